Context: an optimization exercise on an open-source flow, tuned for small area. The choices shown serve that exercise and are no tape-out recipe.
At most, simulation tests tie the RTL to the original design; equivalence was not proved.
The runs stand in the order in which they began. Some may have run side by side, so a run need not build on the results above it, and the first need not be the original design.
Some runs may be left out. An edit can pass the tests and still lose a function that they never use.
No functional check of the RTL was part of runs 4 to 7.
No driver is modelled on the clock port, so clocking that relies on it looks cheaper here than on a real chip.
Power figures rest on the tool's default switching activity, not on a simulated workload.

==> design.v <==
module uart_rx # (
	parameter CLK_FREQ = 50_000_000,
	parameter BAUD_RATE = 9_600
) (
	input wire clk,
	input wire nrst,
	input wire rxd,
	output reg [7:0] data,
	output reg data_v
);
localparam DATA_W = 8;
localparam N = CLK_FREQ / BAUD_RATE;
localparam N3_2 = (3 * CLK_FREQ) / 2 / BAUD_RATE;
reg state_input;	
reg [2:0] state;  
reg [$clog2(N3_2)-1:0] cnt;
reg cnt_low;
always @(posedge clk) begin
	data_v <= 0;
	cnt_low <= (cnt <= 1);
	if (!nrst) begin
		state_input <= 0;
		state <= 0;
		cnt <= 0;
		data <= 0;
	end else if (!state_input) begin
		if (cnt_low) begin  
			if (rxd == 0) begin
				state_input <= 1;
				state <= 0;  
				cnt <= N3_2;
				cnt_low <= 0;
			end
		end else begin
			cnt <= cnt - 1;
		end
	end else begin
		if (cnt_low) begin
			data <= {rxd, data[7:1]};
			state_input <= (state != DATA_W - 1);
			state <= state + 1;
			cnt <= N;
			cnt_low <= 0;
			data_v <= (state == DATA_W - 1);
		end else begin
			cnt <= cnt - 1;
		end
	end
end
endmodule  
module uart_rx_dbg # (
	parameter CLK_FREQ = 50_000_000,
	parameter BAUD_RATE = 9_600
) (
	input wire clk,
	input wire nrst,
	input wire rxd,
	output reg [15:0] data,
	output reg data_v
);
localparam N = CLK_FREQ / BAUD_RATE;
reg [15:0] cnt;
wire good_cnt;
reg rxd_r;
assign good_cnt = (N * 3 / 4 <= cnt) && (cnt <= N * 5 / 4);
always @(posedge clk) begin
	rxd_r <= rxd;
	data_v <= 0;
	if (!nrst) begin
		cnt <= 0;
	end else if (rxd_r != rxd) begin
		if (good_cnt) begin
			data <= cnt;
			data_v <= 1;
		end
		cnt <= 0;
	end else begin
		cnt <= (cnt != '1) ? (cnt + 1) : '1;
	end
end
endmodule  
module uart_tx # (
	parameter CLK_FREQ = 50_000_000,
	parameter BAUD_RATE = 9600,
	parameter DATA_W = 8
) (
	input wire clk,
	input wire nrst,
	input wire [DATA_W-1:0] data,
	input wire data_valid,
	output reg data_ready,
	output reg txd
);
localparam N = CLK_FREQ / BAUD_RATE;
reg cnt0;
reg last_state;
reg [$clog2(N)-1:0] cnt;
reg [$clog2(DATA_W)-1:0] state;
reg [3:0] ostate;
always @(posedge clk) begin
	cnt0 <= (cnt <= 1);
	if (!nrst) begin
		cnt <= 0;
		state <= 0;
		ostate <= 0;
		last_state <= 0;
		data_ready <= 0;
		txd <= 1;
	end else if ((ostate == 0) && data_valid) begin
		cnt0 <= 0;
		cnt <= N;
		ostate <= 1;
		txd <= 0;  
	end else if (ostate == 1) begin
		if (cnt0) begin
			cnt0 <= 0;
			cnt <= N;
			state <= 0;
			ostate <= 2;
			txd <= data[0];
		end else begin
			cnt <= cnt - 1;
		end
	end else if (ostate == 2) begin
		if (cnt0) begin
			cnt0 <= 0;
			cnt <= N;
			if (last_state) begin
				last_state <= 0;
				state <= 0;
				ostate <= 3;
				txd <= 1;  
			end else begin
				last_state <= (state == DATA_W - 2 ? 1 : 0);
				state <= state + 1;
				ostate <= 2;
				txd <= data[state + 1];
			end
		end else begin
			cnt <= cnt - 1;
		end
	end else if (ostate == 3) begin
		if (cnt0) begin
			cnt0 <= 0;
			ostate <= 0;
			data_ready <= 1;
		end else begin
			cnt <= cnt - 1;
		end
	end
end
endmodule  
module led (
	input wire clk,
	input wire nrst,
	input wire [31:0] data,  
	output wire [7:0] led_segments,
	output wire [7:0] led_enable
);
reg [15:0] cnt;
reg [3:0] digit;
reg [7:0] segments;
reg [7:0] enable;
assign led_segments = segments;
assign led_enable = enable;
always @(posedge clk) begin
	if (!nrst) begin
		cnt <= 0;
		digit <= '1;
		enable <= '1;
	end else begin
		cnt <= cnt + 1;
		digit <= data[cnt[15:13]*4 +: 4];
		for (integer i = 0; i < 8; i++) begin
			enable[i] <= (cnt[15:13] != i);
		end
	end
end
always @(posedge clk) begin
	if (!nrst) begin
		segments <= '1;
	end else	case (digit)
		0: segments <= 8'b1100_0000;
		1: segments <= 8'b1111_1001;
		2: segments <= 8'b1010_0100;
		3: segments <= 8'b1011_0000;
		4: segments <= 8'b1001_1001;
		5: segments <= 8'b1001_0010;
		6: segments <= 8'b1000_0010;
		7: segments <= 8'b1111_1000;
		8: segments <= 8'b1000_0000;
		9: segments <= 8'b1001_0000;
		10:segments <= 8'b1000_1000;
		11:segments <= 8'b1000_0011;
		12:segments <= 8'b1100_0110;
		13:segments <= 8'b1010_0001;
		14:segments <= 8'b1000_0110;
		15:segments <= 8'b1000_1110;
	endcase  
end
endmodule  
module ac4e6_board (
	input wire clk50,
	input wire [3:0] key,
	input wire [7:0] switch,
	input wire ps2_data,
	input wire ps2_sdck,
	input wire ch340_rx,
	output wire ch340_tx,
	output wire buzzer,
	output wire [7:0] led_segments,
	output wire [7:0] led_enable,
	output wire [2:0] vga_rgb,
	output wire vga_hsync,
	output wire vga_vsync,
	output wire [11:0] led
);
assign buzzer = '1;
assign vga_rgb = '1;
assign vga_hsync = '1;
assign vga_vsync = '1;
assign led = '1;
wire nrst, rst;
assign nrst = key[2];
assign rst = !nrst;
wire [7:0] uart_q;
wire uart_qv;
uart_rx i_uart_rx(clk50, nrst, ch340_rx, uart_q, uart_qv);
wire [15:0] uart_dbg;
wire uart_dbg_v;
uart_rx_dbg i_uart_dbg(clk50, nrst, ch340_rx, uart_dbg, uart_dbg_v);
localparam DATA_BUF_LG2 = 2;
reg [8*(1<<DATA_BUF_LG2)-1:0] ch340_data_buf;  
reg [7:0] ch340_data;
reg [DATA_BUF_LG2-1:0] ch340_data_h;
reg [DATA_BUF_LG2-1:0] ch340_data_t;
reg ch340_data_valid;
wire ch340_data_ready;
uart_tx i_uart_tx(clk50, nrst, ch340_data, ch340_data_valid, ch340_data_ready, ch340_tx);
always @(posedge clk50) begin
	if (!nrst) begin
		ch340_data_buf <= 0;
		ch340_data <= 0;
		ch340_data_h <= 0;
		ch340_data_t <= 0;
		ch340_data_valid <= 0;
	end else begin
		if (uart_qv) begin
			ch340_data_buf[ch340_data_t*8 +: 8] <= uart_q;
			ch340_data_t <= ch340_data_t + 1;
			ch340_data_valid <= 1;
		end
		if (ch340_data_h != ch340_data_t) begin
			ch340_data <= ch340_data_buf[ch340_data_h*8 +: 8];
			ch340_data_valid <= 1;
		end
		if (ch340_data_valid && ch340_data_ready) begin
			ch340_data_h <= ch340_data_h + 1;
			ch340_data_valid <= 0;
		end
	end
end
reg [31:0] led_data;  
led i_led(clk50, nrst, led_data, led_segments, led_enable);
always @(posedge clk50) begin
	if (!nrst) begin
		led_data <= 0;
	end else if (uart_dbg_v) begin
		led_data[15:0] <= uart_dbg;
		led_data[31:16] <= led_data[15:0];
	end
end
endmodule  
==> run.sh <==
#!/bin/bash
# synth_recipe.tcl (not shown) runs the flow's synth.tcl, then flattens the netlist and writes it again
# the make line also repeats each setting of config.mk as NAME=value (left out here)
make -C /OpenROAD-flow-scripts/flow DESIGN_CONFIG=/design/flow/config.mk WORK_HOME=/design/flow/orfs CLKGATE_MAP_FILE= SYNTH_SCRIPT=/design/flow/synth_recipe.tcl finish
==> config.mk <==
export PLATFORM = sky130hd
export DESIGN_NAME = ac4e6_board
export DESIGN_NICKNAME = ac4e6_board
export VERILOG_FILES = /design/flow/design.v
export SDC_FILE = /design/flow/constraint.sdc
export NUM_CORES = 4
export LEC_CHECK = 0
export CAP_MARGIN = 20
export CORE_MARGIN = 2
export CORE_UTILIZATION = 40
export SLEW_MARGIN = 20
==> constraint.sdc <==
create_clock -name core_clock -period 20.0 [get_ports {clk50}]
set_input_delay 4.0000 -clock core_clock [delete_from_list [all_inputs] [get_ports {clk50}]]
set_output_delay 4.0000 -clock core_clock [all_outputs]
set_load 0.01 [all_outputs]
==> results.rst, run 1 <==
.. list-table::
   :header-rows: 1

   * - Metric
     - Value
   * - Worst hold path cell count
     - 2
   * - Highest metal used
     - met4
   * - Post-synth top area share
     - between 40% and 50%
   * - Total power per unit cell area
     - 90.9 nW/um2
   * - Non-filler instance count after layout
     - ~1100
   * - Antenna Violating Nets Remaining
     - 0
   * - Worst clock skew on the final layout
     - 9.31 ps
   * - Switching pwr
     - 0.213 mW
   * - Endpoint of the worst register-to-register path
     - i_uart_tx.cnt[4]
   * - Combinational share of power
     - 9.7%
   * - Worst EP arrival
     - around 6000 ps
   * - Dpl cells
     - between 1000 and 1500
   * - Prevailing post-synth register cell
     - dfxtp_1
   * - CTS resizes
     - 0
   * - Largest net degree at the start of global routing
     - 87
   * - Worst hold slack after final layout
     - around 460 ps
   * - HPWL after detailed placement
     - between 10 and 15 mm
   * - Hold/Removal Path Class
     - reg2reg
   * - Via density
     - 5.17
   * - Area of the die
     - roughly 22000 um2
   * - Portion of the post-synthesis area used by sequential elements
     - between 40% and 50%
   * - Leading post-synthesis cells by cell area
     - dfxtp_1, mux2i_1, edfxtp_1, nor2_1, mux4_2
   * - Number of synthesized register bits
     - a little under 200
   * - Most frequent cell after synthesis
     - dfxtp_1
   * - Worst R2R Path Depth
     - 6
   * - Final number of hold-violating endpoints
     - 0
   * - Die H
     - around 150 um
   * - H-Tree Depth
     - 4
   * - Total count of max-transition violations in the final report
     - 0
   * - Gr usage total
     - 14.8%
   * - Top Ports
     - a little over 50
   * - Iteration-0 DRC Markers
     - about 300
   * - Relative max-transition margin
     - between 30% and 40%
   * - Cell area after synthesis
     - roughly 8500 um2
   * - DIE WIDTH
     - around 150 um
   * - Longest Clk Path Bufs
     - 2
   * - Count of clock tree sinks
     - a little under 200
   * - Internal power of the cells
     - around 0.64 mW
   * - Minimum period implied by the final worst setup slack
     - 5880 ps
   * - CTS tree
     - done
   * - Total overflow reported by the global router
     - 0
   * - Length of routed met3 wiring
     - roughly 440 um
   * - Wire length of the first global-routing pass
     - 27.0 mm
   * - Clock Power Share
     - about two fifths
   * - Max-cap check violation count
     - 0
   * - Finished Core Util
     - roughly 45%
   * - Critical Path Sink Type
     - register
   * - Final estimated routing congestion in global placement
     - slightly below 0.8
   * - Starting utilization of the core area
     - about two fifths
   * - Rows
     - 53
   * - Period utilization
     - a little under 30%
   * - Met1 wire length
     - 7.83 mm
   * - Type of the setup path with the least slack
     - in2reg
   * - Maximum operating frequency
     - 170 MHz
   * - Sum of routed wire length over all layers
     - ~15 mm
   * - Area added between synthesis and finish
     - 10.7%
   * - Met2 WL post-DR
     - 7.06 mm
   * - Async SR Flop Fraction
     - 0%
   * - Required time of the worst setup path
     - between 20000 and 25000 ps
   * - Max rail drop VDD
     - 0.0000513 V
   * - Top post-synthesis cells by count
     - dfxtp_1, nor2_1, nand2_1, a21oi_1, mux2i_1
   * - Transition time at the pin with the least slew margin
     - 1000 ps
   * - Synth warnings
     - 5
   * - Average footprint of a synthesized cell
     - around 9.7 um2
   * - Core Box Area
     - about 21000 um2
   * - Crit start category
     - primary input
   * - Critical path peak fanout
     - 44
   * - Via count of the first global-routing pass
     - between 5000 and 6000
   * - Layout cells sized above 1
     - between 7 and 8%
   * - Standby leakage power
     - between 3 and 4 nW
   * - Number of buffers inserted during clock tree synthesis
     - 17
   * - Clock-pin slew reported for the worst setup and hold paths after clock tree synthesis
     - ~70 ps
   * - Clock latency (worst-skew pair)
     - roughly 430 ps
   * - Pwr Total
     - approximately 0.85 mW
   * - Post-synthesis cell type count
     - 64
   * - Number of nets in the final layout
     - roughly 900
   * - DR vias
     - between 5000 and 6000
   * - Final count of negative-setup-slack endpoints
     - 0
   * - Count of flip-flops with a built-in enable after synthesis
     - 16
   * - Min-delay src
     - i_uart_tx.cnt[9]
   * - Min-Delay Endpoint
     - i_uart_tx.cnt[9]
   * - Worst setup slack for register-to-register paths
     - about 18000 ps
   * - Diode insertion count for antenna repair
     - 0
   * - CTS Hold Bufs
     - 0
   * - Synthesized instance count
     - between 800 and 900
   * - Switching power share of the total
     - 25.0%
   * - Count of buffers from port buffering
     - 18
   * - Most area-hungry cell type in the Yosys netlist
     - dfxtp_1
   * - Postcts setup bufs
     - 0
   * - Total Neg Setup Slack
     - 0 ps
   * - Unrepaired setup endpoints after global routing
     - no
   * - Status
     - finished clean
   * - Source of the worst register-to-register timing path
     - i_uart_tx.ostate[1]
   * - First-pass iteration count of the detailed router
     - 5
   * - Average routed wire per standard cell
     - around 13 um
   * - Origin of the worst setup path
     - key[2]
   * - Clock tree root buffer cell
     - clkbuf_16
   * - Register share of total power
     - 50.1%
   * - Number of antenna violations at the first check in global routing
     - 0
   * - Fill cell count
     - 1993
   * - Number of remaining DRC errors
     - 0
[state kept, by name, summed over array words and instances (netlist names), 4 cells and up]
register and count:
i_uart_dbg.data 16, i_led.cnt 16, i_uart_rx.cnt 13, ch340_data_buf 32
i_led.segments 7, i_uart_dbg.cnt 16, i_led.enable 8, i_uart_tx.cnt 13
ch340_data 8, led_data 32, i_uart_rx.data 8, i_led.digit 4
[metrics by stage]
stage	worst slack (ps)	instance area, um2
2_1_floorplan	12480	8520
3_3_place_gp	13640	8760
3_5_place_dp	13650	8760
4_1_cts	14100	9360
5_1_grt	13930	9360
6_report	14120	9360
[cell families (layout without fill, tap and decap cells)]
family	count (synthesis)	after routing	synth area share (%)
simple gates	299	299	16.8
xor+xnor	30	30	3.11
compound gates	158	158	12.3
fa+ha+maj	27	27	4.00
buf+inv	89	78	4.96
flops	195	195	48.1
mux	68	68	10.6
other cells	1	19	0.0444
[worst max-delay path by stage]
stage | endpoint | slack, ps | depth (start not counted)
2_1_floorplan | i_uart_dbg.data[0] | 12480 | 3
3_3_place_gp | i_uart_dbg.data[3] | 13640 | 6
3_5_place_dp | i_uart_dbg.data[3] | 13650 | 6
4_1_cts | i_uart_dbg.data[2] | 14100 | 6
5_1_grt | i_uart_dbg.data[9] | 13930 | 6
6_report | i_uart_dbg.data[13] | 14120 | 6
[area by class of cell]
cell class | instances | area [um2] | share of cell area [%]
Clock buffer | 19 | 454 | 4.85
Clock inverter | 13 | 145 | 1.55
Multi-Input combinational cell | 601 | 4050 | 43.3
Sequential cell | 195 | 4070 | 43.4
Timing Repair Buffer | 21 | 203 | 2.17
Tap cell | 275 | 344 | 3.68
Inverter | 25 | 96.3 | 1.03
[metal layers]
metal | vias to the layer above | global-route usage (%)
li1 | 3052 | -
met3 | 11 | 3.03
met5 | - | 0
met4 | 0 | 4.38
met2 | 87 | 23.3
met1 | 2795 | 20.6
[critical path, cell delays in order]
cell	delay, ps
clkdlybuf4s50_1	450
buf_4	290
inv_4	240
or4_1	490
a2111oi_2	220
buf_4	280
[power groups by stage]
| stage | Combinational (mW) | Sequential (mW) | Clock [mW] |
|---|---|---|---|
| 5_1_grt | 0.0933 | 0.430 | 0.371 |
| 2_1_floorplan | 0.0719 | 0.429 | 0 |
| 4_1_cts | 0.0819 | 0.426 | 0.353 |
| 3_3_place_gp | 0.0804 | 0.434 | 0 |
| 3_5_place_dp | 0.0818 | 0.435 | 0 |
| 6_report | 0.0823 | 0.426 | 0.343 |
[cell usage in the layout (no fill, tap or decap), drive strengths merged, types with 7 or more instances in the layout]
cell type / n
mux2i: 49
a22oi: 34
ha: 27
conb: 19
nor3: 12
or4: 11
nor2: 127
inv: 31
or3: 17
edfxtp: 16
nand2: 64
nand4: 7
xor2: 9
mux4: 17
a21oi: 49
nor4: 10
clkdlybuf4s50: 18
dfxtp: 179
o21ai: 22
nand3: 18
clkbuf: 19
xnor2: 21
a31oi: 7
==> run 2, diff against run 1 <==
==> design.v (replaced) <==
module uart_rx # (
	parameter CLK_FREQ = 50_000_000,
	parameter BAUD_RATE = 9_600
) (
	input wire clk,
	input wire nrst,
	input wire rxd,
	output reg [7:0] data,
	output reg data_v
);
localparam N = CLK_FREQ / BAUD_RATE;
localparam N3_2 = (3 * CLK_FREQ) / 2 / BAUD_RATE;
reg state_input;
reg [2:0] state;
reg [12:0] cnt;
wire cnt_low = (cnt == 0);
always @(posedge clk) begin
	data_v <= 0;
	if (!nrst) begin
		state_input <= 0;
		state <= 0;
		cnt <= 0;
	end else if (!state_input) begin
		if (cnt_low) begin
			if (rxd == 0) begin
				state_input <= 1;
				cnt <= N3_2;
			end
		end else begin
			cnt <= cnt - 1;
		end
	end else begin
		if (cnt_low) begin
			data <= {rxd, data[7:1]};
			state_input <= (state != 7);
			state <= state + 1;
			cnt <= N;
			data_v <= (state == 7);
		end else begin
			cnt <= cnt - 1;
		end
	end
end
endmodule  
module uart_rx_dbg (
	input wire clk,
	input wire nrst,
	input wire rxd,
	output wire [12:0] data,
	output wire data_v
);
reg [12:0] cnt;
reg rxd_r;
reg edge_r;
wire chg = rxd_r != rxd;
wire [12:0] cur = edge_r ? 13'd0 : cnt;
assign data = cnt;
assign data_v = edge_r && (cnt >= 13'd3906) && (cnt <= 13'd6510);
always @(posedge clk) begin
	rxd_r <= rxd;
	edge_r <= nrst && chg;
	if (!nrst) begin
		cnt <= 0;
	end else if (chg) begin
		cnt <= cur;
	end else begin
		cnt <= (cur != 13'h1fff) ? (cur + 1) : cur;
	end
end
endmodule  
module uart_tx (
	input wire clk,
	input wire nrst,
	input wire [7:0] data,
	input wire data_valid,
	output reg data_ready,
	output reg txd
);
localparam N = 50_000_000 / 9600;
reg [12:0] cnt;
reg [3:0] ph;
wire cnt0 = (cnt == 0);
wire [3:0] bi = ph - 4'd1;  
always @(posedge clk) begin
	if (!nrst) begin
		ph <= 0;
		data_ready <= 0;
		txd <= 1;
	end else if (ph == 0) begin
		if (data_valid) begin
			cnt <= N;
			ph <= 1;
			txd <= 0;
		end
	end else if (cnt0) begin
		cnt <= N;
		if (ph == 10) begin
			ph <= 0;
			data_ready <= 1;
		end else begin
			ph <= ph + 1;
			txd <= (ph == 9) ? 1'b1 : data[bi[2:0]];
		end
	end else begin
		cnt <= cnt - 1;
	end
end
endmodule  
module led (
	input wire clk,
	input wire nrst,
	input wire [31:0] data,  
	output reg [7:0] led_segments,
	output reg [7:0] led_enable
);
reg [15:0] c;
reg r1;
reg [3:0] digit;
reg [3:0] digit_d;
wire [15:0] cnt = r1 ? 16'd0 : c + 16'd1;
always @(posedge clk) begin
	r1 <= !nrst;
	c <= cnt;
	digit_d <= digit;
	if (!nrst)
		digit <= 4'hf;
	else
		digit <= data[cnt[15:13]*4 +: 4];
end
always @(*) begin
	led_enable = 8'hff;
	if (!r1) led_enable[c[15:13]] = 1'b0;
	if (r1) led_segments = 8'hff;
	else case (digit_d)
		0: led_segments = 8'b1100_0000;
		1: led_segments = 8'b1111_1001;
		2: led_segments = 8'b1010_0100;
		3: led_segments = 8'b1011_0000;
		4: led_segments = 8'b1001_1001;
		5: led_segments = 8'b1001_0010;
		6: led_segments = 8'b1000_0010;
		7: led_segments = 8'b1111_1000;
		8: led_segments = 8'b1000_0000;
		9: led_segments = 8'b1001_0000;
		10:led_segments = 8'b1000_1000;
		11:led_segments = 8'b1000_0011;
		12:led_segments = 8'b1100_0110;
		13:led_segments = 8'b1010_0001;
		14:led_segments = 8'b1000_0110;
		default: led_segments = 8'b1000_1110;
	endcase
end
endmodule  
module ac4e6_board (
	input wire clk50,
	input wire [3:0] key,
	input wire [7:0] switch,
	input wire ps2_data,
	input wire ps2_sdck,
	input wire ch340_rx,
	output wire ch340_tx,
	output wire buzzer,
	output wire [7:0] led_segments,
	output wire [7:0] led_enable,
	output wire [2:0] vga_rgb,
	output wire vga_hsync,
	output wire vga_vsync,
	output wire [11:0] led
);
assign buzzer = '1;
assign vga_rgb = '1;
assign vga_hsync = '1;
assign vga_vsync = '1;
assign led = '1;
wire nrst;
assign nrst = key[2];
wire [7:0] uart_q;
wire uart_qv;
uart_rx i_uart_rx(clk50, nrst, ch340_rx, uart_q, uart_qv);
wire [12:0] uart_dbg;
wire uart_dbg_v;
uart_rx_dbg i_uart_dbg(clk50, nrst, ch340_rx, uart_dbg, uart_dbg_v);
reg [7:0] ch340_data;
reg [1:0] pend;
reg loaded;
reg ch340_data_valid;
wire ch340_data_ready;
uart_tx i_uart_tx(clk50, nrst, ch340_data, ch340_data_valid, ch340_data_ready, ch340_tx);
wire rd = pend != 0;
wire adv = ch340_data_valid && ch340_data_ready;
always @(posedge clk50) begin
	if (rd && !loaded)
		ch340_data <= uart_q;
	if (!nrst) begin
		pend <= 0;
		loaded <= 0;
		ch340_data_valid <= 0;
	end else begin
		loaded <= rd && !adv;
		pend <= pend + uart_qv - adv;
		if (adv)
			ch340_data_valid <= 0;
		else if (uart_qv || rd)
			ch340_data_valid <= 1;
	end
end
reg [12:0] led_lo, led_hi;
led i_led(clk50, nrst, {3'b0, led_hi, 3'b0, led_lo}, led_segments, led_enable);
always @(posedge clk50) begin
	if (!nrst) begin
		led_lo <= 0;
		led_hi <= 0;
	end else if (uart_dbg_v) begin
		led_lo <= uart_dbg;
		led_hi <= led_lo;
	end
end
endmodule  
--- a/config.mk
+++ b/config.mk
@@ -6,4 +6,5 @@
 export NUM_CORES = 4
 export LEC_CHECK = 0
+export ABC_AREA = 1
 export CAP_MARGIN = 20
 export CORE_MARGIN = 2
==> run 2 against run 1 <==
Effect of this change:
- area after synthesis down 24%
- routed wire length down 21%
- register-to-register slack worse by 50 ps
- clock skew down 2.2 ps
- critical endpoint is now led_enable[0]
- clock power fell by about 10%
==> results.rst, run 2 <==
.. list-table::
   :header-rows: 1

   * - Metric
     - Value
   * - Final number of hold-violating endpoints
     - 0 (unchanged)
   * - Critical Path Sink Type
     - output port
   * - Total Neg Setup Slack
     - 0 ps (unchanged)
   * - Gr usage total
     - 15.4% (+0.61 points)
   * - Average routed wire per standard cell
     - 11.2 um (-17%)
   * - Rows
     - 46 (-13%)
   * - Highest metal used
     - met4
   * - Area of the die
     - 17200 um2 (-23%)
   * - Average footprint of a synthesized cell
     - 7.69 um2 (-21%)
   * - Maximum operating frequency
     - 160 MHz (-5.8%)
   * - Finished Core Util
     - 46.4% (+1.6 points)
   * - Relative max-transition margin
     - 54.9% (+22 points)
   * - Sum of buffers and inverters on the critical path
     - 3 (-1)
   * - Transition time at the pin with the least slew margin
     - 675 ps (-326 ps)
   * - Cell area after synthesis
     - 6450 um2 (-24%)
   * - Top Ports
     - 51 (unchanged)
   * - Length of routed met3 wiring
     - 409 um (-7.5%)
   * - Crit start category
     - register
   * - Min-delay src
     - i_uart_rx.data[0]
   * - Worst hold path cell count
     - 0 (-2)
   * - Unrepaired setup endpoints after global routing
     - no
   * - Synthesized instance count
     - 839 (-3.2%)
   * - Clock-pin slew reported for the worst setup and hold paths after clock tree synthesis
     - 50 ps (-20 ps)
   * - DR vias
     - 5143 (-13%)
   * - Leading post-synthesis cells by cell area
     - dfxtp_1, edfxtp_1, nand2_1, nor2_1, inv_1
   * - First-pass iteration count of the detailed router
     - 5 (unchanged)
   * - Clock latency (worst-skew pair)
     - 420 ps (about the same)
   * - DIE WIDTH
     - 131 um (-12%)
   * - Standby leakage power
     - 2.96 nW (-7.4%)
   * - Largest net degree at the start of global routing
     - 42 (-52%)
   * - Async SR Flop Fraction
     - 0% (unchanged)
   * - Worst R2R Path Depth
     - 10 (+4)
   * - Diode insertion count for antenna repair
     - 0 (unchanged)
   * - Worst setup slack for register-to-register paths
     - 17590 ps (-50 ps)
   * - Via density
     - 4.73 (-8.6%)
   * - Antenna Violating Nets Remaining
     - 0 (unchanged)
   * - CTS resizes
     - 0 (unchanged)
   * - Count of buffers from port buffering
     - 18 (unchanged)
   * - HPWL after detailed placement
     - 8.21 mm (-18%)
   * - Core Box Area
     - 15800 um2 (-24%)
   * - Total overflow reported by the global router
     - 0 (unchanged)
   * - Number of flip-flops in the largest register
     - 16
   * - Starting utilization of the core area
     - 40.8% (+0.30 points)
   * - Most flops, register
     - i_led.c
   * - Count of flip-flops with a built-in enable after synthesis
     - 29 (+13)
   * - Final estimated routing congestion in global placement
     - 0.786 (+2.0%)
   * - H-Tree Depth
     - 4 (unchanged)
   * - Min-Delay Endpoint
     - ch340_data[0]
   * - Worst path cell trace
     - inv_1, ha_1, xor2_1, inv_1, nor2_1, nand4_1, clkdlybuf4s50_1
   * - Met2 WL post-DR
     - 5.50 mm (-22%)
   * - Die H
     - 131 um (-12%)
   * - Number of nets in the final layout
     - 899 (-0.55%)
   * - Max rail drop VDD
     - 0.0000706 V (+38%)
   * - Layout cells sized above 1
     - 9.29% (+1.5 points)
   * - Hold/Removal Path Class
     - reg2reg
   * - Longest Clk Path Bufs
     - 2 (unchanged)
   * - Clock tree root buffer cell
     - clkbuf_16
   * - Area added between synthesis and finish
     - 13.8%
   * - Total power per unit cell area
     - 102 nW/um2 (+12%)
   * - Period utilization
     - 31.2% (+1.8 points)
   * - Cell family with the largest share of critical-path delay
     - buffers and inverters
   * - CTS Hold Bufs
     - 0 (unchanged)
   * - Synth warnings
     - 5 (unchanged)
   * - Fill cell count
     - 1623 (-19%)
   * - Iteration-0 DRC Markers
     - 317 (+6.0%)
   * - Most area-hungry cell type in the Yosys netlist
     - dfxtp_1
   * - Met1 wire length
     - 6.08 mm (-22%)
   * - Via count of the first global-routing pass
     - 4666 (-14%)
   * - Wire length of the first global-routing pass
     - 21.0 mm (-22%)
   * - Postcts setup bufs
     - 0 (unchanged)
   * - Prevailing post-synth register cell
     - dfxtp_1
   * - Type of the setup path with the least slack
     - reg2out
   * - Critical path peak fanout
     - 7 (-84%)
   * - Status
     - finished clean
   * - Cell repeated most along the worst path
     - inv_1
   * - CTS tree
     - done
   * - Worst EP arrival
     - 2240 ps (-3760 ps)
   * - Number of buffers inserted during clock tree synthesis
     - 17 (unchanged)
   * - Minimum period implied by the final worst setup slack
     - 6240 ps (+363 ps)
   * - Max-cap check violation count
     - 0 (unchanged)
   * - Number of synthesized register bits
     - 126 (-35%)
   * - Leading cell types in the layout, fill and taps excluded
     - nand2_1, nor2_1, dfxtp_1, inv_1, o21ai_0
   * - Top post-synthesis cells by count
     - nand2_1, nor2_1, dfxtp_1, inv_1, o21ai_0
   * - Total count of max-transition violations in the final report
     - 0 (unchanged)
   * - Worst clock skew on the final layout
     - 7.16 ps (-2.15 ps)
   * - Sum of routed wire length over all layers
     - 12.2 mm (-21%)
   * - Delay of the slowest cell on the worst path
     - 500 ps (about the same)
   * - Most frequent cell after synthesis
     - nand2_1
   * - Most frequent standard cell in the layout excluding fill and tap cells
     - nand2_1
   * - Post-synthesis cell type count
     - 44 (-31%)
   * - Required time of the worst setup path
     - 16000 ps (-4120 ps)
   * - Slowest cell on crit path
     - clkdlybuf4s50_1
   * - Endpoint of the worst register-to-register path
     - i_uart_dbg.cnt[7]
   * - Source of the worst register-to-register timing path
     - i_uart_dbg.edge_r
   * - Final count of negative-setup-slack endpoints
     - 0 (unchanged)
   * - Portion of the post-synthesis area used by sequential elements
     - 43.6% (-4.5 points)
   * - Count of clock tree sinks
     - 126 (-35%)
   * - Number of antenna violations at the first check in global routing
     - 0 (unchanged)
   * - Post-synth top area share
     - 30.1% (-12 points)
   * - Number of remaining DRC errors
     - 0 (unchanged)
[run 2: cell count changes in the layout (fill, tap and decap cells not counted), moves of 28 or more]
cell	delta
o21ai_0	+32
a22oi_1	-34
nand2_1	+93
mux2i_1	-48
inv_1	+63
nand3_1	+28
dfxtp_1	-81
[run 2: stage by stage]
stage | instances | total power [mW] | cell area [um2] | worst slack (ps) | hold slack [ps]
floorplan | 857 | 0.417 | 6520 | 14760 | 400
global placement | 1056 | 0.443 | 6750 | 14010 | 406
detailed placement | 1056 | 0.446 | 6750 | 14030 | 411
CTS | 1088 | 0.756 | 7340 | 13730 | 424
global route | 1088 | 0.792 | 7340 | 13550 | 442
finish | 1088 | 0.746 | 7340 | 13760 | 423
[run 2: routing by layer]
metal  up-vias  global-route usage (%)
li1       2737                       -
met4         0                    5.44
met3        14                    4.52
met2        70                    24.6
met5         -                       0
met1      2322                    20.0
[run 2: logic make-up (layout without fill, tap and decap cells)]
group | count (synthesis) | in the layout | synth area share, %
xor gates and xnor gates | 24 | 24 | 3.26
adders and majority gates | 24 | 24 | 4.65
buffers and inverters | 134 | 149 | 9.35
AOI/OAI and AO/OA | 125 | 125 | 10.5
DFF | 126 | 126 | 43.6
muxes | 1 | 1 | 0.155
other | 1 | 19 | 0.0581
and+or+nand+nor | 404 | 404 | 28.4
[run 2: worst max path at each step]
stage / from / to / slack [ps] / cells after the start
after floorplan: i_led.c[13] / led_enable[0] / 14760 / 6
after global placement: ch340_rx / i_uart_dbg.cnt[5] / 14010 / 6
after detailed placement: ch340_rx / i_uart_dbg.cnt[5] / 14030 / 6
after CTS: i_led.c[13] / led_enable[0] / 13730 / 7
after global routing: i_led.c[13] / led_enable[0] / 13550 / 7
final: i_led.c[13] / led_enable[0] / 13760 / 7
[run 2: cell type report]
class                   count  area, um2  area share, %
clock inverters            11        113           1.53
inverters                  97        367           4.99
multi-input cells         597       3100           42.3
well taps                 216        270           3.68
flip-flops and latches    126       2810           38.3
repair buffers             20        195           2.66
clock buffers              21        482           6.56
[run 2: report_power, final]
part | switching (mW) | internal (mW)
Clock | 0.111 | 0.196
Sequential | 0.0163 | 0.285
Combinational | 0.0875 | 0.0499
Total | 0.215 | 0.531
==> run 3, diff against run 2 <==
--- a/config.mk
+++ b/config.mk
@@ -6,5 +6,4 @@
 export NUM_CORES = 4
 export LEC_CHECK = 0
-export ABC_AREA = 1
 export CAP_MARGIN = 20
 export CORE_MARGIN = 2
==> run 3 against run 2 <==
Effect of this change:
- sequential cell count unchanged
- clock skew about the same
- register-to-register slack worse by 380 ps
- via count down 16%
- non-clock buffer count up 2
- first-iteration DRC count down 34%
- sequential share of layout area up 2.7 points
==> results.rst, run 3 <==
.. list-table::
   :header-rows: 1

   * - Metric
     - Value
   * - Critical path peak fanout
     - 29 (+22)
   * - Origin of the worst setup path
     - i_led.r1
   * - Async SR Flop Fraction
     - 0% (unchanged)
   * - Pre-CTS setup slack
     - 13880 ps (-151 ps)
   * - Portion of the post-synthesis area used by sequential elements
     - 46.8% (+3.2 points)
   * - Die H
     - 127 um (-3.4%)
   * - Number of remaining DRC errors
     - 0 (unchanged)
   * - Count of buffers from port buffering
     - 18 (unchanged)
   * - Gr usage total
     - 14.0% (-1.4 points)
   * - Wire length of the first global-routing pass
     - 18.6 mm (-12%)
   * - Number of antenna violations at the first check in global routing
     - 0 (unchanged)
   * - Total power per unit cell area
     - 102 nW/um2 (+0.67%)
   * - Fill cell count
     - 1373 (-15%)
   * - Delay of the slowest cell on the worst path
     - 870 ps (+370 ps)
   * - Max rail drop VDD
     - 0.0000720 V (+2.1%)
   * - Count of clock tree sinks
     - 126 (unchanged)
   * - Period utilization
     - 30.7% (-0.50 points)
   * - H-Tree Depth
     - 4 (unchanged)
   * - Number of buffers inserted during clock tree synthesis
     - 17 (unchanged)
   * - Area of the die
     - 16000 um2 (-6.6%)
   * - Clock latency (worst-skew pair)
     - 410 ps (about the same)
   * - Most flops, register
     - i_led.c
   * - Relative max-transition margin
     - 42.9% (-12 points)
   * - Synthesized instance count
     - 647 (-23%)
   * - Number of nets in the final layout
     - 700 (-22%)
   * - Average footprint of a synthesized cell
     - 9.29 um2 (+21%)
   * - Final count of negative-setup-slack endpoints
     - 0 (unchanged)
   * - Worst hold path cell count
     - 0 (unchanged)
   * - CTS resizes
     - 0 (unchanged)
   * - Status
     - finished clean
   * - Synth warnings
     - 5 (unchanged)
   * - Internal power of the cells
     - 0.528 mW (-0.62%)
   * - DR vias
     - 4329 (-16%)
   * - Critical Path Sink Type
     - output port
   * - DIE WIDTH
     - 127 um (-3.4%)
   * - HPWL after detailed placement
     - 7.26 mm (-12%)
   * - Leading post-synthesis cells by cell area
     - dfxtp_1, edfxtp_1, ha_1, nor2_1, nand3_1
   * - Transition time at the pin with the least slew margin
     - 856 ps (+181 ps)
   * - Leading cell types in the layout, fill and taps excluded
     - dfxtp_1, nor2_1, nand2_1, nand3_1, edfxtp_1
   * - Longest Clk Path Bufs
     - 2 (unchanged)
   * - Diode insertion count for antenna repair
     - 0 (unchanged)
   * - Post-synthesis cell type count
     - 62 (+41%)
   * - Number of synthesized register bits
     - 126 (unchanged)
   * - Top Ports
     - 51 (unchanged)
   * - Total count of max-transition violations in the final report
     - 0 (unchanged)
   * - Count of flip-flops with a built-in enable after synthesis
     - 29 (unchanged)
   * - Clock tree root buffer cell
     - clkbuf_16
   * - Max-cap check violation count
     - 0 (unchanged)
   * - Most frequent standard cell in the layout excluding fill and tap cells
     - dfxtp_1
   * - Rows
     - 44 (-4.3%)
   * - Most area-hungry cell type in the Yosys netlist
     - dfxtp_1
   * - Type of the setup path with the least slack
     - reg2out
   * - Via density
     - 5.05 (+6.9%)
   * - Starting utilization of the core area
     - 41.2% (+0.44 points)
   * - Required time of the worst setup path
     - 16000 ps (about the same)
   * - Worst clock skew on the final layout
     - 7.43 ps (+0.268 ps)
   * - CTS tree
     - done
   * - Postcts setup bufs
     - 0 (unchanged)
   * - Total Neg Setup Slack
     - 0 ps (unchanged)
   * - Worst path cell trace
     - nor2_1, nand3_1, clkdlybuf4s50_1
   * - Register share of total power
     - 41.8% (+1.4 points)
   * - Cell count along the critical path
     - 3 (-4)
   * - Area added between synthesis and finish
     - 14.2%
   * - Number of flip-flops in the largest register
     - 16 (unchanged)
   * - Most frequent cell after synthesis
     - dfxtp_1
   * - Switching pwr
     - 0.175 mW (-19%)
   * - Slowest cell on crit path
     - dfxtp_1
   * - Switching power share of the total
     - 24.9% (-3.9 points)
   * - Minimum period implied by the final worst setup slack
     - 6140 ps (-99.9 ps)
   * - Standby leakage power
     - 2.53 nW (-15%)
   * - Unrepaired setup endpoints after global routing
     - no
   * - Core Box Area
     - 14600 um2 (-7.8%)
   * - Clock-pin slew reported for the worst setup and hold paths after clock tree synthesis
     - 50 ps (about the same)
   * - Largest net degree at the start of global routing
     - 59 (+40%)
   * - Source of the worst register-to-register timing path
     - i_uart_rx.cnt[4]
   * - Cell area after layout
     - 6870 um2 (-6.5%)
   * - Layout cells sized above 1
     - 7.88% (-1.4 points)
   * - Sum of buffers and inverters on the critical path
     - 1 (-2)
   * - Top post-synthesis cells by count
     - dfxtp_1, nor2_1, nand2_1, nand3_1, edfxtp_1
   * - Maximum operating frequency
     - 163 MHz (+1.6%)
   * - Antenna Violating Nets Remaining
     - 0 (unchanged)
   * - Clock Power Share
     - 44.0% (+2.8 points)
   * - First-pass iteration count of the detailed router
     - 4 (-1)
   * - Worst R2R Path Depth
     - 6 (-4)
   * - Crit start category
     - register
   * - CTS Hold Bufs
     - 0 (unchanged)
   * - Via count of the first global-routing pass
     - 4168 (-11%)
   * - Sum of routed wire length over all layers
     - 10.5 mm (-13%)
   * - Worst EP arrival
     - 2140 ps (-100 ps)
   * - Area after DPL
     - 6270 um2 (-7.0%)
   * - Min-delay src
     - i_uart_rx.data[0]
   * - Combinational share of power
     - 14.3% (-4.1 points)
   * - Average routed wire per standard cell
     - 12.3 um (+10%)
   * - Hold/Removal Path Class
     - reg2reg
   * - Iteration-0 DRC Markers
     - 210 (-34%)
   * - Total overflow reported by the global router
     - 0 (unchanged)
   * - Final estimated routing congestion in global placement
     - 0.800 (+1.8%)
   * - Cell area after synthesis
     - 6010 um2 (-6.8%)
   * - Post-synth top area share
     - 32.3% (+2.2 points)
   * - Worst Setup Slack, final
     - 13860 ps (+99.9 ps)
   * - Prevailing post-synth register cell
     - dfxtp_1
   * - Cell family with the largest share of critical-path delay
     - flip-flops
   * - Final number of hold-violating endpoints
     - 0 (unchanged)
[run 3: cell count changes after synthesis, moves of 10 or more]
cell | before | now
o21ai_0 | 54 | 12
nand2_1 | 157 | 59
a21oi_1 | 46 | 27
o21ai_1 | 11 | 21
clkbuf_1 | 12 | 25
nand2b_1 | 0 | 11
xnor2_1 | 9 | 23
nor2_2 | 10 | 0
inv_1 | 87 | 20
mux2i_1 | 1 | 19
nor2_1 | 130 | 76
[run 3: area by class of cell]
type,instances,area [um2],area share [%]
Sequential cell,126,2810,41.0
Clock inverter,9,144,2.10
Tap cell,184,230,3.35
Multi-Input combinational cell,471,2940,42.9
Inverter,22,82.6,1.20
Clock buffer,23,448,6.52
Timing Repair Buffer,22,205,2.99
[run 3: metal layers]
layer	global-route usage (%)	wire length, um
met1	17.4	5010
met4	6.08	151
met3	3.71	366
met5	0	0
met2	23.2	5010
[run 3: kinds of logic after synthesis]
family / synth area share [%]
and+or+nand+nor: 22.9
adders and majority gates: 5.00
AOI/OAI and AO/OA: 8.93
buffers and inverters: 5.45
DFF: 46.8
other: 0.0624
muxes: 4.85
xor gates and xnor gates: 5.97
[run 3: final timing paths]
path | to | slack (ps)
worst max-delay path | led_enable[6] | 13860
worst min-delay path | ch340_data[0] | 420
worst max register to register | i_uart_rx.state[0] | 17210
worst min register to register | ch340_data[0] | 420
[run 3: power by group through the flow]
| stage | registers, mW | logic [mW] | clock network [mW] |
|---|---|---|---|
| final | 0.293 | 0.100 | 0.309 |
| after global routing | 0.296 | 0.113 | 0.329 |
| after CTS | 0.293 | 0.101 | 0.317 |
| after detailed placement | 0.298 | 0.101 | 0 |
| after global placement | 0.297 | 0.0958 | 0 |
| after floorplan | 0.293 | 0.0865 | 0 |
[run 3: per-stage QoR]
step	cells	total power, mW	utilization (%)	hold slack [ps]
floorplan	665	0.380	-	400
global placement	825	0.393	43.0	402
detailed placement	825	0.399	43.0	406
CTS	857	0.710	47.0	418
global route	857	0.738	47.1	428
finish	857	0.702	47.1	420
==> run 4, diff against run 3 <==
--- a/design.v
+++ b/design.v
@@ -1,6 +1,3 @@
-module uart_rx # (
-	parameter CLK_FREQ = 50_000_000,
-	parameter BAUD_RATE = 9_600
-) (
+module uart_rx (
 	input wire clk,
 	input wire nrst,
@@ -9,10 +6,11 @@
 	output reg data_v
 );
-localparam N = CLK_FREQ / BAUD_RATE;
-localparam N3_2 = (3 * CLK_FREQ) / 2 / BAUD_RATE;
+localparam [12:0] L_N = 13'd339;
+localparam [12:0] L_N3_2 = 13'd4953;
 reg state_input;
-reg [2:0] state;
+reg [2:0] state;  
 reg [12:0] cnt;
 wire cnt_low = (cnt == 0);
+wire [12:0] cnt_step = {cnt[11:0], cnt[12] ^ cnt[2] ^ (cnt[12] && cnt[11:0] == 0)};
 always @(posedge clk) begin
 	data_v <= 0;
@@ -25,8 +23,8 @@
 			if (rxd == 0) begin
 				state_input <= 1;
-				cnt <= N3_2;
+				cnt <= L_N3_2;
 			end
 		end else begin
-			cnt <= cnt - 1;
+			cnt <= cnt_step;
 		end
 	end else begin
@@ -35,8 +33,8 @@
 			state_input <= (state != 7);
 			state <= state + 1;
-			cnt <= N;
+			cnt <= L_N;
 			data_v <= (state == 7);
 		end else begin
-			cnt <= cnt - 1;
+			cnt <= cnt_step;
 		end
 	end
@@ -77,8 +75,9 @@
 	output reg txd
 );
-localparam N = 50_000_000 / 9600;
+localparam [12:0] L_N = 13'd339;
 reg [12:0] cnt;
 reg [3:0] ph;
 wire cnt0 = (cnt == 0);
+wire [12:0] cnt_step = {cnt[11:0], cnt[12] ^ cnt[2] ^ (cnt[12] && cnt[11:0] == 0)};
 wire [3:0] bi = ph - 4'd1;  
 always @(posedge clk) begin
@@ -89,10 +88,10 @@
 	end else if (ph == 0) begin
 		if (data_valid) begin
-			cnt <= N;
+			cnt <= L_N;
 			ph <= 1;
 			txd <= 0;
 		end
 	end else if (cnt0) begin
-		cnt <= N;
+		cnt <= L_N;
 		if (ph == 10) begin
 			ph <= 0;
@@ -103,5 +102,5 @@
 		end
 	end else begin
-		cnt <= cnt - 1;
+		cnt <= cnt_step;
 	end
 end
@@ -114,21 +113,26 @@
 	output reg [7:0] led_enable
 );
-reg [15:0] c;
+reg [12:0] c_lo;
+reg [2:0] c_hi;
 reg r1;
 reg [3:0] digit;
 reg [3:0] digit_d;
-wire [15:0] cnt = r1 ? 16'd0 : c + 16'd1;
+wire lo_z = (c_lo[11:0] == 0);
+wire [12:0] lo_step = {c_lo[11:0], c_lo[12] ^ c_lo[3] ^ c_lo[2] ^ c_lo[0] ^ lo_z};
+wire [12:0] cnt_lo = r1 ? 13'd0 : lo_step;
+wire [2:0] cnt_hi = r1 ? 3'd0 : c_hi + (c_lo[12] && lo_z);
 always @(posedge clk) begin
 	r1 <= !nrst;
-	c <= cnt;
+	c_lo <= cnt_lo;
+	c_hi <= cnt_hi;
 	digit_d <= digit;
 	if (!nrst)
 		digit <= 4'hf;
 	else
-		digit <= data[cnt[15:13]*4 +: 4];
+		digit <= data[cnt_hi*4 +: 4];
 end
 always @(*) begin
 	led_enable = 8'hff;
-	if (!r1) led_enable[c[15:13]] = 1'b0;
+	if (!r1) led_enable[c_hi] = 1'b0;
 	if (r1) led_segments = 8'hff;
 	else case (digit_d)
--- a/config.mk
+++ b/config.mk
@@ -6,6 +6,10 @@
 export NUM_CORES = 4
 export LEC_CHECK = 0
+export ABC_AREA = 1
 export CAP_MARGIN = 20
 export CORE_MARGIN = 2
 export CORE_UTILIZATION = 40
+export CTS_BUF_LIST = sky130_fd_sc_hd__clkbuf_4
+export CTS_CLUSTER_DIAMETER = 100
+export CTS_CLUSTER_SIZE = 30
 export SLEW_MARGIN = 20
==> run 4 against run 3 <==
Effect of this change:
- largest power group is now sequential cells
- final cell count increased by 17%
- largest cell class is now registers
- non-clock buffer count is 2 lower
- clock-buffer cell count shrank 3
- power shrank 22%
- sequential cell count unchanged
- design area decreased by 4.9%
- routed wire length grew 0.28%
- critical path type unchanged
- fmax down 2.2%
- utilization shrank 2.3 points
==> results.rst, run 4 <==
.. list-table::
   :header-rows: 1

   * - Metric
     - Value
   * - Area added between synthesis and finish
     - 9.23%
   * - First-pass iteration count of the detailed router
     - 4 (unchanged)
   * - Top post-synthesis cells by count
     - nand2_1, nor2_1, inv_1, dfxtp_1, nand3_1
   * - Average footprint of a synthesized cell
     - 7.60 um2 (-18%)
   * - Clock-pin slew reported for the worst setup and hold paths after clock tree synthesis
     - 100 ps (+50 ps)
   * - Clock latency (worst-skew pair)
     - 530 ps (+120 ps)
   * - CTS Hold Bufs
     - 0 (unchanged)
   * - Post-synthesis cell type count
     - 36 (-42%)
   * - Max-cap check violation count
     - 0 (unchanged)
   * - Die H
     - 126 um (-0.25%)
   * - Cell area after synthesis
     - 5980 um2 (-0.52%)
   * - Period utilization
     - 31.4% (+0.70 points)
   * - Final estimated routing congestion in global placement
     - 0.791 (-1.2%)
   * - Iteration-0 DRC Markers
     - 294 (+40%)
   * - Total overflow reported by the global router
     - 0 (unchanged)
   * - Most frequent standard cell in the layout excluding fill and tap cells
     - nand2_1
   * - Starting utilization of the core area
     - 41.0% (-0.21 points)
   * - HPWL after detailed placement
     - 7.06 mm (-2.9%)
   * - DIE WIDTH
     - 126 um (-0.25%)
   * - Critical path peak fanout
     - 6 (-79%)
   * - Count of clock tree sinks
     - 126 (unchanged)
   * - Antenna Violating Nets Remaining
     - 0 (unchanged)
   * - Total power per unit cell area
     - 83.6 nW/um2 (-18%)
   * - Count of flip-flops with a built-in enable after synthesis
     - 29 (unchanged)
   * - Number of synthesized register bits
     - 126 (unchanged)
   * - Clock tree root buffer cell
     - clkbuf_4
   * - Via count of the first global-routing pass
     - 4181 (+0.31%)
   * - Required time of the worst setup path
     - 16000 ps (about the same)
   * - Synthesized instance count
     - 787 (+22%)
   * - Minimum period implied by the final worst setup slack
     - 6290 ps (+141 ps)
   * - Count of buffers from port buffering
     - 18 (unchanged)
   * - CTS tree
     - done
   * - Critical Path Sink Type
     - output port
   * - Final count of negative-setup-slack endpoints
     - 0 (unchanged)
   * - Postcts setup bufs
     - 0 (unchanged)
   * - Rows
     - 44 (unchanged)
   * - H-Tree Depth
     - 4 (unchanged)
   * - Top Ports
     - 51 (unchanged)
   * - Worst path cell trace
     - inv_1, ha_1, xor2_1, inv_1, nor2_1, nand4_1, clkdlybuf4s50_1
   * - Most frequent cell after synthesis
     - nand2_1
   * - Standby leakage power
     - 2.80 nW (+11%)
   * - Finished Core Util
     - 44.8% (-2.3 points)
   * - Number of remaining DRC errors
     - 0 (unchanged)
   * - Number of nets in the final layout
     - 839 (+20%)
   * - Synth warnings
     - 5 (unchanged)
   * - Status
     - finished clean
   * - Longest Clk Path Bufs
     - 2 (unchanged)
   * - Core Box Area
     - 14600 um2 (unchanged)
   * - Via density
     - 4.56 (-9.7%)
   * - Crit start category
     - register
   * - Average routed wire per standard cell
     - 10.6 um (-14%)
   * - Prevailing post-synth register cell
     - dfxtp_1
   * - Total count of max-transition violations in the final report
     - 0 (unchanged)
   * - Leading cell types in the layout, fill and taps excluded
     - nand2_1, nor2_1, inv_1, dfxtp_1, nand3_1
   * - Unrepaired setup endpoints after global routing
     - no
   * - Final number of hold-violating endpoints
     - 0 (unchanged)
   * - Most area-hungry cell type in the Yosys netlist
     - dfxtp_1
   * - Sum of routed wire length over all layers
     - 10.6 mm (+0.28%)
   * - Type of the setup path with the least slack
     - reg2out
   * - Delay of the slowest cell on the worst path
     - 500 ps (-370 ps)
   * - Slowest cell on crit path
     - clkdlybuf4s50_1
   * - Fill cell count
     - 1504 (+9.5%)
   * - Area of the die
     - 15900 um2 (-0.50%)
   * - DR vias
     - 4567 (+5.5%)
   * - Worst EP arrival
     - 2290 ps (+150 ps)
   * - Max rail drop VDD
     - 0.0000406 V (-44%)
   * - Post-synth top area share
     - 32.5% (+0.17 points)
   * - Gr usage total
     - 14.2% (+0.21 points)
   * - Maximum operating frequency
     - 159 MHz (-2.2%)
   * - Worst clock skew on the final layout
     - 15.0 ps (+7.61 ps)
   * - Relative max-transition margin
     - 46.2% (+3.3 points)
   * - Largest net degree at the start of global routing
     - 52 (-12%)
   * - Layout cells sized above 1
     - 6.75% (-1.1 points)
   * - Number of antenna violations at the first check in global routing
     - 1 (+1)
   * - Number of buffers inserted during clock tree synthesis
     - 17 (unchanged)
   * - Total Neg Setup Slack
     - 0 ps (unchanged)
   * - Portion of the post-synthesis area used by sequential elements
     - 47.0% (+0.24 points)
   * - Async SR Flop Fraction
     - 0% (unchanged)
   * - CTS resizes
     - 0 (unchanged)
   * - Wire length of the first global-routing pass
     - 18.8 mm (+1.2%)
   * - Cell repeated most along the worst path
     - inv_1
   * - Hold/Removal Path Class
     - reg2reg
   * - Transition time at the pin with the least slew margin
     - 806 ps (-49.4 ps)
   * - Leading post-synthesis cells by cell area
     - dfxtp_1, edfxtp_1, nand2_1, nor2_1, inv_1
==> run 4: through the flow <==
step | power, mW | area [um2] | hold WS (ps) | cells | setup WS [ps]
floorplan | 0.346 | 6050 | 400 | 805 | 14760
global placement | 0.357 | 6210 | 412 | 967 | 13860
detailed placement | 0.358 | 6210 | 417 | 967 | 13810
CTS | 0.553 | 6530 | 430 | 999 | 13630
global route | 0.577 | 6530 | 456 | 1001 | 13410
finish | 0.546 | 6530 | 432 | 1001 | 13710
==> run 4: metal layers <==
| metal | global-route usage [%] | up-vias | part of all wire (%) |
|---|---|---|---|
| li1 | - | 2496 | - |
| met1 | 18.3 | 1998 | 52 |
| met2 | 22.9 | 62 | 44 |
| met3 | 3.87 | 11 | 3.1 |
| met4 | 5.43 | 0 | 1.4 |
| met5 | 0 | - | 0 |
==> run 4: worst max-delay path, delay by kind of cell (launching register included) <==
kind | cells | cell delay [ps]
xor+xnor | 1 | 160
buf+inv | 3 | 640
simple gates | 2 | 320
flops | 1 | 450
fa+ha+maj | 1 | 210
==> run 4: cell families after synthesis <==
kind of cell	synth area share, %
AOI/OAI and AO/OA	6.03
xor gates and xnor gates	1.32
adders and majority gates	4.39
buffers and inverters	11.6
DFF	47.0
other	0.0627
and+or+nand+nor	29.5
==> run 4: where the power goes <==
| part | switching (mW) | internal (mW) | total [mW] |
|---|---|---|---|
| logic | 0.0420 | 0.0245 | 0.0665 |
| registers | 0.00935 | 0.276 | 0.285 |
| clock network | 0.0918 | 0.102 | 0.194 |
==> run 4: worst paths after layout <==
| check | startpoint | to | slack [ps] | depth (start not counted) |
|---|---|---|---|---|
| max | i_led.c_hi[0] | led_enable[0] | 13710 | 7 |
| min | i_uart_rx.cnt[1] | i_uart_rx.cnt[2] | 430 | 2 |
| max reg2reg | i_led.c_lo[4] | i_led.digit[1] | 17690 | 14 |
| min reg2reg | i_uart_rx.cnt[1] | i_uart_rx.cnt[2] | 430 | 2 |
==> run 4: layout make-up <==
class                      count  area (um2)  share of cell area [%]
multi-input combinational    523        2540                    38.9
sequential                   126        2810                    43.1
clock buffer                  20         150                    2.30
timing repair buffer          20         190                    2.91
clock inverter                12         170                    2.61
antenna                        2        5.00                  0.0766
tap                          184         230                    3.52
inverter                     114         433                    6.63
==> run 5, diff against run 4 <==
--- a/design.v
+++ b/design.v
@@ -13,28 +13,22 @@
 wire cnt_low = (cnt == 0);
 wire [12:0] cnt_step = {cnt[11:0], cnt[12] ^ cnt[2] ^ (cnt[12] && cnt[11:0] == 0)};
+wire load = cnt_low && (state_input || !rxd);
 always @(posedge clk) begin
 	data_v <= 0;
+	if (!nrst)
+		cnt <= 0;
+	else
+		cnt <= load ? (state_input ? L_N : L_N3_2) : cnt_step;
 	if (!nrst) begin
 		state_input <= 0;
 		state <= 0;
-		cnt <= 0;
-	end else if (!state_input) begin
-		if (cnt_low) begin
-			if (rxd == 0) begin
-				state_input <= 1;
-				cnt <= L_N3_2;
-			end
+	end else if (load) begin
+		if (!state_input) begin
+			state_input <= 1;
 		end else begin
-			cnt <= cnt_step;
-		end
-	end else begin
-		if (cnt_low) begin
 			data <= {rxd, data[7:1]};
 			state_input <= (state != 7);
 			state <= state + 1;
-			cnt <= L_N;
 			data_v <= (state == 7);
-		end else begin
-			cnt <= cnt_step;
 		end
 	end
@@ -78,29 +72,25 @@
 reg [12:0] cnt;
 reg [3:0] ph;
+wire idle = (ph == 1);
 wire cnt0 = (cnt == 0);
 wire [12:0] cnt_step = {cnt[11:0], cnt[12] ^ cnt[2] ^ (cnt[12] && cnt[11:0] == 0)};
-wire [3:0] bi = ph - 4'd1;  
-always @(posedge clk) begin
-	if (!nrst) begin
-		ph <= 0;
+wire [3:0] ph_inc = ph + 4'd1;
+always @(posedge clk) begin
+	cnt <= (idle || cnt0) ? L_N : cnt_step;
+	if (!nrst) begin
+		ph <= 1;
 		data_ready <= 0;
 		txd <= 1;
-	end else if (ph == 0) begin
+	end else if (idle) begin
 		if (data_valid) begin
-			cnt <= L_N;
-			ph <= 1;
+			ph <= 7;
 			txd <= 0;
 		end
 	end else if (cnt0) begin
-		cnt <= L_N;
-		if (ph == 10) begin
-			ph <= 0;
+		ph <= ph_inc;
+		if (ph == 0)
 			data_ready <= 1;
-		end else begin
-			ph <= ph + 1;
-			txd <= (ph == 9) ? 1'b1 : data[bi[2:0]];
-		end
-	end else begin
-		cnt <= cnt_step;
+		else
+			txd <= ph_inc[3] ? data[ph_inc[2:0]] : 1'b1;
 	end
 end
==> flow/run.sh (new file) <==
#!/bin/bash
# Standard ORFS layout (standard.sh) with three changes:
#  - clock tree: small clock buffers and no dummy loads,
#  - port buffers: buf_1 instead of the default choice,
#  - one tie cell per constant value instead of one per load.
set -euo pipefail
export CTS_ARGS="-sink_clustering_enable -repair_clock_nets -dont_use_dummy_load -buf_list {sky130_fd_sc_hd__clkbuf_4 sky130_fd_sc_hd__clkbuf_8}"
export BUFFER_PORTS_ARGS="-buffer_cell sky130_fd_sc_hd__buf_1"
bash standard.sh finish > standard_flow.log 2>&1
==> standard.sh (new file) <==
#!/bin/bash
# synth_recipe.tcl (not shown) runs the flow's synth.tcl, then flattens the netlist and writes it again
# the make line also repeats each setting of config.mk as NAME=value (left out here)
make -C /OpenROAD-flow-scripts/flow DESIGN_CONFIG=/design/flow/config.mk WORK_HOME=/design/flow/orfs CLKGATE_MAP_FILE= SYNTH_SCRIPT=/design/flow/synth_recipe.tcl "${@:-finish}"
==> config.mk (replaced) <==
export PLATFORM = sky130hd
export DESIGN_NAME = ac4e6_board
export DESIGN_NICKNAME = ac4e6_board
export VERILOG_FILES = /design/flow/design.v
export SDC_FILE = /design/flow/constraint.sdc
export NUM_CORES = 4
export LEC_CHECK = 0
export CAP_MARGIN = 20
export CORE_MARGIN = 2
export CORE_UTILIZATION = 40
export SLEW_MARGIN = 20
removed: run.sh
==> run 5 against run 4 <==
Effect of this change:
- combinational power fell by about 20%
- final cell count decreased by 27%
- clock power shrank about 20%
- setup slack improved by 400 ps
- non-clock buffer count is 1 higher
- synthesized cell count is 30% lower
- sequential power about the same
- fmax is 6.9% higher
- utilization is 1.7 points lower
- clock-buffer cell count decreased by 3
- routed wire length shrank 8.2%
- critical path type is now in2reg
==> results.rst, run 5 <==
.. list-table::
   :header-rows: 1

   * - Metric
     - Value
   * - Largest net degree at the start of global routing
     - 77 (+48%)
   * - Gr usage total
     - 14.2% (-0.029 points)
   * - Core Box Area
     - 13800 um2 (-5.6%)
   * - Number of nets in the final layout
     - 593 (-29%)
   * - Standby leakage power
     - 2.18 nW (-22%)
   * - H-Tree Depth
     - 4 (unchanged)
   * - Final estimated routing congestion in global placement
     - 0.821 (+3.7%)
   * - Count of flip-flops with a built-in enable after synthesis
     - 16 (-45%)
   * - Total Neg Setup Slack
     - 0 ps (unchanged)
   * - HPWL after detailed placement
     - 6.48 mm (-8.2%)
   * - Top post-synthesis cells by count
     - dfxtp_1, nand2_1, mux2i_1, nor2b_1
   * - DR vias
     - 3690 (-19%)
   * - Leading cell types in the layout, fill and taps excluded
     - dfxtp_1, nand2_1, mux2i_1, nor2b_1, nor2_1
   * - Synth warnings
     - 5 (unchanged)
   * - Clock latency (worst-skew pair)
     - 420 ps (-110 ps)
   * - CTS Hold Bufs
     - 0 (unchanged)
   * - Sum of routed wire length over all layers
     - 9.70 mm (-8.2%)
   * - Global routing met3 resource utilization
     - 3.98% (+0.11 points)
   * - Starting utilization of the core area
     - 40.5% (-0.44 points)
   * - Portion of the post-synthesis area used by sequential elements
     - 48.0% (+1.0 points)
   * - Unrepaired setup endpoints after global routing
     - no
   * - Clock tree root buffer cell
     - clkbuf_8
   * - Prevailing post-synth register cell
     - dfxtp_1
   * - Layout cells sized above 1
     - 9.19% (+2.4 points)
   * - Critical path peak fanout
     - 76 (+70)
   * - Leading post-synthesis cells by cell area
     - dfxtp_1, mux2i_1, edfxtp_1, nand2_1, ha_1
   * - Area of the die
     - 14900 um2 (-6.4%)
   * - Cell area after synthesis
     - 5580 um2 (-6.6%)
   * - Crit start category
     - primary input
   * - Switching power share of the total
     - 24.7% (-1.5 points)
   * - Number of synthesized register bits
     - 126 (unchanged)
   * - Number of buffers inserted during clock tree synthesis
     - 17 (unchanged)
   * - Via count of the first global-routing pass
     - 3655 (-13%)
   * - Count of clock tree sinks
     - 126 (unchanged)
   * - Hold/Removal Path Class
     - reg2reg
   * - Postcts setup bufs
     - 0 (unchanged)
   * - Finished Core Util
     - 43.0% (-1.7 points)
   * - Max-cap check violation count
     - 0 (unchanged)
   * - Minimum period implied by the final worst setup slack
     - 5880 ps (-404 ps)
   * - Diode insertion count for antenna repair
     - 0 (-2)
   * - Via density
     - 5.02 (+10%)
   * - Die H
     - 122 um (-3.3%)
   * - Status
     - finished clean
   * - Combinational share of power
     - 10.8% (-1.4 points)
   * - Rows
     - 43 (-2.3%)
   * - Final count of negative-setup-slack endpoints
     - 0 (unchanged)
   * - CTS tree
     - done
   * - Required time of the worst setup path
     - 20300 ps (+4300 ps)
   * - Total power per unit cell area
     - 83.2 nW/um2 (-0.42%)
   * - Total count of max-transition violations in the final report
     - 0 (unchanged)
   * - Period utilization
     - 29.4% (-2.0 points)
   * - Final number of hold-violating endpoints
     - 0 (unchanged)
   * - Worst clock skew on the final layout
     - 26.8 ps (+11.7 ps)
   * - DIE WIDTH
     - 122 um (-3.3%)
   * - Iteration-0 DRC Markers
     - 278 (-5.4%)
   * - Transition time at the pin with the least slew margin
     - 982 ps (+176 ps)
   * - Dpl cells
     - 718 (-26%)
   * - Switching pwr
     - 0.122 mW (-15%)
   * - Total overflow reported by the global router
     - 0 (unchanged)
   * - Worst EP arrival
     - 6180 ps (+3890 ps)
   * - Most frequent standard cell in the layout excluding fill and tap cells
     - dfxtp_1
   * - Number of antenna violations at the first check in global routing
     - 0 (-1)
   * - Post-synthesis cell type count
     - 70 (+94%)
   * - Max rail drop VDD
     - 0.0000612 V (+51%)
   * - Average routed wire per standard cell
     - 13.2 um (+25%)
   * - Internal power of the cells
     - 0.371 mW (-7.8%)
   * - Longest Clk Path Bufs
     - 2 (unchanged)
   * - Maximum operating frequency
     - 170 MHz (+6.9%)
   * - Async SR Flop Fraction
     - 0% (unchanged)
   * - Most used routing layer
     - met2
   * - Worst Setup Slack, final
     - 14120 ps (+404 ps)
   * - Synthesized instance count
     - 548 (-30%)
   * - First-pass iteration count of the detailed router
     - 4 (unchanged)
   * - Clock Power Share
     - 31.5% (-4.1 points)
   * - Wire length of the first global-routing pass
     - 16.9 mm (-9.9%)
   * - Register share of total power
     - 57.7% (+5.5 points)
   * - Number of remaining DRC errors
     - 0 (unchanged)
   * - Type of the setup path with the least slack
     - in2reg
   * - Relative max-transition margin
     - 34.4% (-12 points)
   * - Global Route met1 Usage
     - 18.0% (-0.33 points)
   * - Average footprint of a synthesized cell
     - 10.2 um2 (+34%)
   * - Antenna Violating Nets Remaining
     - 0 (unchanged)
   * - Top Ports
     - 51 (unchanged)
   * - Critical Path Sink Type
     - register
   * - Grt met2 use
     - 23.4% (+0.43 points)
   * - Non-filler instance count after layout
     - 735 (-27%)
   * - Most frequent cell after synthesis
     - dfxtp_1
   * - Most area-hungry cell type in the Yosys netlist
     - dfxtp_1
   * - Area added between synthesis and finish
     - 6.12%
   * - Pre-CTS setup slack
     - 13690 ps (-115 ps)
   * - Clock-pin slew reported for the worst setup and hold paths after clock tree synthesis
     - 60 ps (-40 ps)
   * - Count of buffers from port buffering
     - 18 (unchanged)
   * - Post-synth top area share
     - 39.4% (+7.0 points)
   * - CTS resizes
     - 0 (unchanged)
## run 5: cell count changes in the layout (fill, tap and decap cells not counted), moves of 18 or more
cell,change
nand2_1,-84
o21ai_0,-18
mux2i_1,+53
nand4_1,-24
nor2_1,-130
inv_1,-96
nand3_1,-29
nor2b_1,+23
a21oi_1,-20
clkbuf_4,-20
## run 5: power groups by stage
stage | combinational [mW] | sequential, mW | clock, mW
after floorplan | 0.0482 | 0.285 | 0
after global placement | 0.0519 | 0.289 | 0
after detailed placement | 0.0538 | 0.290 | 0
after CTS | 0.0540 | 0.284 | 0.161
after global routing | 0.0604 | 0.287 | 0.173
final | 0.0534 | 0.284 | 0.155
## run 5: logic make-up after synthesis
| logic type | Yosys count | synth area share (%) |
|---|---|---|
| flip-flops | 126 | 48.0 |
| other | 1 | 0.0672 |
| adder cells (fa/ha/maj) | 20 | 4.48 |
| AND/OR/NAND/NOR | 200 | 19.0 |
| multiplexers | 62 | 12.1 |
| buffers and inverters | 66 | 6.18 |
| AO/OA/AOI/OAI | 60 | 8.02 |
| XOR/XNOR | 13 | 2.04 |
## run 5: per-stage QoR
step | hold slack [ps] | instance area, um2 | power (mW)
2_1_floorplan | 400 | 5650 | 0.333
3_3_place_gp | 400 | 5690 | 0.341
3_5_place_dp | 423 | 5690 | 0.344
4_1_cts | 437 | 5930 | 0.500
5_1_grt | 453 | 5930 | 0.520
6_report | 433 | 5930 | 0.493
## run 5: area by class of cell
| type | count | area (um2) |
|---|---|---|
| Sequential cell | 126 | 2680 |
| Clock buffer | 17 | 234 |
| Tap cell | 180 | 225 |
| Timing Repair Buffer | 21 | 91.3 |
| Multi-Input combinational cell | 374 | 2630 |
| Fill cell | 1350 | 7850 |
| Inverter | 17 | 63.8 |
## run 5: critical path, cell delays in order
cell and delay, ps:
clkbuf_2 70, buf_4 570, clkinv_1 720, nor2_1 470, o311ai_0 210, o41ai_1 100
## run 5: per-layer routing
| layer | part of all wire [%] | vias to the layer above |
|---|---|---|
| met4 | 0.75 | 0 |
| met2 | 48 | 69 |
| li1 | - | 1879 |
| met5 | 0 | - |
| met1 | 48 | 1736 |
| met3 | 3.7 | 6 |
## run 5: worst paths after layout
check / start / to / slack [ps] / cells after the start
max: key[2] / i_uart_dbg.cnt[11] / 14120 / 6
max reg2reg: i_led.c_lo[0] / i_led.digit[3] / 17190 / 9
min: i_uart_tx.cnt[0] / i_uart_tx.cnt[1] / 430 / 1
min reg2reg: i_uart_tx.cnt[0] / i_uart_tx.cnt[1] / 430 / 1
==> run 6, diff against run 5 <==
==> run.sh (new file) <==
#!/bin/bash
# synth_recipe.tcl (not shown) runs the flow's synth.tcl, then flattens the netlist and writes it again
# the make line also repeats each setting of config.mk as NAME=value (left out here)
make -C /OpenROAD-flow-scripts/flow DESIGN_CONFIG=/design/flow/config.mk WORK_HOME=/design/flow/orfs CLKGATE_MAP_FILE= SYNTH_SCRIPT=/design/flow/synth_recipe.tcl finish
--- a/config.mk
+++ b/config.mk
@@ -9,3 +9,4 @@
 export CORE_MARGIN = 2
 export CORE_UTILIZATION = 40
+export CTS_BUF_LIST = sky130_fd_sc_hd__clkbuf_4 sky130_fd_sc_hd__clkbuf_8
 export SLEW_MARGIN = 20
removed: flow/run.sh
removed: standard.sh
==> run 6 against run 5 <==
Effect of this change:
- clock skew decreased by 20 ps
- combinational power increased by 2%
- power increased by 12%
- routed wire length decreased by 2.6%
- critical path type is now reg2out
- sequential cell count unchanged
- first-iteration DRC count increased by 12%
==> results.rst, run 6 <==
.. list-table::
   :header-rows: 1

   * - Metric
     - Value
   * - Largest net degree at the start of global routing
     - 77 (unchanged)
   * - CP Capture Point
     - led_enable[4]
   * - Synthesized instance count
     - 548 (unchanged)
   * - Total count of max-transition violations in the final report
     - 0 (unchanged)
   * - Clock-pin slew reported for the worst setup and hold paths after clock tree synthesis
     - 80 ps (+20 ps)
   * - HPWL after detailed placement
     - 6.40 mm (-1.2%)
   * - Multi-input gate area in the final layout
     - 2630 um2 (+0.19%)
   * - Async SR Flop Fraction
     - 0% (unchanged)
   * - Area of the die
     - 14900 um2 (unchanged)
   * - Worst EP arrival
     - 2170 ps (-4010 ps)
   * - Total power per unit cell area
     - 89.3 nW/um2 (+7.3%)
   * - Minimum period implied by the final worst setup slack
     - 6170 ps (+287 ps)
   * - First-pass iteration count of the detailed router
     - 4 (unchanged)
   * - Worst hold path cell count
     - 0 (-1)
   * - Source of the worst register-to-register timing path
     - i_led.c_lo[9]
   * - Max rail drop VDD
     - 0.0000689 V (+13%)
   * - Unrepaired setup endpoints after global routing
     - no
   * - Antenna Violating Nets Remaining
     - 0 (unchanged)
   * - CTS Hold Bufs
     - 0 (unchanged)
   * - Gr usage total
     - 13.9% (-0.30 points)
   * - Area added between synthesis and finish
     - 10.7%
   * - Leading cell types in the layout, fill and taps excluded
     - dfxtp_1, nand2_1, mux2i_1, nor2b_1, nor2_1
   * - Total overflow reported by the global router
     - 0 (unchanged)
   * - Area fraction in compound gates after synthesis
     - 8.02% (unchanged)
   * - Final estimated routing congestion in global placement
     - 0.856 (+4.3%)
   * - Origin of the worst setup path
     - i_led.r1
   * - Worst setup slack for register-to-register paths
     - 17170 ps (-20 ps)
   * - Fill cell count
     - 1334 (-1.2%)
   * - Post-synth top area share
     - 39.4% (unchanged)
   * - CTS tree
     - done
   * - Diode insertion count for antenna repair
     - 0 (unchanged)
   * - Number of nets in the final layout
     - 592 (-0.17%)
   * - Final count of negative-setup-slack endpoints
     - 0 (unchanged)
   * - Critical path peak fanout
     - 27 (-64%)
   * - Wire length of the first global-routing pass
     - 16.6 mm (-1.8%)
   * - Most frequent cell after synthesis
     - dfxtp_1
   * - Number of synthesized register bits
     - 126 (unchanged)
   * - Prevailing post-synth register cell
     - dfxtp_1
   * - Die H
     - 122 um (unchanged)
   * - Count of clock tree sinks
     - 126 (unchanged)
   * - Type of the setup path with the least slack
     - reg2out
   * - Via density
     - 4.94 (-1.7%)
   * - Count of flip-flops with a built-in enable after synthesis
     - 16 (unchanged)
   * - Synthesized-area fraction occupied by adder cells
     - 4.48% (unchanged)
   * - Via count of the first global-routing pass
     - 3608 (-1.3%)
   * - Synth warnings
     - 5 (unchanged)
   * - Clock tree root buffer cell
     - clkbuf_8
   * - Number of buffers inserted during clock tree synthesis
     - 17 (unchanged)
   * - Most used routing layer
     - met2
   * - Most area-hungry cell type in the Yosys netlist
     - dfxtp_1
   * - Total Neg Setup Slack
     - 0 ps (unchanged)
   * - Maximum operating frequency
     - 162 MHz (-4.6%)
   * - Endpoint of the worst register-to-register path
     - i_led.digit[2]
   * - Rows
     - 43 (unchanged)
   * - Max-cap check violation count
     - 0 (unchanged)
   * - Starting utilization of the core area
     - 40.5% (unchanged)
   * - Pwr Total
     - 0.552 mW (+12%)
   * - Status
     - finished clean
   * - DIE WIDTH
     - 122 um (unchanged)
   * - Transition time at the pin with the least slew margin
     - 932 ps (-50.3 ps)
   * - H-Tree Depth
     - 4 (unchanged)
   * - CTS resizes
     - 0 (unchanged)
   * - Mux contribution to synthesized area
     - 12.1% (unchanged)
   * - Simple-gate area share of the yosys netlist
     - 19.0% (unchanged)
   * - Most frequent standard cell in the layout excluding fill and tap cells
     - dfxtp_1
   * - Critical Path Sink Type
     - output port
   * - Iteration-0 DRC Markers
     - 312 (+12%)
   * - Sequential Area
     - 2680 um2 (unchanged)
   * - DR vias
     - 3698 (+0.22%)
   * - Layout cells sized above 1
     - 11.4% (+2.2 points)
   * - Final number of hold-violating endpoints
     - 0 (unchanged)
   * - Grt met2 use
     - 22.8% (-0.56 points)
   * - Post-synthesis cell type count
     - 70 (unchanged)
   * - XOR/XNOR share of the synthesized area
     - 2.04% (unchanged)
   * - Top post-synthesis cells by count
     - dfxtp_1, nand2_1, mux2i_1, nor2b_1
   * - Leading post-synthesis cells by cell area
     - dfxtp_1, mux2i_1, edfxtp_1, nand2_1, ha_1
   * - Sum of routed wire length over all layers
     - 9.45 mm (-2.6%)
   * - Global routing met3 resource utilization
     - 3.70% (-0.28 points)
   * - Crit start category
     - register
   * - Number of remaining DRC errors
     - 0 (unchanged)
   * - Number of antenna violations at the first check in global routing
     - 0 (unchanged)
   * - Portion of the post-synthesis area used by sequential elements
     - 48.0% (unchanged)
   * - Standby leakage power
     - 2.29 nW (+5.2%)
   * - Clock latency (worst-skew pair)
     - 420 ps (about the same)
   * - Cell area after synthesis
     - 5580 um2 (unchanged)
   * - Longest Clk Path Bufs
     - 2 (unchanged)
   * - Worst clock skew on the final layout
     - 6.62 ps (-20.2 ps)
   * - Worst R2R Path Depth
     - 9 (unchanged)
   * - Top Ports
     - 51 (unchanged)
   * - Relative max-transition margin
     - 37.8% (+3.4 points)
   * - Hold/Removal Path Class
     - reg2reg
   * - Required time of the worst setup path
     - 16000 ps (-4300 ps)
   * - Average routed wire per standard cell
     - 12.6 um (-4.4%)
   * - Average footprint of a synthesized cell
     - 10.2 um2 (unchanged)
   * - Global Route met1 Usage
     - 17.6% (-0.43 points)
   * - Core Box Area
     - 13800 um2 (unchanged)
   * - Count of buffers from port buffering
     - 18 (unchanged)
   * - Main combinational cell family by area after synthesis
     - simple AND/OR/NAND/NOR gates
   * - Postcts setup bufs
     - 0 (unchanged)
   * - Period utilization
     - 30.8% (+1.4 points)
==> run 6: cell counts after synthesis <==
No cell type changed its count.
==> run 6: area by class of cell <==
cell class,instances,share of cell area [%]
repair buffers,20,3.08
clock buffers,17,3.78
inverters,17,1.03
flip-flops and latches,126,43.4
multi-input cells,374,42.6
well taps,180,3.64
clock inverters,15,2.49
==> run 6: worst max-delay path, cell delays in order, from the launching register on <==
cell and delay (ps):
dfxtp_1 840, nor3_1 180, o21ai_0 150, clkdlybuf4s50_1 580
==> run 6: cell families (layout without fill, tap and decap cells) <==
logic type / count (synthesis) / in the layout
AO/OA/AOI/OAI: 60 / 60
adder cells (fa/ha/maj): 20 / 20
flip-flops: 126 / 126
buffers and inverters: 66 / 69
other: 1 / 19
XOR/XNOR: 13 / 13
multiplexers: 62 / 62
AND/OR/NAND/NOR: 200 / 200
==> run 6: worst min path at each step <==
stage | startpoint | to | slack, ps
2_1_floorplan | i_uart_rx.data[0] | ch340_data[0] | 400
3_3_place_gp | i_uart_rx.data[0] | ch340_data[0] | 400
3_5_place_dp | i_uart_rx.data[0] | ch340_data[0] | 420
4_1_cts | i_uart_rx.data[0] | ch340_data[0] | 440
5_1_grt | i_uart_rx.data[0] | ch340_data[0] | 450
6_report | i_uart_rx.data[0] | ch340_data[0] | 430
==> run 6: through the flow <==
step / setup slack [ps] / hold slack [ps] / util, % / cells / instance area [um2]
2_1_floorplan: 14700 / 400 / - / 566 / 5650
3_5_place_dp: 13640 / 415 / 42.0 / 717 / 5790
3_3_place_gp: 13690 / 401 / 42.0 / 717 / 5790
5_1_grt: 13610 / 449 / 44.9 / 749 / 6180
4_1_cts: 13760 / 435 / 44.9 / 749 / 6180
6_report: 13830 / 431 / 44.9 / 749 / 6180
==> run 6: report_power, final <==
group | switching (mW) | total (mW) | leakage [nW] | internal [mW]
registers | 0.0115 | 0.284 | 1.04 | 0.272
clock network | 0.111 | 0.214 | 0.189 | 0.103
logic | 0.0289 | 0.0544 | 1.07 | 0.0255
total | 0.152 | 0.552 | 2.29 | 0.401
==> run 6: per-layer routing <==
layer | wire length [um] | share of wire (%)
met5 | 0 | 0
met3 | 274 | 2.9
met2 | 4490 | 47
met1 | 4590 | 49
met4 | 93 | 0.98
==> run 7, diff against run 6 <==
==> flow/run.sh (new file) <==
#!/bin/bash
set -euo pipefail
export CTS_ARGS="-sink_clustering_enable -repair_clock_nets -dont_use_dummy_load -buf_list sky130_fd_sc_hd__clkbuf_4"
export BUFFER_PORTS_ARGS="-buffer_cell sky130_fd_sc_hd__buf_1"
export SKIP_REPAIR_TIE_FANOUT=1
bash standard.sh finish > standard_flow.log 2>&1
==> standard.sh (new file) <==
#!/bin/bash
# synth_recipe.tcl (not shown) runs the flow's synth.tcl, then flattens the netlist and writes it again
# the make line also repeats each setting of config.mk as NAME=value (left out here)
make -C /OpenROAD-flow-scripts/flow DESIGN_CONFIG=/design/flow/config.mk WORK_HOME=/design/flow/orfs CLKGATE_MAP_FILE= SYNTH_SCRIPT=/design/flow/synth_recipe.tcl "${@:-finish}"
--- a/config.mk
+++ b/config.mk
@@ -9,4 +9,3 @@
 export CORE_MARGIN = 2
 export CORE_UTILIZATION = 40
-export CTS_BUF_LIST = sky130_fd_sc_hd__clkbuf_4 sky130_fd_sc_hd__clkbuf_8
 export SLEW_MARGIN = 20
removed: run.sh
==> run 7 against run 6 <==
Effect of this change:
- sequential share of layout area up 3.2 points
- sequential power about the same
- via count about the same
- critical path type unchanged
- fmax rose by 6.7%
- highest routed layer unchanged
- still clean
==> results.rst, run 7 <==
.. list-table::
   :header-rows: 1

   * - Metric
     - Value
   * - Pre-CTS setup slack
     - 13680 ps (+41.0 ps)
   * - Critical Path Sink Type
     - output port
   * - Top post-synthesis cells by count
     - dfxtp_1, nand2_1, mux2i_1, nor2b_1
   * - CTS tree
     - done
   * - Maximum operating frequency
     - 173 MHz (+6.7%)
   * - Cell area after synthesis
     - 5580 um2 (unchanged)
   * - Count of flip-flops with a built-in enable after synthesis
     - 16 (unchanged)
   * - Async SR Flop Fraction
     - 0% (unchanged)
   * - Clock-pin slew reported for the worst setup and hold paths after clock tree synthesis
     - 100 ps (+20 ps)
   * - Prevailing post-synth register cell
     - dfxtp_1
   * - Hold/Removal Path Class
     - reg2reg
   * - Largest net degree at the start of global routing
     - 77 (unchanged)
   * - Total overflow reported by the global router
     - 0 (unchanged)
   * - HPWL after detailed placement
     - 6.44 mm (+0.68%)
   * - Standby leakage power
     - 2.08 nW (-9.4%)
   * - Worst hold path cell count
     - 0 (unchanged)
   * - Total count of max-transition violations in the final report
     - 0 (unchanged)
   * - Status
     - finished clean
   * - Period utilization
     - 28.9% (-1.9 points)
   * - Finished Core Util
     - 41.8% (-3.1 points)
   * - DR vias
     - 3697 (-0.027%)
   * - Longest Clk Path Bufs
     - 2 (unchanged)
   * - Sum of routed wire length over all layers
     - 9.49 mm (+0.46%)
   * - Most area-hungry cell type in the Yosys netlist
     - dfxtp_1
   * - Worst clock skew on the final layout
     - 34.9 ps (+28.3 ps)
   * - Total power per unit cell area
     - 78.3 nW/um2 (-12%)
   * - Total Neg Setup Slack
     - 0 ps (unchanged)
   * - Worst hold slack after final layout
     - 441 ps (+9.38 ps)
   * - Most frequent standard cell in the layout excluding fill and tap cells
     - dfxtp_1
   * - Transition time at the pin with the least slew margin
     - 972 ps (+40.5 ps)
   * - Worst R2R Path Depth
     - 9 (unchanged)
   * - Type of the setup path with the least slack
     - reg2out
   * - Unrepaired setup endpoints after global routing
     - no
   * - Core Box Area
     - 13800 um2 (unchanged)
   * - Postcts setup bufs
     - 0 (unchanged)
   * - Minimum period implied by the final worst setup slack
     - 5780 ps (-387 ps)
   * - Relative max-transition margin
     - 35.1% (-2.7 points)
   * - First-pass iteration count of the detailed router
     - 4 (unchanged)
   * - H-Tree Depth
     - 4 (unchanged)
   * - Rows
     - 43 (unchanged)
   * - Count of clock tree sinks
     - 126 (unchanged)
   * - CTS resizes
     - 0 (unchanged)
   * - Worst EP arrival
     - 1780 ps (-390 ps)
   * - Critical path peak fanout
     - 5 (-81%)
   * - Clock latency (worst-skew pair)
     - 530 ps (+110 ps)
   * - Post-synth top area share
     - 39.4% (unchanged)
   * - Number of remaining DRC errors
     - 0 (unchanged)
   * - Number of buffers inserted during clock tree synthesis
     - 17 (unchanged)
   * - Final estimated routing congestion in global placement
     - 0.779 (-9.0%)
   * - Average routed wire per standard cell
     - 13.2 um (+4.6%)
   * - Leading cell types in the layout, fill and taps excluded
     - dfxtp_1, nand2_1, mux2i_1, nor2b_1, nor2_1
   * - Iteration-0 DRC Markers
     - 178 (-43%)
   * - Number of synthesized register bits
     - 126 (unchanged)
   * - Wire length of the first global-routing pass
     - 16.4 mm (-1.2%)
   * - Post-synthesis cell type count
     - 70 (unchanged)
   * - Die H
     - 122 um (unchanged)
   * - Worst setup slack for register-to-register paths
     - 17130 ps (-40 ps)
   * - Average footprint of a synthesized cell
     - 10.2 um2 (unchanged)
   * - Layout cells sized above 1
     - 9.68% (-1.7 points)
   * - CTS Hold Bufs
     - 0 (unchanged)
   * - Gr usage total
     - 14.0% (+0.061 points)
   * - Via count of the first global-routing pass
     - 3665 (+1.6%)
   * - Most frequent cell after synthesis
     - dfxtp_1
   * - Final number of hold-violating endpoints
     - 0 (unchanged)
   * - Worst Setup Slack, final
     - 14220 ps (+387 ps)
   * - Area of the die
     - 14900 um2 (unchanged)
   * - Starting utilization of the core area
     - 40.5% (unchanged)
   * - Crit start category
     - register
   * - Endpoint of the worst register-to-register path
     - i_led.digit[2]
   * - Min-delay src
     - i_uart_rx.data[0]
   * - Via density
     - 5.14 (+4.1%)
   * - Max rail drop VDD
     - 0.0000522 V (-24%)
   * - Leading post-synthesis cells by cell area
     - dfxtp_1, mux2i_1, edfxtp_1, nand2_1, ha_1
   * - Antenna Violating Nets Remaining
     - 0 (unchanged)
   * - Final count of negative-setup-slack endpoints
     - 0 (unchanged)
   * - Synthesized instance count
     - 548 (unchanged)
   * - DIE WIDTH
     - 122 um (unchanged)
   * - Synth warnings
     - 5 (unchanged)
   * - Source of the worst register-to-register timing path
     - i_led.c_lo[9]
   * - Top Ports
     - 51 (unchanged)
   * - Fill cell count
     - 1363 (+2.2%)
   * - Max-cap check violation count
     - 0 (unchanged)
   * - Min-Delay Endpoint
     - ch340_data[0]
   * - Number of nets in the final layout
     - 575 (-2.9%)
   * - Count of buffers from port buffering
     - 18 (unchanged)
   * - Required time of the worst setup path
     - 16000 ps (about the same)
   * - Clock tree root buffer cell
     - clkbuf_4
   * - Portion of the post-synthesis area used by sequential elements
     - 48.0% (unchanged)
   * - Number of antenna violations at the first check in global routing
     - 1 (+1)
   * - Area added between synthesis and finish
     - 3.18%
-- run 7: cell counts after synthesis --
No cell type changed its count.
-- run 7: cells by family after synthesis --
family                   after synthesis  share of synthesized area (%)
XOR/XNOR                              13                           2.04
adder cells (fa/ha/maj)               20                           4.48
flip-flops                           126                           48.0
buffers and inverters                 66                           6.18
AND/OR/NAND/NOR                      200                           19.0
AO/OA/AOI/OAI                         60                           8.02
multiplexers                          62                           12.1
other                                  1                         0.0672
-- run 7: how the worst max path moves through the flow --
stage,start,to,slack [ps],cells past startpoint
4_1_cts,i_led.c_hi[0],led_enable[2],14150,5
3_5_place_dp,key[2],i_uart_dbg.cnt[11],13680,6
6_report,i_led.c_hi[0],led_enable[4],14220,5
2_1_floorplan,ch340_rx,i_uart_dbg.cnt[9],14700,4
5_1_grt,i_led.c_hi[0],led_enable[4],13930,5
3_3_place_gp,key[2],i_uart_dbg.cnt[11],13670,6
-- run 7: stage by stage --
| step | power (mW) | cells | area [um2] |
|---|---|---|---|
| floorplan | 0.333 | 548 | 5580 |
| global placement | 0.341 | 700 | 5620 |
| detailed placement | 0.343 | 700 | 5620 |
| CTS | 0.457 | 717 | 5750 |
| global route | 0.476 | 719 | 5760 |
| finish | 0.451 | 719 | 5760 |
-- run 7: worst max-delay path, cell delays in order (launching register included) --
cell and delay (ps):
dfxtp_1 420, inv_1 90, ha_1 290, nor3_1 200, o21ai_0 120, buf_1 140
-- run 7: layout make-up --
class                           instances  area (um2)  share of cell area (%)
Sequential cell                       126        2680                    46.6
Multi-Input combinational cell        356        2570                    44.5
Tap cell                              180         225                    3.91
Clock buffer                           17         128                    2.21
Timing Repair Buffer                   21        91.3                    1.59
Inverter                               17        63.8                    1.11
Antenna cell                            2        5.00                  0.0869
-- run 7: report_power, final --
| part | total (mW) | switching (mW) | internal [mW] |
|---|---|---|---|
| Combinational | 0.0536 | 0.0297 | 0.0239 |
| Clock | 0.114 | 0.0754 | 0.0388 |
| Sequential | 0.283 | 0.0110 | 0.272 |
-- run 7: metal layers --
layer  track usage (%)  share of wire (%)  vias up
met3              4.78                4.3       13
met1              16.7                 48     1759
met2              23.1                 46       58
li1                  -                  -     1867
met4              5.60                1.5        0
met5                 0                  0        -
==> run 8, diff against run 7 <==
--- a/design.v
+++ b/design.v
@@ -46,5 +46,5 @@
 reg edge_r;
 wire chg = rxd_r != rxd;
-wire [12:0] cur = edge_r ? 13'd0 : cnt;
+wire stop = cnt[12] & cnt[11] & cnt[9];
 assign data = cnt;
 assign data_v = edge_r && (cnt >= 13'd3906) && (cnt <= 13'd6510);
@@ -52,11 +52,10 @@
 	rxd_r <= rxd;
 	edge_r <= nrst && chg;
-	if (!nrst) begin
+	if (!nrst)
 		cnt <= 0;
-	end else if (chg) begin
-		cnt <= cur;
-	end else begin
-		cnt <= (cur != 13'h1fff) ? (cur + 1) : cur;
-	end
+	else if (edge_r)
+		cnt <= {12'b0, !chg};
+	else
+		cnt <= cnt + {12'b0, !chg && !stop};
 end
 endmodule  
@@ -100,4 +99,5 @@
 	input wire nrst,
 	input wire [31:0] data,  
+	input wire [1:0] zero,  
 	output reg [7:0] led_segments,
 	output reg [7:0] led_enable
@@ -120,5 +120,5 @@
 		digit <= 4'hf;
 	else
-		digit <= data[cnt_hi*4 +: 4];
+		digit <= zero[cnt_hi[2]] ? 4'd0 : data[cnt_hi*4 +: 4];
 end
 always @(*) begin
@@ -200,13 +200,18 @@
 end
 reg [12:0] led_lo, led_hi;
-led i_led(clk50, nrst, {3'b0, led_hi, 3'b0, led_lo}, led_segments, led_enable);
+reg z_lo, z_hi;
+led i_led(clk50, nrst, {3'b0, led_hi, 3'b0, led_lo}, {z_hi, z_lo}, led_segments, led_enable);
 always @(posedge clk50) begin
-	if (!nrst) begin
-		led_lo <= 0;
-		led_hi <= 0;
-	end else if (uart_dbg_v) begin
+	if (uart_dbg_v) begin
 		led_lo <= uart_dbg;
 		led_hi <= led_lo;
 	end
-end
-endmodule  
+	if (!nrst) begin
+		z_lo <= 1;
+		z_hi <= 1;
+	end else if (uart_dbg_v) begin
+		z_lo <= 0;
+		z_hi <= z_lo;
+	end
+end
+endmodule  
--- a/flow/run.sh
+++ b/flow/run.sh
@@ -1,3 +1,9 @@
 #!/bin/bash
+# The standard ORFS layout (standard.sh, unchanged synthesis, floorplan, power
+# grid and placement), with three settings changed:
+#  - clock tree: clkbuf_4 buffers only and no dummy loads,
+#  - port buffers: buf_1 cells,
+#  - constant outputs: one tie cell per value instead of one per port.
+# The make output goes to standard_flow.log; ORFS's per-step logs are under orfs/logs.
 set -euo pipefail
 export CTS_ARGS="-sink_clustering_enable -repair_clock_nets -dont_use_dummy_load -buf_list sky130_fd_sc_hd__clkbuf_4"
--- a/config.mk
+++ b/config.mk
@@ -8,4 +8,4 @@
 export CAP_MARGIN = 20
 export CORE_MARGIN = 2
-export CORE_UTILIZATION = 40
+export CORE_UTILIZATION = 70
 export SLEW_MARGIN = 20
==> run 8 against run 7 <==
Effect of this change:
- still clean
- critical path depth rose by 1
- power rose by 1.7%
- hold slack improved by 11 ps
- clock skew rose by 7.8 ps
- die area fell by 45%
- utilization rose by 32 points
- critical path type unchanged
==> results.rst, run 8 <==
.. list-table::
   :header-rows: 1

   * - Metric
     - Value
   * - Critical path peak fanout
     - 7 (+2)
   * - Count of buffers from port buffering
     - 18 (unchanged)
   * - Pwr Total
     - 0.459 mW (+1.7%)
   * - First-pass iteration count of the detailed router
     - 4 (unchanged)
   * - Final count of negative-setup-slack endpoints
     - 0 (unchanged)
   * - Core Box Area
     - 7290 um2 (-47%)
   * - Average footprint of a synthesized cell
     - 11.4 um2 (+12%)
   * - Cell family with the largest share of critical-path delay
     - flip-flops
   * - Minimum period implied by the final worst setup slack
     - 5820 ps (+36.6 ps)
   * - Via count of the first global-routing pass
     - 3168 (-14%)
   * - Cell area after layout
     - 5410 um2 (-6.1%)
   * - Post-synth top area share
     - 32.6% (-6.8 points)
   * - Leading post-synthesis cells by cell area
     - dfxtp_1, edfxtp_1, ha_1, mux2i_1, nor2_1
   * - Number of antenna violations at the first check in global routing
     - 0 (-1)
   * - Mux contribution to synthesized area
     - 5.17% (-7.0 points)
   * - Most frequent standard cell in the layout excluding fill and tap cells
     - dfxtp_1
   * - Critical Path Sink Type
     - output port
   * - Clock latency (worst-skew pair)
     - 490 ps (-40 ps)
   * - Delay of the slowest cell on the worst path
     - 440 ps (+20 ps)
   * - Most area-hungry cell type in the Yosys netlist
     - dfxtp_1
   * - Largest net degree at the start of global routing
     - 30 (-61%)
   * - Required time of the worst setup path
     - 16000 ps (about the same)
   * - Synthesized-area fraction occupied by adder cells
     - 4.74% (+0.26 points)
   * - CTS resizes
     - 0 (unchanged)
   * - Number of synthesized register bits
     - 128 (+1.6%)
   * - Total power per unit cell area
     - 84.8 nW/um2 (+8.3%)
   * - Gr usage total
     - 21.5% (+7.5 points)
   * - Total Neg Setup Slack
     - 0 ps (unchanged)
   * - Sequential Area
     - 2980 um2 (+11%)
   * - Main combinational cell family by area after synthesis
     - simple AND/OR/NAND/NOR gates
   * - Area after DPL
     - 5290 um2 (-6.0%)
   * - Multi-input gate area in the final layout
     - 2020 um2 (-21%)
   * - Total count of max-transition violations in the final report
     - 0 (unchanged)
   * - Hold/Removal Path Class
     - reg2reg
   * - Status
     - finished clean
   * - Final number of hold-violating endpoints
     - 0 (unchanged)
   * - Standby leakage power
     - 1.94 nW (-6.5%)
   * - Transition time at the pin with the least slew margin
     - 980 ps (+8.05 ps)
   * - Post-synthesis cell type count
     - 61 (-13%)
   * - Slowest cell on crit path
     - dfxtp_1
   * - Non-filler instance count after layout
     - 564 (-22%)
   * - Worst setup slack for register-to-register paths
     - 17140 ps (about the same)
   * - Synth warnings
     - 5 (unchanged)
   * - DIE WIDTH
     - 90.9 um (-26%)
   * - CTS tree
     - done
   * - CTS Hold Bufs
     - 0 (unchanged)
   * - Worst path cell trace
     - inv_1, ha_1, nor3_1, a21oi_1, nand3b_1, buf_1
   * - Synthesized instance count
     - 463 (-16%)
   * - Total overflow reported by the global router
     - 0 (unchanged)
   * - Prevailing post-synth register cell
     - dfxtp_1
   * - Period utilization
     - 29.1% (+0.18 points)
   * - Rows
     - 31 (-28%)
   * - Antenna Violating Nets Remaining
     - 0 (unchanged)
   * - Layout cells sized above 1
     - 9.68% (about the same)
   * - Via density
     - 5.67 (+10%)
   * - Cell area after synthesis
     - 5280 um2 (-5.4%)
   * - Count of flip-flops with a built-in enable after synthesis
     - 42 (+26)
   * - Sum of routed wire length over all layers
     - 8.21 mm (-13%)
   * - DR vias
     - 3199 (-13%)
   * - Number of remaining DRC errors
     - 0 (unchanged)
   * - Die H
     - 90.9 um (-26%)
   * - Area fraction in compound gates after synthesis
     - 7.16% (-0.87 points)
   * - Leading cell types in the layout, fill and taps excluded
     - dfxtp_1, nor2_1, edfxtp_1, nor2b_1, ha_1
   * - Fill cell count
     - 538 (-61%)
   * - Clock tree root buffer cell
     - clkbuf_4
   * - Starting utilization of the core area
     - 72.4% (+32 points)
   * - Crit start category
     - register
   * - Diode insertion count for antenna repair
     - 0 (-2)
   * - Top Ports
     - 51 (unchanged)
   * - Number of buffers inserted during clock tree synthesis
     - 17 (unchanged)
   * - Number of nets in the final layout
     - 503 (-13%)
   * - Iteration-0 DRC Markers
     - 164 (-7.9%)
   * - XOR/XNOR share of the synthesized area
     - 3.82% (+1.8 points)
   * - H-Tree Depth
     - 4 (unchanged)
   * - Most frequent cell after synthesis
     - dfxtp_1
   * - Wire length of the first global-routing pass
     - 14.1 mm (-14%)
   * - Sum of buffers and inverters on the critical path
     - 2 (unchanged)
   * - Max-cap check violation count
     - 0 (unchanged)
   * - HPWL after detailed placement
     - 5.83 mm (-9.6%)
   * - Worst EP arrival
     - 1820 ps (+40 ps)
   * - Maximum operating frequency
     - 172 MHz (-0.63%)
   * - Average routed wire per standard cell
     - 14.6 um (+10%)
   * - Async SR Flop Fraction
     - 0% (unchanged)
   * - Clock-pin slew reported for the worst setup and hold paths after clock tree synthesis
     - 80 ps (-20 ps)
   * - Area of the die
     - 8250 um2 (-45%)
   * - Top post-synthesis cells by count
     - dfxtp_1, edfxtp_1, nor2_1, nor2b_1, ha_1
   * - Final estimated routing congestion in global placement
     - 0.821 (+5.4%)
   * - Worst clock skew on the final layout
     - 42.7 ps (+7.82 ps)
   * - Relative max-transition margin
     - 34.2% (-0.91 points)
   * - Count of clock tree sinks
     - 128 (+1.6%)
   * - Simple-gate area share of the yosys netlist
     - 17.0% (-2.0 points)
   * - Type of the setup path with the least slack
     - reg2out
   * - Dpl cells
     - 547 (-22%)
   * - Area added between synthesis and finish
     - 2.51%
   * - Portion of the post-synthesis area used by sequential elements
     - 56.5% (+8.5 points)
   * - Unrepaired setup endpoints after global routing
     - no
   * - Max rail drop VDD
     - 0.0000775 V (+48%)
   * - Postcts setup bufs
     - 0 (unchanged)
   * - Longest Clk Path Bufs
     - 2 (unchanged)
run 8: changes by cell type in the layout (fill, tap and decap cells not counted), moves of 6 or more:
| cell | change |
|---|---|
| edfxtp_1 | +26 |
| nor2_1 | +21 |
| and2_1 | -6 |
| dfxtp_1 | -24 |
| nand2_1 | -56 |
| mux2i_1 | -37 |
run 8: per-layer routing:
layer / up-vias / GRT usage, % / routed length, um
met5: - / 0 / 0
met2: 69 / 37.9 / 4180
li1: 1593 / - / -
met1: 1521 / 24.8 / 3580
met4: 0 / 7.45 / 115
met3: 16 / 6.76 / 343
run 8: report_power, final:
group	internal [mW]	switching (mW)
logic	0.0232	0.0317
registers	0.282	0.0109
clock network	0.0389	0.0718
run 8: cell type report:
type | count | area share, %
repair buffers | 21 | 1.66
flip-flops and latches | 128 | 55.1
multi-input cells | 280 | 37.3
inverters | 19 | 1.32
clock buffers | 17 | 2.36
well taps | 99 | 2.29
run 8: worst reg2reg max path, cell delays in order (launching register included):
cell and delay (ps):
dfxtp_1 320, nor4_1 320, nand3_1 170, nor2_1 130, ha_1 160, ha_1 170
nor2b_1 720, mux2i_1 270, mux2i_1 110, a22oi_1 250, o21ai_0 90
run 8: final timing paths:
| check | depth (start not counted) | startpoint | end |
|---|---|---|---|
| setup / recovery | 6 | i_led.c_hi[0] | led_enable[2] |
| hold / removal | 0 | led_lo[11] | led_hi[11] |
| setup reg to reg | 10 | i_led.c_lo[9] | i_led.digit[3] |
| hold reg to reg | 0 | led_lo[11] | led_hi[11] |
run 8: logic make-up after synthesis:
| logic type | after synthesis |
|---|---|
| multiplexers | 23 |
| AND/OR/NAND/NOR | 160 |
| flip-flops | 128 |
| other | 1 |
| XOR/XNOR | 23 |
| adder cells (fa/ha/maj) | 20 |
| buffers and inverters | 55 |
| AO/OA/AOI/OAI | 53 |
run 8: stage by stage:
step	hold WS [ps]	util, %	worst slack, ps
2_1_floorplan	400	-	14500
3_3_place_gp	406	72.5	14130
3_5_place_dp	434	72.5	14090
4_1_cts	456	74.2	14160
5_1_grt	470	74.2	14050
6_report	452	74.2	14180
==> run 9, diff against run 8 <==
==> flow/run.sh (replaced) <==
#!/bin/bash
# The standard ORFS layout (standard.sh: unchanged synthesis, floorplan, power
# grid, placement and routing), with these settings changed:
#  - clock tree: clkbuf_4 buffers and no dummy loads; afterwards each leaf
#    clock buffer gets the smallest clkbuf size that keeps its flip-flop clock
#    pins' slew under 105 ps (flow/post_cts.tcl, run as ORFS's POST_CTS_TCL),
#  - port buffers: buf_1 cells,
#  - constant outputs: one tie cell per value instead of one per port.
# The make output goes to standard_flow.log; ORFS's per-step logs are under orfs/logs.
set -euo pipefail
export CTS_ARGS="-sink_clustering_enable -repair_clock_nets -dont_use_dummy_load -buf_list sky130_fd_sc_hd__clkbuf_4"
export POST_CTS_TCL="$(pwd)/flow/post_cts.tcl"
export BUFFER_PORTS_ARGS="-buffer_cell sky130_fd_sc_hd__buf_1"
export SKIP_REPAIR_TIE_FANOUT=1
bash standard.sh finish > standard_flow.log 2>&1
==> flow/post_cts.tcl (new file) <==
# After CTS: give each leaf clock buffer (one that drives flip-flops) the
# smallest clkbuf whose worst flip-flop clock-pin slew, with placement
# parasitics, stays under CLKBUF_SLEW_NS; then re-legalize the placement.
proc clkbuf_sink_slew {name} {
  set worst 0
  foreach p [get_pins -of_objects [get_nets -of_objects [get_pins $name/X]] -filter "direction==input"] {
    set s [get_property $p slew_max]
    if {$s > $worst} { set worst $s }
  }
  return $worst
}
proc clkbuf_fit {} {
  set thr 0.105
  if {[info exists ::env(CLKBUF_SLEW_NS)]} { set thr $::env(CLKBUF_SLEW_NS) }
  set sizes {sky130_fd_sc_hd__clkbuf_2 sky130_fd_sc_hd__clkbuf_4 sky130_fd_sc_hd__clkbuf_8 sky130_fd_sc_hd__clkbuf_16}
  set changed 0
  foreach inst [[ord::get_db_block] getInsts] {
    set m [[$inst getMaster] getName]
    if {[lsearch $sizes $m] < 0} continue
    set out [$inst findITerm X]
    set net [$out getNet]
    if {$net == "NULL" || [$net getSigType] != "CLOCK"} continue
    set leaf 1
    foreach it [$net getITerms] {
      if {[$it isInputSignal] && [lsearch $sizes [[[$it getInst] getMaster] getName]] >= 0} { set leaf 0 }
    }
    if {!$leaf} continue
    set name [$inst getName]
    set best ""
    foreach s $sizes {
      replace_cell [get_cells $name] [get_lib_cells */$s]
      estimate_parasitics -placement
      if {[clkbuf_sink_slew $name] < $thr} { set best $s; break }
    }
    if {$best == ""} { set best [lindex $sizes end] }
    if {$best != $m} { incr changed; puts "clkbuf_fit: $name $m -> $best" }
  }
  detailed_placement
  check_placement -verbose
  estimate_parasitics -placement
  puts "clkbuf_fit: $changed clock buffers resized"
}
clkbuf_fit
==> run 9 against run 8 <==
Effect of this change:
- still clean on timing, DRC and antenna
- non-clock buffer count stayed put
- via count is 0.66% lower
- clock-buffer cell count is the same
- hold slack got worse by 21 ps
- fmax shrank 0.46%
- die area is the same
- sequential cell count unchanged
==> results.rst, run 9 <==
.. list-table::
   :header-rows: 1

   * - Metric
     - Value
   * - Most frequent cell after synthesis
     - dfxtp_1
   * - Worst EP arrival
     - 1840 ps (+20 ps)
   * - Via count of the first global-routing pass
     - 3170 (+0.063%)
   * - Via density
     - 5.63 (-0.66%)
   * - Total power per unit cell area
     - 85.6 nW/um2 (+0.90%)
   * - Total count of max-transition violations in the final report
     - 0 (unchanged)
   * - Starting utilization of the core area
     - 72.4% (unchanged)
   * - Synthesized-area fraction occupied by adder cells
     - 4.74% (unchanged)
   * - Relative max-transition margin
     - 35.2% (+1.0 points)
   * - Total overflow reported by the global router
     - 0 (unchanged)
   * - Number of synthesized register bits
     - 128 (unchanged)
   * - Portion of the post-synthesis area used by sequential elements
     - 56.5% (unchanged)
   * - Area of the die
     - 8250 um2 (unchanged)
   * - Highest metal used
     - met4
   * - Rows
     - 31 (unchanged)
   * - Number of nets in the final layout
     - 503 (unchanged)
   * - Iteration-0 DRC Markers
     - 173 (+5.5%)
   * - Standby leakage power
     - 1.95 nW (+0.33%)
   * - Hold/Removal Path Class
     - reg2reg
   * - Antenna Violating Nets Remaining
     - 0 (unchanged)
   * - Sum of routed wire length over all layers
     - 8.30 mm (+1.0%)
   * - Count of buffers from port buffering
     - 18 (unchanged)
   * - Finished Core Util
     - 74.4% (+0.15 points)
   * - Final count of negative-setup-slack endpoints
     - 0 (unchanged)
   * - Worst setup slack for register-to-register paths
     - 17090 ps (-50 ps)
   * - Average routed wire per standard cell
     - 14.7 um (+1.0%)
   * - Pwr Total
     - 0.464 mW (+1.1%)
   * - Clock latency (worst-skew pair)
     - 510 ps (+20 ps)
   * - Worst R2R Path Depth
     - 10 (unchanged)
   * - Endpoint of the worst register-to-register path
     - i_led.digit[3]
   * - Final number of hold-violating endpoints
     - 0 (unchanged)
   * - Fill cell count
     - 535 (-0.56%)
   * - Mux contribution to synthesized area
     - 5.17% (unchanged)
   * - Main combinational cell family by area after synthesis
     - simple AND/OR/NAND/NOR gates
   * - Number of remaining DRC errors
     - 0 (unchanged)
   * - Maximum operating frequency
     - 171 MHz (-0.46%)
   * - First-pass iteration count of the detailed router
     - 4 (unchanged)
   * - Worst clock skew on the final layout
     - 59.1 ps (+16.4 ps)
   * - Source of the worst register-to-register timing path
     - i_led.c_lo[9]
   * - Met2 WL post-DR
     - 4.22 mm (+0.93%)
   * - Status
     - finished clean
   * - XOR/XNOR share of the synthesized area
     - 3.82% (unchanged)
   * - Top Ports
     - 51 (unchanged)
   * - CP Capture Point
     - led_enable[2]
   * - Leading cell types in the layout, fill and taps excluded
     - dfxtp_1, nor2_1, edfxtp_1, nor2b_1, ha_1
   * - Type of the setup path with the least slack
     - reg2out
   * - Area fraction in compound gates after synthesis
     - 7.16% (unchanged)
   * - Origin of the worst setup path
     - i_led.c_hi[0]
   * - Count of clock tree sinks
     - 128 (unchanged)
   * - CTS tree
     - done
   * - Largest net degree at the start of global routing
     - 30 (unchanged)
   * - Count of flip-flops with a built-in enable after synthesis
     - 42 (unchanged)
   * - Clock-pin slew reported for the worst setup and hold paths after clock tree synthesis
     - 90 ps (about the same)
   * - Area added between synthesis and finish
     - 2.73%
   * - Gr usage total
     - 21.7% (+0.18 points)
   * - Critical path peak fanout
     - 7 (unchanged)
   * - Non-filler instance count after layout
     - 564 (unchanged)
   * - Unrepaired setup endpoints after global routing
     - no
   * - Post-synth top area share
     - 32.6% (unchanged)
   * - Top post-synthesis cells by count
     - dfxtp_1, edfxtp_1, nor2_1, nor2b_1, ha_1
   * - HPWL after detailed placement
     - 5.83 mm (unchanged)
   * - Critical Path Sink Type
     - output port
   * - Total Neg Setup Slack
     - 0 ps (unchanged)
   * - Die H
     - 90.9 um (unchanged)
   * - Synthesized instance count
     - 463 (unchanged)
   * - Wire length of the first global-routing pass
     - 14.2 mm (+0.54%)
   * - Async SR Flop Fraction
     - 0% (unchanged)
   * - Max-cap check violation count
     - 0 (unchanged)
   * - Prevailing post-synth register cell
     - dfxtp_1
   * - Layout cells sized above 1
     - 9.68% (unchanged)
   * - Leading post-synthesis cells by cell area
     - dfxtp_1, edfxtp_1, ha_1, mux2i_1, nor2_1
   * - Crit start category
     - register
   * - Dpl cells
     - 547 (unchanged)
   * - Most area-hungry cell type in the Yosys netlist
     - dfxtp_1
   * - Most frequent standard cell in the layout excluding fill and tap cells
     - dfxtp_1
   * - Cell area after synthesis
     - 5280 um2 (unchanged)
   * - Minimum period implied by the final worst setup slack
     - 5840 ps (+26.7 ps)
   * - Period utilization
     - 29.2% (+0.13 points)
   * - Length of routed met3 wiring
     - 339 um (-1.2%)
   * - Synth warnings
     - 5 (unchanged)
   * - Area after DPL
     - 5290 um2 (unchanged)
   * - DIE WIDTH
     - 90.9 um (unchanged)
   * - Simple-gate area share of the yosys netlist
     - 17.0% (unchanged)
   * - Core Box Area
     - 7290 um2 (unchanged)
   * - Max rail drop VDD
     - 0.0000786 V (+1.5%)
   * - Diode insertion count for antenna repair
     - 0 (unchanged)
   * - Final estimated routing congestion in global placement
     - 0.821 (unchanged)
   * - Transition time at the pin with the least slew margin
     - 965 ps (-15.0 ps)
   * - Cell area after layout
     - 5420 um2 (+0.21%)
   * - Post-synthesis cell type count
     - 61 (unchanged)
   * - Required time of the worst setup path
     - 16000 ps (about the same)
   * - Min-delay src
     - led_lo[3]
   * - DR vias
     - 3178 (-0.66%)
   * - Met1 wire length
     - 3.60 mm (+0.59%)
   * - Number of antenna violations at the first check in global routing
     - 0 (unchanged)
   * - Average footprint of a synthesized cell
     - 11.4 um2 (unchanged)
run 9: area by class of cell:
cell class | count | area, um2 | area share [%]
Clock buffer | 17 | 139 | 2.56
Inverter | 19 | 71.3 | 1.31
Multi-Input combinational cell | 280 | 2020 | 37.2
Sequential cell | 128 | 2980 | 55.0
Tap cell | 99 | 124 | 2.28
Timing Repair Buffer | 21 | 90.1 | 1.66
run 9: worst max-delay path: stages, from the launching register on:
cell and delay, ps:
dfxtp_1 440, inv_1 70, ha_1 300, nor3_1 160, a21oi_1 80, nand3b_1 170, buf_1 130
run 9: how the worst min path moves through the flow:
stage,endpoint,slack [ps],depth (start not counted)
after floorplan,ch340_data[0],400,0
after global placement,ch340_data[0],410,0
after detailed placement,ch340_data[0],430,0
after global routing,led_hi[3],450,0
final,led_hi[3],430,0
run 9: kinds of logic after synthesis:
logic type,Yosys count
and+or+nand+nor,160
DFF,128
buffers and inverters,55
AOI/OAI and AO/OA,53
xor gates and xnor gates,23
muxes,23
adders and majority gates,20
other,1
run 9: per-layer routing:
layer	GRT usage, %	up-vias
met3	7.01	15
met1	24.7	1502
met5	0	-
li1	-	1597
met4	7.83	0
met2	38.2	64
run 9: power by group:
group | internal [mW] | switching, mW | total, mW
logic | 0.0232 | 0.0319 | 0.0551
clock network | 0.0422 | 0.0734 | 0.116
registers | 0.282 | 0.0110 | 0.293
run 9: metrics by stage:
step / worst slack (ps) / hold WS, ps
5_1_grt: 14020 / 454
3_3_place_gp: 14130 / 406
6_report: 14160 / 431
3_5_place_dp: 14090 / 434
2_1_floorplan: 14500 / 400
==> run 10, diff against run 9 <==
--- a/config.mk
+++ b/config.mk
@@ -8,4 +8,4 @@
 export CAP_MARGIN = 20
 export CORE_MARGIN = 2
-export CORE_UTILIZATION = 70
+export CORE_UTILIZATION = 85
 export SLEW_MARGIN = 20
==> run 10 against run 9 <==
Effect of this change:
- critical path depth decreased by 1
- design area decreased by 0.76%
- global-route usage increased by 10 points
- combinational power increased by 4.5%
- clock-buffer cell count unchanged
- first-iteration DRC count increased by 110%
- utilization increased by 16 points
- final cell count decreased by 4.3%
- sequential cell count unchanged
- die area decreased by 17%
- critical endpoint is now led_enable[0]
- largest cell class unchanged
==> results.rst, run 10 <==
.. list-table::
   :header-rows: 1

   * - Metric
     - Value
   * - Status
     - finished clean
   * - Number of remaining DRC errors
     - 0 (unchanged)
   * - Synth warnings
     - 5 (unchanged)
   * - First-pass iteration count of the detailed router
     - 8 (+4)
   * - DR vias
     - 3479 (+9.5%)
   * - Relative max-transition margin
     - 30.6% (-4.6 points)
   * - Via density
     - 6.44 (+14%)
   * - Number of nets in the final layout
     - 503 (unchanged)
   * - Area added between synthesis and finish
     - 1.94%
   * - Number of synthesized register bits
     - 128 (unchanged)
   * - Iteration-0 DRC Markers
     - 370 (+110%)
   * - Final count of negative-setup-slack endpoints
     - 0 (unchanged)
   * - Wire length of the first global-routing pass
     - 16.9 mm (+19%)
   * - Die H
     - 82.8 um (-8.8%)
   * - Total power per unit cell area
     - 87.1 nW/um2 (+1.9%)
   * - Max-cap check violation count
     - 0 (unchanged)
   * - Total overflow reported by the global router
     - 0 (unchanged)
   * - Worst path cell trace
     - inv_1, ha_1, nor3_1, nand4_1, buf_1
   * - CTS tree
     - done
   * - Most area-hungry cell type in the Yosys netlist
     - dfxtp_1
   * - Worst clock skew on the final layout
     - 50.3 ps (-8.77 ps)
   * - Max rail drop VDD
     - 0.000101 V (+28%)
   * - Number of antenna violations at the first check in global routing
     - 0 (unchanged)
   * - Period utilization
     - 29.2% (about the same)
   * - Transition time at the pin with the least slew margin
     - 1030 ps (+67.9 ps)
   * - Async SR Flop Fraction
     - 0% (unchanged)
   * - Hold/Removal Path Class
     - reg2reg
   * - HPWL after detailed placement
     - 6.29 mm (+8.0%)
   * - Count of clock tree sinks
     - 128 (unchanged)
   * - Worst EP arrival
     - 1850 ps (about the same)
   * - Critical path peak fanout
     - 6 (-1)
   * - Leading post-synthesis cells by cell area
     - dfxtp_1, edfxtp_1, ha_1, mux2i_1, nor2_1
   * - Total count of max-transition violations in the final report
     - 0 (unchanged)
   * - Post-synth top area share
     - 32.6% (unchanged)
   * - Gr usage total
     - 31.8% (+10 points)
   * - Count of flip-flops with a built-in enable after synthesis
     - 42 (unchanged)
   * - Most frequent standard cell in the layout excluding fill and tap cells
     - dfxtp_1
   * - Average routed wire per standard cell
     - 19.4 um (+32%)
   * - Crit start category
     - register
   * - Type of the setup path with the least slack
     - reg2out
   * - Rows
     - 28 (-9.7%)
   * - Area of the die
     - 6860 um2 (-17%)
   * - Final number of hold-violating endpoints
     - 0 (unchanged)
   * - Slowest cell on crit path
     - dfxtp_1
   * - Leading cell types in the layout, fill and taps excluded
     - dfxtp_1, nor2_1, edfxtp_1, nor2b_1, ha_1
   * - Top Ports
     - 51 (unchanged)
   * - Total Neg Setup Slack
     - 0 ps (unchanged)
   * - Diode insertion count for antenna repair
     - 0 (unchanged)
   * - Final estimated routing congestion in global placement
     - 0.844 (+2.7%)
   * - Synthesized instance count
     - 463 (unchanged)
   * - Critical Path Sink Type
     - output port
   * - Delay of the slowest cell on the worst path
     - 450 ps (about the same)
   * - Via count of the first global-routing pass
     - 3507 (+11%)
   * - Standby leakage power
     - 1.95 nW (-0.18%)
   * - Maximum operating frequency
     - 171 MHz (about the same)
   * - Prevailing post-synth register cell
     - dfxtp_1
   * - Sum of buffers and inverters on the critical path
     - 2 (unchanged)
   * - Register share of total power
     - 62.9% (-0.3 points)
   * - Switching power share of the total
     - 26.7% (+1.6 points)
   * - Core Box Area
     - 5960 um2 (-18%)
   * - Unrepaired setup endpoints after global routing
     - no
   * - Antenna Violating Nets Remaining
     - 0 (unchanged)
   * - Post-synthesis cell type count
     - 61 (unchanged)
   * - Switching pwr
     - 0.125 mW (+7.7%)
   * - Count of buffers from port buffering
     - 18 (unchanged)
   * - Pwr Total
     - 0.469 mW (+1.1%)
   * - Portion of the post-synthesis area used by sequential elements
     - 56.5% (unchanged)
   * - Clock Power Share
     - 24.8% (about the same)
   * - Layout cells sized above 1
     - 9.68% (unchanged)
   * - Cell family with the largest share of critical-path delay
     - flip-flops
   * - Required time of the worst setup path
     - 16000 ps (about the same)
   * - DIE WIDTH
     - 82.8 um (-8.8%)
   * - Clock-pin slew reported for the worst setup and hold paths after clock tree synthesis
     - 110 ps (+20 ps)
   * - Top post-synthesis cells by count
     - dfxtp_1, edfxtp_1, nor2_1, nor2b_1, ha_1
   * - Most frequent cell after synthesis
     - dfxtp_1
   * - Largest net degree at the start of global routing
     - 30 (unchanged)
   * - Cell area after synthesis
     - 5280 um2 (unchanged)
   * - Sum of routed wire length over all layers
     - 10.4 mm (+26%)
   * - Minimum period implied by the final worst setup slack
     - 5850 ps (+4.30 ps)
   * - Clock latency (worst-skew pair)
     - 540 ps (+30 ps)
   * - Average footprint of a synthesized cell
     - 11.4 um2 (unchanged)
   * - Combinational share of power
     - 12.3% (+0.4 points)
   * - Internal power of the cells
     - 0.344 mW (-1.1%)
   * - Starting utilization of the core area
     - 88.7% (+16 points)
[run 10: metal layers]
| layer | up-vias | wire (um) | part of all wire [%] | global-route usage, % |
|---|---|---|---|---|
| met4 | 0 | 352 | 3.4 | 14.2 |
| met2 | 217 | 5430 | 52 | 55.9 |
| met1 | 1620 | 3880 | 37 | 35.9 |
| met3 | 42 | 782 | 7.5 | 9.34 |
| met5 | - | 0 | 0 | 0 |
| li1 | 1600 | - | - | - |
[run 10: cell type report]
class	count	area [um2]
repair buffers	21	90.1
fillers	258	573
flip-flops and latches	128	2980
inverters	19	71.3
clock buffers	17	128
well taps	75	93.8
multi-input cells	280	2020
[run 10: worst register-to-register path, stage by stage (launching register included)]
cell and delay (ps):
dfxtp_1 340, nor4_1 280, nand3_1 170, nor2_1 150, ha_1 170, ha_1 160, nor2b_1 730, mux2i_1 290
mux2i_1 120, a22oi_1 240, o21ai_0 90
[run 10: power by group through the flow]
stage | combinational [mW] | clock, mW | sequential [mW]
5_1_grt | 0.0641 | 0.126 | 0.296
3_3_place_gp | 0.0519 | 0 | 0.298
3_5_place_dp | 0.0549 | 0 | 0.299
2_1_floorplan | 0.0488 | 0 | 0.295
6_report | 0.0576 | 0.117 | 0.295
[run 10: cells by family (layout without fill, tap and decap cells)]
family          count (synthesis)  after routing  share of synthesized area (%)
flops                         128            128                           56.5
other cells                     1              1                         0.0710
mux                            23             23                           5.17
xor+xnor                       23             23                           3.82
fa+ha+maj                      20             20                           4.74
buf+inv                        55             57                           5.52
simple gates                  160            160                           17.0
compound gates                 53             53                           7.16
[run 10: stage by stage]
stage | hold WS [ps] | instances | area (um2) | util [%] | setup slack [ps]
2_1_floorplan | 400 | 463 | 5280 | - | 14500
3_3_place_gp | 403 | 523 | 5260 | 88.2 | 14160
3_5_place_dp | 430 | 523 | 5260 | 88.2 | 14030
5_1_grt | 442 | 540 | 5380 | 90.4 | 14000
6_report | 430 | 540 | 5380 | 90.4 | 14150
[run 10: final timing paths]
path                            slack, ps        endpoint         startpoint  cells after the start
worst min register to register        430   ch340_data[0]  i_uart_rx.data[0]                      0
worst max register to register      17130  i_led.digit[3]      i_led.c_lo[3]                     10
worst min-delay path                  430   ch340_data[0]  i_uart_rx.data[0]                      0
worst max-delay path                14150   led_enable[0]      i_led.c_hi[0]                      5
==> run 11, diff against run 10 <==
--- a/design.v
+++ b/design.v
@@ -3,34 +3,29 @@
 	input wire nrst,
 	input wire rxd,
-	output reg [7:0] data,
+	output wire [7:0] data,
 	output reg data_v
 );
 localparam [12:0] L_N = 13'd339;
 localparam [12:0] L_N3_2 = 13'd4953;
-reg state_input;
-reg [2:0] state;  
+reg [8:0] sr;
 reg [12:0] cnt;
+wire idle = sr[0];
 wire cnt_low = (cnt == 0);
 wire [12:0] cnt_step = {cnt[11:0], cnt[12] ^ cnt[2] ^ (cnt[12] && cnt[11:0] == 0)};
-wire load = cnt_low && (state_input || !rxd);
-always @(posedge clk) begin
-	data_v <= 0;
+wire start = cnt_low && idle && !rxd;
+wire sample = cnt_low && !idle;
+assign data = sr[8:1];
+always @(posedge clk) begin
+	data_v <= nrst && sample && sr[1];
 	if (!nrst)
 		cnt <= 0;
 	else
-		cnt <= load ? (state_input ? L_N : L_N3_2) : cnt_step;
-	if (!nrst) begin
-		state_input <= 0;
-		state <= 0;
-	end else if (load) begin
-		if (!state_input) begin
-			state_input <= 1;
-		end else begin
-			data <= {rxd, data[7:1]};
-			state_input <= (state != 7);
-			state <= state + 1;
-			data_v <= (state == 7);
-		end
-	end
+		cnt <= start ? L_N3_2 : sample ? L_N : cnt_step;
+	if (!nrst)
+		sr[0] <= 1;
+	else if (start)
+		sr <= 9'h100;
+	else if (sample)
+		sr <= {rxd, sr[8:1]};
 end
 endmodule  
@@ -175,27 +170,22 @@
 wire uart_dbg_v;
 uart_rx_dbg i_uart_dbg(clk50, nrst, ch340_rx, uart_dbg, uart_dbg_v);
+localparam [2:0] Q_IDLE = 3'b000, Q_NEW = 3'b101, Q_ONE = 3'b100, Q_TWO = 3'b110, Q_NEXT = 3'b001;
 reg [7:0] ch340_data;
-reg [1:0] pend;
-reg loaded;
-reg ch340_data_valid;
+reg [2:0] q;
+wire ch340_data_valid = q[2];
 wire ch340_data_ready;
 uart_tx i_uart_tx(clk50, nrst, ch340_data, ch340_data_valid, ch340_data_ready, ch340_tx);
-wire rd = pend != 0;
-wire adv = ch340_data_valid && ch340_data_ready;
 always @(posedge clk50) begin
-	if (rd && !loaded)
+	if (q[0])
 		ch340_data <= uart_q;
-	if (!nrst) begin
-		pend <= 0;
-		loaded <= 0;
-		ch340_data_valid <= 0;
-	end else begin
-		loaded <= rd && !adv;
-		pend <= pend + uart_qv - adv;
-		if (adv)
-			ch340_data_valid <= 0;
-		else if (uart_qv || rd)
-			ch340_data_valid <= 1;
-	end
+	if (!nrst)
+		q <= Q_IDLE;
+	else case (q)
+		Q_IDLE: q <= uart_qv ? Q_NEW : Q_IDLE;
+		Q_NEW: q <= ch340_data_ready ? Q_IDLE : Q_ONE;
+		Q_ONE: q <= ch340_data_ready ? (uart_qv ? Q_NEXT : Q_IDLE) : (uart_qv ? Q_TWO : Q_ONE);
+		Q_TWO: q <= ch340_data_ready ? Q_NEXT : Q_TWO;
+		default: q <= Q_ONE;  
+	endcase
 end
 reg [12:0] led_lo, led_hi;
--- a/config.mk
+++ b/config.mk
@@ -8,4 +8,4 @@
 export CAP_MARGIN = 20
 export CORE_MARGIN = 2
-export CORE_UTILIZATION = 85
+export CORE_UTILIZATION = 70
 export SLEW_MARGIN = 20
==> run 11 against run 10 <==
Effect of this change:
- routed wire length down 25%
- hold slack worse by 7.4 ps
- largest cell class unchanged
- area after synthesis down 3.1%
- sequential share of layout area up 0.23 points
- critical path depth unchanged
- design area down 3.1%
- setup slack better by 80 ps
- final cell count up 5.0%
- combinational power up about 50%
- largest power group unchanged
- die area up 17%
- utilization down 18 points
==> results.rst, run 11 <==
.. list-table::
   :header-rows: 1

   * - Metric
     - Value
   * - Non-filler instance count after layout
     - 567 (+5.0%)
   * - Average footprint of a synthesized cell
     - 10.9 um2 (-4.3%)
   * - Dpl cells
     - 550 (+5.2%)
   * - Top Ports
     - 51 (unchanged)
   * - Number of antenna violations at the first check in global routing
     - 0 (unchanged)
   * - Most frequent cell after synthesis
     - dfxtp_1
   * - Area after DPL
     - 5090 um2 (-3.0%)
   * - Area added between synthesis and finish
     - 1.93% (about the same)
   * - Antenna Violating Nets Remaining
     - 0 (unchanged)
   * - DR vias
     - 3223 (-7.4%)
   * - Count of buffers from port buffering
     - 18 (unchanged)
   * - Total Neg Setup Slack
     - 0 ps (unchanged)
   * - Starting utilization of the core area
     - 71.3% (-17 points)
   * - Maximum operating frequency
     - 173 MHz (+1.4%)
   * - HPWL after detailed placement
     - 5.40 mm (-14%)
   * - Area of the die
     - 8010 um2 (+17%)
   * - Endpoint of the worst register-to-register path
     - i_led.digit[3]
   * - Count of flip-flops with a built-in enable after synthesis
     - 42 (unchanged)
   * - Worst clock skew on the final layout
     - 58.9 ps (+8.63 ps)
   * - Clock-pin slew reported for the worst setup and hold paths after clock tree synthesis
     - 100 ps (about the same)
   * - Diode insertion count for antenna repair
     - 0 (unchanged)
   * - Worst EP arrival
     - 1770 ps (-80 ps)
   * - Average routed wire per standard cell
     - 13.9 um (-28%)
   * - Leading cell types in the layout, fill and taps excluded
     - dfxtp_1, nor2_1, edfxtp_1, nor2b_1, nand2_1
   * - Multi-input gate area in the final layout
     - 1920 um2 (-4.9%)
   * - Final count of negative-setup-slack endpoints
     - 0 (unchanged)
   * - Required time of the worst setup path
     - 16000 ps (about the same)
   * - Worst path cell trace
     - inv_1, ha_1, nor3_1, nand4_1, buf_1
   * - Worst hold slack after final layout
     - 423 ps (-7.36 ps)
   * - Total overflow reported by the global router
     - 0 (unchanged)
   * - Critical Path Sink Type
     - output port
   * - Status
     - finished clean
   * - Worst Setup Slack, final
     - 14230 ps (+79.7 ps)
   * - DIE WIDTH
     - 89.5 um (+8.1%)
   * - Number of remaining DRC errors
     - 0 (unchanged)
   * - Wire length of the first global-routing pass
     - 12.8 mm (-24%)
   * - Pre-CTS setup slack
     - 14060 ps (+37.0 ps)
   * - Clock latency (worst-skew pair)
     - 490 ps (-50 ps)
   * - Layout cells sized above 1
     - 8.55% (-1.1 points)
   * - Min-delay src
     - i_uart_rx.sr[7]
   * - Total count of max-transition violations in the final report
     - 0 (unchanged)
   * - Post-synth top area share
     - 32.1% (-0.53 points)
   * - Total power per unit cell area
     - 96.2 nW/um2 (+10%)
   * - Cell area after layout
     - 5220 um2 (-3.1%)
   * - CTS tree
     - done
   * - Leading post-synthesis cells by cell area
     - dfxtp_1, edfxtp_1, ha_1, nor2_1, nor2b_1
   * - Core Box Area
     - 7180 um2 (+20%)
   * - Final estimated routing congestion in global placement
     - 0.844 (about the same)
   * - Delay of the slowest cell on the worst path
     - 450 ps (about the same)
   * - Count of clock tree sinks
     - 124 (-3.1%)
   * - Number of synthesized register bits
     - 124 (-3.1%)
   * - Hold/Removal Path Class
     - reg2reg
   * - Pwr Total
     - 0.502 mW (+7.0%)
   * - Type of the setup path with the least slack
     - reg2out
   * - Min-Delay Endpoint
     - ch340_data[6]
   * - Worst setup slack for register-to-register paths
     - 17140 ps (about the same)
   * - First-pass iteration count of the detailed router
     - 4 (-4)
   * - Die H
     - 89.5 um (+8.1%)
   * - Most area-hungry cell type in the Yosys netlist
     - dfxtp_1
   * - Top post-synthesis cells by count
     - dfxtp_1, nor2_1, edfxtp_1, nor2b_1, nand2_1
   * - Rows
     - 31 (+11%)
   * - Number of nets in the final layout
     - 502 (-0.20%)
   * - Portion of the post-synthesis area used by sequential elements
     - 56.7% (+0.23 points)
   * - Prevailing post-synth register cell
     - dfxtp_1
   * - Source of the worst register-to-register timing path
     - i_led.c_lo[3]
   * - Period utilization
     - 28.8% (-0.40 points)
   * - Largest net degree at the start of global routing
     - 30 (unchanged)
   * - Synth warnings
     - 5 (unchanged)
   * - Worst hold path cell count
     - 0 (unchanged)
   * - Max-cap check violation count
     - 0 (unchanged)
   * - Final number of hold-violating endpoints
     - 0 (unchanged)
   * - Worst R2R Path Depth
     - 10 (unchanged)
   * - Gr usage total
     - 21.3% (-11 points)
   * - Standby leakage power
     - 1.85 nW (-5.1%)
   * - Iteration-0 DRC Markers
     - 160 (-57%)
   * - Via density
     - 5.68 (-12%)
   * - Post-synthesis cell type count
     - 51 (-16%)
   * - Critical path peak fanout
     - 6 (unchanged)
   * - Relative max-transition margin
     - 38.6% (+8.0 points)
   * - Most frequent standard cell in the layout excluding fill and tap cells
     - dfxtp_1
   * - Slowest cell on crit path
     - dfxtp_1
   * - Crit start category
     - register
   * - Sum of routed wire length over all layers
     - 7.87 mm (-25%)
   * - Via count of the first global-routing pass
     - 2912 (-17%)
   * - Fill cell count
     - 535 (+110%)
   * - Cell area after synthesis
     - 5120 um2 (-3.1%)
   * - Sequential Area
     - 2900 um2 (-2.7%)
   * - Max rail drop VDD
     - 0.0000844 V (-16%)
   * - Transition time at the pin with the least slew margin
     - 919 ps (-114 ps)
   * - Finished Core Util
     - 72.7% (-18 points)
   * - Unrepaired setup endpoints after global routing
     - no
   * - Synthesized instance count
     - 469 (+1.3%)
   * - Async SR Flop Fraction
     - 0% (unchanged)
   * - Minimum period implied by the final worst setup slack
     - 5770 ps (-79.7 ps)
## run 11: worst max path at each step
stage | from | endpoint | slack [ps]
6_report | i_led.c_hi[0] | led_enable[0] | 14230
5_1_grt | i_led.r1 | led_enable[0] | 14010
3_5_place_dp | ch340_rx | i_uart_dbg.cnt[12] | 14060
3_3_place_gp | ch340_rx | i_uart_dbg.cnt[12] | 14130
2_1_floorplan | ch340_rx | i_uart_dbg.cnt[11] | 14550
## run 11: layer usage
| metal | vias up | wire, um | track usage (%) | part of all wire [%] |
|---|---|---|---|---|
| met4 | 0 | 87 | 8.96 | 1.1 |
| met5 | - | 0 | 0 | 0 |
| met1 | 1506 | 3570 | 26.3 | 45 |
| li1 | 1612 | - | - | - |
| met2 | 92 | 3800 | 34.5 | 48 |
| met3 | 13 | 399 | 7.02 | 5.1 |
## run 11: report_power, final
| part | leakage, nW | total, mW | switching, mW | internal [mW] |
|---|---|---|---|---|
| Combinational | 0.769 | 0.0865 | 0.0488 | 0.0377 |
| Sequential | 0.998 | 0.310 | 0.0183 | 0.291 |
| Clock | 0.0786 | 0.106 | 0.0696 | 0.0361 |
## run 11: final cells by class
type                            count  share of cell area, %
Inverter                           18                   1.30
Timing Repair Buffer               20                   1.58
Sequential cell                   124                   55.6
Multi-Input combinational cell    289                   36.8
Tap cell                           99                   2.37
Clock buffer                       17                   2.33
## run 11: logic make-up after synthesis
kind of cell	synth area share (%)
mux	5.35
buf+inv	5.79
simple gates	17.2
fa+ha+maj	3.91
other cells	0.0733
compound gates	7.53
xor+xnor	3.42
flops	56.7
## run 11: critical path, delay by kind of cell (launching register included)
family | cells | cell delay, ps
adder cells (fa/ha/maj) | 1 | 330
buffers and inverters | 2 | 210
flip-flops | 1 | 450
AND/OR/NAND/NOR | 2 | 330
==> run 12, diff against run 11 <==
--- a/flow/run.sh
+++ b/flow/run.sh
@@ -4,5 +4,7 @@
 #  - clock tree: clkbuf_4 buffers and no dummy loads; afterwards each leaf
 #    clock buffer gets the smallest clkbuf size that keeps its flip-flop clock
-#    pins' slew under 105 ps (flow/post_cts.tcl, run as ORFS's POST_CTS_TCL),
+#    pins' slew under 105 ps, and every other cell is given the smallest
+#    equivalent cell that keeps timing and slew/capacitance limits
+#    (flow/post_cts.tcl, run as ORFS's POST_CTS_TCL),
 #  - port buffers: buf_1 cells,
 #  - constant outputs: one tie cell per value instead of one per port.
--- a/flow/post_cts.tcl
+++ b/flow/post_cts.tcl
@@ -41,3 +41,62 @@
   puts "clkbuf_fit: $changed clock buffers resized"
 }
+
+# Give every non-clock cell the smallest equivalent cell (same function and
+# pins), keeping a change only if it adds no max-slew/max-cap violation and
+# the worst setup slack stays above 5 ns.
+proc cell_area {lc} {
+  set m [[ord::get_db] findMaster [get_name $lc]]
+  if {$m == "NULL"} { return 1e9 }
+  return [expr {[$m getWidth] * [$m getHeight]}]
+}
+proc downsize_all {} {
+  sta::make_equiv_cells [get_libs *]
+  set dont [list]
+  foreach c $::env(DONT_USE_CELLS) { lappend dont $c }
+  set n 0
+  estimate_parasitics -placement
+  set base_slew [sta::max_slew_violation_count]
+  set base_cap [sta::max_capacitance_violation_count]
+  foreach inst [get_cells *] {
+    set lc [get_lib_cells -of_objects $inst]
+    if {$lc == "" || $lc == "NULL"} continue
+    set name [get_name $lc]
+    if {[string match "*clkbuf*" $name] || [string match "*clkinv*" $name] || [string match "*conb*" $name] || [string match "*tap*" $name] || [string match "*fill*" $name]} continue
+    set equiv [sta::find_equiv_cells $lc]
+    if {$equiv == ""} continue
+    set cands {}
+    foreach e $equiv {
+      if {$e == "NULL"} continue
+      set en [get_name $e]
+      set skip 0
+      foreach d $dont { if {[string match $d $en]} { set skip 1 } }
+      if {$skip || [string match "*clk*" $en] || [string match "*lpflow*" $en]} continue
+      if {[string match "*dfxtp*" $name] != [string match "*dfxtp*" $en]} continue
+      if {[string match "*edfxtp*" $name] != [string match "*edfxtp*" $en]} continue
+      lappend cands [list [cell_area $e] $en]
+    }
+    set cands [lsort -real -index 0 $cands]
+    set cur [cell_area $lc]
+    foreach c $cands {
+      lassign $c a en
+      if {$a >= $cur} break
+      replace_cell $inst [get_lib_cells */$en]
+      estimate_parasitics -placement
+      if {[sta::max_slew_violation_count] > $base_slew || [sta::max_capacitance_violation_count] > $base_cap || [sta::worst_slack_cmd max] < 5e-9} {
+        replace_cell $inst $lc
+      } else {
+        incr n
+        puts "downsize: [get_full_name $inst] $name -> $en"
+        break
+      }
+    }
+  }
+  estimate_parasitics -placement
+  puts "downsize: $n cells downsized"
+}
+
 clkbuf_fit
+downsize_all
+detailed_placement
+check_placement -verbose
+estimate_parasitics -placement
==> run 12 against run 11 <==
Effect of this change:
- clock power hardly changed
- critical path depth stayed put
- hold slack is essentially flat
- die area is the same
- setup slack about the same
- area after synthesis stayed put
- non-clock buffer count unchanged
- critical path type unchanged
==> results.rst, run 12 <==
.. list-table::
   :header-rows: 1

   * - Metric
     - Value
   * - Status
     - finished clean
   * - Most frequent standard cell in the layout excluding fill and tap cells
     - dfxtp_1
   * - Final number of hold-violating endpoints
     - 0 (unchanged)
   * - Number of antenna violations at the first check in global routing
     - 0 (unchanged)
   * - Post-synth top area share
     - 32.1% (unchanged)
   * - Number of nets in the final layout
     - 502 (unchanged)
   * - Hold/Removal Path Class
     - reg2reg
   * - Total power per unit cell area
     - 96.3 nW/um2 (about the same)
   * - Antenna Violating Nets Remaining
     - 0 (unchanged)
   * - Starting utilization of the core area
     - 71.3% (unchanged)
   * - Highest metal used
     - met4
   * - Non-filler instance count after layout
     - 567 (unchanged)
   * - Max-cap check violation count
     - 0 (unchanged)
   * - Sum of routed wire length over all layers
     - 7.87 mm (about the same)
   * - Worst hold slack after final layout
     - 422 ps (-0.439 ps)
   * - Fill cell count
     - 538 (+0.56%)
   * - Min-Delay Endpoint
     - ch340_data[6]
   * - Number of synthesized register bits
     - 124 (unchanged)
   * - Number of remaining DRC errors
     - 0 (unchanged)
   * - Endpoint of the worst register-to-register path
     - i_led.digit[3]
   * - Max rail drop VDD
     - 0.0000843 V (about the same)
   * - Count of flip-flops with a built-in enable after synthesis
     - 42 (unchanged)
   * - Worst clock skew on the final layout
     - 60.1 ps (+1.13 ps)
   * - Total Neg Setup Slack
     - 0 ps (unchanged)
   * - Length of routed met3 wiring
     - 413 um (+3.5%)
   * - Largest net degree at the start of global routing
     - 30 (unchanged)
   * - Transition time at the pin with the least slew margin
     - 958 ps (+38.5 ps)
   * - Average footprint of a synthesized cell
     - 10.9 um2 (unchanged)
   * - Average routed wire per standard cell
     - 13.9 um (about the same)
   * - Final count of negative-setup-slack endpoints
     - 0 (unchanged)
   * - Relative max-transition margin
     - 36.1% (-2.4 points)
   * - HPWL after detailed placement
     - 5.40 mm (unchanged)
   * - Count of buffers from port buffering
     - 18 (unchanged)
   * - CTS tree
     - done
   * - Prevailing post-synth register cell
     - dfxtp_1
   * - Slowest cell on crit path
     - dfxtp_1
   * - Unrepaired setup endpoints after global routing
     - no
   * - Core Box Area
     - 7180 um2 (unchanged)
   * - Portion of the post-synthesis area used by sequential elements
     - 56.7% (unchanged)
   * - Total count of max-transition violations in the final report
     - 0 (unchanged)
   * - Async SR Flop Fraction
     - 0% (unchanged)
   * - Die H
     - 89.5 um (unchanged)
   * - Leading post-synthesis cells by cell area
     - dfxtp_1, edfxtp_1, ha_1, nor2_1, nor2b_1
   * - Gr usage total
     - 21.3% (about the same)
   * - Worst EP arrival
     - 1770 ps (about the same)
   * - Period utilization
     - 28.8% (about the same)
   * - Type of the setup path with the least slack
     - reg2out
   * - Clock-pin slew reported for the worst setup and hold paths after clock tree synthesis
     - 100 ps (about the same)
   * - Delay of the slowest cell on the worst path
     - 450 ps (about the same)
   * - Most area-hungry cell type in the Yosys netlist
     - dfxtp_1
   * - Multi-input gate area in the final layout
     - 1920 um2 (unchanged)
   * - Area of the die
     - 8010 um2 (unchanged)
   * - Area added between synthesis and finish
     - 1.78%
   * - DR vias
     - 3233 (+0.31%)
   * - Worst setup slack for register-to-register paths
     - 17080 ps (-60 ps)
   * - Standby leakage power
     - 1.84 nW (-0.36%)
   * - DIE WIDTH
     - 89.5 um (unchanged)
   * - Pwr Total
     - 0.502 mW (about the same)
   * - Minimum period implied by the final worst setup slack
     - 5770 ps (+0.200 ps)
   * - Rows
     - 31 (unchanged)
   * - Leading cell types in the layout, fill and taps excluded
     - dfxtp_1, nor2_1, edfxtp_1, nor2b_1, nand2_1
   * - Count of clock tree sinks
     - 124 (unchanged)
   * - Dpl cells
     - 550 (unchanged)
   * - First-pass iteration count of the detailed router
     - 4 (unchanged)
   * - Via count of the first global-routing pass
     - 2910 (-0.069%)
   * - Source of the worst register-to-register timing path
     - i_led.c_lo[3]
   * - Iteration-0 DRC Markers
     - 158 (-1.3%)
   * - Crit start category
     - register
   * - Diode insertion count for antenna repair
     - 0 (unchanged)
   * - Wire length of the first global-routing pass
     - 12.8 mm (+0.11%)
   * - Cell area after synthesis
     - 5120 um2 (unchanged)
   * - Sequential Area
     - 2900 um2 (unchanged)
   * - Required time of the worst setup path
     - 16000 ps (about the same)
   * - Maximum operating frequency
     - 173 MHz (about the same)
   * - Worst path cell trace
     - inv_1, ha_1, nor3_1, nand4_1, buf_1
   * - Most frequent cell after synthesis
     - dfxtp_1
   * - Met1 wire length
     - 3.57 mm (about the same)
   * - Origin of the worst setup path
     - i_led.c_hi[0]
   * - Met2 WL post-DR
     - 3.77 mm (-0.76%)
   * - Synthesized instance count
     - 469 (unchanged)
   * - Min-delay src
     - i_uart_rx.sr[7]
   * - Worst R2R Path Depth
     - 10 (unchanged)
   * - Final estimated routing congestion in global placement
     - 0.844 (unchanged)
   * - Clock latency (worst-skew pair)
     - 490 ps (about the same)
   * - Total overflow reported by the global router
     - 0 (unchanged)
   * - Worst hold path cell count
     - 0 (unchanged)
   * - Synth warnings
     - 5 (unchanged)
   * - Layout cells sized above 1
     - 8.12% (-0.43 points)
   * - Top Ports
     - 51 (unchanged)
   * - Post-synthesis cell type count
     - 51 (unchanged)
   * - Critical path peak fanout
     - 6 (unchanged)
   * - Via density
     - 5.70 (+0.31%)
   * - Top post-synthesis cells by count
     - dfxtp_1, nor2_1, edfxtp_1, nor2b_1, nand2_1
   * - Critical Path Sink Type
     - output port
==> run 12: cell types whose count changed in the layout (fill, tap and decap cells not counted) <==
cell | previous run | this run
buf_4 | 2 | 0
buf_1 | 18 | 20
==> run 12: per-stage QoR <==
step / setup slack [ps] / util, % / cell area (um2)
finish: 14230 / 72.6 / 5210
global route: 14010 / 72.6 / 5210
detailed placement: 14060 / 71.0 / 5090
global placement: 14130 / 71.0 / 5090
floorplan: 14550 / - / 5120
==> run 12: layer usage <==
| layer | track usage, % | up-vias |
|---|---|---|
| li1 | - | 1615 |
| met1 | 26.4 | 1513 |
| met2 | 34.5 | 90 |
| met3 | 7.02 | 15 |
| met4 | 8.96 | 0 |
| met5 | 0 | - |
==> run 12: kinds of logic after synthesis <==
kind of cell / synth area share [%]
buf+inv: 5.79
simple gates: 17.2
fa+ha+maj: 3.91
compound gates: 7.53
xor+xnor: 3.42
mux: 5.35
flops: 56.7
other cells: 0.0733
==> run 12: area by class of cell <==
class                           count  area share, %
Sequential cell                   124           55.7
Multi-Input combinational cell    289           36.8
Tap cell                           99           2.38
Clock buffer                       17           2.33
Timing Repair Buffer               20           1.44
Inverter                           18           1.30
==> run 12: worst max-delay path, delay by kind of cell (launching register included) <==
kind,cells,cell delay (ps)
DFF,1,450
adders and majority gates,1,330
buffers and inverters,2,210
and+or+nand+nor,2,330
==> run 12: worst max-delay path by stage <==
stage / endpoint / slack (ps) / cells past startpoint
3_5_place_dp: i_uart_dbg.cnt[12] / 14060 / 9
3_3_place_gp: i_uart_dbg.cnt[12] / 14130 / 9
2_1_floorplan: i_uart_dbg.cnt[11] / 14550 / 7
5_1_grt: led_enable[0] / 14010 / 3
6_report: led_enable[0] / 14230 / 5
==> run 12: report_power, final <==
part	switching, mW	total (mW)	internal (mW)
registers	0.0183	0.310	0.291
logic	0.0490	0.0861	0.0371
clock network	0.0698	0.106	0.0361
==> run 13, diff against run 12 <==
--- a/design.v
+++ b/design.v
@@ -4,5 +4,5 @@
 	input wire rxd,
 	output wire [7:0] data,
-	output reg data_v
+	output wire data_v
 );
 localparam [12:0] L_N = 13'd339;
@@ -16,6 +16,6 @@
 wire sample = cnt_low && !idle;
 assign data = sr[8:1];
+assign data_v = idle && (cnt == L_N);
 always @(posedge clk) begin
-	data_v <= nrst && sample && sr[1];
 	if (!nrst)
 		cnt <= 0;
@@ -117,26 +117,14 @@
 		digit <= zero[cnt_hi[2]] ? 4'd0 : data[cnt_hi*4 +: 4];
 end
+localparam [111:0] PAT = {
+	7'b000_1110, 7'b000_0110, 7'b010_0001, 7'b100_0110,
+	7'b000_0011, 7'b000_1000, 7'b001_0000, 7'b000_0000,
+	7'b111_1000, 7'b000_0010, 7'b001_0010, 7'b001_1001,
+	7'b011_0000, 7'b010_0100, 7'b111_1001, 7'b100_0000};
+wire [6:0] pat = PAT[digit_d*7 +: 7];
 always @(*) begin
 	led_enable = 8'hff;
 	if (!r1) led_enable[c_hi] = 1'b0;
-	if (r1) led_segments = 8'hff;
-	else case (digit_d)
-		0: led_segments = 8'b1100_0000;
-		1: led_segments = 8'b1111_1001;
-		2: led_segments = 8'b1010_0100;
-		3: led_segments = 8'b1011_0000;
-		4: led_segments = 8'b1001_1001;
-		5: led_segments = 8'b1001_0010;
-		6: led_segments = 8'b1000_0010;
-		7: led_segments = 8'b1111_1000;
-		8: led_segments = 8'b1000_0000;
-		9: led_segments = 8'b1001_0000;
-		10:led_segments = 8'b1000_1000;
-		11:led_segments = 8'b1000_0011;
-		12:led_segments = 8'b1100_0110;
-		13:led_segments = 8'b1010_0001;
-		14:led_segments = 8'b1000_0110;
-		default: led_segments = 8'b1000_1110;
-	endcase
+	led_segments = r1 ? 8'hff : {1'b1, pat};
 end
 endmodule  
--- a/flow/run.sh
+++ b/flow/run.sh
@@ -4,5 +4,5 @@
 #  - clock tree: clkbuf_4 buffers and no dummy loads; afterwards each leaf
 #    clock buffer gets the smallest clkbuf size that keeps its flip-flop clock
-#    pins' slew under 105 ps, and every other cell is given the smallest
+#    pins' slew under 95 ps, and every other cell is given the smallest
 #    equivalent cell that keeps timing and slew/capacitance limits
 #    (flow/post_cts.tcl, run as ORFS's POST_CTS_TCL),
--- a/flow/post_cts.tcl
+++ b/flow/post_cts.tcl
@@ -11,5 +11,5 @@
 }
 proc clkbuf_fit {} {
-  set thr 0.105
+  set thr 0.095
   if {[info exists ::env(CLKBUF_SLEW_NS)]} { set thr $::env(CLKBUF_SLEW_NS) }
   set sizes {sky130_fd_sc_hd__clkbuf_2 sky130_fd_sc_hd__clkbuf_4 sky130_fd_sc_hd__clkbuf_8 sky130_fd_sc_hd__clkbuf_16}
==> run 13 against run 12 <==
Effect of this change:
- final cell count fell by 4.4%
- routed wire length fell by 4.8%
- hold slack got worse by 93 ps
- fmax fell by 6.7%
- die area fell by 1.7%
- sequential share of layout area fell by 0.52 points
- synthesized cell count fell by 4.9%
- non-clock buffer count fell by 1
- critical path type unchanged
- critical endpoint is now led_segments[3]
- largest cell class unchanged
==> results.rst, run 13 <==
.. list-table::
   :header-rows: 1

   * - Metric
     - Value
   * - Total Neg Setup Slack
     - 0 ps (unchanged)
   * - Synth warnings
     - 5 (unchanged)
   * - Number of remaining DRC errors
     - 0 (unchanged)
   * - Iteration-0 DRC Markers
     - 88 (-44%)
   * - Async SR Flop Fraction
     - 0% (unchanged)
   * - Pre-CTS setup slack
     - 13880 ps (-182 ps)
   * - Relative max-transition margin
     - 33.1% (-3.1 points)
   * - Leading cell types in the layout, fill and taps excluded
     - dfxtp_1, edfxtp_1, nor2_1, nand2_1, nor2b_1
   * - Maximum operating frequency
     - 162 MHz (-6.7%)
   * - Via count of the first global-routing pass
     - 2901 (-0.31%)
   * - Total count of max-transition violations in the final report
     - 0 (unchanged)
   * - Crit start category
     - register
   * - Transition time at the pin with the least slew margin
     - 1000 ps (+43.8 ps)
   * - Starting utilization of the core area
     - 73.2% (+1.9 points)
   * - First-pass iteration count of the detailed router
     - 4 (unchanged)
   * - Standby leakage power
     - 1.81 nW (-1.7%)
   * - Area of the die
     - 7870 um2 (-1.7%)
   * - Synthesized instance count
     - 446 (-4.9%)
   * - Diode insertion count for antenna repair
     - 0 (unchanged)
   * - DR vias
     - 3086 (-4.5%)
   * - Count of clock tree sinks
     - 120 (-3.2%)
   * - Dpl cells
     - 525 (-4.5%)
   * - Largest net degree at the start of global routing
     - 29 (-3.3%)
   * - Type of the setup path with the least slack
     - reg2out
   * - Clock-pin slew reported for the worst setup and hold paths after clock tree synthesis
     - 80 ps (-20 ps)
   * - Leading post-synthesis cells by cell area
     - dfxtp_1, edfxtp_1, ha_1, mux2i_1, buf_4
   * - Die H
     - 88.7 um (-0.85%)
   * - Number of synthesized register bits
     - 120 (-3.2%)
   * - Worst clock skew on the final layout
     - 50.2 ps (-9.85 ps)
   * - Worst Setup Slack, final
     - 13820 ps (-414 ps)
   * - Final estimated routing congestion in global placement
     - 0.851 (+0.76%)
   * - Cell area after synthesis
     - 5030 um2 (-1.8%)
   * - Most frequent cell after synthesis
     - dfxtp_1
   * - Count of buffers from port buffering
     - 18 (unchanged)
   * - HPWL after detailed placement
     - 5.16 mm (-4.4%)
   * - Critical path peak fanout
     - 5 (-1)
   * - Area added between synthesis and finish
     - 1.72% (about the same)
   * - Rows
     - 30 (-3.2%)
   * - Status
     - finished clean
   * - Most frequent standard cell in the layout excluding fill and tap cells
     - dfxtp_1
   * - Non-filler instance count after layout
     - 542 (-4.4%)
   * - Post-synth top area share
     - 31.1% (-1.0 points)
   * - Clock latency (worst-skew pair)
     - 480 ps (about the same)
   * - Minimum period implied by the final worst setup slack
     - 6180 ps (+414 ps)
   * - Top post-synthesis cells by count
     - dfxtp_1, edfxtp_1, nor2_1, nand2_1, nor2b_1
   * - Wire length of the first global-routing pass
     - 12.7 mm (-0.81%)
   * - Total power per unit cell area
     - 91.6 nW/um2 (-4.9%)
   * - Hold/Removal Path Class
     - reg2reg
   * - Count of flip-flops with a built-in enable after synthesis
     - 42 (unchanged)
   * - Antenna Violating Nets Remaining
     - 0 (unchanged)
   * - Portion of the post-synthesis area used by sequential elements
     - 56.2% (-0.56 points)
   * - Pwr Total
     - 0.468 mW (-6.7%)
   * - Via density
     - 5.69 (-0.14%)
   * - Worst EP arrival
     - 2180 ps (+410 ps)
   * - Prevailing post-synth register cell
     - dfxtp_1
   * - Number of antenna violations at the first check in global routing
     - 0 (unchanged)
   * - Final count of negative-setup-slack endpoints
     - 0 (unchanged)
   * - Max-cap check violation count
     - 0 (unchanged)
   * - Required time of the worst setup path
     - 16000 ps (about the same)
   * - Average routed wire per standard cell
     - 13.8 um (-0.37%)
   * - Total overflow reported by the global router
     - 0 (unchanged)
   * - Period utilization
     - 30.9% (+2.1 points)
   * - Critical Path Sink Type
     - output port
   * - Number of nets in the final layout
     - 481 (-4.2%)
   * - Final number of hold-violating endpoints
     - 0 (unchanged)
   * - Core Box Area
     - 6870 um2 (-4.3%)
   * - Sum of routed wire length over all layers
     - 7.49 mm (-4.8%)
   * - Post-synthesis cell type count
     - 58 (+14%)
   * - Layout cells sized above 1
     - 6.50% (-1.6 points)
   * - Max rail drop VDD
     - 0.0000792 V (-6.0%)
   * - Average footprint of a synthesized cell
     - 11.3 um2 (+3.3%)
   * - Gr usage total
     - 21.3% (-0.069 points)
   * - DIE WIDTH
     - 88.7 um (-0.85%)
   * - Most area-hungry cell type in the Yosys netlist
     - dfxtp_1
   * - Top Ports
     - 51 (unchanged)
   * - Unrepaired setup endpoints after global routing
     - no
   * - CTS tree
     - done
   * - Fill cell count
     - 513 (-4.6%)
-- run 13: layout make-up --
type / instances / area (um2) / area share, %
sequential: 120 / 2820 / 55.2
multi-input combinational: 274 / 1910 / 37.3
clock buffer: 17 / 133 / 2.59
tap: 96 / 120 / 2.35
timing repair buffer: 19 / 71.3 / 1.40
inverter: 16 / 60.1 / 1.17
-- run 13: worst max-delay path: stages (launching register included) --
cell and delay [ps]:
dfxtp_1 410, inv_1 130, ha_1 320, inv_1 50, mux4_2 430, or2_2 280
buf_1 130
-- run 13: cell families after synthesis --
group | after synthesis | synth area share [%]
AO/OA/AOI/OAI | 60 | 8.09
AND/OR/NAND/NOR | 151 | 16.6
XOR/XNOR | 20 | 3.49
buffers and inverters | 52 | 5.53
adder cells (fa/ha/maj) | 17 | 4.23
multiplexers | 25 | 5.85
flip-flops | 120 | 56.2
other | 1 | 0.0746
-- run 13: path summary, 6_finish.rpt --
| check | from | to | slack, ps | cells past startpoint |
|---|---|---|---|---|
| setup reg to reg | i_led.c_lo[10] | i_led.digit[2] | 16960 | 10 |
| setup / recovery | i_led.digit_d[0] | led_segments[3] | 13820 | 6 |
| hold reg to reg | i_led.digit[3] | i_led.digit_d[3] | 330 | 0 |
| hold / removal | i_led.digit[3] | i_led.digit_d[3] | 330 | 0 |
-- run 13: power by group --
part           switching [mW]  leakage, nW  internal, mW
sequential             0.0147        0.965         0.276
clock                  0.0675       0.0820        0.0401
combinational          0.0388        0.761        0.0308
-- run 13: per-stage QoR --
stage                     utilization [%]  hold WS [ps]  instance area, um2
after floorplan                         -           310                5030
after global placement               72.8           310                5000
after detailed placement             72.8           312                5000
after global routing                 74.4           341                5110
final                                74.4           329                5110
-- run 13: per-layer routing --
layer	GRT usage [%]	wire (um)
met5	0	0
met4	8.26	79
met3	7.74	337
met2	33.3	3540
met1	27.1	3540
==> run 14, diff against run 13 <==
--- a/flow/run.sh
+++ b/flow/run.sh
@@ -1,5 +1,8 @@
 #!/bin/bash
-# The standard ORFS layout (standard.sh: unchanged synthesis, floorplan, power
-# grid, placement and routing), with these settings changed:
+# The standard ORFS layout (standard.sh: synthesis, floorplan, power grid,
+# placement and routing), with these changes:
+#  - after the standard synthesis, its combinational cells are mapped again
+#    for area by flow/remap.sh (flip-flops and tie cells kept as they are);
+#    the standard netlist is kept as 1_2_yosys_standard.v,
 #  - clock tree: clkbuf_4 buffers and no dummy loads; afterwards each leaf
 #    clock buffer gets the smallest clkbuf size that keeps its flip-flop clock
@@ -15,3 +18,7 @@
 export BUFFER_PORTS_ARGS="-buffer_cell sky130_fd_sc_hd__buf_1"
 export SKIP_REPAIR_TIE_FANOUT=1
+R=$(pwd)/orfs/results/sky130hd/ac4e6_board/base
+bash standard.sh "$R/1_2_yosys.v" > standard_synth.log 2>&1
+cp "$R/1_2_yosys.v" "$R/1_2_yosys_standard.v"
+bash flow/remap.sh "$R/1_2_yosys_standard.v" "$R/1_2_yosys.v" > remap.log 2>&1
 bash standard.sh finish > standard_flow.log 2>&1
==> flow/remap.sh (new file) <==
#!/bin/bash
# remap.sh IN.v OUT.v: re-map the combinational logic of the standard
# synthesis netlist IN.v with Yosys's ABC (default, area-oriented script) and
# write OUT.v. The flip-flops and tie cells are kept as they are (same
# instances, names and cell types); every other cell is read as its liberty
# function and mapped again.
set -euo pipefail
IN=$1; OUT=$2
LIB=${FLOW_HOME:-/OpenROAD-flow-scripts/flow}/platforms/sky130hd/lib/sky130_fd_sc_hd__tt_025C_1v80.lib
YOSYS=${FLOW_HOME:-/OpenROAD-flow-scripts/flow}/../tools/install/yosys/bin/yosys
[[ -x $YOSYS ]] || YOSYS=yosys
DU="-dont_use *probe* -dont_use *lpflow* -dont_use *clkbuf* -dont_use *clkinv* -dont_use *clkdly* -dont_use *dlygate* -dont_use *dlymetal* -dont_use *bufbuf* -dont_use *_16 -dont_use *_12"
$YOSYS -p "
read_liberty -ignore_miss_func $LIB
read_verilog -sv $IN
hierarchy -top ac4e6_board
blackbox sky130_fd_sc_hd__*df* sky130_fd_sc_hd__*dl* sky130_fd_sc_hd__conb_1
flatten
opt_clean -purge
abc -liberty $LIB $DU
opt_clean -purge
setundef -zero
splitnets
hilomap -singleton -hicell sky130_fd_sc_hd__conb_1 HI -locell sky130_fd_sc_hd__conb_1 LO
insbuf -buf sky130_fd_sc_hd__buf_1 A X
opt_clean -purge
read_liberty -overwrite -lib $LIB
hierarchy -top ac4e6_board
stat -liberty $LIB
check -assert -mapped
write_verilog -noattr -nohex -nodec $OUT
"
==> run 14 against run 13 <==
Effect of this change:
- register-to-register slack improved by 150 ps
- area after synthesis fell by 10%
- sequential cell count did not move
- die area fell by 10%
- setup slack improved by 100 ps
- clock-buffer cell count did not move
- synthesized cell count fell by 8.1%
- highest routed layer unchanged
==> results.rst, run 14 <==
.. list-table::
   :header-rows: 1

   * - Metric
     - Value
   * - Clock Power Share
     - 24.9% (+1.9 points)
   * - Number of remaining DRC errors
     - 0 (unchanged)
   * - Status
     - finished clean
   * - Total overflow reported by the global router
     - 0 (unchanged)
   * - Synthesized instance count
     - 410 (-8.1%)
   * - Clock latency (worst-skew pair)
     - 500 ps (+20 ps)
   * - Final estimated routing congestion in global placement
     - 0.852 (+0.18%)
   * - Cell family with the largest share of critical-path delay
     - buffers and inverters
   * - Starting utilization of the core area
     - 71.7% (-1.5 points)
   * - Relative max-transition margin
     - 31.1% (-2.0 points)
   * - Origin of the worst setup path
     - key[2]
   * - Total power per unit cell area
     - 95.8 nW/um2 (+4.7%)
   * - Standby leakage power
     - 1.72 nW (-4.8%)
   * - Average routed wire per standard cell
     - 14.5 um (+4.7%)
   * - Register share of total power
     - 63.4% (+1.3 points)
   * - Delay of the slowest cell on the worst path
     - 760 ps (+330 ps)
   * - Worst EP arrival
     - 6210 ps (+4030 ps)
   * - Crit start category
     - primary input
   * - Most frequent standard cell in the layout excluding fill and tap cells
     - dfxtp_1
   * - Pwr Total
     - 0.455 mW (-2.8%)
   * - Type of the setup path with the least slack
     - in2reg
   * - Critical Path Sink Type
     - register
   * - Diode insertion count for antenna repair
     - 0 (unchanged)
   * - Number of antenna violations at the first check in global routing
     - 0 (unchanged)
   * - Wire length of the first global-routing pass
     - 12.6 mm (-0.99%)
   * - Cell repeated most along the worst path
     - buf_1
   * - Area added between synthesis and finish
     - 5.50%
   * - Largest net degree at the start of global routing
     - 28 (-3.4%)
   * - Max-cap check violation count
     - 0 (unchanged)
   * - Sum of buffers and inverters on the critical path
     - 4 (+1)
   * - Iteration-0 DRC Markers
     - 130 (+48%)
   * - Min-delay src
     - i_led.digit[3]
   * - Critical path peak fanout
     - 25 (+20)
   * - Via density
     - 5.78 (+1.6%)
   * - Final number of hold-violating endpoints
     - 0 (unchanged)
   * - Top Ports
     - 51 (unchanged)
   * - CTS tree
     - done
   * - Via count of the first global-routing pass
     - 2753 (-5.1%)
   * - Layout cells sized above 1
     - 3.96% (-2.5 points)
   * - Leading cell types in the layout, fill and taps excluded
     - dfxtp_1, edfxtp_1, nor2_1, nand2_1, nor2b_1
   * - DR vias
     - 2926 (-5.2%)
   * - Worst clock skew on the final layout
     - 49.1 ps (-1.08 ps)
   * - Required time of the worst setup path
     - 20120 ps (+4120 ps)
   * - First-pass iteration count of the detailed router
     - 5 (+1)
   * - Total count of max-transition violations in the final report
     - 0 (unchanged)
   * - Switching pwr
     - 0.115 mW (-4.6%)
   * - Max rail drop VDD
     - 0.0000933 V (+18%)
   * - Antenna Violating Nets Remaining
     - 0 (unchanged)
   * - Cell area after synthesis
     - 4500 um2 (-10%)
   * - Sum of routed wire length over all layers
     - 7.33 mm (-2.2%)
   * - Count of buffers from port buffering
     - 18 (unchanged)
   * - Average footprint of a synthesized cell
     - 11.0 um2 (-2.6%)
   * - Count of clock tree sinks
     - 120 (unchanged)
   * - Unrepaired setup endpoints after global routing
     - no
   * - Maximum operating frequency
     - 164 MHz (+1.7%)
   * - Source of the worst register-to-register timing path
     - i_led.c_lo[0]
   * - Transition time at the pin with the least slew margin
     - 1030 ps (+32.2 ps)
   * - Worst path cell trace
     - buf_1, buf_1, inv_1, a2111oi_0, buf_1
   * - Area of the die
     - 7090 um2 (-10%)
   * - Synth warnings
     - 5 (unchanged)
   * - Worst hold slack after final layout
     - 300 ps (-28.9 ps)
   * - Non-filler instance count after layout
     - 506 (-6.6%)
   * - Dpl cells
     - 489 (-6.9%)
   * - Gr usage total
     - 22.5% (+1.3 points)
   * - Combinational share of power
     - 11.7% (-3.2 points)
   * - Hold/Removal Path Class
     - reg2reg
   * - Switching power share of the total
     - 25.4% (-0.48 points)
   * - Period utilization
     - 30.4% (-0.50 points)
   * - Total Neg Setup Slack
     - 0 ps (unchanged)
   * - Internal power of the cells
     - 0.340 mW (-2.2%)
   * - Rows
     - 29 (-3.3%)
   * - Clock-pin slew reported for the worst setup and hold paths after clock tree synthesis
     - 80 ps (about the same)
   * - Finished Core Util
     - 75.6% (+1.2 points)
   * - Slowest cell on crit path
     - buf_1
   * - Number of nets in the final layout
     - 447 (-7.1%)
   * - Minimum period implied by the final worst setup slack
     - 6080 ps (-101 ps)
   * - HPWL after detailed placement
     - 4.91 mm (-4.8%)
   * - Core Box Area
     - 6280 um2 (-8.6%)
   * - DIE WIDTH
     - 84.2 um (-5.1%)
   * - Die H
     - 84.2 um (-5.1%)
   * - Final count of negative-setup-slack endpoints
     - 0 (unchanged)
==> run 14: cell count changes in the layout (fill, tap and decap cells not counted), moves of 8 or more <==
| cell | delta |
|---|---|
| xnor2_1 | -9 |
| and2_1 | -12 |
| and2_0 | +9 |
| a21oi_1 | +10 |
| nor3_1 | +8 |
| ha_1 | -17 |
==> run 14: area by class of cell <==
cell class	instances	area [um2]
Timing Repair Buffer	20	75.1
Clock buffer	17	144
Sequential cell	120	2820
Fill cell	426	1530
Tap cell	77	96.3
Multi-Input combinational cell	264	1580
Inverter	8	30.0
==> run 14: worst register-to-register path: stages (launching register included) <==
cell and delay [ps]:
dfxtp_1 340, nor4_1 400, and4_1 350, nand3_1 150, xor2_1 170, nor2_1 650, mux2_1 400, a22oi_1 180
o21ai_0 80
==> run 14: metrics by stage <==
stage	setup slack (ps)	area, um2
after floorplan	13610	4500
after global placement	13650	4620
after detailed placement	13610	4620
after global routing	13680	4750
final	13920	4750
==> run 14: power groups by stage <==
stage                     combinational [mW]  clock, mW  sequential, mW
after floorplan                       0.0429          0           0.289
after global placement                0.0525          0           0.293
after detailed placement              0.0548          0           0.294
after global routing                  0.0600      0.124           0.291
final                                 0.0534      0.113           0.288
==> run 14: path summary, 6_finish.rpt <==
| kind | slack [ps] | end | cells after the start |
|---|---|---|---|
| worst min-delay path | 300 | i_led.digit_d[3] | 0 |
| worst max register to register | 17110 | i_led.digit[1] | 8 |
| worst max-delay path | 13920 | i_uart_rx.sr[7] | 5 |
| worst min register to register | 300 | i_led.digit_d[3] | 0 |
==> run 14: layer usage <==
metal / global-route usage (%) / vias to the layer above / part of all wire (%)
met5: 0 / - / 0
met4: 9.09 / 0 / 1.5
met3: 7.08 / 9 / 4.1
met2: 35.1 / 52 / 48
met1: 29.8 / 1366 / 47
li1: - / 1499 / -
==> run 15, diff against run 14 <==
--- a/flow/remap.sh
+++ b/flow/remap.sh
@@ -4,5 +4,6 @@
 # write OUT.v. The flip-flops and tie cells are kept as they are (same
 # instances, names and cell types); every other cell is read as its liberty
-# function and mapped again.
+# function and mapped again: ABC restructures it (&deepsyn, 30 s) and maps
+# it to the library (&dch, &nf).
 set -euo pipefail
 IN=$1; OUT=$2
@@ -18,5 +19,5 @@
 flatten
 opt_clean -purge
-abc -liberty $LIB $DU
+abc -liberty $LIB $DU -script +strash;&get,-n;&deepsyn,-T,30;&put;&get,-n;&dch,-f;&nf,-R,1000;&put
 opt_clean -purge
 setundef -zero
@@ -31,2 +32,23 @@
 write_verilog -noattr -nohex -nodec $OUT
 "
+
+# Prove the new netlist equivalent to the standard one (flip-flops cut, same
+# names on both sides); keep the standard netlist if the proof fails.
+if ! $YOSYS -p "
+read_liberty -ignore_miss_func $LIB
+blackbox sky130_fd_sc_hd__*df* sky130_fd_sc_hd__*dl* sky130_fd_sc_hd__conb_1
+read_verilog -sv $IN
+rename ac4e6_board gold
+read_verilog -sv $OUT
+rename ac4e6_board gate
+flatten gold gate
+opt_clean
+equiv_make gold gate eq
+hierarchy -top eq
+equiv_simple
+equiv_induct
+equiv_status -assert
+"; then
+  echo "remap: equivalence not proven, using the standard netlist"
+  cp "$IN" "$OUT"
+fi
==> run 15 against run 14 <==
Effect of this change:
- critical path type is now reg2out
- fmax rose by 1.7%
- non-clock buffer count stayed put
- critical endpoint is now led_segments[6]
- hold slack improved by 29 ps
- clock power is essentially flat
- design area shrank 1.7%
- still clean
- combinational power is 3% lower
- register-to-register slack better by 150 ps
- sequential cell count unchanged
- utilization grew 1.8 points
==> results.rst, run 15 <==
.. list-table::
   :header-rows: 1

   * - Metric
     - Value
   * - Die H
     - 83.5 um (-0.81%)
   * - Final number of hold-violating endpoints
     - 0 (unchanged)
   * - Wire length of the first global-routing pass
     - 12.3 mm (-2.2%)
   * - Number of remaining DRC errors
     - 0 (unchanged)
   * - Layout cells sized above 1
     - 4.12% (+0.16 points)
   * - Critical path peak fanout
     - 8 (-68%)
   * - Average footprint of a synthesized cell
     - 10.6 um2 (-3.6%)
   * - Synth warnings
     - 5 (unchanged)
   * - Antenna Violating Nets Remaining
     - 0 (unchanged)
   * - Gr usage total
     - 22.2% (-0.36 points)
   * - Average routed wire per standard cell
     - 14.0 um (-3.2%)
   * - Starting utilization of the core area
     - 73.4% (+1.7 points)
   * - Period utilization
     - 29.9% (-0.50 points)
   * - Number of antenna violations at the first check in global routing
     - 0 (unchanged)
   * - CTS tree
     - done
   * - Count of buffers from port buffering
     - 18 (unchanged)
   * - Slowest cell on crit path
     - dfxtp_1
   * - Largest net degree at the start of global routing
     - 28 (unchanged)
   * - Diode insertion count for antenna repair
     - 0 (unchanged)
   * - Via count of the first global-routing pass
     - 2758 (+0.18%)
   * - Synthesized instance count
     - 418 (+2.0%)
   * - Status
     - finished clean
   * - Worst EP arrival
     - 1980 ps (-4230 ps)
   * - First-pass iteration count of the detailed router
     - 4 (-1)
   * - Type of the setup path with the least slack
     - reg2out
   * - DIE WIDTH
     - 83.5 um (-0.81%)
   * - Total count of max-transition violations in the final report
     - 0 (unchanged)
   * - Via density
     - 5.82 (+0.69%)
   * - Hold/Removal Path Class
     - reg2reg
   * - Worst path cell trace
     - nand2b_1, nand3_1, o21bai_1, o21a_1, o221ai_1, buf_1
   * - Critical Path Sink Type
     - output port
   * - Transition time at the pin with the least slew margin
     - 962 ps (-72.0 ps)
   * - Sum of routed wire length over all layers
     - 7.18 mm (-2.0%)
   * - Total Neg Setup Slack
     - 0 ps (unchanged)
   * - Worst setup slack for register-to-register paths
     - 17260 ps (+150 ps)
   * - Unrepaired setup endpoints after global routing
     - no
   * - Number of nets in the final layout
     - 455 (+1.8%)
   * - DR vias
     - 2981 (+1.9%)
   * - Max rail drop VDD
     - 0.0000906 V (-3.0%)
   * - Leading cell types in the layout, fill and taps excluded
     - dfxtp_1, nor2_1, edfxtp_1, nand2_1, a21oi_1
   * - Minimum period implied by the final worst setup slack
     - 5980 ps (-100 ps)
   * - Total power per unit cell area
     - 95.5 nW/um2 (-0.37%)
   * - Most frequent standard cell in the layout excluding fill and tap cells
     - dfxtp_1
   * - Max-cap check violation count
     - 0 (unchanged)
   * - Final estimated routing congestion in global placement
     - 0.907 (+6.4%)
   * - Relative max-transition margin
     - 35.8% (+4.7 points)
   * - Area added between synthesis and finish
     - 5.49% (about the same)
   * - Standby leakage power
     - 1.68 nW (-2.7%)
   * - Clock latency (worst-skew pair)
     - 490 ps (about the same)
   * - Rows
     - 28 (-3.4%)
   * - Count of clock tree sinks
     - 120 (unchanged)
   * - Total overflow reported by the global router
     - 0 (unchanged)
   * - Area of the die
     - 6970 um2 (-1.6%)
   * - Clock-pin slew reported for the worst setup and hold paths after clock tree synthesis
     - 70 ps (about the same)
   * - Iteration-0 DRC Markers
     - 175 (+35%)
   * - Delay of the slowest cell on the worst path
     - 450 ps (-310 ps)
   * - Final count of negative-setup-slack endpoints
     - 0 (unchanged)
   * - Top Ports
     - 51 (unchanged)
   * - Cell area after synthesis
     - 4420 um2 (-1.7%)
   * - Worst clock skew on the final layout
     - 46.3 ps (-2.81 ps)
   * - Required time of the worst setup path
     - 16000 ps (-4120 ps)
   * - Core Box Area
     - 6030 um2 (-4.0%)
   * - Crit start category
     - register
   * - HPWL after detailed placement
     - 4.94 mm (+0.52%)
   * - Maximum operating frequency
     - 167 MHz (+1.7%)
   * - Non-filler instance count after layout
     - 512 (+1.2%)
   * - Dpl cells
     - 495 (+1.2%)
run 15: layout make-up:
type                            instances  area (um2)
Clock buffer                           17         141
Fill cell                             405        1360
Inverter                                8        30.0
Multi-Input combinational cell        272        1500
Sequential cell                       120        2820
Tap cell                               75        93.8
Timing Repair Buffer                   20        75.1
run 15: worst max-delay path: cells and delay by family, from the launching register on:
family / cells / cell delay, ps
AND/OR/NAND/NOR: 2 / 370
buffers and inverters: 1 / 170
AO/OA/AOI/OAI: 3 / 500
flip-flops: 1 / 450
run 15: worst paths after layout:
check                                       from               end  depth (start not counted)
worst max-delay path            i_led.digit_d[0]   led_segments[6]                          6
worst min-delay path              i_led.digit[1]  i_led.digit_d[1]                          0
worst max register to register  i_uart_rx.cnt[2]   i_uart_rx.sr[5]                          6
worst min register to register    i_led.digit[1]  i_led.digit_d[1]                          0
run 15: per-stage QoR:
step | worst slack, ps | area (um2) | utilization (%) | hold WS (ps) | total power, mW
after detailed placement | 13920 | 4530 | 75.2 | 315 | 0.340
final | 14020 | 4670 | 77.5 | 329 | 0.446
after floorplan | 14340 | 4420 | - | 310 | 0.327
after global placement | 13950 | 4530 | 75.2 | 311 | 0.338
after global routing | 13870 | 4670 | 77.5 | 336 | 0.467
run 15: power by group:
part | internal [mW] | switching, mW | total, mW | leakage (nW)
registers | 0.272 | 0.0113 | 0.283 | 0.967
logic | 0.0200 | 0.0317 | 0.0517 | 0.623
clock network | 0.0431 | 0.0680 | 0.111 | 0.0851
run 15: layer usage:
metal	track usage [%]	wire, um	up-vias
met4	8.21	63	0
met1	30.0	3320	1394
li1	-	-	1495
met2	33.7	3420	85
met5	0	0	-
met3	7.52	381	7
==> run 16, diff against run 15 <==
--- a/design.v
+++ b/design.v
@@ -92,5 +92,6 @@
 module led (
 	input wire clk,
-	input wire nrst,
+	input wire r1,
+	input wire r2,
 	input wire [31:0] data,  
 	input wire [1:0] zero,  
@@ -100,21 +101,12 @@
 reg [12:0] c_lo;
 reg [2:0] c_hi;
-reg r1;
-reg [3:0] digit;
-reg [3:0] digit_d;
 wire lo_z = (c_lo[11:0] == 0);
 wire [12:0] lo_step = {c_lo[11:0], c_lo[12] ^ c_lo[3] ^ c_lo[2] ^ c_lo[0] ^ lo_z};
-wire [12:0] cnt_lo = r1 ? 13'd0 : lo_step;
-wire [2:0] cnt_hi = r1 ? 3'd0 : c_hi + (c_lo[12] && lo_z);
 always @(posedge clk) begin
-	r1 <= !nrst;
-	c_lo <= cnt_lo;
-	c_hi <= cnt_hi;
-	digit_d <= digit;
-	if (!nrst)
-		digit <= 4'hf;
-	else
-		digit <= zero[cnt_hi[2]] ? 4'd0 : data[cnt_hi*4 +: 4];
+	c_lo <= r1 ? 13'd0 : lo_step;
+	c_hi <= r1 ? 3'd0 : c_hi + (c_lo[12] && lo_z);
 end
+wire [2:0] sel = c_hi - (!c_lo[12] && lo_z);
+wire [3:0] digit = r2 ? 4'hf : zero[sel[2]] ? 4'd0 : data[sel*4 +: 4];
 localparam [111:0] PAT = {
 	7'b000_1110, 7'b000_0110, 7'b010_0001, 7'b100_0110,
@@ -122,5 +114,5 @@
 	7'b111_1000, 7'b000_0010, 7'b001_0010, 7'b001_1001,
 	7'b011_0000, 7'b010_0100, 7'b111_1001, 7'b100_0000};
-wire [6:0] pat = PAT[digit_d*7 +: 7];
+wire [6:0] pat = PAT[digit*7 +: 7];
 always @(*) begin
 	led_enable = 8'hff;
@@ -157,5 +149,12 @@
 wire [12:0] uart_dbg;
 wire uart_dbg_v;
-uart_rx_dbg i_uart_dbg(clk50, nrst, ch340_rx, uart_dbg, uart_dbg_v);
+reg r1, r2;
+reg [1:0] rxd_d;
+always @(posedge clk50) begin
+	r1 <= !nrst;
+	r2 <= r1;
+	rxd_d <= {rxd_d[0], ch340_rx};
+end
+uart_rx_dbg i_uart_dbg(clk50, !r2, rxd_d[1], uart_dbg, uart_dbg_v);
 localparam [2:0] Q_IDLE = 3'b000, Q_NEW = 3'b101, Q_ONE = 3'b100, Q_TWO = 3'b110, Q_NEXT = 3'b001;
 reg [7:0] ch340_data;
@@ -179,5 +178,5 @@
 reg [12:0] led_lo, led_hi;
 reg z_lo, z_hi;
-led i_led(clk50, nrst, {3'b0, led_hi, 3'b0, led_lo}, {z_hi, z_lo}, led_segments, led_enable);
+led i_led(clk50, r1, r2, {3'b0, led_hi, 3'b0, led_lo}, {z_hi, z_lo}, led_segments, led_enable);
 always @(posedge clk50) begin
 	if (uart_dbg_v) begin
@@ -185,5 +184,5 @@
 		led_hi <= led_lo;
 	end
-	if (!nrst) begin
+	if (r2) begin
 		z_lo <= 1;
 		z_hi <= 1;
==> run 16 against run 15 <==
Effect of this change:
- sequential share of layout area fell by 1.8 points
- hold slack improved by 3.3 ps
- synthesized cell count did not move
- global-route usage rose by 1.5 points
- design area fell by 0.67%
- critical path depth rose by 12
- register-to-register slack got worse by 390 ps
- clock power barely moved
- still clean on timing, DRC and antenna
- critical path type unchanged
- routed wire length rose by 6.7%
- fmax fell by 28%
- sequential power fell by 4%
==> results.rst, run 16 <==
.. list-table::
   :header-rows: 1

   * - Metric
     - Value
   * - Average routed wire per standard cell
     - 15.0 um (+7.2%)
   * - Total overflow reported by the global router
     - 0 (unchanged)
   * - Final estimated routing congestion in global placement
     - 0.825 (-9.0%)
   * - Max rail drop VDD
     - 0.0000813 V (-10%)
   * - Hold/Removal Path Class
     - reg2reg
   * - Unrepaired setup endpoints after global routing
     - no
   * - Worst EP arrival
     - 4310 ps (+2330 ps)
   * - HPWL after detailed placement
     - 5.44 mm (+10%)
   * - Iteration-0 DRC Markers
     - 129 (-26%)
   * - Worst Setup Slack, final
     - 11690 ps (-2330 ps)
   * - Synthesized instance count
     - 418 (unchanged)
   * - Worst clock skew on the final layout
     - 43.8 ps (-2.48 ps)
   * - Standby leakage power
     - 1.62 nW (-3.6%)
   * - Type of the setup path with the least slack
     - reg2out
   * - Transition time at the pin with the least slew margin
     - 984 ps (+22.0 ps)
   * - Status
     - finished clean
   * - Max-cap check violation count
     - 0 (unchanged)
   * - DR vias
     - 3016 (+1.2%)
   * - Via density
     - 5.91 (+1.6%)
   * - Critical Path Sink Type
     - output port
   * - Rows
     - 28 (unchanged)
   * - Final count of negative-setup-slack endpoints
     - 0 (unchanged)
   * - Top Ports
     - 51 (unchanged)
   * - Register share of total power
     - 60.3% (-3.2 points)
   * - Via count of the first global-routing pass
     - 2881 (+4.5%)
   * - CTS tree
     - done
   * - Total count of max-transition violations in the final report
     - 0 (unchanged)
   * - Antenna Violating Nets Remaining
     - 0 (unchanged)
   * - Critical path peak fanout
     - 7 (-1)
   * - Die H
     - 83.3 um (-0.23%)
   * - DIE WIDTH
     - 83.3 um (-0.23%)
   * - Clock Power Share
     - 24.1% (-0.8 points)
   * - Wire length of the first global-routing pass
     - 13.1 mm (+6.8%)
   * - Clock latency (worst-skew pair)
     - 500 ps (about the same)
   * - Sum of routed wire length over all layers
     - 7.66 mm (+6.7%)
   * - Number of antenna violations at the first check in global routing
     - 0 (unchanged)
   * - Area of the die
     - 6940 um2 (-0.45%)
   * - Switching power share of the total
     - 27.2% (+2.3 points)
   * - Minimum period implied by the final worst setup slack
     - 8310 ps (+2330 ps)
   * - Combinational share of power
     - 15.6% (+4.0 points)
   * - Total power per unit cell area
     - 97.8 nW/um2 (+2.4%)
   * - Leading cell types in the layout, fill and taps excluded
     - dfxtp_1, nor2_1, edfxtp_1, nand2_1, nor2b_1
   * - Average footprint of a synthesized cell
     - 10.5 um2 (-0.48%)
   * - Switching pwr
     - 0.123 mW (+11%)
   * - Crit start category
     - register
   * - Area after DPL
     - 4500 um2 (-0.80%)
   * - Required time of the worst setup path
     - 16000 ps (about the same)
   * - Count of clock tree sinks
     - 115 (-4.2%)
   * - Relative max-transition margin
     - 34.3% (-1.5 points)
   * - Final number of hold-violating endpoints
     - 0 (unchanged)
   * - Count of buffers from port buffering
     - 18 (unchanged)
   * - First-pass iteration count of the detailed router
     - 5 (+1)
   * - Number of remaining DRC errors
     - 0 (unchanged)
   * - Largest net degree at the start of global routing
     - 28 (unchanged)
   * - Period utilization
     - 41.5% (+12 points)
   * - Cell area after layout
     - 4640 um2 (-0.67%)
   * - Clock-pin slew reported for the worst setup and hold paths after clock tree synthesis
     - 80 ps (about the same)
   * - Total Neg Setup Slack
     - 0 ps (unchanged)
   * - Most frequent standard cell in the layout excluding fill and tap cells
     - dfxtp_1
   * - Number of nets in the final layout
     - 453 (-0.44%)
   * - Gr usage total
     - 23.7% (+1.5 points)
   * - Area added between synthesis and finish
     - 5.29%
   * - Starting utilization of the core area
     - 73.5% (+0.074 points)
   * - Layout cells sized above 1
     - 4.37% (+0.25 points)
   * - Synth warnings
     - 5 (unchanged)
   * - Cell area after synthesis
     - 4400 um2 (-0.48%)
   * - Maximum operating frequency
     - 120 MHz (-28%)
   * - Internal power of the cells
     - 0.330 mW (-1.4%)
   * - Diode insertion count for antenna repair
     - 0 (unchanged)
   * - Pre-CTS setup slack
     - 12230 ps (-1680 ps)
   * - Core Box Area
     - 5990 um2 (-0.58%)
run 16: worst max-delay path, cell delays in order (launching register included):
cell	delay [ps]
dfxtp_1	320
nor4_1	330
nand4_1	230
o31a_1	280
nor2_1	480
mux2i_1	280
o22ai_1	110
o21a_1	280
xnor2_1	160
nor2_1	170
or2_0	180
nand2b_1	80
a32o_1	300
a21oi_1	160
nor2_1	50
nand2_1	110
o21ai_0	80
nand2_1	80
buf_1	150
run 16: routing by layer:
metal	track usage, %	part of all wire [%]	vias to the layer above
met3	8.55	6.0	6
met1	29.9	44	1428
met5	0	0	-
met2	39.4	50	89
li1	-	-	1493
met4	5.07	0.60	0
run 16: worst paths after layout:
kind | startpoint | end | slack (ps) | depth (start not counted)
worst max-delay path | i_led.c_lo[1] | led_segments[5] | 11690 | 18
worst min-delay path | rxd_d[0] | rxd_d[1] | 330 | 0
worst max register to register | i_uart_rx.cnt[2] | i_uart_rx.sr[5] | 16870 | 9
worst min register to register | rxd_d[0] | rxd_d[1] | 330 | 0
run 16: final cells by class:
class                      count  area, um2
clock buffer                  17        139
multi-input combinational    274       1570
timing repair buffer          18       67.6
inverter                      11       41.3
tap                           75       93.8
fill                         408       1360
sequential                   115       2720
run 16: through the flow:
stage          total power, mW  cells  hold WS, ps  util [%]
2_1_floorplan            0.331    418          310         -
3_3_place_gp             0.346    493          313      75.1
3_5_place_dp             0.349    493          315      75.1
5_1_grt                  0.479    510          351      77.4
6_report                 0.453    510          332      77.4
run 16: power by group through the flow:
stage | logic [mW] | registers, mW | clock network [mW]
floorplan | 0.0566 | 0.274 | 0
global placement | 0.0678 | 0.278 | 0
detailed placement | 0.0706 | 0.278 | 0
global route | 0.0812 | 0.276 | 0.122
finish | 0.0709 | 0.273 | 0.109
==> run 17, diff against run 16 <==
--- a/config.mk
+++ b/config.mk
@@ -8,4 +8,4 @@
 export CAP_MARGIN = 20
 export CORE_MARGIN = 2
-export CORE_UTILIZATION = 70
+export CORE_UTILIZATION = 85
 export SLEW_MARGIN = 20
==> run 17 against run 16 <==
Effect of this change:
- still clean
- die area shrank 17%
- register-to-register slack worse by 340 ps
- combinational power increased by 8.2%
- routed wire length up 24%
- critical path depth did not move
- sequential cell count unchanged
- clock-buffer cell count unchanged
- power up 1.2%
- design area decreased by 0.40%
- utilization increased by 14 points
- highest routed layer unchanged
==> results.rst, run 17 <==
.. list-table::
   :header-rows: 1

   * - Metric
     - Value
   * - Wire length of the first global-routing pass
     - 15.3 mm (+17%)
   * - Pre-CTS setup slack
     - 12120 ps (-114 ps)
   * - Gr usage total
     - 34.7% (+11 points)
   * - Iteration-0 DRC Markers
     - 299 (+130%)
   * - Clock latency (worst-skew pair)
     - 510 ps (about the same)
   * - Period utilization
     - 43.0% (+1.4 points)
   * - Final estimated routing congestion in global placement
     - 0.949 (+15%)
   * - Delay of the slowest cell on the worst path
     - 410 ps (-70 ps)
   * - Type of the setup path with the least slack
     - reg2out
   * - Average routed wire per standard cell
     - 18.8 um (+25%)
   * - Total count of max-transition violations in the final report
     - 0 (unchanged)
   * - Critical path peak fanout
     - 7 (unchanged)
   * - Antenna Violating Nets Remaining
     - 0 (unchanged)
   * - DIE WIDTH
     - 76.0 um (-8.8%)
   * - Minimum period implied by the final worst setup slack
     - 8590 ps (+282 ps)
   * - Unrepaired setup endpoints after global routing
     - no
   * - Most frequent standard cell in the layout excluding fill and tap cells
     - dfxtp_1
   * - Top Ports
     - 51 (unchanged)
   * - Layout cells sized above 1
     - 4.37% (unchanged)
   * - Clock-pin slew reported for the worst setup and hold paths after clock tree synthesis
     - 80 ps (about the same)
   * - Cell area after layout
     - 4620 um2 (-0.40%)
   * - Count of buffers from port buffering
     - 18 (unchanged)
   * - Maximum operating frequency
     - 116 MHz (-3.3%)
   * - Die H
     - 76.0 um (-8.8%)
   * - Fill cell count
     - 205 (-50%)
   * - First-pass iteration count of the detailed router
     - 8 (+3)
   * - Pwr Total
     - 0.459 mW (+1.2%)
   * - Sum of routed wire length over all layers
     - 9.50 mm (+24%)
   * - Via count of the first global-routing pass
     - 3191 (+11%)
   * - Rows
     - 26 (-7.1%)
   * - Max rail drop VDD
     - 0.000116 V (+42%)
   * - Relative max-transition margin
     - 35.6% (+1.2 points)
   * - Leading cell types in the layout, fill and taps excluded
     - dfxtp_1, nor2_1, edfxtp_1, nand2_1, nor2b_1
   * - Final number of hold-violating endpoints
     - 0 (unchanged)
   * - Number of nets in the final layout
     - 453 (unchanged)
   * - Hold/Removal Path Class
     - reg2reg
   * - Starting utilization of the core area
     - 87.3% (+14 points)
   * - Worst EP arrival
     - 4590 ps (+280 ps)
   * - Count of clock tree sinks
     - 115 (unchanged)
   * - Crit start category
     - register
   * - Worst clock skew on the final layout
     - 44.4 ps (+0.557 ps)
   * - Diode insertion count for antenna repair
     - 0 (unchanged)
   * - Area after DPL
     - 4490 um2 (-0.14%)
   * - Core Box Area
     - 5040 um2 (-16%)
   * - HPWL after detailed placement
     - 6.24 mm (+15%)
   * - Status
     - finished clean
   * - Average footprint of a synthesized cell
     - 10.5 um2 (unchanged)
   * - Area of the die
     - 5770 um2 (-17%)
   * - Total power per unit cell area
     - 99.4 nW/um2 (+1.6%)
   * - Max-cap check violation count
     - 0 (unchanged)
   * - Area added between synthesis and finish
     - 4.86%
   * - Total overflow reported by the global router
     - 0 (unchanged)
   * - Worst hold slack after final layout
     - 332 ps (-0.661 ps)
   * - Cell area after synthesis
     - 4400 um2 (unchanged)
   * - Number of antenna violations at the first check in global routing
     - 0 (unchanged)
   * - Synth warnings
     - 5 (unchanged)
   * - Final count of negative-setup-slack endpoints
     - 0 (unchanged)
   * - Slowest cell on crit path
     - nor4_1
   * - DR vias
     - 3251 (+7.8%)
   * - Worst path cell trace
     - nor4_1, nand4_1, nor4_1, xnor2_1, or2_0, o221ai_1, o21a_1, xnor2_1, nor2_1, or2_0, nand2b_1, a32o_1, a21oi_1, nor2_1, nand2_1, o21ai_0, nand2_1, buf_1
   * - Critical Path Sink Type
     - output port
   * - CTS tree
     - done
   * - Number of remaining DRC errors
     - 0 (unchanged)
   * - Required time of the worst setup path
     - 16000 ps (about the same)
   * - Transition time at the pin with the least slew margin
     - 966 ps (-18.2 ps)
   * - Synthesized instance count
     - 418 (unchanged)
   * - Via density
     - 6.44 (+8.9%)
   * - Worst Setup Slack, final
     - 11410 ps (-282 ps)
   * - Largest net degree at the start of global routing
     - 28 (unchanged)
   * - Standby leakage power
     - 1.61 nW (-0.32%)
   * - Total Neg Setup Slack
     - 0 ps (unchanged)
==> run 17: worst max-delay path: cells and delay by family, from the launching register on <==
| family | cells | cell delay, ps |
|---|---|---|
| buf+inv | 1 | 160 |
| flops | 1 | 340 |
| simple gates | 10 | 2130 |
| xor+xnor | 2 | 330 |
| compound gates | 5 | 1140 |
==> run 17: path summary, 6_finish.rpt <==
check	startpoint	to	slack, ps	cells after the start
worst max-delay path	i_led.c_lo[2]	led_segments[5]	11410	18
worst min-delay path	rxd_d[0]	rxd_d[1]	330	0
worst max register to register	i_uart_rx.cnt[2]	i_uart_rx.sr[7]	16530	9
worst min register to register	rxd_d[0]	rxd_d[1]	330	0
==> run 17: report_power, final <==
group	internal [mW]	switching [mW]
Combinational	0.0259	0.0508
Sequential	0.262	0.0127
Clock	0.0379	0.0693
Total	0.326	0.133
==> run 17: area by class of cell <==
class	instances	area, um2	area share, %
sequential	115	2720	59.0
multi-input combinational	274	1570	34.0
clock buffer	17	126	2.74
tap	70	87.6	1.90
timing repair buffer	18	67.6	1.46
inverter	11	41.3	0.894
==> run 17: metal layers <==
layer / routed length, um / vias to the layer above / part of all wire (%) / GRT usage [%]
li1: - / 1496 / - / -
met1: 3540 / 1505 / 37 / 40.2
met2: 4820 / 210 / 51 / 59.7
met3: 845 / 40 / 8.9 / 11.4
met4: 286 / 0 / 3.0 / 14.9
met5: 0 / - / 0 / 0
==> run 17: stage by stage <==
| stage | util (%) | instances |
|---|---|---|
| global route | 91.6 | 505 |
| global placement | 89.1 | 488 |
| floorplan | - | 418 |
| finish | 91.6 | 505 |
| detailed placement | 89.1 | 488 |
==> run 18, diff against run 17 <==
--- a/design.v
+++ b/design.v
@@ -103,9 +103,11 @@
 wire lo_z = (c_lo[11:0] == 0);
 wire [12:0] lo_step = {c_lo[11:0], c_lo[12] ^ c_lo[3] ^ c_lo[2] ^ c_lo[0] ^ lo_z};
+wire [2:0] hi_next = c_hi + (c_lo[12] && lo_z);
 always @(posedge clk) begin
-	c_lo <= r1 ? 13'd0 : lo_step;
-	c_hi <= r1 ? 3'd0 : c_hi + (c_lo[12] && lo_z);
+	c_lo <= r2 ? 13'd0 : lo_step;
+	c_hi <= r2 ? 3'd0 : hi_next;
 end
-wire [2:0] sel = c_hi - (!c_lo[12] && lo_z);
+wire [2:0] en_sel = r2 ? 3'd0 : hi_next;
+wire [2:0] sel = c_hi;
 wire [3:0] digit = r2 ? 4'hf : zero[sel[2]] ? 4'd0 : data[sel*4 +: 4];
 localparam [111:0] PAT = {
@@ -117,5 +119,5 @@
 always @(*) begin
 	led_enable = 8'hff;
-	if (!r1) led_enable[c_hi] = 1'b0;
+	if (!r1) led_enable[en_sel] = 1'b0;
 	led_segments = r1 ? 8'hff : {1'b1, pat};
 end
@@ -177,17 +179,18 @@
 end
 reg [12:0] led_lo, led_hi;
-reg z_lo, z_hi;
+wire z_lo = &led_lo[12:10];
+wire z_hi = &led_hi[12:10];
 led i_led(clk50, r1, r2, {3'b0, led_hi, 3'b0, led_lo}, {z_hi, z_lo}, led_segments, led_enable);
 always @(posedge clk50) begin
+	if (r2) begin
+		led_lo[12:10] <= 3'b111;
+		led_hi[12:10] <= 3'b111;
+	end else if (uart_dbg_v) begin
+		led_lo[12:10] <= uart_dbg[12:10];
+		led_hi[12:10] <= led_lo[12:10];
+	end
 	if (uart_dbg_v) begin
-		led_lo <= uart_dbg;
-		led_hi <= led_lo;
-	end
-	if (r2) begin
-		z_lo <= 1;
-		z_hi <= 1;
-	end else if (uart_dbg_v) begin
-		z_lo <= 0;
-		z_hi <= z_lo;
+		led_lo[9:0] <= uart_dbg[9:0];
+		led_hi[9:0] <= led_lo[9:0];
 	end
 end
--- a/config.mk
+++ b/config.mk
@@ -8,4 +8,4 @@
 export CAP_MARGIN = 20
 export CORE_MARGIN = 2
-export CORE_UTILIZATION = 85
+export CORE_UTILIZATION = 70
 export SLEW_MARGIN = 20
==> run 18 against run 17 <==
Effect of this change:
- still clean on timing, DRC and antenna
- final cell count down 1.4%
- sequential cell count shrank 2
- register-to-register slack improved by 240 ps
- critical path depth decreased by 5
- combinational power shrank 36%
- design area down 2.5%
- critical endpoint is now led_segments[6]
==> results.rst, run 18 <==
.. list-table::
   :header-rows: 1

   * - Metric
     - Value
   * - DR vias
     - 2947 (-9.4%)
   * - Total overflow reported by the global router
     - 0 (unchanged)
   * - Layout cells sized above 1
     - 4.73% (+0.36 points)
   * - Required time of the worst setup path
     - 16000 ps (about the same)
   * - Core Box Area
     - 5920 um2 (+17%)
   * - Pwr Total
     - 0.420 mW (-8.4%)
   * - Transition time at the pin with the least slew margin
     - 909 ps (-56.1 ps)
   * - DIE WIDTH
     - 82.1 um (+8.0%)
   * - Iteration-0 DRC Markers
     - 113 (-62%)
   * - Cell area after synthesis
     - 4270 um2 (-3.1%)
   * - Clock latency (worst-skew pair)
     - 510 ps (about the same)
   * - Via density
     - 5.92 (-8.1%)
   * - Area of the die
     - 6740 um2 (+17%)
   * - Area after DPL
     - 4370 um2 (-2.7%)
   * - Unrepaired setup endpoints after global routing
     - no
   * - Cell repeated most along the worst path
     - or2_0
   * - Status
     - finished clean
   * - Sum of routed wire length over all layers
     - 7.16 mm (-25%)
   * - First-pass iteration count of the detailed router
     - 5 (-3)
   * - Switching pwr
     - 0.107 mW (-19%)
   * - Diode insertion count for antenna repair
     - 0 (unchanged)
   * - Via count of the first global-routing pass
     - 2645 (-17%)
   * - Count of clock tree sinks
     - 113 (-1.7%)
   * - Maximum operating frequency
     - 130 MHz (+12%)
   * - Clock-pin slew reported for the worst setup and hold paths after clock tree synthesis
     - 90 ps (about the same)
   * - Antenna Violating Nets Remaining
     - 0 (unchanged)
   * - Combinational share of power
     - 11.7% (-5.0 points)
   * - Number of nets in the final layout
     - 441 (-2.6%)
   * - Type of the setup path with the least slack
     - reg2out
   * - Number of antenna violations at the first check in global routing
     - 0 (unchanged)
   * - Number of remaining DRC errors
     - 0 (unchanged)
   * - Most frequent standard cell in the layout excluding fill and tap cells
     - dfxtp_1
   * - Worst path cell trace
     - or2_0, o22ai_1, o41ai_1, or2_0, nor2_1, nor3_1, o21ai_0, a21o_1, or3b_1, o211ai_1, a211oi_1, a21oi_1, buf_1
   * - Critical Path Sink Type
     - output port
   * - Cell area after layout
     - 4500 um2 (-2.5%)
   * - Relative max-transition margin
     - 39.3% (+3.7 points)
   * - Leading cell types in the layout, fill and taps excluded
     - dfxtp_1, nor2_1, edfxtp_1, nand2_1, nor2b_1
   * - Area added between synthesis and finish
     - 5.45%
   * - Worst clock skew on the final layout
     - 47.5 ps (+3.08 ps)
   * - Average footprint of a synthesized cell
     - 10.5 um2 (about the same)
   * - Starting utilization of the core area
     - 72.1% (-15 points)
   * - Hold/Removal Path Class
     - reg2reg
   * - Standby leakage power
     - 1.62 nW (+0.74%)
   * - Fill cell count
     - 429 (+110%)
   * - Final count of negative-setup-slack endpoints
     - 0 (unchanged)
   * - Worst setup slack for register-to-register paths
     - 16770 ps (+240 ps)
   * - Synthesized instance count
     - 405 (-3.1%)
   * - Max rail drop VDD
     - 0.0000795 V (-31%)
   * - Top Ports
     - 51 (unchanged)
   * - Slowest cell on crit path
     - dfxtp_1
   * - Final number of hold-violating endpoints
     - 0 (unchanged)
   * - Wire length of the first global-routing pass
     - 11.6 mm (-25%)
   * - Period utilization
     - 38.5% (-4.5 points)
   * - Count of buffers from port buffering
     - 18 (unchanged)
   * - Gr usage total
     - 23.4% (-11 points)
   * - HPWL after detailed placement
     - 4.89 mm (-22%)
   * - Largest net degree at the start of global routing
     - 29 (+3.6%)
   * - Average routed wire per standard cell
     - 14.4 um (-24%)
   * - CTS tree
     - done
   * - Rows
     - 28 (+7.7%)
   * - Worst EP arrival
     - 3700 ps (-890 ps)
   * - Die H
     - 82.1 um (+8.0%)
   * - Dpl cells
     - 481 (-1.4%)
   * - Delay of the slowest cell on the worst path
     - 560 ps (+150 ps)
   * - Internal power of the cells
     - 0.313 mW (-4.0%)
   * - Clock Power Share
     - 25.2% (+1.8 points)
   * - Critical path peak fanout
     - 11 (+4)
   * - Synth warnings
     - 5 (unchanged)
   * - Register share of total power
     - 63.2% (+3.3 points)
   * - Minimum period implied by the final worst setup slack
     - 7700 ps (-891 ps)
   * - Total count of max-transition violations in the final report
     - 0 (unchanged)
   * - Non-filler instance count after layout
     - 498 (-1.4%)
   * - Crit start category
     - register
   * - Final estimated routing congestion in global placement
     - 0.811 (-15%)
   * - Total power per unit cell area
     - 93.3 nW/um2 (-6.1%)
   * - Max-cap check violation count
     - 0 (unchanged)
   * - Total Neg Setup Slack
     - 0 ps (unchanged)
   * - Switching power share of the total
     - 25.5% (-3.4 points)
   * - Worst hold slack after final layout
     - 331 ps (-0.945 ps)
run 18: final timing paths:
| path | start | end | cells after the start |
|---|---|---|---|
| worst min register to register | rxd_d[0] | rxd_d[1] | 0 |
| worst min-delay path | rxd_d[0] | rxd_d[1] | 0 |
| worst max register to register | i_uart_rx.cnt[2] | i_uart_rx.sr[4] | 8 |
| worst max-delay path | i_led.c_hi[2] | led_segments[6] | 13 |
run 18: power by group through the flow:
| stage | clock network (mW) | logic, mW | registers [mW] |
|---|---|---|---|
| after floorplan | 0 | 0.0392 | 0.267 |
| after global placement | 0 | 0.0470 | 0.269 |
| after detailed placement | 0 | 0.0484 | 0.270 |
| after global routing | 0.115 | 0.0559 | 0.267 |
| final | 0.106 | 0.0491 | 0.265 |
run 18: metal layers:
| layer | part of all wire [%] | vias up | track usage, % |
|---|---|---|---|
| li1 | - | 1479 | - |
| met5 | 0 | - | 0 |
| met4 | 2.1 | 0 | 11.5 |
| met2 | 45 | 66 | 35.0 |
| met3 | 5.0 | 19 | 7.91 |
| met1 | 48 | 1383 | 30.6 |
run 18: area by class of cell:
type	count	area (um2)	area share [%]
multi-input combinational	263	1540	34.2
clock buffer	17	130	2.89
sequential	113	2620	58.3
tap	75	93.8	2.09
timing repair buffer	19	71.3	1.59
inverter	11	41.3	0.918
run 18: per-stage QoR:
step                util [%]  worst slack, ps
floorplan                  -            13260
global placement        73.8            12980
detailed placement      73.8            12890
global route            76.0            11900
finish                  76.0            12300
run 18: worst max-delay path: cells and delay by family, from the launching register on:
| family | cells | cell delay, ps |
|---|---|---|
| and+or+nand+nor | 5 | 1280 |
| AOI/OAI and AO/OA | 7 | 1200 |
| buffers and inverters | 1 | 160 |
| DFF | 1 | 560 |
==> run 19, diff against run 18 <==
--- a/design.v
+++ b/design.v
@@ -66,25 +66,27 @@
 reg [12:0] cnt;
 reg [3:0] ph;
-wire idle = (ph == 1);
+wire idle = (ph == 0);
 wire cnt0 = (cnt == 0);
 wire [12:0] cnt_step = {cnt[11:0], cnt[12] ^ cnt[2] ^ (cnt[12] && cnt[11:0] == 0)};
-wire [3:0] ph_inc = ph + 4'd1;
+wire [3:0] bi = ph - 4'd1;
 always @(posedge clk) begin
 	cnt <= (idle || cnt0) ? L_N : cnt_step;
 	if (!nrst) begin
-		ph <= 1;
+		ph <= 0;
 		data_ready <= 0;
 		txd <= 1;
 	end else if (idle) begin
 		if (data_valid) begin
-			ph <= 7;
+			ph <= 1;
 			txd <= 0;
 		end
 	end else if (cnt0) begin
-		ph <= ph_inc;
-		if (ph == 0)
+		if (ph == 10) begin
+			ph <= 0;
 			data_ready <= 1;
-		else
-			txd <= ph_inc[3] ? data[ph_inc[2:0]] : 1'b1;
+		end else begin
+			ph <= ph + 1;
+			txd <= (ph == 9) ? 1'b1 : data[bi[2:0]];
+		end
 	end
 end
==> run 19 against run 18 <==
Effect of this change:
- largest power group unchanged
- sequential cell count stayed put
- clock-buffer cell count is the same
- final cell count down 2.8%
- combinational power grew 8.6%
- via count decreased by 1.9%
==> results.rst, run 19 <==
.. list-table::
   :header-rows: 1

   * - Metric
     - Value
   * - DIE WIDTH
     - 82.2 um (+0.13%)
   * - Standby leakage power
     - 1.60 nW (-1.3%)
   * - Area added between synthesis and finish
     - 5.44% (about the same)
   * - DR vias
     - 2890 (-1.9%)
   * - Max-cap check violation count
     - 0 (unchanged)
   * - Transition time at the pin with the least slew margin
     - 893 ps (-16.3 ps)
   * - Status
     - finished clean
   * - Largest net degree at the start of global routing
     - 29 (unchanged)
   * - Cell area after synthesis
     - 4280 um2 (+0.26%)
   * - Rows
     - 28 (unchanged)
   * - Diode insertion count for antenna repair
     - 0 (unchanged)
   * - Critical path peak fanout
     - 12 (+1)
   * - Synthesized instance count
     - 391 (-3.5%)
   * - Switching pwr
     - 0.112 mW (+4.3%)
   * - Leading cell types in the layout, fill and taps excluded
     - dfxtp_1, nor2_1, edfxtp_1, nor2b_1, a21oi_1
   * - Final count of negative-setup-slack endpoints
     - 0 (unchanged)
   * - Combinational share of power
     - 12.4% (+0.7 points)
   * - Total power per unit cell area
     - 95.7 nW/um2 (+2.5%)
   * - Area after DPL
     - 4380 um2 (+0.26%)
   * - Maximum operating frequency
     - 126 MHz (-3.3%)
   * - Type of the setup path with the least slack
     - reg2out
   * - Number of nets in the final layout
     - 427 (-3.2%)
   * - Required time of the worst setup path
     - 16000 ps (about the same)
   * - Sum of buffers and inverters on the critical path
     - 1 (unchanged)
   * - Relative max-transition margin
     - 40.4% (+1.1 points)
   * - Gr usage total
     - 24.7% (+1.3 points)
   * - Via count of the first global-routing pass
     - 2705 (+2.3%)
   * - Antenna Violating Nets Remaining
     - 0 (unchanged)
   * - Average footprint of a synthesized cell
     - 10.9 um2 (+3.9%)
   * - Worst setup slack for register-to-register paths
     - 17200 ps (+430 ps)
   * - Count of buffers from port buffering
     - 18 (unchanged)
   * - Most frequent standard cell in the layout excluding fill and tap cells
     - dfxtp_1
   * - Total count of max-transition violations in the final report
     - 0 (unchanged)
   * - Crit start category
     - register
   * - Length of routed met3 wiring
     - 282 um (-21%)
   * - Average routed wire per standard cell
     - 15.6 um (+8.7%)
   * - Cell area after layout
     - 4510 um2 (+0.25%)
   * - Min-Delay Endpoint
     - rxd_d[1]
   * - Highest metal used
     - met4
   * - Pwr Total
     - 0.431 mW (+2.7%)
   * - First-pass iteration count of the detailed router
     - 5 (unchanged)
   * - Iteration-0 DRC Markers
     - 149 (+32%)
   * - Fill cell count
     - 400 (-6.8%)
   * - Die H
     - 82.2 um (+0.13%)
   * - Source of the worst register-to-register timing path
     - i_uart_rx.cnt[11]
   * - Unrepaired setup endpoints after global routing
     - no
   * - Met1 wire length
     - 3.37 mm (-1.6%)
   * - Min-delay src
     - rxd_d[0]
   * - Slowest cell on crit path
     - dfxtp_1
   * - Clock-pin slew reported for the worst setup and hold paths after clock tree synthesis
     - 80 ps (about the same)
   * - Critical Path Sink Type
     - output port
   * - Internal power of the cells
     - 0.320 mW (+2.2%)
   * - Delay of the slowest cell on the worst path
     - 640 ps (+80 ps)
   * - Max rail drop VDD
     - 0.0000786 V (-1.2%)
   * - Hold/Removal Path Class
     - reg2reg
   * - Cell repeated most along the worst path
     - a21oi_1
   * - CTS tree
     - done
   * - Final estimated routing congestion in global placement
     - 0.796 (-1.8%)
   * - Synth warnings
     - 5 (unchanged)
   * - Period utilization
     - 39.8% (+1.3 points)
   * - HPWL after detailed placement
     - 5.26 mm (+7.6%)
   * - Wire length of the first global-routing pass
     - 12.2 mm (+5.5%)
   * - Core Box Area
     - 5920 um2 (unchanged)
   * - Count of clock tree sinks
     - 113 (unchanged)
   * - Number of antenna violations at the first check in global routing
     - 0 (unchanged)
   * - Worst EP arrival
     - 3960 ps (+260 ps)
   * - Via density
     - 5.97 (+0.90%)
   * - Worst R2R Path Depth
     - 7 (-1)
   * - Layout cells sized above 1
     - 5.62% (+0.90 points)
   * - Worst clock skew on the final layout
     - 47.5 ps (-0.00310 ps)
   * - Worst hold slack after final layout
     - 324 ps (-6.77 ps)
   * - Worst hold path cell count
     - 0 (unchanged)
   * - Register share of total power
     - 62.7% (-0.5 points)
   * - Number of remaining DRC errors
     - 0 (unchanged)
   * - Top Ports
     - 51 (unchanged)
   * - Area of the die
     - 6750 um2 (+0.26%)
   * - Cell family with the largest share of critical-path delay
     - compound AO/OA/AOI/OAI gates
   * - Sum of routed wire length over all layers
     - 7.56 mm (+5.6%)
   * - Total Neg Setup Slack
     - 0 ps (unchanged)
   * - Met2 WL post-DR
     - 3.79 mm (+18%)
   * - Finished Core Util
     - 76.2% (+0.19 points)
   * - Minimum period implied by the final worst setup slack
     - 7960 ps (+263 ps)
   * - Clock latency (worst-skew pair)
     - 490 ps (-20 ps)
   * - Starting utilization of the core area
     - 72.3% (+0.19 points)
   * - Switching power share of the total
     - 25.9% (+0.39 points)
   * - Endpoint of the worst register-to-register path
     - i_uart_rx.sr[3]
   * - Final number of hold-violating endpoints
     - 0 (unchanged)
   * - Clock Power Share
     - 24.9% (-0.3 points)
   * - Total overflow reported by the global router
     - 0 (unchanged)
   * - Worst path cell trace
     - mux4_2, nor2b_1, a221oi_1, a2111oi_0, a31oi_1, nor3b_1, nand2b_1, mux2i_1, a21oi_1, a21oi_1, buf_1
run 19: metal layers:
layer / vias up / GRT usage (%)
met5: - / 0
met4: 0 / 9.33
met3: 14 / 7.93
met2: 58 / 41.6
met1: 1378 / 29.7
li1: 1440 / -
run 19: through the flow:
| step | worst slack [ps] | std cells |
|---|---|---|
| floorplan | 12950 | 391 |
| global placement | 12620 | 467 |
| detailed placement | 12550 | 467 |
| global route | 11680 | 484 |
| finish | 12040 | 484 |
run 19: worst max-delay path by stage:
stage                             start              end  slack (ps)  depth (start not counted)
after floorplan           i_led.c_hi[1]  led_segments[5]       12950                         11
final                     i_led.c_hi[1]  led_segments[5]       12040                         11
after global routing      i_led.c_hi[1]  led_segments[5]       11680                         12
after detailed placement  i_led.c_hi[1]  led_segments[5]       12550                         11
after global placement    i_led.c_hi[1]  led_segments[5]       12620                         11
run 19: power by group through the flow:
stage	clock network, mW	logic, mW	registers, mW
3_3_place_gp	0	0.0504	0.275
6_report	0.108	0.0533	0.271
3_5_place_dp	0	0.0530	0.275
2_1_floorplan	0	0.0427	0.271
5_1_grt	0.119	0.0607	0.273
run 19: final cells by class:
cell class                 instances  area [um2]  area share (%)
clock buffer                      17         135            3.00
multi-input combinational        252        1560            34.5
inverter                           8        30.0           0.666
sequential                       113        2620            58.1
timing repair buffer              19        71.3            1.58
tap                               75        93.8            2.08
==> run 20, diff against run 19 <==
--- a/flow/remap.sh
+++ b/flow/remap.sh
@@ -1,9 +1,10 @@
 #!/bin/bash
 # remap.sh IN.v OUT.v: re-map the combinational logic of the standard
-# synthesis netlist IN.v with Yosys's ABC (default, area-oriented script) and
-# write OUT.v. The flip-flops and tie cells are kept as they are (same
-# instances, names and cell types); every other cell is read as its liberty
-# function and mapped again: ABC restructures it (&deepsyn, 30 s) and maps
-# it to the library (&dch, &nf).
+# synthesis netlist IN.v with Yosys's ABC and write OUT.v. The flip-flops and
+# tie cells are kept as they are (same instances, names and cell types);
+# every other cell is read as its liberty function and mapped again: ABC
+# restructures it (&deepsyn, 30 s) and maps it to the library (&dch, &nf).
+# &deepsyn is run with four random seeds and the smallest result is kept.
+# Each run's Yosys output goes to remap_<seed>.log in the current folder.
 set -euo pipefail
 IN=$1; OUT=$2
@@ -12,4 +13,6 @@
 [[ -x $YOSYS ]] || YOSYS=yosys
 DU="-dont_use *probe* -dont_use *lpflow* -dont_use *clkbuf* -dont_use *clkinv* -dont_use *clkdly* -dont_use *dlygate* -dont_use *dlymetal* -dont_use *bufbuf* -dont_use *_16 -dont_use *_12"
+
+run_seed() {
 $YOSYS -p "
 read_liberty -ignore_miss_func $LIB
@@ -19,5 +22,5 @@
 flatten
 opt_clean -purge
-abc -liberty $LIB $DU -script +strash;&get,-n;&deepsyn,-T,30;&put;&get,-n;&dch,-f;&nf,-R,1000;&put
+abc -liberty $LIB $DU -script +strash;&get,-n;&deepsyn,-T,30,-S,$1;&put;&get,-n;&dch,-f;&nf,-R,1000;&put
 opt_clean -purge
 setundef -zero
@@ -28,8 +31,26 @@
 read_liberty -overwrite -lib $LIB
 hierarchy -top ac4e6_board
-stat -liberty $LIB
+tee -o remap_$1.area stat -liberty $LIB
 check -assert -mapped
-write_verilog -noattr -nohex -nodec $OUT
-"
+write_verilog -noattr -nohex -nodec $OUT.$1
+" > remap_$1.log 2>&1
+}
+
+for s in 1 2 3 4; do run_seed $s & done
+wait
+best=""; best_area=""
+for s in 1 2 3 4; do
+  [[ -f $OUT.$s ]] || continue
+  a=$(grep "Chip area" remap_$s.area | awk '{print $NF}')
+  echo "remap: seed $s area $a"
+  if [[ -z $best ]] || awk "BEGIN{exit !($a < $best_area)}"; then best=$s; best_area=$a; fi
+done
+if [[ -z $best ]]; then
+  echo "remap: no result, using the standard netlist"
+  cp "$IN" "$OUT"
+  exit 0
+fi
+echo "remap: using seed $best"
+cp "$OUT.$best" "$OUT"
 
 # Prove the new netlist equivalent to the standard one (flip-flops cut, same
@@ -49,6 +70,8 @@
 equiv_induct
 equiv_status -assert
-"; then
+" > remap_equiv.log 2>&1; then
   echo "remap: equivalence not proven, using the standard netlist"
   cp "$IN" "$OUT"
+else
+  echo "remap: equivalence proven"
 fi
==> run 20 against run 19 <==
Effect of this change:
- largest power group unchanged
- routed wire length is 2.6% lower
- utilization hardly changed
- clock skew hardly changed
- final cell count is 3.1% higher
==> results.rst, run 20 <==
.. list-table::
   :header-rows: 1

   * - Metric
     - Value
   * - Status
     - finished clean
   * - Relative max-transition margin
     - 38.6% (-1.7 points)
   * - Total count of max-transition violations in the final report
     - 0 (unchanged)
   * - Cell area after synthesis
     - 4250 um2 (-0.70%)
   * - Cell repeated most along the worst path
     - nor2_1
   * - Diode insertion count for antenna repair
     - 0 (unchanged)
   * - Count of buffers from port buffering
     - 18 (unchanged)
   * - Switching pwr
     - 0.110 mW (-1.8%)
   * - Average footprint of a synthesized cell
     - 10.5 um2 (-4.1%)
   * - Worst EP arrival
     - 3190 ps (-770 ps)
   * - Most frequent standard cell in the layout excluding fill and tap cells
     - dfxtp_1
   * - Worst hold path cell count
     - 0 (unchanged)
   * - Hold/Removal Path Class
     - reg2reg
   * - Cell family with the largest share of critical-path delay
     - compound AO/OA/AOI/OAI gates
   * - Worst R2R Path Depth
     - 7 (unchanged)
   * - Leading cell types in the layout, fill and taps excluded
     - dfxtp_1, nor2_1, edfxtp_1, o21ai_0, nor2b_1
   * - Critical path peak fanout
     - 15 (+3)
   * - Switching power share of the total
     - 25.7% (-0.21 points)
   * - DR vias
     - 2988 (+3.4%)
   * - Via count of the first global-routing pass
     - 2589 (-4.3%)
   * - Sum of buffers and inverters on the critical path
     - 1 (unchanged)
   * - Max-cap check violation count
     - 0 (unchanged)
   * - CTS tree
     - done
   * - Worst clock skew on the final layout
     - 47.7 ps (+0.206 ps)
   * - Synth warnings
     - 5 (unchanged)
   * - Layout cells sized above 1
     - 4.48% (-1.1 points)
   * - Clock Power Share
     - 25.6% (+0.7 points)
   * - Worst path cell trace
     - nand2b_1, o22ai_1, nor4_1, a221oi_1, nand2_1, nor2_1, nor2_1, o211ai_1, o21ai_0, o31ai_1, buf_1
   * - Area added between synthesis and finish
     - 5.57%
   * - Gr usage total
     - 23.7% (-1.0 points)
   * - Period utilization
     - 35.9% (-3.9 points)
   * - Clock-pin slew reported for the worst setup and hold paths after clock tree synthesis
     - 80 ps (about the same)
   * - Core Box Area
     - 5890 um2 (-0.59%)
   * - Final number of hold-violating endpoints
     - 0 (unchanged)
   * - Area of the die
     - 6710 um2 (-0.67%)
   * - Final count of negative-setup-slack endpoints
     - 0 (unchanged)
   * - Crit start category
     - register
   * - Unrepaired setup endpoints after global routing
     - no
   * - Slowest cell on crit path
     - dfxtp_1
   * - Final estimated routing congestion in global placement
     - 0.798 (+0.18%)
   * - Internal power of the cells
     - 0.317 mW (-0.77%)
   * - Die H
     - 81.9 um (-0.33%)
   * - Required time of the worst setup path
     - 16000 ps (about the same)
   * - Delay of the slowest cell on the worst path
     - 630 ps (about the same)
   * - Count of clock tree sinks
     - 113 (unchanged)
   * - Maximum operating frequency
     - 139 MHz (+11%)
   * - Number of remaining DRC errors
     - 0 (unchanged)
   * - Sum of routed wire length over all layers
     - 7.36 mm (-2.6%)
   * - Dpl cells
     - 482 (+3.2%)
   * - Starting utilization of the core area
     - 72.2% (-0.080 points)
   * - Largest net degree at the start of global routing
     - 30 (+3.4%)
   * - Antenna Violating Nets Remaining
     - 0 (unchanged)
   * - Wire length of the first global-routing pass
     - 11.8 mm (-3.7%)
   * - Iteration-0 DRC Markers
     - 174 (+17%)
   * - Rows
     - 28 (unchanged)
   * - Standby leakage power
     - 1.61 nW (+0.49%)
   * - Top Ports
     - 51 (unchanged)
   * - Endpoint of the worst register-to-register path
     - i_uart_rx.sr[2]
   * - Total overflow reported by the global router
     - 0 (unchanged)
   * - Via density
     - 5.99 (+0.28%)
   * - Min-Delay Endpoint
     - rxd_d[1]
   * - Number of nets in the final layout
     - 442 (+3.5%)
   * - Total power per unit cell area
     - 95.2 nW/um2 (-0.47%)
   * - Max rail drop VDD
     - 0.0000811 V (+3.1%)
   * - HPWL after detailed placement
     - 5.09 mm (-3.2%)
   * - Minimum period implied by the final worst setup slack
     - 7190 ps (-775 ps)
   * - Average routed wire per standard cell
     - 14.8 um (-5.5%)
   * - Critical Path Sink Type
     - output port
   * - Clock latency (worst-skew pair)
     - 500 ps (about the same)
   * - Register share of total power
     - 63.5% (+0.8 points)
   * - Worst setup slack for register-to-register paths
     - 17010 ps (-190 ps)
   * - Synthesized instance count
     - 405 (+3.6%)
   * - Number of antenna violations at the first check in global routing
     - 0 (unchanged)
   * - First-pass iteration count of the detailed router
     - 5 (unchanged)
   * - Non-filler instance count after layout
     - 499 (+3.1%)
   * - DIE WIDTH
     - 81.9 um (-0.33%)
   * - Combinational share of power
     - 10.9% (-1.5 points)
   * - Total Neg Setup Slack
     - 0 ps (unchanged)
   * - Transition time at the pin with the least slew margin
     - 919 ps (+25.9 ps)
   * - Type of the setup path with the least slack
     - reg2out
   * - Source of the worst register-to-register timing path
     - i_uart_rx.cnt[5]
   * - Min-delay src
     - rxd_d[0]
run 20: worst max path at each step:
stage | slack (ps) | cells past startpoint | end | from
floorplan | 13650 | 10 | led_segments[6] | i_led.c_hi[2]
global placement | 13400 | 9 | led_segments[4] | i_led.c_hi[2]
detailed placement | 13350 | 11 | led_segments[6] | i_led.c_hi[2]
global route | 12440 | 11 | led_segments[6] | i_led.c_hi[2]
finish | 12810 | 11 | led_segments[2] | i_led.c_hi[2]
run 20: area by class of cell:
cell class | instances | area (um2)
clock buffer | 17 | 135
fill | 399 | 1400
multi-input combinational | 264 | 1520
sequential | 113 | 2620
timing repair buffer | 20 | 75.1
inverter | 10 | 37.5
tap | 75 | 93.8
run 20: layer usage:
metal,vias to the layer above,GRT usage (%),part of all wire (%)
met3,11,7.25,5.9
met1,1404,30.4,46
met4,0,9.00,1.2
met2,87,37.8,47
li1,1486,-,-
met5,-,0,0
run 20: stage by stage:
stage / cell area (um2) / setup slack, ps / power [mW] / utilization [%] / hold slack [ps]
6_report: 4480 / 12810 / 0.427 / 76.2 / 356
3_3_place_gp: 4360 / 13400 / 0.322 / 74.0 / 320
5_1_grt: 4480 / 12440 / 0.447 / 76.2 / 362
2_1_floorplan: 4250 / 13650 / 0.309 / - / 310
3_5_place_dp: 4360 / 13350 / 0.324 / 74.0 / 324
run 20: power groups by stage:
stage | Combinational (mW) | Clock [mW] | Sequential, mW
finish | 0.0465 | 0.109 | 0.271
global route | 0.0532 | 0.120 | 0.274
detailed placement | 0.0479 | 0 | 0.276
global placement | 0.0464 | 0 | 0.275
floorplan | 0.0381 | 0 | 0.271
==> run 21, diff against run 20 <==
--- a/flow/remap.sh
+++ b/flow/remap.sh
@@ -5,5 +5,5 @@
 # every other cell is read as its liberty function and mapped again: ABC
 # restructures it (&deepsyn, 30 s) and maps it to the library (&dch, &nf).
-# &deepsyn is run with four random seeds and the smallest result is kept.
+# &deepsyn is run with eight random seeds, four at a time, and the smallest result is kept.
 # Each run's Yosys output goes to remap_<seed>.log in the current folder.
 set -euo pipefail
@@ -39,6 +39,8 @@
 for s in 1 2 3 4; do run_seed $s & done
 wait
+for s in 5 6 7 8; do run_seed $s & done
+wait
 best=""; best_area=""
-for s in 1 2 3 4; do
+for s in 1 2 3 4 5 6 7 8; do
   [[ -f $OUT.$s ]] || continue
   a=$(grep "Chip area" remap_$s.area | awk '{print $NF}')
--- a/config.mk
+++ b/config.mk
@@ -8,4 +8,4 @@
 export CAP_MARGIN = 20
 export CORE_MARGIN = 2
-export CORE_UTILIZATION = 70
+export CORE_UTILIZATION = 80
 export SLEW_MARGIN = 20
==> run 21 against run 20 <==
Effect of this change:
- still clean
- synthesized cell count stayed put
- design area is 0.39% lower
- clock-buffer cell count stayed put
- power is 0.60% lower
- die area is 12% lower
- via count is 5.0% higher
- final cell count is 1.0% lower
- clock power is 6% lower
- critical endpoint is now led_segments[6]
- highest routed layer unchanged
==> results.rst, run 21 <==
.. list-table::
   :header-rows: 1

   * - Metric
     - Value
   * - Status
     - finished clean
   * - Number of remaining DRC errors
     - 0 (unchanged)
   * - Pre-CTS setup slack
     - 13290 ps (-66.2 ps)
   * - Wire length of the first global-routing pass
     - 14.2 mm (+21%)
   * - HPWL after detailed placement
     - 5.69 mm (+12%)
   * - Largest net degree at the start of global routing
     - 30 (unchanged)
   * - Clock-pin slew reported for the worst setup and hold paths after clock tree synthesis
     - 90 ps (about the same)
   * - Max rail drop VDD
     - 0.0000989 V (+22%)
   * - Antenna Violating Nets Remaining
     - 0 (unchanged)
   * - Leading cell types in the layout, fill and taps excluded
     - dfxtp_1, nor2_1, edfxtp_1, o21ai_0, nor2b_1
   * - Final number of hold-violating endpoints
     - 0 (unchanged)
   * - Worst path cell trace
     - nand2b_1, o22ai_1, nor4_1, a221oi_1, inv_1, nand3_1, o211ai_1, o21bai_1, nand2_1, o21ai_0, buf_1
   * - Iteration-0 DRC Markers
     - 263 (+51%)
   * - Most frequent standard cell in the layout excluding fill and tap cells
     - dfxtp_1
   * - Total Neg Setup Slack
     - 0 ps (unchanged)
   * - Core Box Area
     - 5110 um2 (-13%)
   * - Critical path peak fanout
     - 15 (unchanged)
   * - Total count of max-transition violations in the final report
     - 0 (unchanged)
   * - Via density
     - 6.35 (+6.0%)
   * - Finished Core Util
     - 87.5% (+11 points)
   * - Fill cell count
     - 264 (-34%)
   * - Required time of the worst setup path
     - 16000 ps (about the same)
   * - Synth warnings
     - 5 (unchanged)
   * - Worst setup slack for register-to-register paths
     - 17390 ps (+380 ps)
   * - Relative max-transition margin
     - 35.0% (-3.6 points)
   * - Area added between synthesis and finish
     - 5.15%
   * - Die H
     - 76.9 um (-6.1%)
   * - Count of buffers from port buffering
     - 18 (unchanged)
   * - Sum of routed wire length over all layers
     - 8.46 mm (+15%)
   * - Non-filler instance count after layout
     - 494 (-1.0%)
   * - Worst EP arrival
     - 3250 ps (+60 ps)
   * - Synthesized instance count
     - 405 (unchanged)
   * - Final count of negative-setup-slack endpoints
     - 0 (unchanged)
   * - Cell area after layout
     - 4470 um2 (-0.39%)
   * - Number of nets in the final layout
     - 442 (unchanged)
   * - Delay of the slowest cell on the worst path
     - 730 ps (+100 ps)
   * - DR vias
     - 3137 (+5.0%)
   * - Worst Setup Slack, final
     - 12750 ps (-63.3 ps)
   * - Hold/Removal Path Class
     - reg2reg
   * - Total overflow reported by the global router
     - 0 (unchanged)
   * - Top Ports
     - 51 (unchanged)
   * - Average footprint of a synthesized cell
     - 10.5 um2 (unchanged)
   * - CTS tree
     - done
   * - Slowest cell on crit path
     - a221oi_1
   * - Unrepaired setup endpoints after global routing
     - no
   * - Number of antenna violations at the first check in global routing
     - 0 (unchanged)
   * - Count of clock tree sinks
     - 113 (unchanged)
   * - Worst clock skew on the final layout
     - 42.4 ps (-5.29 ps)
   * - Average routed wire per standard cell
     - 17.1 um (+16%)
   * - Starting utilization of the core area
     - 83.2% (+11 points)
   * - Pwr Total
     - 0.424 mW (-0.60%)
   * - Crit start category
     - register
   * - Standby leakage power
     - 1.61 nW (-0.22%)
   * - Transition time at the pin with the least slew margin
     - 973 ps (+54.4 ps)
   * - Critical Path Sink Type
     - output port
   * - Gr usage total
     - 31.0% (+7.3 points)
   * - Area of the die
     - 5910 um2 (-12%)
   * - Clock latency (worst-skew pair)
     - 490 ps (about the same)
   * - Worst hold slack after final layout
     - 341 ps (-14.5 ps)
   * - Area after DPL
     - 4350 um2 (-0.14%)
   * - Diode insertion count for antenna repair
     - 0 (unchanged)
   * - DIE WIDTH
     - 76.9 um (-6.1%)
   * - Maximum operating frequency
     - 138 MHz (-0.87%)
   * - Total power per unit cell area
     - 95.0 nW/um2 (-0.21%)
   * - Minimum period implied by the final worst setup slack
     - 7250 ps (+63.3 ps)
   * - Type of the setup path with the least slack
     - reg2out
   * - Max-cap check violation count
     - 0 (unchanged)
   * - Period utilization
     - 36.3% (+0.32 points)
   * - First-pass iteration count of the detailed router
     - 5 (unchanged)
   * - Final estimated routing congestion in global placement
     - 0.881 (+11%)
   * - Via count of the first global-routing pass
     - 3077 (+19%)
   * - Rows
     - 26 (-7.1%)
   * - Cell area after synthesis
     - 4250 um2 (unchanged)
   * - Layout cells sized above 1
     - 4.48% (unchanged)
   * - Dpl cells
     - 477 (-1.0%)
[run 21: power by group]
| part | switching, mW | total [mW] | leakage (nW) | internal [mW] |
|---|---|---|---|---|
| Clock | 0.0663 | 0.103 | 0.0790 | 0.0370 |
| Combinational | 0.0304 | 0.0486 | 0.607 | 0.0182 |
| Sequential | 0.0145 | 0.272 | 0.919 | 0.258 |
| Total | 0.111 | 0.424 | 1.61 | 0.313 |
[run 21: cell type report]
type	instances	area [um2]	area share, %
Multi-Input combinational cell	264	1520	34.0
Sequential cell	113	2620	58.7
Timing Repair Buffer	20	75.1	1.68
Inverter	10	37.5	0.840
Tap cell	70	87.6	1.96
Clock buffer	17	124	2.77
[run 21: routing by layer]
layer | up-vias | global-route usage [%] | part of all wire [%]
met5 | - | 0 | 0
met4 | 0 | 11.3 | 2.6
met3 | 33 | 8.94 | 6.7
met2 | 152 | 52.0 | 49
met1 | 1465 | 38.2 | 41
li1 | 1487 | - | -
[run 21: worst max-delay path: cells and delay by family, from the launching register on]
kind,cells,cell delay (ps)
AO/OA/AOI/OAI,5,1340
buffers and inverters,2,340
flip-flops,1,620
AND/OR/NAND/NOR,4,500
[run 21: path summary, 6_finish.rpt]
check               endpoint  depth (start not counted)         startpoint
max          led_segments[6]                         11      i_led.c_hi[2]
max reg2reg  i_uart_rx.sr[1]                          6  i_uart_rx.cnt[11]
min                 rxd_d[1]                          0           rxd_d[0]
min reg2reg         rxd_d[1]                          0           rxd_d[0]
==> run 22, diff against run 21 <==
--- a/flow/remap.sh
+++ b/flow/remap.sh
@@ -4,5 +4,5 @@
 # tie cells are kept as they are (same instances, names and cell types);
 # every other cell is read as its liberty function and mapped again: ABC
-# restructures it (&deepsyn, 30 s) and maps it to the library (&dch, &nf).
+# restructures it (&deepsyn, 60 s) and maps it to the library (&dch, &nf).
 # &deepsyn is run with eight random seeds, four at a time, and the smallest result is kept.
 # Each run's Yosys output goes to remap_<seed>.log in the current folder.
@@ -22,5 +22,5 @@
 flatten
 opt_clean -purge
-abc -liberty $LIB $DU -script +strash;&get,-n;&deepsyn,-T,30,-S,$1;&put;&get,-n;&dch,-f;&nf,-R,1000;&put
+abc -liberty $LIB $DU -script +strash;&get,-n;&deepsyn,-T,60,-S,$1;&put;&get,-n;&dch,-f;&nf,-R,1000;&put
 opt_clean -purge
 setundef -zero
==> run 22 against run 21 <==
Effect of this change:
- still clean
- die area about the same
- clock-buffer cell count unchanged
- final cell count unchanged
- global-route usage down 0.25 points
- combinational power up 7.0%
- area after synthesis about the same
- first-iteration DRC count down 17%
- register-to-register slack worse by 320 ps
- non-clock buffer count unchanged
- hold slack better by 0.53 ps
- via count down 1.8%
- clock skew up 1.6 ps
- critical endpoint is now led_segments[0]
==> results.rst, run 22 <==
.. list-table::
   :header-rows: 1

   * - Metric
     - Value
   * - DR vias
     - 3080 (-1.8%)
   * - Source of the worst register-to-register timing path
     - i_uart_rx.cnt[11]
   * - Rows
     - 26 (unchanged)
   * - Worst clock skew on the final layout
     - 44.0 ps (+1.57 ps)
   * - Max rail drop VDD
     - 0.000120 V (+22%)
   * - Top Ports
     - 51 (unchanged)
   * - Area of the die
     - 5910 um2 (about the same)
   * - Worst path cell trace
     - nand2b_1, o22a_1, o21ai_0, nor3_1, a221oi_1, or2_0, nor2_1, o21bai_1, nor2_1, nor2_1, o41ai_1, a21oi_1, nand2_1, nand2_1, buf_1
   * - Pwr Total
     - 0.429 mW (+0.98%)
   * - Worst setup slack for register-to-register paths
     - 17070 ps (-320 ps)
   * - Gr usage total
     - 30.7% (-0.25 points)
   * - Worst R2R Path Depth
     - 7 (+1)
   * - Count of clock tree sinks
     - 113 (unchanged)
   * - Minimum period implied by the final worst setup slack
     - 7690 ps (+440 ps)
   * - Most frequent standard cell in the layout excluding fill and tap cells
     - dfxtp_1
   * - Standby leakage power
     - 1.60 nW (about the same)
   * - Via density
     - 6.23 (-1.8%)
   * - Met1 wire length
     - 3.34 mm (-4.9%)
   * - Max-cap check violation count
     - 0 (unchanged)
   * - Largest net degree at the start of global routing
     - 29 (-3.3%)
   * - Final count of negative-setup-slack endpoints
     - 0 (unchanged)
   * - Sum of routed wire length over all layers
     - 8.16 mm (-3.6%)
   * - Total Neg Setup Slack
     - 0 ps (unchanged)
   * - Average routed wire per standard cell
     - 16.5 um (-3.6%)
   * - Worst Setup Slack, final
     - 12310 ps (-440 ps)
   * - Maximum operating frequency
     - 130 MHz (-5.7%)
   * - Antenna Violating Nets Remaining
     - 0 (unchanged)
   * - Type of the setup path with the least slack
     - reg2out
   * - Area added between synthesis and finish
     - 5.33%
   * - Fill cell count
     - 254 (-3.8%)
   * - Delay of the slowest cell on the worst path
     - 620 ps (-110 ps)
   * - Endpoint of the worst register-to-register path
     - i_uart_rx.sr[1]
   * - Cell count along the critical path
     - 15 (+4)
   * - Synth warnings
     - 5 (unchanged)
   * - Cell family with the largest share of critical-path delay
     - compound AO/OA/AOI/OAI gates
   * - Met2 WL post-DR
     - 4.17 mm (+0.12%)
   * - Final estimated routing congestion in global placement
     - 0.824 (-6.5%)
   * - Origin of the worst setup path
     - i_led.c_hi[2]
   * - Transition time at the pin with the least slew margin
     - 885 ps (-88.9 ps)
   * - Count of buffers from port buffering
     - 18 (unchanged)
   * - Average footprint of a synthesized cell
     - 10.5 um2 (about the same)
   * - Wire length of the first global-routing pass
     - 14.1 mm (-0.53%)
   * - Critical Path Sink Type
     - output port
   * - Unrepaired setup endpoints after global routing
     - no
   * - Number of antenna violations at the first check in global routing
     - 0 (unchanged)
   * - CTS tree
     - done
   * - CP Capture Point
     - led_segments[0]
   * - Synthesized instance count
     - 405 (unchanged)
   * - Iteration-0 DRC Markers
     - 218 (-17%)
   * - Status
     - finished clean
   * - Via count of the first global-routing pass
     - 3104 (+0.88%)
   * - Die H
     - 76.9 um (about the same)
   * - Final number of hold-violating endpoints
     - 0 (unchanged)
   * - Worst EP arrival
     - 3690 ps (+440 ps)
   * - Number of nets in the final layout
     - 442 (unchanged)
   * - Total overflow reported by the global router
     - 0 (unchanged)
   * - Critical path peak fanout
     - 13 (-2)
   * - Total power per unit cell area
     - 95.8 nW/um2 (+0.78%)
   * - Length of routed met3 wiring
     - 487 um (-13%)
   * - Total count of max-transition violations in the final report
     - 0 (unchanged)
   * - Cell area after synthesis
     - 4250 um2 (about the same)
   * - Hold/Removal Path Class
     - reg2reg
   * - Diode insertion count for antenna repair
     - 0 (unchanged)
   * - Relative max-transition margin
     - 40.9% (+5.9 points)
   * - Starting utilization of the core area
     - 83.2% (about the same)
   * - Layout cells sized above 1
     - 4.72% (+0.24 points)
   * - Highest metal used
     - met4
   * - Cell repeated most along the worst path
     - nor2_1
   * - Core Box Area
     - 5110 um2 (unchanged)
   * - DIE WIDTH
     - 76.9 um (about the same)
   * - Pre-CTS setup slack
     - 12940 ps (-344 ps)
   * - Leading cell types in the layout, fill and taps excluded
     - dfxtp_1, nor2_1, edfxtp_1, a21oi_1, nor2b_1
   * - Required time of the worst setup path
     - 16000 ps (about the same)
   * - Sum of buffers and inverters on the critical path
     - 1 (-1)
   * - Period utilization
     - 38.5% (+2.2 points)
   * - Number of remaining DRC errors
     - 0 (unchanged)
   * - First-pass iteration count of the detailed router
     - 5 (unchanged)
   * - Worst hold slack after final layout
     - 342 ps (+0.534 ps)
   * - Crit start category
     - register
   * - Clock-pin slew reported for the worst setup and hold paths after clock tree synthesis
     - 90 ps (about the same)
   * - Clock latency (worst-skew pair)
     - 510 ps (+20 ps)
   * - HPWL after detailed placement
     - 5.51 mm (-3.2%)
   * - Slowest cell on crit path
     - dfxtp_1
## run 22: power breakdown
part	leakage (nW)	switching (mW)	internal (mW)
Clock	0.0833	0.0685	0.0392
Combinational	0.604	0.0316	0.0204
Sequential	0.918	0.0124	0.257
## run 22: layer usage
layer	up-vias	global-route usage, %
li1	1470	-
met1	1476	36.6
met2	112	52.1
met3	22	9.76
met4	0	11.8
met5	-	0
## run 22: cell type report
type                    count  area (um2)  share of cell area [%]
flip-flops and latches    113        2620                    58.6
multi-input cells         262        1510                    33.8
clock buffers              17         131                    2.94
well taps                  70        87.6                    1.96
repair buffers             20        75.1                    1.68
inverters                  12        45.0                    1.01
## run 22: through the flow
step | instance area (um2) | util [%] | std cells
3_3_place_gp | 4350 | 85.2 | 477
5_1_grt | 4480 | 87.6 | 494
6_report | 4480 | 87.6 | 494
2_1_floorplan | 4250 | - | 405
3_5_place_dp | 4350 | 85.2 | 477
## run 22: worst min path at each step
| stage | startpoint | endpoint | slack, ps | depth (start not counted) |
|---|---|---|---|---|
| floorplan | rxd_d[0] | rxd_d[1] | 310 | 0 |
| global placement | rxd_d[0] | rxd_d[1] | 320 | 0 |
| detailed placement | rxd_d[0] | rxd_d[1] | 320 | 0 |
| global route | rxd_d[0] | rxd_d[1] | 360 | 0 |
| finish | rxd_d[0] | rxd_d[1] | 340 | 0 |

-- separate check: timing with driven ports --
How much do the figures lean on ideal ports? The routed layouts below were timed once more, with nothing changed but the port constraints.
Step 1 (the two cells are an assumption about what drives the block):
set clk [get_ports {clk50}]
set_driving_cell -lib_cell sky130_fd_sc_hd__clkbuf_16 $clk
set_driving_cell -lib_cell sky130_fd_sc_hd__buf_2 [delete_from_list [all_inputs] $clk]
Step 2 also shifts input and output timing later by t, the mid clock arrival at the registers, as if the neighbouring blocks saw the same clock.
a / b / c = ideal / step 1 / step 2; a / b = the first two.
run	t (ns)	setup slack, ns	worst register clock-pin slew, ns
run 1	0.467	14.118 / 14.137 / 13.671	0.07 / 0.07
run 2	0.458	13.755 / 13.717 / 14.000	0.06 / 0.06
run 3	0.445	13.855 / 13.817 / 13.907	0.06 / 0.06
run 4	0.551	13.714 / 13.679 / 13.914	0.11 / 0.11
run 5	0.439	14.118 / 14.131 / 13.692	0.08 / 0.08
run 6	0.452	13.832 / 13.795 / 13.697	0.08 / 0.08
run 7	0.545	14.219 / 14.185 / 13.713	0.11 / 0.11
run 8	0.500	14.182 / 14.153 / 14.101	0.11 / 0.11
run 9	0.512	14.155 / 14.126 / 14.082	0.10 / 0.10
run 10	0.541	14.151 / 14.122 / 13.904	0.11 / 0.11
run 11	0.489	14.231 / 14.203 / 14.050	0.11 / 0.11
run 12	0.490	14.230 / 14.203 / 13.783	0.11 / 0.11
run 13	0.485	13.816 / 13.788 / 13.660	0.09 / 0.09
run 14	0.508	13.917 / 13.924 / 13.417	0.09 / 0.09
run 15	0.497	14.017 / 13.990 / 13.867	0.09 / 0.09
run 16	0.503	11.690 / 11.665 / 12.168	0.09 / 0.09
run 17	0.516	11.408 / 11.378 / 11.894	0.10 / 0.10
run 18	0.514	12.300 / 12.271 / 12.785	0.10 / 0.10
run 19	0.498	12.037 / 12.008 / 12.506	0.09 / 0.09
run 20	0.506	12.811 / 12.787 / 13.292	0.09 / 0.09
run 21	0.490	12.748 / 12.725 / 13.215	0.10 / 0.10
run 22	0.520	12.308 / 12.278 / 12.799	0.10 / 0.10
After both steps every run listed still meets setup and hold. For run 7, which loses most, drivers alone change the setup slack by -0.034 ns; drivers and shift together by -0.506 ns.
